Context: an optimization exercise on an open-source flow, tuned for small area. The choices shown serve that exercise and are no tape-out recipe.
Where RTL was checked, it was by simulation tests only, not by an equivalence proof against the original.
The runs stand in the order in which they began. Some may have run side by side, so a run need not build on the results above it, and the first need not be the original design.
Some runs may be left out. An edit can pass the tests and still lose a function that they never use.
No functional check of the RTL was part of run 1.

$ cat run.sh
#!/bin/bash
# synth_recipe.tcl (not shown) runs the flow's synth.tcl, then flattens the netlist and writes it again
# the make line also repeats each setting of config.mk as NAME=value (left out here)
make -C /OpenROAD-flow-scripts/flow DESIGN_CONFIG=/design/flow/config.mk WORK_HOME=/design/flow/orfs CLKGATE_MAP_FILE= SYNTH_SCRIPT=/design/flow/synth_recipe.tcl finish
$ cat config.mk
export PLATFORM = sky130hd
export DESIGN_NAME = ddr_core
export DESIGN_NICKNAME = ddr_core
export VERILOG_FILES = /design/flow/design.v
export SDC_FILE = /design/flow/constraint.sdc
export NUM_CORES = 4
export LEC_CHECK = 0
export CAP_MARGIN = 20
export CORE_MARGIN = 2
export CORE_UTILIZATION = 45
export PLACE_DENSITY = 0.6
export SLEW_MARGIN = 20
$ cat constraint.sdc
create_clock -name core_clock -period 10.0 [get_ports {clk}]
set_input_delay 2.0000 -clock core_clock [delete_from_list [all_inputs] [get_ports {clk}]]
set_output_delay 2.0000 -clock core_clock [all_outputs]
set_load 0.01 [all_outputs]
$ cat design.v
module dancechoreography(clock,resetn,enablecount);
input clock;
input resetn;
output reg [3:0]enablecount; 
reg [29:0]counterbetweenpulses; 
reg [29:0]upcounter;
reg [1:0]analysetimebetweensteps;
reg [200:0]choreography;
reg [200:0]timing;
reg [20:0]timingcounter;
reg [1:0]analysewhichsteptopress;
reg [1:0]storeChorBits;  
always@(posedge clock)
begin
case(analysetimebetweensteps) 
2'd0:begin
	counterbetweenpulses<=30'd9999;
	end
2'd1:begin
	counterbetweenpulses<=30'd5999;
	end
2'd2:begin
	counterbetweenpulses<=30'd19999;
	end
3'd3:begin
	counterbetweenpulses<=30'd8999;
	end
endcase
end
always@(posedge clock)
begin
	case(analysewhichsteptopress) 
	2'd0:begin
		enablecount<=4'b0001;
	end
	2'd1:begin
		enablecount<=4'b0010;
	end
	2'd2:begin
		enablecount<=4'b0100;
	end
	3'd3:begin
		enablecount<=4'b1000;
	end
	endcase
end
always@(posedge clock)
begin
if(resetn)
	begin
	choreography<= 201'b010101000001011100000011011000000100011001000011000000111001001110010011110011100111110011000101101011101010101101101100001010001101010001001010010100101101000110000010111001111111011001010001010100000;
	timing <= 201'b110011100010011100111100001101001000110011000000010100101100011010101111000001100101110010101100010100000000101100011011110010101001000001110011110101011111100011100101110000010110010000010011011101100; 
	analysewhichsteptopress<=2'b11;
	analysetimebetweensteps<=2'b11;
	storeChorBits<=2'b11;
	upcounter<=0;
	end
else
	begin 
	if(upcounter>=counterbetweenpulses)
		begin
		timing<=timing<<2;
		storeChorBits <= choreography[200:199];
		choreography<=choreography<<2;
		choreography[1:0] <= storeChorBits;
		timing[1:0]<=analysewhichsteptopress;
		analysewhichsteptopress<=choreography[200:199];
		analysetimebetweensteps<=timing[200:199];
		upcounter <= 30'd0;
		end
	else if(upcounter<counterbetweenpulses)
		begin
		upcounter<=upcounter+1;
		end
	end
end
endmodule 
module FSM(clock, resetn,inputs,wir_x,wir_y,colour,plot,enablecount,pressEnable,score);
input clock,resetn;
input [7:0]score;
output plot;
output [3:0]pressEnable;
input [7:0]inputs;
input [3:0]enablecount;
wire [10:0]state;
wire [7:0]x;
wire [7:0]y;
wire [7:0]x1;
wire [7:0]y1;
wire [7:0]x2;
wire [7:0]y2;
wire [7:0]x3;
wire [7:0]y3;
wire [7:0]y4;
wire [7:0]x4;
wire [7:0]y5;
wire [7:0]x5;
assign y4=8'd30;
assign x4=8'd110;
assign y5=8'd30;
assign x5=8'd103;
wire black,moveup,movedown,moveleft,moveright;
wire [5:0]draw;
output [7:0] wir_x;
output [7:0] wir_y;
output [2:0] colour;
reg [7:0]finalx;
reg [7:0]finaly;
wire [7:0]wir_x1;
wire [7:0]wir_x2;
wire [7:0]wir_y1;
wire [7:0]wir_y2;
reg [3:0]inputscore;
control C0(clock,resetn,inputs,state);
datapath D0(clock,resetn,state,x,y,x1,y1,x2,y2,x3,y3,inputs,black,movedown,plot,draw,enablecount,pressEnable);
always@(*)
begin
if(draw==6'b100000)
	inputscore=score[7:4];
else
	inputscore=score[3:0];
end
always@(posedge clock) 
begin
case(draw)
5'b00001:begin
	finalx<=x;
	finaly<=y;
	end	
5'b00010:begin
	finalx<=x1;
	finaly<=y1;
	end	
5'b00100:begin
	finalx<=x2;
	finaly<=y2;
	end	
5'b01000:begin
	finalx<=x3;
	finaly<=y3;
	end
5'b10000: begin
	finalx<=x4;
	finaly<=y4;
	end
6'b100000:begin
	finalx<=x5;
	finaly<=y5;
	end	
endcase
end
square S0(finalx,finaly, clock, wir_x,  wir_y,black,resetn,draw[5:0],plot,colour,inputscore); 
endmodule
module control(clock,resetn,inputs,state);
input clock;
input [7:0]inputs;
input resetn;
output reg [10:0]state;
reg [27:0]counter;
reg [10:0]drawcount;
always@(posedge clock)
	begin
	if(~resetn)
	begin
	state<=0;
	counter<=0;
	drawcount<=0;
	end
	else 
		begin
			case(state)
			25'd0: 
				begin
				if(drawcount<=4)
					drawcount<=drawcount+1;
				else if(drawcount>4)
					begin
					drawcount<=0;
					state<=state+1;
					end
				end
			25'd1:begin 
				if(drawcount<=17)
					drawcount<=drawcount+1;
				else if(drawcount>17)
					begin
					drawcount<=0;
					state<=state+1;
					end
				end
			25'd2: state<=state+1;
			25'd3:
			begin
				if(drawcount<=4)
					drawcount<=drawcount+1;
				else if(drawcount>4)
					begin
					drawcount<=0;
					state<=state+1;
					end
				end
			25'd4: 
				begin
				if(drawcount<=17)
					drawcount<=drawcount+1;
				else if(drawcount>17)
					begin
					drawcount<=0;
					state<=state+1;
					end
				end
			25'd5: state<=state+1;
			25'd6:begin
				if(drawcount<=4)
					drawcount<=drawcount+1;
				else if(drawcount>4)
					begin
					drawcount<=0;
					state<=state+1;
					end
				end
			25'd7:begin 
				if(drawcount<=17)
					drawcount<=drawcount+1;
				else if(drawcount>17)
					begin
					drawcount<=0;
					state<=state+1;
					end
				end
			25'd8: state<=state+1;
			25'd9:begin
				if(drawcount<=4)
					drawcount<=drawcount+1;
				else if(drawcount>4)
					begin
					drawcount<=0;
					state<=state+1;
					end
				end
			25'd10:begin 
				if(drawcount<=17)
					drawcount<=drawcount+1;
				else if(drawcount>17)
					begin
					drawcount<=0;
					state<=state+1;
					end
				end
			25'd11:begin 
					if(counter<=28'd833)
					counter<=counter+1;
					else
						begin
						counter<=0;
						state<=state+1;
						end
					end
			25'd12: state<=state+1;
			25'd13:begin
				if(drawcount<=4)
					drawcount<=drawcount+1;
				else if(drawcount>4)
					begin
					drawcount<=0;
					state<=state+1;
					end
				end	
			25'd14:begin 
					if(drawcount<=17)
					drawcount<=drawcount+1;
				else if(drawcount>17)
						begin
						drawcount<=0;
						state<=state+1;
						end
					end
			25'd15: state<=state+1;
			25'd16:
			begin
				if(drawcount<=4)
					drawcount<=drawcount+1;
				else if(drawcount>4)
					begin
					drawcount<=0;
					state<=state+1;
					end
				end
			25'd17:begin 
				if(drawcount<=17)
					drawcount<=drawcount+1;
				else if(drawcount>17)
					begin
					drawcount<=0;
					state<=state+1;
					end
				end
			25'd18: state<=state+1;
			25'd19:
			begin
				if(drawcount<=4)
					drawcount<=drawcount+1;
				else if(drawcount>4)
					begin
					drawcount<=0;
					state<=state+1;
					end
				end
			25'd20:begin 
					if(drawcount<=17)
					drawcount<=drawcount+1;
				else if(drawcount>17)
						begin
						drawcount<=0;
						state<=state+1;
							end
					end
			25'd21:state<=state+1;
			25'd22:begin
				if(drawcount<=4)
					drawcount<=drawcount+1;
				else if(drawcount>4)
					begin
					drawcount<=0;
					state<=state+1;
					end
				end
			25'd23:begin 
				if(drawcount<=17)
					drawcount<=drawcount+1;
				else if(drawcount>17)
					begin
					drawcount<=0;
					state<=state+1;
					end
				end
			25'd24:state<=state+1;
			25'd25:state<=state+1;
			25'd26:begin
				if(drawcount<=4)
					drawcount<=drawcount+1;
				else if(drawcount>4)
					begin
					drawcount<=0;
					state<=state+1;
					end
				end
			25'd27:begin
				if(drawcount<=100) 
					drawcount<=drawcount+1;
				else if(drawcount>100)
					begin
					drawcount<=0;
					state<=state+1;
					end
				end
			25'd28:state<=state+1;
			25'd29:state<=state+1;
			25'd30:begin
				if(drawcount<=4)
					drawcount<=drawcount+1;
				else if(drawcount>4)
					begin
					drawcount<=0;
					state<=state+1;
					end
				end
			25'd31:begin
				if(drawcount<=100) 
					drawcount<=drawcount+1;
				else if(drawcount>100)
					begin
					drawcount<=0;
					state<=state+1;
					end
				end
			25'd32:state<=state+1;
			25'd33:begin
				if(drawcount<=4)
					drawcount<=drawcount+1;
				else if(drawcount>4)
					begin
					drawcount<=0;
					state<=0;
					end
				end
			default: ;
			endcase
		end
	end
endmodule
module datapath(clock,resetn,state,x,y,x1,y1,x2,y2,x3,y3,inputs,black,movedown,plot,draw,enablecount,pressEnable);
input clock;
input [7:0]inputs;
input resetn;
input [10:0] state;
input [3:0]enablecount;
output reg [3:0]pressEnable;
output reg [7:0]x;
output reg [7:0]y;
output reg [7:0]x1;
output reg [7:0]y1;
output reg [7:0]x2;
output reg [7:0]y2;
output reg [7:0]x3;
output reg [7:0]y3;
output reg plot;
output reg movedown;
output reg black;
output reg [5:0]draw;
reg [3:0]rundown;
always@(posedge clock)
begin
if(~resetn) begin
	plot<=0;
	draw<=0;
	black<=0;
	movedown<=0;
	x<=8'd20;
	y<=8'd20;
	x1<=8'd40;
	y1<=8'd20;
	x2<=8'd60;
	y2<=8'd20;
	x3<=8'd80;
	y3<=8'd20;
	pressEnable<=4'd0;
	rundown<=4'b0;
	end 
	else if(resetn)  begin
	if(enablecount[0]==1&&y==20) 
				begin
					rundown[0]<=1;
					x<= 8'd20;
					y<=8'd20;
				end
				if(enablecount[1]==1&&y1==20)
				begin
					rundown[1]<=1;
					x1<=8'd40;
					y1<=8'd20;
				end
				if(enablecount[2]==1&&y2==20)
				begin
					rundown[2]<=1;
					x2<=8'd60;
						y2<=8'd20;
				end
				if(enablecount[3]==1&&y3==20)
				begin
					rundown[3]<=1;
					x3<=8'd80;
					y3<=8'd20;
				end
		case(state)		
		25'd0:begin
		plot<=0;
		draw<=4'b0001;
		end
		25'd1:begin 
		if(rundown[0])
			begin
			plot<=1;
			draw<=4'b0001;
			end
		end
		25'd2: draw<=0;
		25'd3: begin
		plot<=0;
		draw<=4'b0010;
		end
		25'd4:
		begin
		if(rundown[1]) 
			begin
			plot<=1;
			draw<=4'b0010;
			end
		end
		25'd5: draw<=0;
		25'd6:begin
		plot<=0;
		draw<=4'b0100;
		end
		25'd7:begin
		if(rundown[2]) 
			begin
			plot<=1;
			draw<=4'b0100;
			end
		end
		25'd8: draw<=0;
		25'd9:begin
		plot<=0;
		draw<=4'b1000;
		end
		25'd10:begin 
		if(rundown[3])
			begin
			plot<=1; 
			draw<=4'b1000; 
			end
		end
		25'd11:; 
		25'd12: draw<=0;
		25'd13:begin
		plot<=0;
		draw<=4'b0001;
		end
		25'd14:begin 
		if(rundown[0])
			begin
			plot<=1;
			black<=1;
			draw<=4'b0001;
			end
		end
		25'd15: draw<=0;
		25'd16:begin
		plot<=0;
		draw<=4'b0010;
		end
		25'd17:begin 
		if(rundown[1])
			begin
			plot<=1;
			black<=1;
			draw<=4'b0010;
			end
		end
		25'd18: draw<=0;
		25'd19:begin
		plot<=0;
		draw<=4'b0100;
		end
		25'd20:begin 
		if(rundown[2])
			begin
			plot<=1;
			black<=1;
			draw<=4'b0100;
			end
		end
		25'd21: draw<=0;
		25'd22:begin
		plot<=0;
		draw<=4'b1000;
		end
		25'd23:begin 
		if(rundown[3]) 
		begin
			black<=1;
			draw<=4'b1000;
			plot<=1;
			end
		end
		25'd24:begin  
		black<=0;
		draw<=0;
		plot<=0;
		if(rundown[0])
			begin
			if(y>75)
			pressEnable[0]<=1;
			if(y<90)
			y<=y+1;
				else begin
				y<=20;
				rundown[0]<=0;
				pressEnable[0]<=0;
				end
			end
		if(rundown[1])
			begin
			if(y1>75)
			pressEnable[1]<=1;
			if(y1<90)
			y1<=y1+1;
				else begin
				y1<=20;
				rundown[1]<=0;
				pressEnable[1]<=0;
				end
			end
		if(rundown[2])
			begin
			if(y2>75)
			pressEnable[2]<=1;
			if(y2<90)
			y2<=y2+1;
				else begin
				y2<=20;
				rundown[2]<=0;
				pressEnable[2]<=0;
				end
			end
		if(rundown[3])
			begin
			if(y3>75)
			pressEnable[3]<=1;
			if(y3<90)
			y3<=y3+1;
				else begin
				y3<=20;
				rundown[3]<=0;
				pressEnable[3]<=0;
				end
			end
		end
		25'd25:begin
		draw<=0;
		end
		25'd26:begin
		plot<=0;
		draw<=5'b10000;
		end
		25'd27:plot<=1; 
		25'd28:begin
		draw<=0;
		plot<=0;
		end
		25'd29:begin
		draw<=0;
		end
		25'd30:begin
		plot<=0;
		draw<=6'b100000;
		end
		25'd31:plot<=1; 
		25'd32:begin
		draw<=0;
		plot<=0;
		end
		25'd33:
		begin
		plot<=0;
		draw<=4'b0001;
		end
		default: ; 
		endcase
	end
end
endmodule
	module square (input [7:0]x,input [7:0]y, input clock, output [7:0] wir_x, output [7:0] wir_y,input black,input resetn,input [5:0]draw,input plot,output [2:0]colour,input [3:0]score);
		reg [2:0] countx; 
		reg [2:0] county;  
		reg go;
		reg [24:0]bits;
		reg [2:0] counter;
		reg assignblack;
		reg black2;
		 assign wir_x = x + countx;
		 assign wir_y = y + county;
		 mux2to1 M0(assignblack, colour);
		always@(*)
			begin
			if(draw==5'b1||draw==5'd2||draw==5'd4||draw==5'd8)
			assignblack=black; 
			else
			assignblack=black2; 
			end
		always@ (posedge clock) 
			if(~resetn||draw[5:0]==6'b0)
				begin
				countx<=3'b000;
				county<=3'b000;
				go<=1; 
				counter<=0;
				if(~resetn)
					black2<=1'b0;
				end
			else if(plot)
					begin if(draw[3]==1'b1||draw[2]==1'b1||draw[1]==1'b1||draw[0]==1'b1)
						case(countx)
						3'd0: countx<=countx+1;
						3'd1: countx<=countx+1;
						3'd2:	countx<=countx+1;
						3'd3:	begin
								countx<=3'b0;
								if(county<=2)
									county<=county+1'b1;
								else if(county==3)
									begin
									county<=county;
									countx<=countx;
									end
								end
						endcase
					else if(draw[4]==1'b1||draw[5]==1'b1)
					begin
						case(score)
						4'd0: begin if(go) bits=25'b0111010001100011000101110;go<=0;end
						4'd1: begin if(go) bits=25'b0010000100001000010000100;go<=0;end
						4'd2: begin if(go) bits=25'b1111100001111111000011111;go<=0;end
						4'd3: begin if(go) bits=25'b1111100001111110000111111;go<=0;end
						4'd4: begin if(go) bits=25'b1000110001111110000100001;go<=0;end
						4'd5: begin if(go) bits=25'b1111110000111110000111111;go<=0;end
						4'd6: begin if(go) bits=25'b1111110000111111000111111;go<=0;end
						4'd7: begin if(go) bits=25'b1111100001000010000100001;go<=0;end
						4'd8: begin if(go) bits=25'b1111110001111111000111111;go<=0;end
						4'd9: begin if(go) bits=25'b1111110001111110000100001;go<=0;end
						4'hA: begin if(go) bits=25'b0111010001111111000110001;go<=0;end
						4'hB: begin if(go) bits=25'b1000010000111111000101110;go<=0;end
						4'hC: begin if(go) bits=25'b0111110000100001000001111;go<=0;end
						4'hD: begin if(go) bits=25'b0000100001111111000101110;go<=0;end
						4'hE: begin if(go) bits=25'b1111110000111111000011111;go<=0;end
						4'hF: begin if(go) bits=25'b1111110000111111000010000;go<=0;end
						default: bits=bits;
						endcase
						case(countx) 
						3'd0: begin if(counter<2)
							begin
							counter<=counter+1;
							if(bits[24]==0)
							black2<=1'b1;
							else if (bits[24]==1)
							black2<=1'b0;
							end
						if(counter>=2)
							begin
							counter<=0;
							countx<=countx+1;
							bits<=bits<<1;
							end
						end
						3'd1: begin if(counter<2)
							begin
							counter<=counter+1;
							if(bits[24]==0)
							black2<=1'b1;
							else if (bits[24]==1)
							black2<=1'b0;
							end
						if(counter>=2)
							begin
							counter<=0;
							countx<=countx+1;
							bits<=bits<<1;
							end
						end
						3'd2: begin	if(counter<2)
							begin
							counter<=counter+1;
							if(bits[24]==0)
							black2<=1'b1;
							else if (bits[24]==1)
							black2<=1'b0;
							end
						if(counter>=2)
							begin
							counter<=0;
							countx<=countx+1;
							bits<=bits<<1;
							end
						end
						3'd3: begin if(counter<2)
							begin
							counter<=counter+1;
							if(bits[24]==0)
							black2<=1'b1;
							else if (bits[24]==1)
							black2<=1'b0;
							end
						if(counter>=2)
							begin
							counter<=0;
							countx<=countx+1;
							bits<=bits<<1;
							end
						end
						3'd4:	begin
							if(counter<2)
							begin
							counter<=counter+1;
							if(bits[24]==0)
							black2<=1'b1;
							else if (bits[24]==1)
							black2<=1'b0;
							end
						if(counter>=2)
							begin
							counter<=0;
							bits<=bits<<1;
							countx<=3'b0;
							if(county<=3)
								county<=county+1'b1;
							else if(county==4)
									begin
									county<=county;
									countx<=countx;
									end
							end
						end
						endcase
					end
				end
			endmodule
module mux2to1(input black,  output reg[2:0]color); 
			always@(*)
			begin
			if(black)
				color = 3'b000;
			else
				color = 3'b111;
				end
		endmodule					
module reactiontime(enableCount1, enableCount2, enableCount3, enableCount4, overallScore, press1, press2, press3, press4, clk, reset,HEXCOUNTER1,HEXCOUNTER2,HEXCOUNTER3,HEXCOUNTER4,pad1, pad2, pad3, pad4,resetscore);
	input enableCount1, enableCount2, enableCount3, enableCount4, clk, reset;
	reg startCount1, startCount2, startCount3, startCount4;
	reg enablescore;
	reg [25:0]countbeforeincrement;	
	input press1, press2, press3, press4, pad1, pad2, pad3, pad4;
	input resetscore;
	reg [30:0] count1, count2, count3, count4;
	output reg [7:0]overallScore; 
	output reg [3:0]HEXCOUNTER1;
	output reg [3:0]HEXCOUNTER2;
	output reg [3:0]HEXCOUNTER3;
	output reg [3:0]HEXCOUNTER4;
	always@(posedge clk)
		begin
			if(resetscore)begin
			overallScore<=8'b0;end
			if(reset) begin   
				count1<=31'd50000;
				count2<=31'd50000;
				count3<=31'd50000;
				count4<=31'd50000;
				countbeforeincrement<=0;
				overallScore<=8'b0;
				startCount1<=1'b0;
				startCount2<=1'b0;
				startCount3<=1'b0;
				startCount4<=1'b0;
				enablescore<=1'b0;
				HEXCOUNTER1<=4'd0;
				HEXCOUNTER2<=4'd0;
				HEXCOUNTER3<=4'd0;
				HEXCOUNTER4<=4'd0;
				end
			else begin
			if(enableCount1)
				startCount1<=1'b1;
			if(enableCount2)
				startCount2<=1'b1;
			if(enableCount3)
				startCount3<=1'b1;
			if(enableCount4)
				startCount4<=1'b1;
			if(enablescore==1'b1)
				begin 
					if(countbeforeincrement<26'd5000)
					countbeforeincrement<=countbeforeincrement+1;
					else if(countbeforeincrement>=26'd5000)
						begin
						overallScore<=overallScore+1;
						enablescore<=1'b0;
						countbeforeincrement<=0;
						end
				end
			if(startCount1)begin
				if(count1 > 31'd90000) 
					begin
					HEXCOUNTER1<=4'd3;
					count1<=count1-1;
					end
				else if(count1<=31'd90000 && count1>31'd50001)
					begin
					HEXCOUNTER1 <= 4'd2;
					count1<=count1-1;
					if(press1 || pad1)
						begin
						enablescore<=1'b1;
						startCount1 <= 1'b0;
						count1 <= 31'd0;
						HEXCOUNTER1 <= 3'd0;
						end
					end
				else if(count1<=31'd50001 && count1>31'd5000) 
					begin
					HEXCOUNTER1<=4'd1;
					count1<=count1-1;
					if(press1 || pad1) 
						begin
						enablescore<=1'b1;
						startCount1<=1'b0;
						count1<=31'd0;
						HEXCOUNTER1<=3'd0;
						end
					end
				else if(count1<=31'd5000&&count1>31'd0)
					begin
					HEXCOUNTER1<=4'd0;
					count1<=count1-1;
					if(press1 || pad1)
						begin
						enablescore<=1'b1;
						startCount1<=1'b0;
						count1<=31'd0;
						HEXCOUNTER1<=3'd0;
						end
					end
				else if(count1==31'd0)
					begin
					count1<=31'd50000;
					startCount1<=1'b0;
					end
				end
			if(startCount2)begin
				if(count2>31'd90000)
					begin
					HEXCOUNTER2<=4'd3;
					count2<=count2-1;
					end
				else if(count2<=31'd90000&&count2>31'd50001)
					begin
					HEXCOUNTER2<=4'd2;
					count2<=count2-1;
					if(press2 || pad2)
						begin
						enablescore<=1'b1;
						startCount2<=1'b0;
						count2<=31'd0;
						HEXCOUNTER2<=3'd0;
						end
					end
				else if(count2<=31'd50001&&count2>31'd5000)
					begin
					HEXCOUNTER2<=4'd1;
					count2<=count2-1;
					if(press2 || pad2)
						begin
						enablescore<=1'b1;
						startCount2<=1'b0;
						count2<=31'd0;
						HEXCOUNTER2<=3'd0;
						end
					end
				else if(count2<=31'd5000&&count2>31'd0)
					begin
					HEXCOUNTER2<=4'd0;
					count2<=count2-1;
					if(press2 || pad2)
						begin
						enablescore<=1'b1;
						startCount2<=1'b0;
						count2<=31'd0;
						HEXCOUNTER2<=3'd0;
						end
					end
				else if(count2==31'd0)
					begin
					count2<=31'd50000;
					startCount2 <= 1'b0;
					end
				end
			if(startCount3)begin
				if(count3>31'd90000)
					begin
					HEXCOUNTER3<=4'd3;
					count3<=count3-1;
					end
				else if(count3<=31'd90000&&count3>31'd50001)
					begin
					HEXCOUNTER3<=4'd2;
					count3<=count3-1;
					if(press3 || pad3)
						begin
						enablescore<=1'b1;
						startCount3<=1'b0;
						count3<=31'd0;
						HEXCOUNTER3<=3'd0;
						end
					end
				else if(count3<=31'd50001&&count3>31'd5000)
					begin
					HEXCOUNTER3<=4'd1;
					count3<=count3-1;
					if(press3 || pad3)
						begin
						enablescore<=1'b1;
						startCount3 <= 1'b0;
						count3 <= 31'd0;
						HEXCOUNTER3<=3'd0;
						end
					end
				else if(count3<=31'd5000&&count3>31'd0)
					begin
					HEXCOUNTER3<=4'd0;
					count3<=count3-1;
					if(press3 || pad3)
						begin
						enablescore<=1'b1;
						startCount3<=1'b0;
						count3<=31'd0;
						HEXCOUNTER3<=3'd0;
						end
					end
				else if(count3==31'd0)
					begin
					count3<=31'd50000;
					startCount3<=1'b0;
					end
				end
			if(startCount4)begin
				if(count4>31'd90000)
					begin
					HEXCOUNTER4<=4'd3;
					count4<=count4-1;
					end
				else if(count4<=31'd90000&&count4>31'd50001)
					begin
					HEXCOUNTER4<=4'd2;
					count4<=count4-1;
					if(press4 || pad4)
						begin
						enablescore<=1'b1;
						startCount4<=1'b0;
						count4<=31'd0;
						HEXCOUNTER4<=3'd0;
						end
					end
				else if(count4<=31'd50001&&count4>31'd5000)
					begin
					HEXCOUNTER4<=4'd1;
					count4<=count4-1;
					if(press4 || pad4)
						begin
						enablescore<=1'b1;
						startCount4<=1'b0;
						count4<=31'd0;
						HEXCOUNTER4<=3'd0;
						end
					end
				else if(count4<=31'd5000&&count4>31'd0)
					begin
					HEXCOUNTER4<=4'd0;
					count4<=count4-1;
					if(press4 || pad4)
						begin
						enablescore<=1'b1;
						startCount4<=1'b0;
						count4<=31'd0;
						HEXCOUNTER4<=3'd0;
						end
					end
				else if(count4==31'd0)
					begin
					count4<=31'd50000;
					startCount4<=1'b0;
					end
				end
			end
		end
	endmodule
	module hex_decoder(hex_digit, segments);
    input [3:0] hex_digit;
    output reg [6:0] segments;
    always @(*)
        case (hex_digit)
            4'h0: segments = 7'b100_0000;
            4'h1: segments = 7'b111_1001;
            4'h2: segments = 7'b010_0100;
            4'h3: segments = 7'b011_0000;
            4'h4: segments = 7'b001_1001;
            4'h5: segments = 7'b001_0010;
            4'h6: segments = 7'b000_0010;
            4'h7: segments = 7'b111_1000;
            4'h8: segments = 7'b000_0000;
            4'h9: segments = 7'b001_1000;
            4'hA: segments = 7'b000_1000;
            4'hB: segments = 7'b000_0011;
            4'hC: segments = 7'b100_0110;
            4'hD: segments = 7'b010_0001;
            4'hE: segments = 7'b000_0110;
            4'hF: segments = 7'b000_1110;   
            default: segments = 7'h7f;
        endcase
endmodule
module ddr_core (
	input        clk,
	input        resetn,       
	input        resetscore,   
	input  [3:0] key_n,        
	input  [3:0] pad_n,        
	output [7:0] x,
	output [7:0] y,
	output [2:0] colour,
	output       plot,
	output [6:0] hex0,
	output [6:0] hex1,
	output [6:0] hex2,
	output [6:0] hex3,
	output [6:0] hex4,
	output [6:0] hex5
);
	wire [3:0] HEXCOUNTER1;
	wire [3:0] HEXCOUNTER2;
	wire [3:0] HEXCOUNTER3;
	wire [3:0] HEXCOUNTER4;
	wire [7:0] scoring;
	wire [3:0] enableCount;
	wire [3:0] pressEnable;
	dancechoreography d0(clk, ~resetn, enableCount[3:0]);
	FSM simulatechoreography(clk, resetn, 8'd0, x, y, colour, plot, enableCount[3:0], pressEnable[3:0], scoring[7:0]);
	reactiontime test(pressEnable[0], pressEnable[1], pressEnable[2], pressEnable[3], scoring, ~key_n[0], ~key_n[1], ~key_n[2], ~key_n[3],
		clk, ~resetn, HEXCOUNTER1, HEXCOUNTER2, HEXCOUNTER3, HEXCOUNTER4, ~pad_n[0], ~pad_n[1], ~pad_n[2], ~pad_n[3], resetscore);
	hex_decoder hex0_dec(scoring[3:0], hex0);
	hex_decoder hex1_dec(scoring[7:4], hex1);
	hex_decoder hex3_dec(HEXCOUNTER1, hex2);
	hex_decoder hex4_dec(HEXCOUNTER2, hex3);
	hex_decoder hex5_dec(HEXCOUNTER3, hex4);
	hex_decoder hex6_dec(HEXCOUNTER4, hex5);
endmodule
==> results of run 1 <==
[worst min-delay path by stage]
stage                                       to  slack [ns]
after floorplan                d0.upcounter[0]        0.42
after global placement         d0.upcounter[0]        0.43
after detailed placement         d0.timing[54]        0.44
after CTS                       d0.timing[127]        0.45
after global routing      d0.choreography[149]        0.46
final                           d0.timing[127]        0.45
[flip-flops by register name (all words and copies together), names as in the netlist, 11 cells and up]
| signal | cells |
|---|---|
| test.count3 | 31 |
| test.count1 | 31 |
| simulatechoreography.S0.bits | 25 |
| d0.timing | 201 |
| d0.choreography | 199 |
| test.countbeforeincrement | 26 |
| simulatechoreography.C0.counter | 28 |
| simulatechoreography.C0.state | 11 |
| test.count2 | 31 |
| simulatechoreography.C0.drawcount | 11 |
| test.count4 | 31 |
| d0.upcounter | 30 |
[per-layer routing]
metal  wire [um]  track usage, %  vias up
li1            -               -    14000
met1       34300            24.3    12500
met2       31200            29.0      447
met3        2660            2.83      121
met4        1850            5.56        0
met5           0               0        -
[cells in the mapped netlist (all sizes together), types with 11 or more instances]
cell type / n / area, um2
a211oi: 13 / 103
a21oi: 339 / 1700
a22oi: 15 / 113
a31oi: 27 / 169
and2: 41 / 257
and3: 47 / 294
buf: 22 / 129
clkbuf: 236 / 886
dfxtp: 757 / 15200
edfxtp: 41 / 1230
ha: 75 / 938
inv: 89 / 334
mux2i: 29 / 290
nand2: 1010 / 3790
nand2b: 28 / 175
nand3: 255 / 1280
nand3b: 15 / 113
nand4: 50 / 313
nand4b: 11 / 96.3
nor2: 336 / 1260
nor2b: 26 / 163
nor3: 73 / 377
nor4: 54 / 350
nor4b: 13 / 114
o211ai: 15 / 113
o21ai: 102 / 510
o21bai: 11 / 82.6
o22ai: 14 / 87.6
o311ai: 12 / 105
o31ai: 11 / 82.6
or2: 20 / 125
or3: 27 / 170
or4: 23 / 178
xnor2: 76 / 666
xor2: 74 / 648
[final cells by class]
cell class                      count  area, um2  share of cell area [%]
Clock buffer                      127       2490                    6.53
Sequential cell                   798      16400                    43.0
Tap cell                          969       1210                    3.18
Clock inverter                     31        509                    1.34
Multi-Input combinational cell   3017      16200                    42.6
Timing Repair Buffer               87        886                    2.33
Inverter                           92        353                   0.927
[worst max-delay path, stage by stage, from the launching register on]
cell and delay [ns]:
dfxtp_1 0.56, xnor2_1 0.12, nor2_1 0.09, a211oi_1 0.05, nor4_1 0.54, mux2i_1 0.44
clkdlybuf4s50_1 0.62
[cells by family (layout without fill, tap and decap cells)]
group / after synthesis / count (layout) / synth area share, %
compound gates: 663 / 663 / 11.8
buf+inv: 350 / 337 / 4.01
simple gates: 2068 / 2068 / 27.8
fa+ha+maj: 77 / 77 / 2.89
xor+xnor: 150 / 150 / 3.88
flops: 798 / 798 / 48.3
other cells: 1 / 18 / 0.0111
mux: 41 / 41 / 1.32
[metrics by stage]
step | cell area, um2 | hold WS, ns | cells | util (%) | setup WS [ns]
floorplan | 34000 | 0.418 | 4165 | - | 5.43
global placement | 35000 | 0.427 | 4962 | 47.0 | 5.08
detailed placement | 35000 | 0.444 | 4962 | 47.0 | 5.11
CTS | 38000 | 0.446 | 5120 | 51.0 | 4.90
global route | 38100 | 0.463 | 5121 | 51.0 | 4.74
finish | 38100 | 0.446 | 5121 | 51.0 | 4.95
==> impl_results.md, run 1 <==
* Status: complete, no violations
* TNS Setup at 0 ns
* Reg2reg start: simulatechoreography.D0.draw[1]
* Worst reg2reg path depth at 6
* TritonCTS clock tree: built
* Detail Route Antenna Nets at 0
* FMAX at 198 MHz
* Crit path DAT at 3.05 ns
* Setup crit start kind: flip-flop
* Cells after Synth at 4,148
* MaxCap Viol Count at 0
* Diode count at 0
* TritonRoute pass-1 iters at 5
* Post-synth EDFFs at 41
* Most frequent cells in the layout: nand2_1, dfxtp_1, a21oi_1
* Worst-path fanout max at 12
* Via-per-instance ratio at 5.28
* Min Clock Period, post-route at 5.05 ns
* DIE WIDTH at 278 um
* Post_cts resized at 0
* Final #Nets at 4,170
* Final period utilization at 50.5%
* Post-CTS Setup Repair Bufs at 0
* Avg Inst Size Synth at 8.17 um2
* DP HPWL at 42,400 um
* Ys async rst share at 0%
* Final-report hold violation count at 0
* Avg WL per Cell at 13.7 um
* Crit path to: colour[2]
* CTS Root Cell: clkbuf_16
* Synth cell types at 96
* First-pass GRT wire length at 121,000 um
* Predominant post-synthesis flop cell: dfxtp_1
* Share of layout cells above drive strength 1 at 5.30%
* #FFs+latches synth at 798
* Clk slew on worst S/H paths at 0.06 ns
* Overall routed net length at 70,000 um
* Syn-to-layout area delta at 12.3%
* Reg2reg end: simulatechoreography.S0.bits[20]
* Initial antenna violation count at 0
* TritonCTS Buffers at 86
* Worst Setup SP: simulatechoreography.D0.draw[2]
* Max-slew violations at 0
* Fillers at 7,154
* Yosys warns at 8
* Worst Tran Pin Value at 1.20 ns
* Hold WC Path Type: flip-flop to flip-flop
* CP Class: flip-flop to output port
* Commonest non-fill, non-tap cell in the layout: nand2_1
* Clk sink count at 798
* Rel. slew slack at 20.2%
* CTS Buffer Depth at 3
* RSZ-0062 raised after global routing: false
* Crit end category: output port
* Grt ovf at 0
* Row cnt at 100
* Worst Hold Path Cells at 2
* Vias in the first global route at 25,100
* Core area at 0.0746 mm2
* Die Area at 0.0775 mm2
* Setup Skew at 0.0151 ns
* Seq/Total Area, Yosys at 48.3%
* Port Buf Inserts at 68
* CTS hold repair buffers at 0
* Clk Latency, worst-skew pair at 0.64 ns
* # DRC at 0
* Setup-failing EPs final at 0
* Largest net degree at the start of global routing at 249
* Initial Util at 45.5%
* Detailed Route Iter0 Violations at 1,998
* R2R Setup Slk at 6.32 ns
* H-tree levels at 3
* Via count at 27,000
* Synth Cell Area at 0.0339 mm2
* Number of placed I/O pins at 73
* Die Y at 278 um
* Total GRT Usage at 17.8%
* CP required at 8.00 ns
* Hold path start: d0.timing[125]
* GP Congestion at 0.882
Power of run 1 is not shown: the default activity estimate is doubtful for this run.
==> inputs of run 2 (changes only) <==
==> design.v (replaced) <==
module dancechoreography(
	input            clock,
	input            reset,        
	output     [3:0] enablecount
);
	reg  [7:0]  j;         
	reg         first;     
	reg         stepd;     
	reg  [14:0] upcounter;
	reg  [1:0]  a, bp;
	wire [1:0]  b = first ? bp : a;
	reg  [14:0] interval;
	always @(*) begin
		case (j)
			8'd0: a = 2'd1;
			8'd1: a = 2'd1;
			8'd2: a = 2'd1;
			8'd3: a = 2'd0;
			8'd4: a = 2'd0;
			8'd5: a = 2'd1;
			8'd6: a = 2'd1;
			8'd7: a = 2'd3;
			8'd8: a = 2'd0;
			8'd9: a = 2'd0;
			8'd10: a = 2'd0;
			8'd11: a = 2'd3;
			8'd12: a = 2'd1;
			8'd13: a = 2'd2;
			8'd14: a = 2'd0;
			8'd15: a = 2'd0;
			8'd16: a = 2'd1;
			8'd17: a = 2'd0;
			8'd18: a = 2'd1;
			8'd19: a = 2'd2;
			8'd20: a = 2'd1;
			8'd21: a = 2'd0;
			8'd22: a = 2'd0;
			8'd23: a = 2'd3;
			8'd24: a = 2'd0;
			8'd25: a = 2'd0;
			8'd26: a = 2'd0;
			8'd27: a = 2'd3;
			8'd28: a = 2'd2;
			8'd29: a = 2'd1;
			8'd30: a = 2'd0;
			8'd31: a = 2'd3;
			8'd32: a = 2'd2;
			8'd33: a = 2'd1;
			8'd34: a = 2'd0;
			8'd35: a = 2'd3;
			8'd36: a = 2'd3;
			8'd37: a = 2'd0;
			8'd38: a = 2'd3;
			8'd39: a = 2'd2;
			8'd40: a = 2'd1;
			8'd41: a = 2'd3;
			8'd42: a = 2'd3;
			8'd43: a = 2'd0;
			8'd44: a = 2'd3;
			8'd45: a = 2'd0;
			8'd46: a = 2'd1;
			8'd47: a = 2'd1;
			8'd48: a = 2'd2;
			8'd49: a = 2'd2;
			8'd50: a = 2'd3;
			8'd51: a = 2'd2;
			8'd52: a = 2'd2;
			8'd53: a = 2'd2;
			8'd54: a = 2'd2;
			8'd55: a = 2'd3;
			8'd56: a = 2'd1;
			8'd57: a = 2'd2;
			8'd58: a = 2'd3;
			8'd59: a = 2'd0;
			8'd60: a = 2'd0;
			8'd61: a = 2'd2;
			8'd62: a = 2'd2;
			8'd63: a = 2'd0;
			8'd64: a = 2'd3;
			8'd65: a = 2'd1;
			8'd66: a = 2'd1;
			8'd67: a = 2'd0;
			8'd68: a = 2'd1;
			8'd69: a = 2'd0;
			8'd70: a = 2'd2;
			8'd71: a = 2'd2;
			8'd72: a = 2'd1;
			8'd73: a = 2'd1;
			8'd74: a = 2'd0;
			8'd75: a = 2'd2;
			8'd76: a = 2'd3;
			8'd77: a = 2'd1;
			8'd78: a = 2'd0;
			8'd79: a = 2'd1;
			8'd80: a = 2'd2;
			8'd81: a = 2'd0;
			8'd82: a = 2'd0;
			8'd83: a = 2'd2;
			8'd84: a = 2'd3;
			8'd85: a = 2'd2;
			8'd86: a = 2'd1;
			8'd87: a = 2'd3;
			8'd88: a = 2'd3;
			8'd89: a = 2'd3;
			8'd90: a = 2'd1;
			8'd91: a = 2'd2;
			8'd92: a = 2'd1;
			8'd93: a = 2'd1;
			8'd94: a = 2'd0;
			8'd95: a = 2'd1;
			8'd96: a = 2'd1;
			8'd97: a = 2'd1;
			8'd98: a = 2'd0;
			8'd99: a = 2'd0;
			8'd100: a = 2'd1;
			8'd101: a = 2'd2;
			8'd102: a = 2'd2;
			8'd103: a = 2'd2;
			8'd104: a = 2'd2;
			8'd105: a = 2'd0;
			8'd106: a = 2'd0;
			8'd107: a = 2'd2;
			8'd108: a = 2'd3;
			8'd109: a = 2'd2;
			8'd110: a = 2'd0;
			8'd111: a = 2'd0;
			8'd112: a = 2'd1;
			8'd113: a = 2'd2;
			8'd114: a = 2'd3;
			8'd115: a = 2'd0;
			8'd116: a = 2'd0;
			8'd117: a = 2'd0;
			8'd118: a = 2'd2;
			8'd119: a = 2'd0;
			8'd120: a = 2'd3;
			8'd121: a = 2'd0;
			8'd122: a = 2'd2;
			8'd123: a = 2'd0;
			8'd124: a = 2'd1;
			8'd125: a = 2'd2;
			8'd126: a = 2'd0;
			8'd127: a = 2'd0;
			8'd128: a = 2'd1;
			8'd129: a = 2'd3;
			8'd130: a = 2'd0;
			8'd131: a = 2'd2;
			8'd132: a = 2'd1;
			8'd133: a = 2'd3;
			8'd134: a = 2'd0;
			8'd135: a = 2'd2;
			8'd136: a = 2'd1;
			8'd137: a = 2'd3;
			8'd138: a = 2'd2;
			8'd139: a = 2'd1;
			8'd140: a = 2'd3;
			8'd141: a = 2'd0;
			8'd142: a = 2'd3;
			8'd143: a = 2'd3;
			8'd144: a = 2'd2;
			8'd145: a = 2'd1;
			8'd146: a = 2'd2;
			8'd147: a = 2'd0;
			8'd148: a = 2'd2;
			8'd149: a = 2'd3;
			8'd150: a = 2'd1;
			8'd151: a = 2'd1;
			8'd152: a = 2'd3;
			8'd153: a = 2'd1;
			8'd154: a = 2'd1;
			8'd155: a = 2'd1;
			8'd156: a = 2'd1;
			8'd157: a = 2'd2;
			8'd158: a = 2'd3;
			8'd159: a = 2'd1;
			8'd160: a = 2'd2;
			8'd161: a = 2'd0;
			8'd162: a = 2'd1;
			8'd163: a = 2'd1;
			8'd164: a = 2'd0;
			8'd165: a = 2'd1;
			8'd166: a = 2'd2;
			8'd167: a = 2'd2;
			8'd168: a = 2'd2;
			8'd169: a = 2'd0;
			8'd170: a = 2'd2;
			8'd171: a = 2'd1;
			8'd172: a = 2'd1;
			8'd173: a = 2'd0;
			8'd174: a = 2'd2;
			8'd175: a = 2'd2;
			8'd176: a = 2'd1;
			8'd177: a = 2'd1;
			8'd178: a = 2'd2;
			8'd179: a = 2'd2;
			8'd180: a = 2'd0;
			8'd181: a = 2'd3;
			8'd182: a = 2'd0;
			8'd183: a = 2'd0;
			8'd184: a = 2'd1;
			8'd185: a = 2'd1;
			8'd186: a = 2'd3;
			8'd187: a = 2'd0;
			8'd188: a = 2'd3;
			8'd189: a = 2'd3;
			8'd190: a = 2'd3;
			8'd191: a = 2'd2;
			8'd192: a = 2'd3;
			8'd193: a = 2'd0;
			8'd194: a = 2'd2;
			8'd195: a = 2'd2;
			8'd196: a = 2'd0;
			8'd197: a = 2'd2;
			8'd198: a = 2'd2;
			8'd199: a = 2'd2;
			8'd200: a = 2'd0;
			8'd201: a = 2'd0;
			8'd202: a = 2'd3;
			default: a = 2'd0;
		endcase
	end
	always @(*) begin
		case (j)
			8'd0: bp = 2'd3;
			8'd1: bp = 2'd0;
			8'd2: bp = 2'd3;
			8'd3: bp = 2'd2;
			8'd4: bp = 2'd0;
			8'd5: bp = 2'd2;
			8'd6: bp = 2'd1;
			8'd7: bp = 2'd3;
			8'd8: bp = 2'd0;
			8'd9: bp = 2'd3;
			8'd10: bp = 2'd3;
			8'd11: bp = 2'd0;
			8'd12: bp = 2'd0;
			8'd13: bp = 2'd3;
			8'd14: bp = 2'd1;
			8'd15: bp = 2'd0;
			8'd16: bp = 2'd2;
			8'd17: bp = 2'd0;
			8'd18: bp = 2'd3;
			8'd19: bp = 2'd0;
			8'd20: bp = 2'd3;
			8'd21: bp = 2'd0;
			8'd22: bp = 2'd0;
			8'd23: bp = 2'd0;
			8'd24: bp = 2'd1;
			8'd25: bp = 2'd1;
			8'd26: bp = 2'd0;
			8'd27: bp = 2'd2;
			8'd28: bp = 2'd3;
			8'd29: bp = 2'd0;
			8'd30: bp = 2'd1;
			8'd31: bp = 2'd2;
			8'd32: bp = 2'd2;
			8'd33: bp = 2'd2;
			8'd34: bp = 2'd3;
			8'd35: bp = 2'd3;
			8'd36: bp = 2'd0;
			8'd37: bp = 2'd0;
			8'd38: bp = 2'd1;
			8'd39: bp = 2'd2;
			8'd40: bp = 2'd1;
			8'd41: bp = 2'd1;
			8'd42: bp = 2'd3;
			8'd43: bp = 2'd0;
			8'd44: bp = 2'd2;
			8'd45: bp = 2'd2;
			8'd46: bp = 2'd3;
			8'd47: bp = 2'd0;
			8'd48: bp = 2'd1;
			8'd49: bp = 2'd1;
			8'd50: bp = 2'd0;
			8'd51: bp = 2'd0;
			8'd52: bp = 2'd0;
			8'd53: bp = 2'd0;
			8'd54: bp = 2'd2;
			8'd55: bp = 2'd3;
			8'd56: bp = 2'd0;
			8'd57: bp = 2'd1;
			8'd58: bp = 2'd2;
			8'd59: bp = 2'd3;
			8'd60: bp = 2'd3;
			8'd61: bp = 2'd0;
			8'd62: bp = 2'd2;
			8'd63: bp = 2'd2;
			8'd64: bp = 2'd2;
			8'd65: bp = 2'd1;
			8'd66: bp = 2'd0;
			8'd67: bp = 2'd0;
			8'd68: bp = 2'd1;
			8'd69: bp = 2'd3;
			8'd70: bp = 2'd0;
			8'd71: bp = 2'd3;
			8'd72: bp = 2'd3;
			8'd73: bp = 2'd1;
			8'd74: bp = 2'd1;
			8'd75: bp = 2'd1;
			8'd76: bp = 2'd3;
			8'd77: bp = 2'd3;
			8'd78: bp = 2'd2;
			8'd79: bp = 2'd0;
			8'd80: bp = 2'd3;
			8'd81: bp = 2'd2;
			8'd82: bp = 2'd1;
			8'd83: bp = 2'd1;
			8'd84: bp = 2'd3;
			8'd85: bp = 2'd0;
			8'd86: bp = 2'd0;
			8'd87: bp = 2'd1;
			8'd88: bp = 2'd1;
			8'd89: bp = 2'd2;
			8'd90: bp = 2'd1;
			8'd91: bp = 2'd0;
			8'd92: bp = 2'd0;
			8'd93: bp = 2'd1;
			8'd94: bp = 2'd0;
			8'd95: bp = 2'd3;
			8'd96: bp = 2'd1;
			8'd97: bp = 2'd3;
			8'd98: bp = 2'd1;
			8'd99: bp = 2'd2;
			8'd202: bp = 2'd3;
			default: bp = 2'd0;
		endcase
	end
	always @(*) begin
		case (b)
			2'd0: interval = 15'd9999;
			2'd1: interval = 15'd5999;
			2'd2: interval = 15'd19999;
			default: interval = 15'd8999;
		endcase
	end
	wire pulse = (upcounter == interval);
	assign enablecount = 4'b0001 << a;
	always @(posedge clock) begin
		if (reset) begin
			j <= 8'd202;
			first <= 1'b1;
			stepd <= 1'b0;
			upcounter <= 15'd0;
		end else begin
			stepd <= pulse;
			if (pulse)
				upcounter <= 15'd0;
			else
				upcounter <= upcounter + 15'd1;
			if (stepd) begin
				j <= (j == 8'd202) ? 8'd0 : j + 8'd1;
				if (j == 8'd99)
					first <= 1'b0;
			end
		end
	end
endmodule
module FSM(
	input            clock,
	input            resetn,
	input      [3:0] enablecount,
	input      [7:0] score,
	output     [7:0] wir_x,
	output     [7:0] wir_y,
	output     [2:0] colour,
	output reg       plot,
	output     [3:0] pressEnable
);
	reg [5:0] state;
	reg [9:0] cnt;
	reg [9:0] term;
	always @(*) begin
		case (state)
			6'd0, 6'd3, 6'd6, 6'd9, 6'd13, 6'd16, 6'd19, 6'd22, 6'd26, 6'd30, 6'd33: term = 10'd5;
			6'd1, 6'd4, 6'd7, 6'd10, 6'd14, 6'd17, 6'd20, 6'd23: term = 10'd18;
			6'd27, 6'd31: term = 10'd101;
			6'd11: term = 10'd834;
			default: term = 10'd0;
		endcase
	end
	always @(posedge clock) begin
		if (~resetn) begin
			state <= 6'd0;
			cnt <= 10'd0;
		end else if (cnt == term) begin
			cnt <= 10'd0;
			state <= (state == 6'd33) ? 6'd0 : state + 6'd1;
		end else
			cnt <= cnt + 10'd1;
	end
	reg [2:0] dc;
	reg [6:0] y0, y1, y2, y3;
	reg [3:0] rundown;
	assign pressEnable = {y3 >= 7'd77, y2 >= 7'd77, y1 >= 7'd77, y0 >= 7'd77};
	always @(posedge clock) begin
		if (~resetn) begin
			plot <= 1'b0;
			dc <= 3'd0;
			y0 <= 7'd20; y1 <= 7'd20; y2 <= 7'd20; y3 <= 7'd20;
			rundown <= 4'd0;
		end else begin
			if (enablecount[0] && y0 == 7'd20) rundown[0] <= 1'b1;
			if (enablecount[1] && y1 == 7'd20) rundown[1] <= 1'b1;
			if (enablecount[2] && y2 == 7'd20) rundown[2] <= 1'b1;
			if (enablecount[3] && y3 == 7'd20) rundown[3] <= 1'b1;
			case (state)
				6'd0, 6'd13, 6'd33: begin plot <= 1'b0; dc <= 3'd4; end
				6'd3, 6'd16:        begin plot <= 1'b0; dc <= 3'd5; end
				6'd6, 6'd19:        begin plot <= 1'b0; dc <= 3'd6; end
				6'd9, 6'd22:        begin plot <= 1'b0; dc <= 3'd7; end
				6'd1, 6'd14: if (rundown[0]) plot <= 1'b1;
				6'd4, 6'd17: if (rundown[1]) plot <= 1'b1;
				6'd7, 6'd20: if (rundown[2]) plot <= 1'b1;
				6'd10, 6'd23: if (rundown[3]) plot <= 1'b1;
				6'd2, 6'd5, 6'd8, 6'd12, 6'd15, 6'd18, 6'd21, 6'd25, 6'd29: dc <= 3'd0;
				6'd24: begin
					dc <= 3'd0;
					plot <= 1'b0;
					if (rundown[0]) begin
						if (y0 < 7'd90) y0 <= y0 + 7'd1;
						else begin y0 <= 7'd20; rundown[0] <= 1'b0; end
					end
					if (rundown[1]) begin
						if (y1 < 7'd90) y1 <= y1 + 7'd1;
						else begin y1 <= 7'd20; rundown[1] <= 1'b0; end
					end
					if (rundown[2]) begin
						if (y2 < 7'd90) y2 <= y2 + 7'd1;
						else begin y2 <= 7'd20; rundown[2] <= 1'b0; end
					end
					if (rundown[3]) begin
						if (y3 < 7'd90) y3 <= y3 + 7'd1;
						else begin y3 <= 7'd20; rundown[3] <= 1'b0; end
					end
				end
				6'd26: begin plot <= 1'b0; dc <= 3'd2; end
				6'd30: begin plot <= 1'b0; dc <= 3'd3; end
				6'd27, 6'd31: plot <= 1'b1;
				6'd28, 6'd32: begin plot <= 1'b0; dc <= 3'd0; end
				default: ;
			endcase
		end
	end
	wire colmode = dc[2];
	wire glymode = ~dc[2] & dc[1];
	reg [2:0] countx, county;
	reg [1:0] counter;
	reg       go, done, black2;
	reg [3:0] digit;
	wire [3:0] scoresel = (dc == 3'd3) ? score[7:4] : score[3:0];
	wire [3:0] dsel = go ? scoresel : digit;
	reg [24:0] glyph;
	always @(*) begin
		case (dsel)
			4'd0: glyph = 25'b0111010001100011000101110;
			4'd1: glyph = 25'b0010000100001000010000100;
			4'd2: glyph = 25'b1111100001111111000011111;
			4'd3: glyph = 25'b1111100001111110000111111;
			4'd4: glyph = 25'b1000110001111110000100001;
			4'd5: glyph = 25'b1111110000111110000111111;
			4'd6: glyph = 25'b1111110000111111000111111;
			4'd7: glyph = 25'b1111100001000010000100001;
			4'd8: glyph = 25'b1111110001111111000111111;
			4'd9: glyph = 25'b1111110001111110000100001;
			4'hA: glyph = 25'b0111010001111111000110001;
			4'hB: glyph = 25'b1000010000111111000101110;
			4'hC: glyph = 25'b0111110000100001000001111;
			4'hD: glyph = 25'b0000100001111111000101110;
			4'hE: glyph = 25'b1111110000111111000011111;
			default: glyph = 25'b1111110000111111000010000;
		endcase
	end
	wire [4:0] idx = county * 3'd5 + countx;
	wire pix = ~done & glyph[5'd24 - idx];
	always @(posedge clock) begin
		if (~resetn || dc == 3'd0) begin
			countx <= 3'd0;
			county <= 3'd0;
			go <= 1'b1;
			counter <= 2'd0;
			done <= 1'b0;
			if (~resetn)
				black2 <= 1'b0;
		end else if (plot) begin
			if (colmode) begin
				if (countx == 3'd3) begin
					if (county != 3'd3) begin
						countx <= 3'd0;
						county <= county + 3'd1;
					end
				end else
					countx <= countx + 3'd1;
			end else if (glymode) begin
				go <= 1'b0;
				if (go)
					digit <= scoresel;
				if (counter != 2'd2) begin
					counter <= counter + 2'd1;
					black2 <= ~pix;
				end else begin
					counter <= 2'd0;
					if (countx == 3'd4) begin
						if (county == 3'd4)
							done <= 1'b1;
						else begin
							countx <= 3'd0;
							county <= county + 3'd1;
						end
					end else
						countx <= countx + 3'd1;
				end
			end
		end
	end
	reg [7:0] xb;
	reg [6:0] yb;
	reg       blk;
	always @(*) begin
		xb = 8'd20; yb = y0; blk = 1'b0;
		case (state)
			6'd1, 6'd2, 6'd3:           begin xb = 8'd20; yb = y0; end
			6'd4, 6'd5, 6'd6:           begin xb = 8'd40; yb = y1; end
			6'd7, 6'd8, 6'd9:           begin xb = 8'd60; yb = y2; end
			6'd10, 6'd11, 6'd12, 6'd13: begin xb = 8'd80; yb = y3; end
			6'd14, 6'd15, 6'd16:        begin xb = 8'd20; yb = y0; blk = 1'b1; end
			6'd17, 6'd18, 6'd19:        begin xb = 8'd40; yb = y1; blk = 1'b1; end
			6'd20, 6'd21, 6'd22:        begin xb = 8'd60; yb = y2; blk = 1'b1; end
			6'd23, 6'd24:               begin xb = 8'd80; yb = y3; blk = 1'b1; end
			6'd27, 6'd28:               begin xb = 8'd110; yb = 7'd30; end
			6'd31, 6'd32:               begin xb = 8'd103; yb = 7'd30; end
			default: ;
		endcase
	end
	assign wir_x = xb + {5'd0, countx};
	assign wir_y = {1'b0, yb} + {5'd0, county};
	assign colour = (colmode ? blk : black2) ? 3'b000 : 3'b111;
endmodule
module reactwin(
	input        clk,
	input        reset,
	input        enable,
	input        press,
	output       hit,
	output       digit
);
	reg        s;
	reg [15:0] c;
	assign hit = s & (c != 16'd0) & press;
	assign digit = (c >= 16'd5000) & (c <= 16'd49999);
	always @(posedge clk) begin
		if (reset) begin
			s <= 1'b0;
			c <= 16'd50000;
		end else if (s) begin
			if (c == 16'd0) begin
				c <= 16'd50000;
				s <= 1'b0;
			end else if (press) begin
				c <= 16'd0;
				s <= 1'b0;
			end else
				c <= c - 16'd1;
		end else
			s <= enable;
	end
endmodule
module reactiontime(
	input        clk,
	input        reset,
	input        resetscore,
	input  [3:0] enable,
	input  [3:0] press,
	output [3:0] digit,
	output reg [7:0] overallScore
);
	wire [3:0] hit;
	reactwin w0(clk, reset, enable[0], press[0], hit[0], digit[0]);
	reactwin w1(clk, reset, enable[1], press[1], hit[1], digit[1]);
	reactwin w2(clk, reset, enable[2], press[2], hit[2], digit[2]);
	reactwin w3(clk, reset, enable[3], press[3], hit[3], digit[3]);
	reg        enablescore;
	reg [12:0] cbi;
	wire       inc = enablescore & (cbi == 13'd5000);
	always @(posedge clk) begin
		if (reset) begin
			enablescore <= 1'b0;
			cbi <= 13'd0;
			overallScore <= 8'd0;
		end else begin
			if (enablescore)
				cbi <= inc ? 13'd0 : cbi + 13'd1;
			if (|hit)
				enablescore <= 1'b1;
			else if (inc)
				enablescore <= 1'b0;
			if (inc)
				overallScore <= overallScore + 8'd1;
			else if (resetscore)
				overallScore <= 8'd0;
		end
	end
endmodule
module hex_decoder(hex_digit, segments);
    input [3:0] hex_digit;
    output reg [6:0] segments;
    always @(*)
        case (hex_digit)
            4'h0: segments = 7'b100_0000;
            4'h1: segments = 7'b111_1001;
            4'h2: segments = 7'b010_0100;
            4'h3: segments = 7'b011_0000;
            4'h4: segments = 7'b001_1001;
            4'h5: segments = 7'b001_0010;
            4'h6: segments = 7'b000_0010;
            4'h7: segments = 7'b111_1000;
            4'h8: segments = 7'b000_0000;
            4'h9: segments = 7'b001_1000;
            4'hA: segments = 7'b000_1000;
            4'hB: segments = 7'b000_0011;
            4'hC: segments = 7'b100_0110;
            4'hD: segments = 7'b010_0001;
            4'hE: segments = 7'b000_0110;
            default: segments = 7'b000_1110;
        endcase
endmodule
module ddr_core (
	input        clk,
	input        resetn,       
	input        resetscore,   
	input  [3:0] key_n,        
	input  [3:0] pad_n,        
	output [7:0] x,
	output [7:0] y,
	output [2:0] colour,
	output       plot,
	output [6:0] hex0,
	output [6:0] hex1,
	output [6:0] hex2,
	output [6:0] hex3,
	output [6:0] hex4,
	output [6:0] hex5
);
	wire [3:0] enableCount;
	wire [3:0] pressEnable;
	wire [7:0] scoring;
	wire [3:0] digit;
	dancechoreography d0(clk, ~resetn, enableCount);
	FSM simulatechoreography(clk, resetn, enableCount, scoring, x, y, colour, plot, pressEnable);
	reactiontime test(clk, ~resetn, resetscore, pressEnable, ~key_n | ~pad_n, digit, scoring);
	hex_decoder hex0_dec(scoring[3:0], hex0);
	hex_decoder hex1_dec(scoring[7:4], hex1);
	assign hex2 = {1'b1, {3{digit[0]}}, 2'b00, digit[0]};
	assign hex3 = {1'b1, {3{digit[1]}}, 2'b00, digit[1]};
	assign hex4 = {1'b1, {3{digit[2]}}, 2'b00, digit[2]};
	assign hex5 = {1'b1, {3{digit[3]}}, 2'b00, digit[3]};
endmodule
==> impl_results.md, run 2 <==
* Status: complete, no violations
* TritonCTS clock tree: built
* Overall routed net length at 36,600 um (-48%)
* Grt ovf at 0 (unchanged)
* FMAX at 135 MHz (-32%)
* GP Congestion at 0.913 (+3.5%)
* First-pass GRT wire length at 61,500 um (-49%)
* Total GRT Usage at 21.8% (+4.0 points)
* Die Area at 0.0330 mm2 (-57%)
* Worst Tran Pin Value at 0.972 ns (-0.225 ns)
* TritonRoute pass-1 iters at 7 (+2)
* Largest net degree at the start of global routing at 52 (-79%)
* Ys async rst share at 0% (unchanged)
* Commonest non-fill, non-tap cell in the layout: nor2_1
* Post_cts resized at 0 (unchanged)
* Share of layout cells above drive strength 1 at 4.80% (-0.50 points)
* Clk Latency, worst-skew pair at 0.54 ns (-0.10 ns)
* Setup-failing EPs final at 0 (unchanged)
* Top-area cell type share of the netlist area at 28.3% (-16 points)
* Setup crit start kind: flip-flop
* Seq/Total Area, Yosys at 29.4% (-19 points)
* Post-CTS Setup Repair Bufs at 0 (unchanged)
* Worst-path fanout max at 28 (+16)
* Crit end category: output port
* Crit path DAT at 5.41 ns (+2.36 ns)
* Count leader, synth: nor2_1
* Core area at 0.0313 mm2 (-58%)
* CP Class: flip-flop to output port
* Detailed Route Iter0 Violations at 1,252 (-37%)
* Fillers at 3,017 (-58%)
* Via-per-instance ratio at 5.98 (+13%)
* # DRC at 0 (unchanged)
* Post-synth top cells: nor2_1, dfxtp_1, nand2_1
* Worst Setup SP: simulatechoreography.state[4]
* Clk slew on worst S/H paths at 0.06 ns (about the same)
* Diode count at 0 (unchanged)
* Cells after Synth at 1,852 (-55%)
* Max-slew violations at 0 (unchanged)
* H-tree levels at 1 (-2)
* Placed Area at 0.0148 mm2 (-58%)
* Hold WC Path Type: flip-flop to flip-flop
* R2R Setup Slk at 6.02 ns (-0.30 ns)
* DP HPWL at 26,100 um (-38%)
* Die Y at 182 um (-35%)
* Syn-to-layout area delta at 10.8%
* Vias in the first global route at 12,200 (-51%)
* Row cnt at 65 (-35%)
* Post-route cell area at 0.0158 mm2 (-59%)
* Fin cells at 2,256 (-56%)
* #FFs+latches synth at 206 (-74%)
* DIE WIDTH at 182 um (-35%)
* Avg WL per Cell at 16.2 um (+19%)
* Port Buf Inserts at 60 (-12%)
* Setup Skew at 0.0197 ns (+0.00458 ns)
* Post-synth top area cell: dfxtp_1
* MaxCap Viol Count at 0 (unchanged)
* Reg2reg start: d0.j[3]
* Final period utilization at 74.1% (+24 points)
* Final-report hold violation count at 0 (unchanged)
* Number of placed I/O pins at 73 (unchanged)
* Predominant post-synthesis flop cell: dfxtp_1
* Synth area leaders: dfxtp_1, ha_1, nor2_1
* CTS Root Cell: clkbuf_16
* RSZ-0062 raised after global routing: false
* CTS hold repair buffers at 0 (unchanged)
* Detail Route Antenna Nets at 0 (unchanged)
* Synth Cell Area at 0.0142 mm2 (-58%)
* Avg Inst Size Synth at 7.68 um2 (-6.1%)
* Clk sink count at 206 (-74%)
* Most frequent cells in the layout: nor2_1, dfxtp_1, nand2_1
* Initial Util at 45.4% (-0.061 points)
* CTS Buffer Depth at 3 (unchanged)
* Post-synth EDFFs at 5 (-88%)
* TritonCTS Buffers at 26 (-70%)
* TNS Setup at 0 ns (unchanged)
* Rel. slew slack at 34.4% (+14 points)
* Post-Place Cells at 2,209 (-55%)
* Final #Nets at 1,932 (-54%)
* Min Clock Period, post-route at 7.41 ns (+2.36 ns)
* Initial antenna violation count at 0 (unchanged)
* Via count at 13,500 (-50%)
* Synth cell types at 87 (-9.4%)
* CP required at 8.00 ns (about the same)
* Yosys warns at 5 (-3)
* Hold path start: d0.upcounter[0]
## run 2: logic make-up after synthesis
family / after synthesis / share of synthesized area (%)
AND/OR/NAND/NOR: 710 / 25.0
adder cells (fa/ha/maj): 86 / 7.78
flip-flops: 206 / 29.4
other: 2 / 0.0528
AO/OA/AOI/OAI: 510 / 23.7
buffers and inverters: 232 / 7.05
XOR/XNOR: 73 / 4.50
multiplexers: 33 / 2.55
## run 2: worst max-delay path, cell delays in order, from the launching register on
cell             delay [ns]
dfxtp_1                0.90
mux2_4                 0.37
and3_4                 0.18
or3_1                  0.56
or4_4                  0.68
mux2_2                 0.33
ha_1                   0.28
a21o_1                 0.11
a21oi_1                0.11
or3_1                  0.32
nor3_1                 0.42
clkdlybuf4s50_1        0.63
## run 2: area by class of cell
type | instances | area (um2) | share of cell area (%)
multi-input cells | 1424 | 9080 | 57.6
flip-flops and latches | 206 | 4170 | 26.5
clock buffers | 31 | 699 | 4.44
repair buffers | 72 | 686 | 4.35
well taps | 402 | 503 | 3.19
inverters | 105 | 394 | 2.50
clock inverters | 16 | 219 | 1.39
## run 2: path summary, 6_finish.rpt
kind | endpoint | cells past startpoint
max reg2reg | d0.a[0] | 11
min reg2reg | d0.upcounter[0] | 1
max | y[7] | 11
min | d0.upcounter[0] | 1
## run 2: per-layer routing
layer | GRT usage, % | up-vias | wire, um
met5 | 0 | - | 0
met4 | 6.83 | 0 | 1120
met3 | 2.93 | 89 | 1940
met2 | 34.6 | 425 | 16300
met1 | 30.6 | 6259 | 17300
li1 | - | 6712 | -
## run 2: per-stage QoR
step                      setup WS [ns]  util (%)  hold WS [ns]
final                              2.59      50.3         0.454
after global routing               2.32      50.3         0.500
after CTS                          2.62      50.3         0.454
after detailed placement           3.21      47.4         0.446
after global placement             3.23      47.4         0.429
after floorplan                    4.40         -         0.418
Power of run 2 is not shown: the default activity estimate is doubtful for this run.
==> inputs of run 3 (changes only) <==
==> design.v (replaced) <==
module dancechoreography(
	input        clock,
	input        reset,        
	output [3:0] enablecount
);
	reg  [7:0]  j;         
	reg         first;     
	reg         stepd;     
	reg  [14:0] up;        
	wire [511:0] tab_a = {
		64'b1100000000000000000000000000000000000000000000000000000000000000,
		64'b0000000000000000000000000000000000000000001100001010100010100011,
		64'b1011111100110101000011001010010110100001011000101010010001010010,
		64'b0111100101010111010111100010011011110011011011011000110110001101,
		64'b0000100100100011001000000011100100001011100000101010100100000101,
		64'b0100010110011111110110111000001001000111100001011010000100010111,
		64'b0010100000111001111010101011101001010011001111011011001111000110,
		64'b1100011011000000110000011001000100001001110000001101010000010101};
	wire [255:0] tab_b = {
		64'b0000000000000000000000000000000000000000000000000000000010011101,
		64'b1100010000011001010000110101101100101111010101111100110100000110,
		64'b1010001111100100111000000000010100111010001101011001000011111010,
		64'b1001001110000101000000110011001000011100001111001101100010110011};
	wire [1:0] a = tab_a[{j, 1'b0} +: 2];
	wire [1:0] bp = tab_b[{j[6:0], 1'b0} +: 2];
	wire [1:0] b = first ? bp : a;
	reg [14:0] target;     
	always @(*) begin
		case (b)
			2'd0: target = 15'h0a71;
			2'd1: target = 15'h0650;
			2'd2: target = 15'h4ec9;
			default: target = 15'h4bd8;
		endcase
	end
	wire pulse = (up == target);
	assign enablecount = 4'b0001 << a;
	always @(posedge clock) begin
		up <= (reset | pulse) ? 15'd0 : {up[13:0], ~(up[14] ^ up[12] ^ up[6] ^ up[2])};
		if (reset) begin
			j <= 8'd255;
			first <= 1'b0;
			stepd <= 1'b0;
		end else begin
			stepd <= pulse;
			if (stepd) begin
				j <= (j == 8'd202) ? 8'd0 : j + 8'd1;
				first <= (j == 8'd255) | (first & (j != 8'd99));
			end
		end
	end
endmodule
module FSM(
	input            clock,
	input            resetn,
	input      [3:0] enablecount,
	input      [7:0] score,
	output     [7:0] wir_x,
	output     [7:0] wir_y,
	output     [2:0] colour,
	output reg       plot,
	output     [3:0] pressEnable
);
	reg [5:0] state;
	reg [6:0] cnt;
	wire       colst = ~state[5];
	wire       waitst = state[5] & ~state[4];
	wire       glyst = state[5] & state[4];
	wire [1:0] ss = state[1:0];
	wire       lastwait = waitst & (state[3:0] == 4'd8);
	reg [6:0] term;
	always @(*) begin
		if (colst)
			term = (ss == 2'd0) ? 7'd5 : (ss == 2'd1) ? 7'd18 : 7'd0;
		else if (waitst)
			term = lastwait ? 7'd18 : 7'd101;
		else
			term = (ss == 2'd0 || (state[2] && ss == 2'd3)) ? 7'd5 :
			       (ss == 2'd1) ? 7'd101 : 7'd0;
	end
	reg [5:0] nstate;
	always @(*) begin
		if (colst) begin
			if (state[4:0] == 5'b01101)           
				nstate = 6'b100000;
			else if (state[4:0] == 5'b11111)      
				nstate = 6'b110000;
			else if (ss == 2'd2 && state[4:0] != 5'b11110)
				nstate = {1'b0, state[4:2] + 3'd1, 2'd0};
			else
				nstate = state + 6'd1;
		end else if (waitst)
			nstate = lastwait ? 6'b001110 : state + 6'd1;
		else
			nstate = (state[2] && ss == 2'd3) ? 6'd0 : state + 6'd1;
	end
	always @(posedge clock) begin
		if (~resetn) begin
			state <= 6'd0;
			cnt <= 7'd0;
		end else if (cnt == term) begin
			cnt <= 7'd0;
			state <= nstate;
		end else
			cnt <= cnt + 7'd1;
	end
	reg [2:0] dc;
	reg [6:0] yc [0:3];
	wire [3:0] idle, falling;
	genvar g;
	generate for (g = 0; g < 4; g = g + 1) begin : col
		assign idle[g] = (yc[g] == 7'd19);
		assign falling[g] = ~idle[g];
		assign pressEnable[g] = (yc[g] >= 7'd77);
		always @(posedge clock) begin
			if (~resetn)
				yc[g] <= 7'd19;
			else if (idle[g]) begin
				if (enablecount[g])
					yc[g] <= 7'd20;
			end else if (colst && state[4:0] == 5'b11110)
				yc[g] <= (yc[g] == 7'd90) ? 7'd19 : yc[g] + 7'd1;
		end
	end endgenerate
	wire [1:0] cc = state[3:2];
	always @(posedge clock) begin
		if (~resetn) begin
			plot <= 1'b0;
			dc <= 3'd0;
		end else if (colst) begin
			case (ss)
				2'd0: begin plot <= 1'b0; dc <= {1'b1, cc}; end
				2'd1: if (falling[cc]) plot <= 1'b1;
				default: begin
					dc <= 3'd0;
					if (state[4:0] == 5'b11110) plot <= 1'b0;
				end
			endcase
		end else if (glyst) begin
			case (ss)
				2'd0: begin plot <= 1'b0; dc <= {2'b01, state[2]}; end
				2'd1: plot <= 1'b1;
				2'd2: begin plot <= 1'b0; dc <= 3'd0; end
				default: if (state[2]) begin plot <= 1'b0; dc <= 3'd4; end
			endcase
		end
	end
	wire colmode = dc[2];
	wire glymode = ~dc[2] & dc[1];
	reg [2:0] countx, county;
	reg [1:0] counter;
	reg       go, done, black2;
	reg [3:0] digit;
	wire [3:0] scoresel = dc[0] ? score[7:4] : score[3:0];
	wire [3:0] dsel = go ? scoresel : digit;
	wire [1023:0] font = {
		64'b0000000000000000000000000000000100000001000111110000000100011111,
		64'b0000000000000000000000000001111100000001000111110000000100011111,
		64'b0000000000000000000000000000111000010001000111110001000000010000,
		64'b0000000000000000000000000001111000000001000000010000000100011110,
		64'b0000000000000000000000000000111000010001000111110000000100000001,
		64'b0000000000000000000000000001000100010001000111110001000100001110,
		64'b0000000000000000000000000001000000010000000111110001000100011111,
		64'b0000000000000000000000000001111100010001000111110001000100011111,
		64'b0000000000000000000000000001000000010000000100000001000000011111,
		64'b0000000000000000000000000001111100010001000111110000000100011111,
		64'b0000000000000000000000000001111100010000000111110000000100011111,
		64'b0000000000000000000000000001000000010000000111110001000100010001,
		64'b0000000000000000000000000001111100010000000111110001000000011111,
		64'b0000000000000000000000000001111100000001000111110001000000011111,
		64'b0000000000000000000000000000010000000100000001000000010000000100,
		64'b0000000000000000000000000000111000010001000100010001000100001110};
	wire pix = ~done & font[{dsel, county, countx}];
	always @(posedge clock) begin
		if (~resetn || dc == 3'd0) begin
			countx <= 3'd0;
			county <= 3'd0;
			go <= 1'b1;
			counter <= 2'd0;
			done <= 1'b0;
			if (~resetn)
				black2 <= 1'b0;
		end else if (plot) begin
			if (colmode) begin
				if (countx == 3'd3) begin
					if (county != 3'd3) begin
						countx <= 3'd0;
						county <= county + 3'd1;
					end
				end else
					countx <= countx + 3'd1;
			end else if (glymode) begin
				go <= 1'b0;
				if (go)
					digit <= scoresel;
				if (counter != 2'd2) begin
					counter <= counter + 2'd1;
					black2 <= ~pix;
				end else begin
					counter <= 2'd0;
					if (countx == 3'd4) begin
						if (county == 3'd4)
							done <= 1'b1;
						else begin
							countx <= 3'd0;
							county <= county + 3'd1;
						end
					end else
						countx <= countx + 3'd1;
				end
			end
		end
	end
	wire [1:0] pc = cc - {1'b0, colst && ss == 2'd0};
	wire [1:0] xc = waitst ? 2'd3 : pc;
	reg  [7:0] xb;
	reg  [6:0] yb;
	always @(*) begin
		if (glyst) begin
			xb = state[2] ? 8'd103 : 8'd110;
			yb = 7'd30;
		end else begin
			xb = (xc == 2'd0) ? 8'd20 : (xc == 2'd1) ? 8'd40 : (xc == 2'd2) ? 8'd60 : 8'd80;
			yb = yc[xc];
		end
	end
	wire blk = colst & state[4] & ~(ss == 2'd0 && cc == 2'd0);
	assign wir_x = xb + {5'd0, countx};
	assign wir_y = {1'b0, yb} + {5'd0, county};
	assign colour = (colmode ? blk : black2) ? 3'b000 : 3'b111;
endmodule
module reactwin(
	input        clk,
	input        reset,
	input        enable,
	input        press,
	output       hit,
	output reg   digit
);
	localparam [15:0] C50000 = 16'h813e;
	localparam [15:0] C5000  = 16'h5b4d;
	localparam [15:0] C0     = 16'h813f;
	reg        s;
	reg [15:0] c;
	wire       top = (c[15:1] == C0[15:1]);
	wire       zero = top & c[0];
	wire       full = top & ~c[0];
	wire       load = reset | ~s | zero | press;
	wire       selz = ~reset & (s ^ zero);
	assign hit = s & ~zero & press;
	always @(posedge clk) begin
		c <= load ? {C0[15:1], selz} : {c[14:0], c[15] ^ c[14] ^ c[12] ^ c[3]};
		if (reset) begin
			s <= 1'b0;
			digit <= 1'b0;
		end else if (s) begin
			if (zero | press)
				s <= 1'b0;
			if (~zero) begin
				if (press)
					digit <= 1'b0;
				else if (full)
					digit <= 1'b1;
				else if (c == C5000)
					digit <= 1'b0;
			end
		end else
			s <= enable;
	end
endmodule
module reactiontime(
	input        clk,
	input        reset,
	input        resetscore,
	input  [3:0] enable,
	input  [3:0] press,
	output [3:0] digit,
	output reg [7:0] overallScore
);
	wire [3:0] hit;
	reactwin w0(clk, reset, enable[0], press[0], hit[0], digit[0]);
	reactwin w1(clk, reset, enable[1], press[1], hit[1], digit[1]);
	reactwin w2(clk, reset, enable[2], press[2], hit[2], digit[2]);
	reactwin w3(clk, reset, enable[3], press[3], hit[3], digit[3]);
	reg        enablescore;
	reg [12:0] cbi;
	wire       inc = enablescore & (cbi == 13'h026e);
	always @(posedge clk) begin
		cbi <= (reset | ~enablescore | inc) ? 13'd0 : {cbi[11:0], ~(cbi[12] ^ cbi[0])};
		if (reset) begin
			enablescore <= 1'b0;
			overallScore <= 8'd0;
		end else begin
			if (|hit)
				enablescore <= 1'b1;
			else if (inc)
				enablescore <= 1'b0;
			if (inc)
				overallScore <= overallScore + 8'd1;
			else if (resetscore)
				overallScore <= 8'd0;
		end
	end
endmodule
module hex_decoder(
	input  [3:0] hex_digit,
	output [6:0] segments
);
	wire [15:0] seg6 = 16'b0001000010000011;
	wire [15:0] seg5 = 16'b0010000010001110;
	wire [15:0] seg4 = 16'b0000001010111010;
	wire [15:0] seg3 = 16'b1000011010010010;
	wire [15:0] seg2 = 16'b1101000000000100;
	wire [15:0] seg1 = 16'b1101100001100000;
	wire [15:0] seg0 = 16'b0010100000010010;
	assign segments = {seg6[hex_digit], seg5[hex_digit], seg4[hex_digit], seg3[hex_digit],
	                   seg2[hex_digit], seg1[hex_digit], seg0[hex_digit]};
endmodule
module ddr_core (
	input        clk,
	input        resetn,       
	input        resetscore,   
	input  [3:0] key_n,        
	input  [3:0] pad_n,        
	output [7:0] x,
	output [7:0] y,
	output [2:0] colour,
	output       plot,
	output [6:0] hex0,
	output [6:0] hex1,
	output [6:0] hex2,
	output [6:0] hex3,
	output [6:0] hex4,
	output [6:0] hex5
);
	wire [3:0] enableCount;
	wire [3:0] pressEnable;
	wire [7:0] scoring;
	wire [3:0] digit;
	dancechoreography d0(clk, ~resetn, enableCount);
	FSM simulatechoreography(clk, resetn, enableCount, scoring, x, y, colour, plot, pressEnable);
	reactiontime test(clk, ~resetn, resetscore, pressEnable, ~key_n | ~pad_n, digit, scoring);
	hex_decoder hex0_dec(scoring[3:0], hex0);
	hex_decoder hex1_dec(scoring[7:4], hex1);
	assign hex2 = {1'b1, {3{digit[0]}}, 2'b00, digit[0]};
	assign hex3 = {1'b1, {3{digit[1]}}, 2'b00, digit[1]};
	assign hex4 = {1'b1, {3{digit[2]}}, 2'b00, digit[2]};
	assign hex5 = {1'b1, {3{digit[3]}}, 2'b00, digit[3]};
endmodule
==> impl_results.md, run 3 <==
* Setup Skew at 0.0126 ns (-0.00712 ns)
* CP Class: flip-flop to output port
* Vias in the first global route at 9,095 (-26%)
* Die Y at 162 um (-11%)
* Min Clock Period, post-route at 6.68 ns (-0.729 ns)
* Detailed Route Iter0 Violations at 959 (-23%)
* Top-area cell type share of the netlist area at 31.0% (+2.7 points)
* Port Buf Inserts at 59 (-1.7%)
* Most frequent cells in the layout: dfxtp_1, nor2_1, nand2_1
* RSZ-0062 raised after global routing: false
* Crit path DAT at 4.68 ns (-0.73 ns)
* Synth cell types at 88 (+1.1%)
* Overall routed net length at 27,000 um (-26%)
* Critical path buffers and inverters at 6 (+5)
* Largest stage delay, worst path at 0.55 ns (-0.35 ns)
* Initial antenna violation count at 0 (unchanged)
* Worst Tran Pin Value at 0.920 ns (-0.0513 ns)
* Via count at 9,867 (-27%)
* Grt ovf at 0 (unchanged)
* Final-report hold violation count at 0 (unchanged)
* FMAX at 150 MHz (+11%)
* Avg Inst Size Synth at 8.21 um2 (+6.9%)
* Post-synth EDFFs at 5 (unchanged)
* MaxCap Viol Count at 0 (unchanged)
* Avg WL per Cell at 15.8 um (-3.0%)
* Crit end category: output port
* Via-per-instance ratio at 5.76 (-3.6%)
* Commonest non-fill, non-tap cell in the layout: dfxtp_1
* Post-synth top cells: dfxtp_1, nor2_1, nand2_1
* Status: complete, no violations
* Top Family by Delay on Critical Path: adder cells
* Fillers at 2,383 (-21%)
* GP Congestion at 0.898 (-1.6%)
* H-tree levels at 4 (+3)
* CP required at 8.00 ns (about the same)
* First-pass GRT wire length at 44,800 um (-27%)
* Largest net degree at the start of global routing at 60 (+15%)
* Largest Register: simulatechoreography.yc
* Synth Cell Area at 0.0112 mm2 (-21%)
* Setup crit start kind: flip-flop
* Total GRT Usage at 20.7% (-1.0 points)
* Synth area leaders: dfxtp_1, ha_1, nor2_1
* TritonCTS clock tree: built
* Predominant post-synthesis flop cell: dfxtp_1
* TritonCTS Buffers at 17 (-35%)
* Syn-to-layout area delta at 10.5%
* Yosys warns at 5 (unchanged)
* Share of layout cells above drive strength 1 at 5.69% (+0.89 points)
* TritonRoute pass-1 iters at 5 (-2)
* Ys async rst share at 0% (unchanged)
* Hold WC Path Type: flip-flop to flip-flop
* CTS Buffer Depth at 2 (-1)
* Rel. slew slack at 38.5% (+4.2 points)
* Final period utilization at 66.8% (-7.3 points)
* Row cnt at 57 (-12%)
* Cells after Synth at 1,369 (-26%)
* Clk Latency, worst-skew pair at 0.44 ns (-0.10 ns)
* Worst-path fanout max at 10 (-64%)
* Post-synth top area cell: dfxtp_1
* TNS Setup at 0 ns (unchanged)
* DIE WIDTH at 162 um (-11%)
* Die Area at 0.0262 mm2 (-21%)
* CTS hold repair buffers at 0 (unchanged)
* CTS Root Cell: clkbuf_16
* Clk slew on worst S/H paths at 0.07 ns (about the same)
* Post_cts resized at 0 (unchanged)
* Max-slew violations at 0 (unchanged)
* Worst path slowest cell: clkdlybuf4s50_1
* DP HPWL at 19,000 um (-27%)
* Count leader, synth: dfxtp_1
* Final #Nets at 1,471 (-24%)
* Diode count at 0 (unchanged)
* Critical Path Most Common Cell: inv_1
* CP cell instances: inv_1 > ha_1 > inv_1 > nor2_1 > ha_1 > xnor2_1 > nand2_1 > inv_1 > ha_1 > a222oi_1 > nor2_1 > a21oi_1 > nor2_1 > ha_1 > inv_1 > fa_1 > inv_1 > a21oi_1 > nor4b_1 > xor2_1 > clkdlybuf4s50_1
* #FFs+latches synth at 179 (-13%)
* Seq/Total Area, Yosys at 32.3% (+3.0 points)
* Max reg flops at 28
* Clk sink count at 179 (-13%)
* Setup-failing EPs final at 0 (unchanged)
* Detail Route Antenna Nets at 0 (unchanged)
* # DRC at 0 (unchanged)
* Number of placed I/O pins at 73 (unchanged)
* Initial Util at 46.1% (+0.67 points)
* Post-CTS Setup Repair Bufs at 0 (unchanged)
* Core area at 0.0244 mm2 (-22%)
-- run 3: cell count changes in the layout (fill, tap and decap cells not counted), sizes merged, moves of 30 or more --
cell / previous run / this run
nand3: 77 / 46
and2: 17 / 63
o21ai: 109 / 79
nor4: 40 / 4
nor2: 214 / 119
a21oi: 132 / 62
-- run 3: metal layers --
metal	global-route usage, %	wire length [um]	up-vias
met3	3.09	1440	46
met2	31.8	12000	300
met4	7.72	605	0
li1	-	-	4894
met5	0	0	-
met1	29.5	12900	4627
-- run 3: path summary, 6_finish.rpt --
path,start,end,slack [ns],depth (start not counted)
setup reg to reg,d0.j[1],d0.up[0],4.60,17
setup / recovery,simulatechoreography.state[0],y[6],3.32,21
hold reg to reg,test.w0.c[7],test.w0.c[8],0.44,1
hold / removal,test.w0.c[7],test.w0.c[8],0.44,1
-- run 3: kinds of logic (layout without fill, tap and decap cells) --
logic type	Yosys count	in the layout	share of synthesized area [%]
other	2	13	0.0668
buffers and inverters	172	181	7.13
DFF	179	179	32.3
muxes	28	28	3.12
xor gates and xnor gates	39	39	3.04
adders and majority gates	84	84	9.49
and+or+nand+nor	550	550	25.5
AOI/OAI and AO/OA	315	315	19.3
-- run 3: cell type report --
| type | instances | area (um2) | share of cell area, % |
|---|---|---|---|
| multi-input cells | 1029 | 6840 | 55.1 |
| well taps | 324 | 405 | 3.26 |
| clock buffers | 18 | 429 | 3.46 |
| repair buffers | 67 | 646 | 5.20 |
| clock inverters | 14 | 150 | 1.21 |
| inverters | 82 | 310 | 2.50 |
| flip-flops and latches | 179 | 3630 | 29.3 |
-- run 3: through the flow --
step	setup slack, ns	hold slack, ns	util [%]	cells	instance area, um2
floorplan	4.64	0.406	-	1380	11300
global placement	3.94	0.414	48.5	1681	11800
detailed placement	3.82	0.427	48.5	1681	11800
CTS	3.33	0.435	50.9	1713	12400
global route	2.98	0.458	50.9	1713	12400
finish	3.32	0.437	50.9	1713	12400
Power of run 3 is not shown: the default activity estimate is doubtful for this run.
==> inputs of run 4 (changes only) <==
--- a/config.mk
+++ b/config.mk
@@ -10,2 +10,3 @@
 export CORE_UTILIZATION = 45
+export CTS_BUF_LIST = sky130_fd_sc_hd__clkbuf_8
 export PLACE_DENSITY = 0.6
==> impl_results.md, run 4 <==
* Synth Area in Simple Gates at 25.5% (unchanged)
* Hold path start: test.w0.c[7]
* Crit path depth at 21 (unchanged)
* Largest family of logic cells by synthesized area: simple AND/OR/NAND/NOR gates
* Synth area leaders: dfxtp_1, ha_1, nor2_1
* Worst Hold Path Cells at 1 (unchanged)
* Clk slew on worst S/H paths at 0.10 ns (+0.03 ns)
* Setup-failing EPs final at 0 (unchanged)
* Status: complete, no violations
* CTS hold repair buffers at 0 (unchanged)
* Via count at 9,838 (-0.29%)
* Min Clock Period, post-route at 6.71 ns (+0.0275 ns)
* Count leader, synth: dfxtp_1
* Clk Latency, worst-skew pair at 0.47 ns (+0.03 ns)
* Compound-Gate Fraction of Synth Area at 19.3% (unchanged)
* H-tree levels at 4 (unchanged)
* Final #Nets at 1,471 (unchanged)
* Detail Route Antenna Nets at 0 (unchanged)
* Setup crit start kind: flip-flop
* GP Congestion at 0.898 (unchanged)
* Detailed Route Iter0 Violations at 948 (-1.1%)
* Commonest non-fill, non-tap cell in the layout: dfxtp_1
* Post-CTS Setup Repair Bufs at 0 (unchanged)
* Port Buf Inserts at 59 (unchanged)
* Setup Skew at 0.0209 ns (+0.00834 ns)
* TritonCTS Buffers at 17 (unchanged)
* Clk sink count at 179 (unchanged)
* Post-synth top cells: dfxtp_1, nor2_1, nand2_1
* Critical path buffers and inverters at 6 (unchanged)
* TritonRoute pass-1 iters at 6 (+1)
* Register area at 0.00363 mm2 (unchanged)
* DP HPWL at 19,000 um (unchanged)
* Predominant post-synthesis flop cell: dfxtp_1
* Yosys warns at 5 (unchanged)
* Post_cts resized at 0 (unchanged)
* Largest stage delay, worst path at 0.55 ns (about the same)
* M1 GR Usage at 29.4% (-0.064 points)
* Synth Cell Area at 0.0112 mm2 (unchanged)
* Overall routed net length at 27,000 um (about the same)
* Worst-path fanout max at 10 (unchanged)
* Final period utilization at 67.1% (+0.27 points)
* Avg Inst Size Synth at 8.21 um2 (unchanged)
* Synth cell types at 88 (unchanged)
* Initial Util at 46.1% (unchanged)
* Die Area at 0.0262 mm2 (unchanged)
* Ys async rst share at 0% (unchanged)
* First-pass GRT wire length at 44,700 um (-0.22%)
* Die Y at 162 um (unchanged)
* Core area at 0.0244 mm2 (unchanged)
* Syn-to-layout area delta at 8.82%
* Grt ovf at 0 (unchanged)
* Max reg flops at 28 (unchanged)
* Post-synthesis xor/xnor area fraction at 3.04% (unchanged)
* Max-slew violations at 0 (unchanged)
* Cells after Synth at 1,369 (unchanged)
* RSZ-0062 raised after global routing: false
* Final-report hold violation count at 0 (unchanged)
* Post-synth top area cell: dfxtp_1
* Top Family by Delay on Critical Path: adder cells
* Area of the multi-input gates at 0.00684 mm2 (unchanged)
* Avg WL per Cell at 15.8 um (about the same)
* GRT busiest layer: met2
* FMAX at 149 MHz (-0.41%)
* Row cnt at 57 (unchanged)
* CTS Root Cell: clkbuf_8
* Top-area cell type share of the netlist area at 31.0% (unchanged)
* M3 GR Usage at 3.27% (+0.18 points)
* Reg2reg end: d0.up[0]
* Total GRT Usage at 20.7% (-0.076 points)
* Critical Path Most Common Cell: inv_1
* CP required at 8.00 ns (about the same)
* # DRC at 0 (unchanged)
* Min-Delay Endpoint: test.w0.c[8]
* Diode count at 0 (unchanged)
* Number of placed I/O pins at 73 (unchanged)
* Worst path slowest cell: clkdlybuf4s50_1
* Vias in the first global route at 9,074 (-0.23%)
* Initial antenna violation count at 0 (unchanged)
* MaxCap Viol Count at 0 (unchanged)
* Share of layout cells above drive strength 1 at 5.69% (unchanged)
* Largest net degree at the start of global routing at 60 (unchanged)
* TritonCTS clock tree: built
* DIE WIDTH at 162 um (unchanged)
* Post-Synth Adder-Cell Area at 9.49% (unchanged)
* Post-synth EDFFs at 5 (unchanged)
* TNS Setup at 0 ns (unchanged)
* Most frequent cells in the layout: dfxtp_1, nor2_1, nand2_1
* CP cell instances: inv_1 > ha_1 > inv_1 > nor2_1 > ha_1 > xnor2_1 > nand2_1 > inv_1 > ha_1 > a222oi_1 > nor2_1 > a21oi_1 > nor2_1 > ha_1 > inv_1 > fa_1 > inv_1 > a21oi_1 > nor4b_1 > xor2_1 > clkdlybuf4s50_1
* Largest Register: simulatechoreography.yc
* Crit path DAT at 4.71 ns (+0.03 ns)
* Worst reg2reg path depth at 17 (unchanged)
* Multiplexer share of the synthesized area at 3.12% (unchanged)
* R2R Setup Slk at 4.57 ns (-0.03 ns)
* Rel. slew slack at 37.7% (-0.88 points)
* CP Class: flip-flop to output port
* Hold WC Path Type: flip-flop to flip-flop
* Reg2reg start: d0.j[1]
* Via-per-instance ratio at 5.74 (-0.29%)
* CTS Buffer Depth at 2 (unchanged)
* GR Util met2 at 31.8% (unchanged)
* Seq/Total Area, Yosys at 32.3% (unchanged)
* Worst Tran Pin Value at 0.934 ns (+0.0132 ns)
* Crit end category: output port
* Fillers at 2,402 (+0.80%)
* #FFs+latches synth at 179 (unchanged)
==> run 4: cell counts after synthesis <==
No cell type changed its count.
==> run 4: worst register-to-register path, delay by kind of cell (launching register included) <==
kind	cells	cell delay (ns)
AO/OA/AOI/OAI	4	1.21
XOR/XNOR	1	0.16
AND/OR/NAND/NOR	8	2.00
flip-flops	1	0.78
adder cells (fa/ha/maj)	2	0.74
buffers and inverters	2	0.41
==> run 4: kinds of logic after synthesis <==
| group | count (synthesis) |
|---|---|
| buffers and inverters | 172 |
| XOR/XNOR | 39 |
| AND/OR/NAND/NOR | 550 |
| flip-flops | 179 |
| AO/OA/AOI/OAI | 315 |
| adder cells (fa/ha/maj) | 84 |
| other | 2 |
| multiplexers | 28 |
==> run 4: layout make-up <==
| type | instances | share of cell area, % |
|---|---|---|
| clock buffer | 17 | 1.91 |
| clock inverter | 15 | 1.26 |
| inverter | 82 | 2.54 |
| multi-input combinational | 1029 | 56.0 |
| sequential | 179 | 29.7 |
| tap | 324 | 3.32 |
| timing repair buffer | 67 | 5.28 |
==> run 4: routing by layer <==
metal	part of all wire (%)	up-vias
met5	0	-
met4	2.2	0
met3	4.6	46
met2	44	303
met1	49	4597
li1	-	4892
==> run 4: worst max-delay path by stage <==
| stage | end | from | slack, ns |
|---|---|---|---|
| CTS | y[6] | simulatechoreography.state[0] | 3.28 |
| global route | y[6] | simulatechoreography.state[0] | 2.92 |
| detailed placement | y[6] | simulatechoreography.state[0] | 3.82 |
| finish | y[6] | simulatechoreography.state[0] | 3.29 |
| global placement | y[6] | simulatechoreography.state[0] | 3.94 |
| floorplan | y[6] | simulatechoreography.state[0] | 4.64 |
==> run 4: through the flow <==
step                area (um2)  hold slack [ns]  worst slack, ns  utilization, %  cells
finish                   12200            0.443             3.29            50.1   1713
global route             12200            0.466             2.92            50.1   1713
CTS                      12200            0.443             3.28            50.1   1713
detailed placement       11800            0.427             3.82            48.5   1681
global placement         11800            0.414             3.94            48.5   1681
floorplan                11300            0.406             4.64               -   1380
Power of run 4 is not shown: the default activity estimate is doubtful for this run.
## Run 5: large edit since run 4, in outline
design.v: 349 -> 8888 lines; modules unchanged: 0
  ddr_core: edited, 31 -> 8888 lines, shown in part
  removed: dancechoreography, FSM, reactwin, reactiontime, hex_decoder
==> module ddr_core, changes in run 5, first 65 of 8919 lines <==
@@ -1,31 +1,8888 @@
-module ddr_core (
-	input        clk,
-	input        resetn,       
-	input        resetscore,   
-	input  [3:0] key_n,        
-	input  [3:0] pad_n,        
-	output [7:0] x,
-	output [7:0] y,
-	output [2:0] colour,
-	output       plot,
-	output [6:0] hex0,
-	output [6:0] hex1,
-	output [6:0] hex2,
-	output [6:0] hex3,
-	output [6:0] hex4,
-	output [6:0] hex5
-);
-	wire [3:0] enableCount;
-	wire [3:0] pressEnable;
-	wire [7:0] scoring;
-	wire [3:0] digit;
-	dancechoreography d0(clk, ~resetn, enableCount);
-	FSM simulatechoreography(clk, resetn, enableCount, scoring, x, y, colour, plot, pressEnable);
-	reactiontime test(clk, ~resetn, resetscore, pressEnable, ~key_n | ~pad_n, digit, scoring);
-	hex_decoder hex0_dec(scoring[3:0], hex0);
-	hex_decoder hex1_dec(scoring[7:4], hex1);
-	assign hex2 = {1'b1, {3{digit[0]}}, 2'b00, digit[0]};
-	assign hex3 = {1'b1, {3{digit[1]}}, 2'b00, digit[1]};
-	assign hex4 = {1'b1, {3{digit[2]}}, 2'b00, digit[2]};
-	assign hex5 = {1'b1, {3{digit[3]}}, 2'b00, digit[3]};
+module ddr_core(clk, resetn, resetscore, key_n, pad_n, x, y, colour, plot, hex0, hex1, hex2, hex3, hex4, hex5);
+  input clk;
+  wire clk;
+  input resetn;
+  wire resetn;
+  input resetscore;
+  wire resetscore;
+  input [3:0] key_n;
+  wire [3:0] key_n;
+  input [3:0] pad_n;
+  wire [3:0] pad_n;
+  output [7:0] x;
+  wire [7:0] x;
+  output [7:0] y;
+  wire [7:0] y;
+  output [2:0] colour;
+  wire [2:0] colour;
+  output plot;
+  reg plot;
+  output [6:0] hex0;
+  wire [6:0] hex0;
+  output [6:0] hex1;
+  wire [6:0] hex1;
+  output [6:0] hex2;
+  wire [6:0] hex2;
+  output [6:0] hex3;
+  wire [6:0] hex3;
+  output [6:0] hex4;
+  wire [6:0] hex4;
+  output [6:0] hex5;
+  wire [6:0] hex5;
+  reg \d0.first ;
+  reg [7:0] \d0.j ;
+  reg \d0.stepd ;
removed: run.sh
==> flow/run.sh (new file) <==
#!/bin/bash
# The standard layout (standard.sh: ORFS synthesis through finish),
# with the port buffers that global placement inserts made of the smallest
# buffer cell instead of the default choice. All tool output goes to
# standard.log here (and ORFS's own per-step logs under orfs/logs/).
set -euo pipefail
export BUFFER_PORTS_ARGS="-buffer_cell sky130_fd_sc_hd__buf_1"
bash standard.sh > standard.log 2>&1
==> standard.sh (new file) <==
#!/bin/bash
# synth_recipe.tcl (not shown) runs the flow's synth.tcl, then flattens the netlist and writes it again
# the make line also repeats each setting of config.mk as NAME=value (left out here)
make -C /OpenROAD-flow-scripts/flow DESIGN_CONFIG=/design/flow/config.mk WORK_HOME=/design/flow/orfs CLKGATE_MAP_FILE= SYNTH_SCRIPT=/design/flow/synth_recipe.tcl "${@:-finish}"
--- a/config.mk
+++ b/config.mk
@@ -7,2 +7,3 @@
 export LEC_CHECK = 0
+export ABC_AREA = 1
 export CAP_MARGIN = 20
==> impl_results.md, run 5 <==
* Status: complete, no violations
* Max reg flops at 28 (unchanged)
* Post_cts resized at 0 (unchanged)
* Cells after Synth at 1,326 (-3.1%)
* #FFs+latches synth at 178 (-0.56%)
* DP HPWL at 17,000 um (-10%)
* Top-area cell type share of the netlist area at 37.5% (+6.5 points)
* Worst path slowest cell: dfxtp_1
* Yosys warns at 1 (-4)
* Synth Cell Area at 0.00941 mm2 (-16%)
* Post-synth top area cell: dfxtp_1
* Max-slew violations at 0 (unchanged)
* Placed Area at 0.00964 mm2 (-19%)
* Row cnt at 52 (-8.8%)
* Detailed Route Iter0 Violations at 613 (-35%)
* Count leader, synth: nand2_1
* Final #Nets at 1,414 (-3.9%)
* TritonRoute pass-1 iters at 7 (+1)
* Clk Latency, worst-skew pair at 0.46 ns (about the same)
* Avg WL per Cell at 13.8 um (-13%)
* Grt ovf at 0 (unchanged)
* RSZ-0062 raised after global routing: false
* Post-CTS Setup Repair Bufs at 0 (unchanged)
* Core area at 0.0204 mm2 (-17%)
* Largest stage delay, worst path at 0.51 ns (-0.04 ns)
* Register area at 0.00358 mm2 (-1.4%)
* Port Buf Inserts at 59 (unchanged)
* Rel. slew slack at 44.9% (+7.3 points)
* Post-route cell area at 0.0100 mm2 (-18%)
* CP required at 8.00 ns (about the same)
* Vias in the first global route at 7,677 (-15%)
* Post-synth EDFFs at 2 (-3)
* Clk sink count at 178 (-0.56%)
* Synth cell types at 51 (-42%)
* Clk slew on worst S/H paths at 0.10 ns (about the same)
* Min Clock Period, post-route at 5.87 ns (-0.838 ns)
* First-pass GRT wire length at 37,100 um (-17%)
* Share of layout cells above drive strength 1 at 6.85% (+1.2 points)
* Seq/Total Area, Yosys at 38.1% (+5.8 points)
* GP Congestion at 0.959 (+6.7%)
* TNS Setup at 0 ns (unchanged)
* Via-per-instance ratio at 5.13 (-11%)
* Fillers at 2,067 (-14%)
* Detail Route Antenna Nets at 0 (unchanged)
* DIE WIDTH at 149 um (-8.3%)
* Diode count at 0 (unchanged)
* Largest Register: simulatechoreography.yc
* Final-report hold violation count at 0 (unchanged)
* Critical Path Most Common Cell: ha_1
* Initial Util at 46.2% (+0.13 points)
* Worst-path fanout max at 8 (-2)
* Largest net degree at the start of global routing at 36 (-40%)
* Syn-to-layout area delta at 6.56%
* Commonest non-fill, non-tap cell in the layout: nand2_1
* Number of placed I/O pins at 73 (unchanged)
* Avg Inst Size Synth at 7.09 um2 (-14%)
* Setup-failing EPs final at 0 (unchanged)
* FMAX at 170 MHz (+14%)
* TritonCTS clock tree: built
* CTS hold repair buffers at 0 (unchanged)
* H-tree levels at 4 (unchanged)
* Crit path DAT at 3.87 ns (-0.84 ns)
* MaxCap Viol Count at 0 (unchanged)
* Predominant post-synthesis flop cell: dfxtp_1
* CTS Root Cell: clkbuf_8
* Setup crit start kind: flip-flop
* Setup Skew at 0.0177 ns (-0.00323 ns)
* Worst Tran Pin Value at 0.816 ns (-0.118 ns)
* Final period utilization at 58.7% (-8.4 points)
* CP Class: flip-flop to output port
* Hold WC Path Type: flip-flop to flip-flop
* # DRC at 0 (unchanged)
* TritonCTS Buffers at 17 (unchanged)
* CP cell instances: inv_2 > ha_1 > nand2_1 > nor2_1 > inv_1 > o22ai_1 > nor3_1 > ha_1 > inv_1 > fa_1 > o21bai_1 > ha_1 > ha_1 > ha_1 > inv_1 > nor2_1 > a21oi_1 > buf_1
* Area of the multi-input gates at 0.00467 mm2 (-32%)
* Ys async rst share at 0% (unchanged)
* Post-synth top cells: nand2_1, inv_1, dfxtp_1
* Die Y at 149 um (-8.3%)
* Overall routed net length at 22,700 um (-16%)
* Die Area at 0.0221 mm2 (-16%)
* Synth area leaders: dfxtp_1, nand2_1, inv_1
* Fin util at 49.2% (-0.91 points)
* CTS Buffer Depth at 2 (unchanged)
* Initial antenna violation count at 0 (unchanged)
* Most frequent cells in the layout: nand2_1, inv_1, dfxtp_1
* Via count at 8,423 (-14%)
* Crit end category: output port
* Total GRT Usage at 20.8% (+0.12 points)
==> run 5: cell types whose count changed in the layout (fill, tap and decap cells not counted), moves of 39 or more <==
| cell | change |
|---|---|
| and2_1 | -62 |
| buf_1 | +58 |
| inv_1 | +132 |
| ha_1 | -40 |
| nand3_1 | +39 |
| nand2_1 | +113 |
| nor2_1 | +55 |
| clkdlybuf4s50_1 | -58 |
==> run 5: final cells by class <==
cell class | instances | area share (%)
clock buffer | 19 | 2.61
clock inverter | 13 | 1.20
inverter | 216 | 8.09
multi-input combinational | 886 | 46.6
sequential | 178 | 35.8
tap | 270 | 3.37
timing repair buffer | 61 | 2.37
==> run 5: per-layer routing <==
metal	up-vias	track usage (%)	wire, um
li1	4305	-	-
met1	3809	29.3	10900
met2	285	32.5	9950
met3	24	4.66	1520
met4	0	4.76	253
met5	-	0	0
==> run 5: worst max-delay path: cells and delay by family (launching register included) <==
family / cells / cell delay, ns
AOI/OAI and AO/OA: 3 / 0.39
adders and majority gates: 6 / 1.25
buffers and inverters: 5 / 0.66
DFF: 1 / 0.51
and+or+nand+nor: 4 / 0.59
==> run 5: kinds of logic after synthesis <==
group	synth area share, %
compound gates	13.0
xor+xnor	2.79
fa+ha+maj	5.80
buf+inv	12.7
flops	38.1
other cells	0.0798
simple gates	27.5
==> run 5: through the flow <==
step	hold slack, ns	instances	setup slack (ns)
detailed placement	0.412	1611	4.71
CTS	0.432	1643	4.17
global route	0.450	1643	3.85
floorplan	0.399	1337	5.07
finish	0.432	1643	4.13
global placement	0.409	1611	4.78
==> run 5: worst paths after layout <==
check / cells after the start / slack (ns) / endpoint / from
hold / removal: 2 / 0.43 / test.w1.c[14] / test.w1.c[13]
setup / recovery: 18 / 4.13 / y[6] / simulatechoreography.cc[0]
setup reg to reg: 20 / 5.88 / simulatechoreography.yc[0][4] / d0.j[3]
hold reg to reg: 2 / 0.43 / test.w1.c[14] / test.w1.c[13]
Power of run 5 is not shown: the default activity estimate is doubtful for this run.
==> inputs of run 6 (changes only) <==
==> design.v (replaced) <==
module dancechoreography(
	input        clock,
	input        reset,        
	output [3:0] enablecount
);
	reg  [7:0]  j;         
	reg         first;     
	reg         stepd;     
	reg  [14:0] up;        
	wire [511:0] tab_a = {
		64'b1100000000000000000000000000000000000000000000000000000000000000,
		64'b0000000000000000000000000000000000000000001100001010100010100011,
		64'b1011111100110101000011001010010110100001011000101010010001010010,
		64'b0111100101010111010111100010011011110011011011011000110110001101,
		64'b0000100100100011001000000011100100001011100000101010100100000101,
		64'b0100010110011111110110111000001001000111100001011010000100010111,
		64'b0010100000111001111010101011101001010011001111011011001111000110,
		64'b1100011011000000110000011001000100001001110000001101010000010101};
	wire [255:0] tab_b = {
		64'b0000000000000000000000000000000000000000000000000000000010011101,
		64'b1100010000011001010000110101101100101111010101111100110100000110,
		64'b1010001111100100111000000000010100111010001101011001000011111010,
		64'b1001001110000101000000110011001000011100001111001101100010110011};
	wire [1:0] a = tab_a[{j, 1'b0} +: 2];
	wire [1:0] bp = tab_b[{j[6:0], 1'b0} +: 2];
	wire [1:0] b = first ? bp : a;
	reg [14:0] target;     
	always @(*) begin
		case (b)
			2'd0: target = 15'h0a71;
			2'd1: target = 15'h0650;
			2'd2: target = 15'h4ec9;
			default: target = 15'h4bd8;
		endcase
	end
	wire pulse = (up == target);
	assign enablecount = 4'b0001 << a;
	always @(posedge clock) begin
		up <= (reset | pulse) ? 15'd0 : {up[13:0], ~(up[14] ^ up[12] ^ up[6] ^ up[2])};
		if (reset) begin
			j <= 8'd255;
			first <= 1'b0;
			stepd <= 1'b0;
		end else begin
			stepd <= pulse;
			if (stepd) begin
				j <= (j == 8'd202) ? 8'd0 : j + 8'd1;
				first <= (j == 8'd255) | (first & (j != 8'd99));
			end
		end
	end
endmodule
module FSM(
	input            clock,
	input            resetn,
	input      [3:0] enablecount,
	input      [7:0] score,
	output     [7:0] wir_x,
	output     [7:0] wir_y,
	output     [2:0] colour,
	output reg       plot,
	output     [3:0] pressEnable
);
	reg [5:0] state;
	reg [6:0] cnt;         
	wire       colst = ~state[5];
	wire       waitst = state[5] & ~state[4];
	wire       glyst = state[5] & state[4];
	wire [1:0] ss = state[1:0];
	wire       lastwait = waitst & (state[3:0] == 4'd8);
	localparam [6:0] T6 = 7'h1f, T19 = 7'h4f, T102 = 7'h2d;
	reg [6:0] term;
	always @(*) begin
		if (colst)
			term = (ss == 2'd0) ? T6 : (ss == 2'd1) ? T19 : 7'd0;
		else if (waitst)
			term = lastwait ? T19 : T102;
		else
			term = (ss == 2'd0 || (state[2] && ss == 2'd3)) ? T6 :
			       (ss == 2'd1) ? T102 : 7'd0;
	end
	reg [5:0] nstate;
	always @(*) begin
		if (colst) begin
			if (state[4:0] == 5'b01101)           
				nstate = 6'b100000;
			else if (state[4:0] == 5'b11111)      
				nstate = 6'b110000;
			else if (ss == 2'd2 && state[4:0] != 5'b11110)
				nstate = {1'b0, state[4:2] + 3'd1, 2'd0};
			else
				nstate = state + 6'd1;
		end else if (waitst)
			nstate = lastwait ? 6'b001110 : state + 6'd1;
		else
			nstate = (state[2] && ss == 2'd3) ? 6'd0 : state + 6'd1;
	end
	always @(posedge clock) begin
		if (~resetn) begin
			state <= 6'd0;
			cnt <= 7'd0;
		end else if (cnt == term) begin
			cnt <= 7'd0;
			state <= nstate;
		end else
			cnt <= {cnt[5:0], ~(cnt[6] ^ cnt[5])};
	end
	reg [2:0] dc;
	reg [27:0] ycs;        
	wire [6:0] yc [0:3];
	wire [3:0] idle, falling;
	genvar g;
	generate for (g = 0; g < 4; g = g + 1) begin : col
		assign yc[g] = ycs[7*g +: 7];
		assign idle[g] = (yc[g] == 7'd19);
		assign falling[g] = ~idle[g];
		assign pressEnable[g] = (yc[g] >= 7'd77);
		always @(posedge clock) begin
			if (~resetn)
				ycs[7*g +: 7] <= 7'd19;
			else if (idle[g] ? enablecount[g] : (colst && state[4:0] == 5'b11110))
				ycs[7*g +: 7] <= (yc[g] == 7'd90) ? 7'd19 : yc[g] + 7'd1;
		end
	end endgenerate
	wire [1:0] cc = state[3:2];
	always @(posedge clock) begin
		if (~resetn) begin
			plot <= 1'b0;
			dc <= 3'd0;
		end else if (colst) begin
			case (ss)
				2'd0: begin plot <= 1'b0; dc <= {1'b1, cc}; end
				2'd1: if (falling[cc]) plot <= 1'b1;
				default: begin
					dc <= 3'd0;
					if (state[4:0] == 5'b11110) plot <= 1'b0;
				end
			endcase
		end else if (glyst) begin
			case (ss)
				2'd0: begin plot <= 1'b0; dc <= {2'b01, state[2]}; end
				2'd1: plot <= 1'b1;
				2'd2: begin plot <= 1'b0; dc <= 3'd0; end
				default: if (state[2]) begin plot <= 1'b0; dc <= 3'd4; end
			endcase
		end
	end
	wire colmode = dc[2];
	wire glymode = ~dc[2] & dc[1];
	reg [2:0] countx, county;
	reg [1:0] counter;
	reg       done, black2;
	wire      go = (counter == 2'd0) & (countx == 3'd0) & (county == 3'd0);
	reg [3:0] digit;
	wire [3:0] scoresel = dc[0] ? score[7:4] : score[3:0];
	wire [3:0] dsel = go ? scoresel : digit;
	wire [383:0] rowcode = {
		64'b1001001001001001101001101101101101101001101001100100100100101011,
		64'b1000000001101101101110010010001101001001001010111010010010110110,
		64'b1101101110101010000000000000000110101110110110110110101110101110,
		64'b0000000000000000000001101101101101101011101001101101101101100001,
		64'b1010011000000000000000011010110111011011011000011000011011011011,
		64'b0110100110000110001001001001001001001001010010010010101101101010};
	wire [2:0]  prow = rowcode[{dsel, county}*3 +: 3];
	wire [63:0] pattern = 64'b1111000011111111111100010000000111111110000011100000010011110000;
	wire pix = ~done & pattern[{prow, countx}];
	always @(posedge clock) begin
		if (~resetn || dc == 3'd0) begin
			countx <= 3'd0;
			county <= 3'd0;
			counter <= 2'd0;
			done <= 1'b0;
			if (~resetn)
				black2 <= 1'b0;
		end else if (plot) begin
			if (colmode) begin
				if (countx == 3'd3) begin
					if (county != 3'd3) begin
						countx <= 3'd0;
						county <= county + 3'd1;
					end
				end else
					countx <= countx + 3'd1;
			end else if (glymode) begin
				if (go)
					digit <= scoresel;
				if (counter != 2'd2) begin
					counter <= counter + 2'd1;
					black2 <= ~pix;
				end else begin
					counter <= 2'd0;
					if (countx == 3'd4) begin
						if (county == 3'd4)
							done <= 1'b1;
						else begin
							countx <= 3'd0;
							county <= county + 3'd1;
						end
					end else
						countx <= countx + 3'd1;
				end
			end
		end
	end
	wire [1:0] pc = cc - {1'b0, colst && ss == 2'd0};
	wire [1:0] xc = waitst ? 2'd3 : pc;
	reg  [7:0] xb;
	reg  [6:0] yb;
	always @(*) begin
		if (glyst) begin
			xb = state[2] ? 8'd103 : 8'd110;
			yb = 7'd30;
		end else begin
			xb = (xc == 2'd0) ? 8'd20 : (xc == 2'd1) ? 8'd40 : (xc == 2'd2) ? 8'd60 : 8'd80;
			yb = yc[xc];
		end
	end
	wire blk = colst & state[4] & ~(ss == 2'd0 && cc == 2'd0);
	assign wir_x = xb + {5'd0, countx};
	assign wir_y = {1'b0, yb} + {5'd0, county};
	assign colour = (colmode ? blk : black2) ? 3'b000 : 3'b111;
endmodule
module reactwin(
	input        clk,
	input        reset,
	input        enable,
	input        press,
	output       hit,
	output reg   digit
);
	localparam [15:0] C50000 = 16'h1cbd;
	localparam [15:0] C5000  = 16'hd4bd;
	localparam [15:0] C0     = 16'h1c9d;
	reg        s;
	reg [15:0] c;
	wire       zero = (c == C0);
	wire       full = (c == C50000);
	wire       load = reset | ~s | zero | press;
	wire       selz = ~reset & (s ^ zero);
	assign hit = s & ~zero & press;
	always @(posedge clk) begin
		c <= load ? {C0[15:6], ~selz, C0[4:0]} : {c[14:0], c[15] ^ c[10] ^ c[8] ^ c[6]};
		if (reset) begin
			s <= 1'b0;
			digit <= 1'b0;
		end else if (s) begin
			if (zero | press)
				s <= 1'b0;
			if (~zero) begin
				if (press)
					digit <= 1'b0;
				else if (full)
					digit <= 1'b1;
				else if (c == C5000)
					digit <= 1'b0;
			end
		end else
			s <= enable;
	end
endmodule
module reactiontime(
	input        clk,
	input        reset,
	input        resetscore,
	input  [3:0] enable,
	input  [3:0] press,
	output [3:0] digit,
	output reg [7:0] overallScore
);
	wire [3:0] hit;
	reactwin w0(clk, reset, enable[0], press[0], hit[0], digit[0]);
	reactwin w1(clk, reset, enable[1], press[1], hit[1], digit[1]);
	reactwin w2(clk, reset, enable[2], press[2], hit[2], digit[2]);
	reactwin w3(clk, reset, enable[3], press[3], hit[3], digit[3]);
	reg        enablescore;
	reg [12:0] cbi;
	wire       inc = enablescore & (cbi == 13'h026e);
	always @(posedge clk) begin
		cbi <= (reset | ~enablescore | inc) ? 13'd0 : {cbi[11:0], ~(cbi[12] ^ cbi[0])};
		if (reset) begin
			enablescore <= 1'b0;
			overallScore <= 8'd0;
		end else begin
			if (|hit)
				enablescore <= 1'b1;
			else if (inc)
				enablescore <= 1'b0;
			if (inc)
				overallScore <= overallScore + 8'd1;
			else if (resetscore)
				overallScore <= 8'd0;
		end
	end
endmodule
module hex_decoder(
	input  [3:0] hex_digit,
	output [6:0] segments
);
	wire [15:0] seg6 = 16'b0001000010000011;
	wire [15:0] seg5 = 16'b0010000010001110;
	wire [15:0] seg4 = 16'b0000001010111010;
	wire [15:0] seg3 = 16'b1000011010010010;
	wire [15:0] seg2 = 16'b1101000000000100;
	wire [15:0] seg1 = 16'b1101100001100000;
	wire [15:0] seg0 = 16'b0010100000010010;
	assign segments = {seg6[hex_digit], seg5[hex_digit], seg4[hex_digit], seg3[hex_digit],
	                   seg2[hex_digit], seg1[hex_digit], seg0[hex_digit]};
endmodule
module ddr_core (
	input        clk,
	input        resetn,       
	input        resetscore,   
	input  [3:0] key_n,        
	input  [3:0] pad_n,        
	output [7:0] x,
	output [7:0] y,
	output [2:0] colour,
	output       plot,
	output [6:0] hex0,
	output [6:0] hex1,
	output [6:0] hex2,
	output [6:0] hex3,
	output [6:0] hex4,
	output [6:0] hex5
);
	wire [3:0] enableCount;
	wire [3:0] pressEnable;
	wire [7:0] scoring;
	wire [3:0] digit;
	dancechoreography d0(clk, ~resetn, enableCount);
	FSM simulatechoreography(clk, resetn, enableCount, scoring, x, y, colour, plot, pressEnable);
	reactiontime test(clk, ~resetn, resetscore, pressEnable, ~key_n | ~pad_n, digit, scoring);
	hex_decoder hex0_dec(scoring[3:0], hex0);
	hex_decoder hex1_dec(scoring[7:4], hex1);
	assign hex2 = {1'b1, {3{digit[0]}}, 2'b00, digit[0]};
	assign hex3 = {1'b1, {3{digit[1]}}, 2'b00, digit[1]};
	assign hex4 = {1'b1, {3{digit[2]}}, 2'b00, digit[2]};
	assign hex5 = {1'b1, {3{digit[3]}}, 2'b00, digit[3]};
endmodule
==> flow/run.sh (replaced) <==
#!/bin/bash
# Own layout flow: the standard flow (standard.sh) with two changes.
#  1. After the standard synthesis, the combinational logic of its netlist is
#     optimised again (flow/reopt.sh: ABC &deepsyn, then area mapping to the
#     sky130hd cells). The flip-flops, their cell types and names are kept.
#  2. The port buffers that global placement inserts use the smallest buffer
#     cell.
# Each tool's output goes to its own log in this folder (ORFS's per-step logs
# are under orfs/logs/).
set -euo pipefail
R=orfs/results/${FLOW_PLATFORM:-sky130hd}/ddr_core/base
export BUFFER_PORTS_ARGS="-buffer_cell sky130_fd_sc_hd__buf_1"
bash standard.sh synth > synth.log 2>&1
cp $R/1_2_yosys.v 1_2_yosys.standard.v
bash flow/reopt.sh 1_2_yosys.standard.v $R/1_2_yosys.v reopt.log reopt_tmp
rm -f $R/1_synth.odb $R/1_synth.sdc
bash standard.sh > standard.log 2>&1
==> flow/cellmodels.py (new file) <==
#!/usr/bin/env python3
"""cellmodels.py LIB NETLIST > models.v
Writes a Verilog model (assign from the Liberty function) for every
combinational sky130 cell type used in NETLIST, under the cell's own name.
Sequential cells (those with an ff/latch group) get no model."""
import re, sys
lib = open(sys.argv[1]).read()
net = open(sys.argv[2]).read()
used = sorted(set(re.findall(r'^\s*(sky130_fd_sc_hd__\w+)\s', net, re.M)))
def block(text, start):
    j = text.index('{', start); depth = 0; k = j
    while True:
        if text[k] == '{': depth += 1
        elif text[k] == '}':
            depth -= 1
            if depth == 0: return text[j:k]
        k += 1
def conv(f):
    f = f.strip().replace('!', '~').replace('+', '|').replace('*', '&')
    f = re.sub(r'(\w|\))\s+(?=[\w~(])', r'\1 & ', f)
    return f if f not in ('0', '1') else "1'b" + f
out = []
for c in used:
    body = block(lib, lib.index('cell ("%s")' % c))
    if re.search(r'\b(ff|latch|statetable)\s*\(', body):
        continue
    ins, outs = [], []
    for m in re.finditer(r'\bpin\s*\(\s*"?(\w+)"?\s*\)\s*\{', body):
        blk = block(body, m.end() - 1)
        d = re.search(r'direction\s*:\s*"?(\w+)"?', blk).group(1)
        f = re.search(r'\bfunction\s*:\s*"([^"]*)"', blk)
        (ins if d == 'input' else outs).append((m.group(1), f.group(1) if f else None))
    ports = ', '.join(['input ' + p for p, _ in ins] + ['output ' + p for p, _ in outs])
    out.append('module %s(%s);' % (c, ports))
    for p, f in outs:
        out.append('\tassign %s = %s;' % (p, conv(f)))
    out.append('endmodule')
print('\n'.join(out))
==> flow/reopt.abc (new file) <==
strash
&get -n
&deepsyn -T 60
&put
dch -f
amap
topo
==> flow/reopt.sh (new file) <==
#!/bin/bash
# reopt.sh IN.v OUT.v LOG TMPDIR : re-optimises the combinational logic of the
# standard synthesis netlist IN.v (flip-flops and their names untouched) and
# maps it again to the sky130hd cells, avoiding the platform's don't-use cells.
set -euo pipefail
IN=$1; OUT=$2; LOG=$3; TMP=$4
HERE=$(dirname "$(readlink -f "$0")")
PLAT=${FLOW_HOME:-/OpenROAD-flow-scripts/flow}/platforms/sky130hd
LIB=$PLAT/lib/sky130_fd_sc_hd__tt_025C_1v80.lib
YOSYS=$(command -v yosys || echo ${FLOW_HOME:-/OpenROAD-flow-scripts/flow}/../tools/install/yosys/bin/yosys)
mkdir -p "$TMP"
python3 "$HERE/cellmodels.py" "$LIB" "$IN" > "$TMP/models.v"
DONT=$(sed -n '/^export DONT_USE_CELLS/,/^$/p' "$PLAT/config.mk" | grep -oE 'sky130_fd_sc_hd__\w+' | sed 's/^/-dont_use /' | tr '\n' ' ')
cp "$HERE/reopt.abc" "$TMP/reopt.abc"
cat > "$TMP/reopt.ys" <<EOY
read_liberty -lib $LIB
read_verilog -overwrite $TMP/models.v
read_verilog $IN
hierarchy -top ddr_core
flatten
techmap
opt -fast -purge
opt_clean -purge
abc -script $TMP/reopt.abc -liberty $LIB $DONT
opt_clean -purge
hilomap -singleton -hicell sky130_fd_sc_hd__conb_1 HI -locell sky130_fd_sc_hd__conb_1 LO
insbuf -buf sky130_fd_sc_hd__buf_4 A X
splitnets
opt_clean -purge
rename -enumerate -pattern rn%
tee -o $TMP/stat.txt stat -liberty $LIB
write_verilog -noattr -nohex -nodec $OUT
EOY
"$YOSYS" -s "$TMP/reopt.ys" > "$LOG" 2>&1
==> impl_results.md, run 6 <==
* Status: complete, no violations
* Setup-failing EPs final at 0 (unchanged)
* Placed Area at 0.00895 mm2 (-7.1%)
* Most frequent cells in the layout: nor2_1, dfxtp_1, clkinv_1
* Share of layout cells above drive strength 1 at 2.90% (-3.9 points)
* Initial Util at 46.1% (-0.12 points)
* Final #Nets at 1,240 (-12%)
* First-pass GRT wire length at 35,400 um (-4.7%)
* Worst Tran Pin Value at 1.14 ns (+0.322 ns)
* Via-per-instance ratio at 5.48 (+7.0%)
* Via count at 8,094 (-3.9%)
* TritonRoute pass-1 iters at 5 (-2)
* DIE WIDTH at 143 um (-4.0%)
* Avg WL per Cell at 14.4 um (+4.3%)
* Synth Cell Area at 0.00865 mm2 (-8.1%)
* Initial antenna violation count at 0 (unchanged)
* Diode count at 0 (unchanged)
* Yosys warns at 4 (+3)
* Clk slew on worst S/H paths at 0.10 ns (about the same)
* TritonCTS Buffers at 17 (unchanged)
* Post-route cell area at 0.00937 mm2 (-6.6%)
* CTS Root Cell: clkbuf_8
* # DRC at 0 (unchanged)
* Core area at 0.0188 mm2 (-7.8%)
* Detailed Route Iter0 Violations at 536 (-13%)
* TNS Setup at 0 ns (unchanged)
* Die Y at 143 um (-4.0%)
* Syn-to-layout area delta at 8.34%
* Largest Register: simulatechoreography.ycs
* CP required at 8.00 ns (about the same)
* Clk sink count at 178 (unchanged)
* Setup crit start kind: flip-flop
* Final-report hold violation count at 0 (unchanged)
* Overall routed net length at 21,200 um (-6.3%)
* Detail Route Antenna Nets at 0 (unchanged)
* DP HPWL at 16,100 um (-5.5%)
* H-tree levels at 4 (unchanged)
* Cells after Synth at 1,173 (-12%)
* Worst-path fanout max at 6 (-2)
* Worst path slowest cell: a2111oi_0
* Port Buf Inserts at 59 (unchanged)
* Critical Path Most Common Cell: nor2_1
* Fin cells at 1,476 (-10%)
* Final period utilization at 63.6% (+5.0 points)
* Total GRT Usage at 21.5% (+0.73 points)
* Largest net degree at the start of global routing at 48 (+33%)
* CTS Buffer Depth at 2 (unchanged)
* Pre-CTS WS at 4.16 ns (-0.553 ns)
* Avg Inst Size Synth at 7.37 um2 (+3.9%)
* Grt ovf at 0 (unchanged)
* Clk Latency, worst-skew pair at 0.45 ns (about the same)
* Row cnt at 50 (-3.8%)
* Setup Skew at 0.0149 ns (-0.00272 ns)
* Commonest non-fill, non-tap cell in the layout: nor2_1
* Rel. slew slack at 22.2% (-23 points)
* Hold WC Path Type: flip-flop to flip-flop
* TritonCTS clock tree: built
* CTS hold repair buffers at 0 (unchanged)
* Post_cts resized at 0 (unchanged)
* Crit path DAT at 4.36 ns (+0.49 ns)
* FMAX at 157 MHz (-7.8%)
* CP Class: flip-flop to output port
* Max-slew violations at 0 (unchanged)
* Post-Place Cells at 1,444 (-10%)
* Number of placed I/O pins at 73 (unchanged)
* Largest stage delay, worst path at 0.67 ns (+0.16 ns)
* Worst Slack Setup Final at 3.64 ns (-0.496 ns)
* Die Area at 0.0203 mm2 (-7.9%)
* Fillers at 1,852 (-10%)
* Min Clock Period, post-route at 6.36 ns (+0.496 ns)
* RSZ-0062 raised after global routing: false
* Crit end category: output port
* MaxCap Viol Count at 0 (unchanged)
* Vias in the first global route at 7,313 (-4.7%)
* Post-CTS Setup Repair Bufs at 0 (unchanged)
* CP cell instances: nor2_1 > clkinv_1 > o22ai_1 > or2_0 > nor2_1 > clkinv_1 > o22ai_1 > a2111oi_0 > nor2_1 > a21oi_1 > nand2_1 > o21ai_0 > nand2_1 > o21ai_0 > nand2_1 > nor2_1 > and2_0 > nor2_1 > nor2_1 > buf_1
* GP Congestion at 0.929 (-3.1%)
* Max reg flops at 28 (unchanged)
## run 6: area by class of cell
type                    count  area, um2  area share [%]
multi-input cells         811       4200            44.9
clock inverters            14        164            1.75
flip-flops and latches    178       3610            38.6
well taps                 234        293            3.13
repair buffers             63        253            2.70
inverters                 158        593            6.33
clock buffers              18        248            2.64
## run 6: per-stage QoR
step	util, %	hold WS (ns)
4_1_cts	49.9	0.417
2_1_floorplan	-	0.398
3_3_place_gp	47.7	0.410
3_5_place_dp	47.7	0.412
5_1_grt	49.9	0.422
6_report	49.9	0.422
## run 6: worst paths after layout
kind | startpoint | to | slack, ns | depth (start not counted)
min | test.w1.c[12] | test.w1.c[13] | 0.42 | 2
max reg2reg | d0.j[0] | d0.up[6] | 4.84 | 14
max | simulatechoreography.state[1] | y[6] | 3.64 | 20
min reg2reg | test.w1.c[12] | test.w1.c[13] | 0.42 | 2
## run 6: metal layers
metal | GRT usage, % | vias up | share of wire, % | routed length, um
met2 | 33.1 | 270 | 44 | 9430
met3 | 4.43 | 41 | 5.0 | 1060
met1 | 29.7 | 3608 | 48 | 10200
met5 | 0 | - | 0 | 0
met4 | 8.34 | 0 | 2.4 | 517
li1 | - | 4175 | - | -
## run 6: critical path: cells and delay by family (launching register included)
kind	cells	cell delay, ns
compound gates	6	1.48
simple gates	11	1.65
buf+inv	3	0.43
flops	1	0.36
Power of run 6 is not shown: the default activity estimate is doubtful for this run.
==> inputs of run 7 (changes only) <==
==> flow/reopt.abc (replaced) <==
strash
&get -n
&deepsyn -T 60 -S @SEED@
&put
dch -f
amap
topo
strash
dch -f
amap
topo
--- a/flow/reopt.sh
+++ b/flow/reopt.sh
@@ -2,4 +2,6 @@
 # reopt.sh IN.v OUT.v LOG TMPDIR : re-optimises the combinational logic of the
-# standard synthesis netlist IN.v (flip-flops and their names untouched) and
-# maps it again to the sky130hd cells, avoiding the platform's don't-use cells.
+# standard synthesis netlist IN.v (flip-flops, their cell types and names
+# untouched) and maps it again to the sky130hd cells, avoiding the platform's
+# don't-use cells. Four ABC runs with different &deepsyn seeds go in parallel;
+# the netlist with the smallest cell area is kept.
 set -euo pipefail
@@ -13,4 +15,5 @@
 DONT=$(sed -n '/^export DONT_USE_CELLS/,/^$/p' "$PLAT/config.mk" | grep -oE 'sky130_fd_sc_hd__\w+' | sed 's/^/-dont_use /' | tr '\n' ' ')
-cp "$HERE/reopt.abc" "$TMP/reopt.abc"
-cat > "$TMP/reopt.ys" <<EOY
+for S in 1 2 3 4; do
+  sed "s/@SEED@/$S/" "$HERE/reopt.abc" > "$TMP/reopt$S.abc"
+  cat > "$TMP/reopt$S.ys" <<EOY
 read_liberty -lib $LIB
@@ -22,4 +25,3 @@
 opt -fast -purge
-opt_clean -purge
-abc -script $TMP/reopt.abc -liberty $LIB $DONT
+abc -script $TMP/reopt$S.abc -liberty $LIB $DONT
 opt_clean -purge
@@ -30,5 +32,10 @@
 rename -enumerate -pattern rn%
-tee -o $TMP/stat.txt stat -liberty $LIB
-write_verilog -noattr -nohex -nodec $OUT
+tee -o $TMP/stat$S.txt stat -liberty $LIB
+write_verilog -noattr -nohex -nodec $TMP/out$S.v
 EOY
-"$YOSYS" -s "$TMP/reopt.ys" > "$LOG" 2>&1
+  "$YOSYS" -s "$TMP/reopt$S.ys" > "$TMP/reopt$S.log" 2>&1 &
+done
+wait
+best=$(for S in 1 2 3 4; do echo "$(grep 'Chip area' "$TMP/stat$S.txt" | awk '{print $NF}') $S"; done | sort -g | head -1 | awk '{print $2}')
+{ for S in 1 2 3 4; do echo "seed $S: $(grep 'Chip area' "$TMP/stat$S.txt")"; done; echo "kept seed $best"; cat "$TMP/reopt$best.log"; } > "$LOG"
+cp "$TMP/out$best.v" "$OUT"
==> impl_results.md, run 7 <==
* GP Congestion at 0.983 (+5.8%)
* Final-report hold violation count at 0 (unchanged)
* TNS Setup at 0 ns (unchanged)
* Max reg flops at 28 (unchanged)
* Largest net degree at the start of global routing at 41 (-15%)
* CP Class: flip-flop to output port
* Clk Latency, worst-skew pair at 0.46 ns (about the same)
* Hold path start: test.w0.c[12]
* DIE WIDTH at 142 um (-0.31%)
* Max-slew violations at 0 (unchanged)
* TritonCTS clock tree: built
* RSZ-0062 raised after global routing: false
* CTS Root Cell: clkbuf_8
* Largest Register: simulatechoreography.ycs
* Overall routed net length at 21,500 um (+1.4%)
* First-pass GRT wire length at 36,200 um (+2.5%)
* Worst path slowest cell: dfxtp_1
* Synth Cell Area at 0.00859 mm2 (-0.64%)
* Clk slew on worst S/H paths at 0.10 ns (about the same)
* # DRC at 0 (unchanged)
* Die Area at 0.0202 mm2 (-0.62%)
* Worst Setup SP: simulatechoreography.state[1]
* Setup crit start kind: flip-flop
* Fillers at 1,884 (+1.7%)
* Clk sink count at 178 (unchanged)
* Vias in the first global route at 7,435 (+1.7%)
* Min Clock Period, post-route at 5.94 ns (-0.425 ns)
* Commonest non-fill, non-tap cell in the layout: nor2_1
* Worst-path fanout max at 7 (+1)
* Die Y at 142 um (-0.31%)
* Post_cts resized at 0 (unchanged)
* FMAX at 168 MHz (+7.2%)
* Hold WC Path Type: flip-flop to flip-flop
* Worst Tran Pin Value at 1.14 ns (+0.00309 ns)
* Area of the multi-input gates at 0.00413 mm2 (-1.8%)
* Syn-to-layout area delta at 8.45%
* Post-Place Cells at 1,450 (+0.42%)
* TritonRoute pass-1 iters at 8 (+3)
* Grt ovf at 0 (unchanged)
* Port Buf Inserts at 59 (unchanged)
* Register area at 0.00361 mm2 (unchanged)
* Final #Nets at 1,247 (+0.56%)
* TritonCTS Buffers at 17 (unchanged)
* Row cnt at 50 (unchanged)
* Setup Skew at 0.0113 ns (-0.00361 ns)
* Core area at 0.0187 mm2 (-0.33%)
* DP HPWL at 15,900 um (-1.1%)
* Most frequent cells in the layout: nor2_1, dfxtp_1, clkinv_1
* CP required at 8.00 ns (about the same)
* Share of layout cells above drive strength 1 at 2.80% (-0.096 points)
* Cells after Synth at 1,179 (+0.51%)
* H-tree levels at 4 (unchanged)
* Avg Inst Size Synth at 7.29 um2 (-1.1%)
* Via-per-instance ratio at 5.50 (+0.24%)
* Critical Path Most Common Cell: nand2_1
* Yosys warns at 4 (unchanged)
* Reg2reg start: simulatechoreography.county[2]
* Diode count at 0 (unchanged)
* Avg WL per Cell at 14.5 um (+0.90%)
* CP cell instances: clkinv_1 > nand3_1 > nor2_1 > o21ai_0 > clkinv_1 > a221oi_1 > o221ai_1 > nand2_1 > o21ai_0 > o21ai_0 > nand2_1 > nand2_1 > nand2_1 > nor2_1 > nand2_1 > o21a_1 > nor2_1 > buf_1
* Largest stage delay, worst path at 0.44 ns (-0.23 ns)
* Initial Util at 45.9% (-0.14 points)
* CTS Buffer Depth at 2 (unchanged)
* Via count at 8,152 (+0.72%)
* Rel. slew slack at 23.3% (+1.1 points)
* Setup-failing EPs final at 0 (unchanged)
* Post-CTS Setup Repair Bufs at 0 (unchanged)
* Total GRT Usage at 22.3% (+0.74 points)
* Status: complete, no violations
* Detailed Route Iter0 Violations at 735 (+37%)
* Crit end category: output port
* Crit path DAT at 3.94 ns (-0.42 ns)
* Final period utilization at 59.4% (-4.2 points)
* Number of placed I/O pins at 73 (unchanged)
* Fin cells at 1,483 (+0.47%)
* MaxCap Viol Count at 0 (unchanged)
* Initial antenna violation count at 0 (unchanged)
* CTS hold repair buffers at 0 (unchanged)
* Detail Route Antenna Nets at 0 (unchanged)
## run 7: per-stage QoR
step	setup WS (ns)	util, %	cell area (um2)	hold WS [ns]
finish	4.06	49.8	9320	0.416
global route	3.34	49.8	9320	0.433
CTS	4.04	49.7	9300	0.417
detailed placement	4.58	47.6	8900	0.412
global placement	4.73	47.6	8900	0.408
floorplan	5.05	-	8630	0.398
## run 7: worst paths after layout
check                                      to  slack, ns  cells after the start
setup / recovery                         y[6]       4.06                     18
hold / removal                  test.w0.c[13]       0.42                      2
setup reg to reg  simulatechoreography.black2       5.01                     22
hold reg to reg                 test.w0.c[13]       0.42                      2
## run 7: routing by layer
layer	vias up	global-route usage [%]	routed length, um
li1	4186	-	-
met5	-	0	0
met4	0	6.79	474
met2	266	35.7	9740
met3	42	4.88	1220
met1	3658	30.1	10100
## run 7: layout make-up
type | count | share of cell area (%)
clock buffer | 17 | 2.51
clock inverter | 15 | 1.83
inverter | 165 | 6.65
multi-input combinational | 811 | 44.3
sequential | 178 | 38.8
tap | 234 | 3.14
timing repair buffer | 63 | 2.77
## run 7: worst max-delay path: cells and delay by family, from the launching register on
family	cells	cell delay [ns]
AOI/OAI and AO/OA	6	1.44
and+or+nand+nor	9	0.99
buffers and inverters	3	0.62
DFF	1	0.44
Power of run 7 is not shown: the default activity estimate is doubtful for this run.
==> inputs of run 8 (changes only) <==
--- a/flow/run.sh
+++ b/flow/run.sh
@@ -7,2 +7,4 @@
 #     cell.
+#  3. Clock tree synthesis (same options as the standard flow with the
+#     CTS_BUF_LIST of config.mk) inserts no dummy loads to balance the tree.
 # Each tool's output goes to its own log in this folder (ORFS's per-step logs
@@ -12,2 +14,3 @@
 export BUFFER_PORTS_ARGS="-buffer_cell sky130_fd_sc_hd__buf_1"
+export CTS_ARGS="-sink_clustering_enable -repair_clock_nets -buf_list sky130_fd_sc_hd__clkbuf_8 -dont_use_dummy_load"
 bash standard.sh synth > synth.log 2>&1
==> impl_results.md, run 8 <==
* Status: complete, no violations
* Post_cts resized at 0 (unchanged)
* Crit path DAT at 4.55 ns (+0.61 ns)
* FMAX at 153 MHz (-9.4%)
* Post-route cell area at 0.00919 mm2 (-1.4%)
* Final-report hold violation count at 0 (unchanged)
* Initial Util at 45.9% (about the same)
* Commonest non-fill, non-tap cell in the layout: nor2_1
* Hold WC Path Type: flip-flop to flip-flop
* Most frequent cells in the layout: nor2_1, dfxtp_1, clkinv_1
* Worst-path fanout max at 13 (+6)
* Largest Register: simulatechoreography.ycs
* Worst Tran Pin Value at 1.01 ns (-0.131 ns)
* CTS Buffer Depth at 2 (unchanged)
* CTS hold repair buffers at 0 (unchanged)
* TNS Setup at 0 ns (unchanged)
* Final period utilization at 65.5% (+6.2 points)
* Die Y at 142 um (+0.18%)
* CP Class: flip-flop to output port
* Min Clock Period, post-route at 6.55 ns (+0.617 ns)
* Row cnt at 50 (unchanged)
* TritonRoute pass-1 iters at 5 (-3)
* Die Area at 0.0203 mm2 (+0.35%)
* Rel. slew slack at 32.5% (+9.2 points)
* RSZ-0062 raised after global routing: false
* Core area at 0.0188 mm2 (+0.33%)
* Vias in the first global route at 7,123 (-4.2%)
* DP HPWL at 16,000 um (+0.32%)
* Setup crit start kind: flip-flop
* Max-slew violations at 0 (unchanged)
* Diode count at 0 (unchanged)
* Post-CTS Setup Repair Bufs at 0 (unchanged)
* Largest stage delay, worst path at 0.76 ns (+0.32 ns)
* Clk Latency, worst-skew pair at 0.47 ns (about the same)
* CP cell instances: nand2_1 > o21ai_0 > nor2_1 > clkinv_1 > o22ai_1 > a2111oi_0 > nor2_1 > a21oi_1 > nand2_1 > o21ai_0 > nand2_1 > nand2_1 > nand2_1 > nor2_1 > nand2_1 > o21a_1 > nor2_1 > buf_1
* Crit end category: output port
* Max reg flops at 28 (unchanged)
* # DRC at 0 (unchanged)
* Worst path slowest cell: o21ai_0
* TritonCTS clock tree: built
* Setup-failing EPs final at 0 (unchanged)
* Number of placed I/O pins at 73 (unchanged)
* Detailed Route Iter0 Violations at 692 (-5.9%)
* MaxCap Viol Count at 0 (unchanged)
* Grt ovf at 0 (unchanged)
* Yosys warns at 4 (unchanged)
* Total GRT Usage at 21.5% (-0.80 points)
* Largest net degree at the start of global routing at 45 (+9.8%)
* CP required at 8.00 ns (about the same)
* Clk slew on worst S/H paths at 0.09 ns (about the same)
* R2R Setup Slk at 5.27 ns (+0.26 ns)
* TritonCTS Buffers at 17 (unchanged)
* Cells after Synth at 1,169 (-0.85%)
* Share of layout cells above drive strength 1 at 1.80% (-1.0 points)
* Critical Path Most Common Cell: nand2_1
* Avg Inst Size Synth at 7.38 um2 (+1.2%)
* Detail Route Antenna Nets at 0 (unchanged)
* Placed Area at 0.00895 mm2 (+0.59%)
* GP Congestion at 0.991 (+0.82%)
* H-tree levels at 4 (unchanged)
* First-pass GRT wire length at 34,900 um (-3.6%)
* Synth Cell Area at 0.00862 mm2 (+0.36%)
* DIE WIDTH at 142 um (+0.18%)
* Port Buf Inserts at 59 (unchanged)
* Final #Nets at 1,238 (-0.72%)
* Overall routed net length at 21,400 um (-0.55%)
* Setup Skew at 0.0461 ns (+0.0347 ns)
* Via count at 8,176 (+0.29%)
* Critical path buffers and inverters at 2 (-1)
* CTS Root Cell: clkbuf_8
* Syn-to-layout area delta at 6.54%
* Clk sink count at 178 (unchanged)
* Via-per-instance ratio at 5.60 (+1.9%)
* Top Family by Delay on Critical Path: compound AO/OA/AOI/OAI gates
* Avg WL per Cell at 14.7 um (+1.1%)
* Initial antenna violation count at 0 (unchanged)
## run 8: area by class of cell
| cell class | instances | area [um2] |
|---|---|---|
| Clock buffer | 17 | 234 |
| Fill cell | 1886 | 9580 |
| Inverter | 171 | 642 |
| Multi-Input combinational cell | 797 | 4160 |
| Sequential cell | 178 | 3610 |
| Tap cell | 234 | 293 |
| Timing Repair Buffer | 62 | 245 |
## run 8: routing by layer
layer  GRT usage, %  wire (um)
met1           31.9      10800
met2           30.5       8710
met3           4.91       1500
met4           7.14        420
met5              0          0
## run 8: worst register-to-register path: stages (launching register included)
cell      delay, ns
dfxtp_1        0.57
clkinv_1       0.49
nand2_1        0.28
nor2_1         0.09
or4_1          0.54
o41ai_1        0.59
o21ai_0        0.38
o32ai_1        0.47
nand2_1        0.13
nor2_1         0.21
clkinv_1       0.12
nor3_1         0.19
nand2_1        0.13
nor2_1         0.14
o21ai_0        0.11
a211oi_1       0.23
## run 8: through the flow
stage / hold slack [ns] / worst slack (ns) / util, % / std cells
final: 0.390 / 3.45 / 48.9 / 1459
after global routing: 0.407 / 2.83 / 48.9 / 1459
after CTS: 0.402 / 3.43 / 48.9 / 1459
after detailed placement: 0.406 / 3.93 / 47.7 / 1442
after global placement: 0.407 / 4.12 / 47.7 / 1442
after floorplan: 0.398 / 4.79 / - / 1180
## run 8: worst paths after layout
path,endpoint,startpoint,cells past startpoint
worst min-delay path,test.cbi[8],test.cbi[7],2
worst min register to register,test.cbi[8],test.cbi[7],2
worst max register to register,simulatechoreography.ycs[6],d0.j[0],15
worst max-delay path,y[6],simulatechoreography.state[3],18
Power of run 8 is not shown: the default activity estimate is doubtful for this run.
==> inputs of run 9 (changes only) <==
--- a/design.v
+++ b/design.v
@@ -107,3 +107,2 @@
 	end
-	reg [2:0] dc;
 	reg [27:0] ycs;        
@@ -126,13 +125,9 @@
 	always @(posedge clock) begin
-		if (~resetn) begin
+		if (~resetn)
 			plot <= 1'b0;
-			dc <= 3'd0;
-		end else if (colst) begin
+		else if (colst) begin
 			case (ss)
-				2'd0: begin plot <= 1'b0; dc <= {1'b1, cc}; end
+				2'd0: plot <= 1'b0;
 				2'd1: if (falling[cc]) plot <= 1'b1;
-				default: begin
-					dc <= 3'd0;
-					if (state[4:0] == 5'b11110) plot <= 1'b0;
-				end
+				default: if (state[4:0] == 5'b11110) plot <= 1'b0;
 			endcase
@@ -140,6 +135,6 @@
 			case (ss)
-				2'd0: begin plot <= 1'b0; dc <= {2'b01, state[2]}; end
+				2'd0: plot <= 1'b0;
 				2'd1: plot <= 1'b1;
-				2'd2: begin plot <= 1'b0; dc <= 3'd0; end
-				default: if (state[2]) begin plot <= 1'b0; dc <= 3'd4; end
+				2'd2: plot <= 1'b0;
+				default: if (state[2]) plot <= 1'b0;
 			endcase
@@ -147,2 +142,20 @@
 	end
+	wire       first = (cnt == 7'd0);
+	reg  [2:0] dc;
+	always @(*) begin
+		if (colst)
+			case (ss)
+				2'd0: dc = ~first ? {1'b1, cc} : (state[4:0] == 5'd0) ? 3'd4 : 3'd0;
+				2'd3: dc = 3'd0;
+				default: dc = {1'b1, cc};
+			endcase
+		else if (waitst)
+			dc = 3'd7;
+		else
+			case (ss)
+				2'd0: dc = first ? 3'd0 : {2'b01, state[2]};
+				2'd3: dc = (state[2] & ~first) ? 3'd4 : 3'd0;
+				default: dc = {2'b01, state[2]};
+			endcase
+	end
 	wire colmode = dc[2];
@@ -151,3 +164,4 @@
 	reg [1:0] counter;
-	reg       done, black2;
+	reg       black2;
+	wire      done = (counter == 2'd3);    
 	wire      go = (counter == 2'd0) & (countx == 3'd0) & (county == 3'd0);
@@ -171,3 +185,2 @@
 			counter <= 2'd0;
-			done <= 1'b0;
 			if (~resetn)
@@ -186,3 +199,5 @@
 					digit <= scoresel;
-				if (counter != 2'd2) begin
+				if (done)
+					black2 <= 1'b1;
+				else if (counter != 2'd2) begin
 					counter <= counter + 2'd1;
@@ -193,3 +208,3 @@
 						if (county == 3'd4)
-							done <= 1'b1;
+							counter <= 2'd3;
 						else begin
@@ -233,27 +248,33 @@
 	localparam [15:0] C0     = 16'h1c9d;
-	reg        s;
-	reg [15:0] c;
-	wire       zero = (c == C0);
-	wire       full = (c == C50000);
-	wire       load = reset | ~s | zero | press;
-	wire       selz = ~reset & (s ^ zero);
-	assign hit = s & ~zero & press;
+	localparam [15:0] IDLE   = 16'h9cbd;
+	localparam [15:0] IDLEZ  = 16'h9c9d;
+	reg  [15:0] c;
+	wire        idle  = (c == IDLE);
+	wire        idlez = (c == IDLEZ);
+	wire        zero  = (c == C0);
+	wire        open_ = ~(idle | idlez | zero);    
+	assign hit = open_ & press;
 	always @(posedge clk) begin
-		c <= load ? {C0[15:6], ~selz, C0[4:0]} : {c[14:0], c[15] ^ c[10] ^ c[8] ^ c[6]};
-		if (reset) begin
-			s <= 1'b0;
+		if (reset)
+			c <= IDLE;
+		else if (idle)
+			c <= enable ? C50000 : IDLE;
+		else if (idlez)
+			c <= enable ? C0 : IDLEZ;
+		else if (zero)
+			c <= IDLE;
+		else if (press)
+			c <= IDLEZ;
+		else
+			c <= {c[14:0], c[15] ^ c[10] ^ c[8] ^ c[6]};
+		if (reset)
 			digit <= 1'b0;
-		end else if (s) begin
-			if (zero | press)
-				s <= 1'b0;
-			if (~zero) begin
-				if (press)
-					digit <= 1'b0;
-				else if (full)
-					digit <= 1'b1;
-				else if (c == C5000)
-					digit <= 1'b0;
-			end
-		end else
-			s <= enable;
+		else if (open_) begin
+			if (press)
+				digit <= 1'b0;
+			else if (c == C50000)
+				digit <= 1'b1;
+			else if (c == C5000)
+				digit <= 1'b0;
+		end
 	end
@@ -274,20 +295,19 @@
 	reactwin w3(clk, reset, enable[3], press[3], hit[3], digit[3]);
-	reg        enablescore;
-	reg [12:0] cbi;
-	wire       inc = enablescore & (cbi == 13'h026e);
+	localparam [12:0] SEND = 13'h026e, REST = 13'h1000;
+	reg  [12:0] cbi;
+	wire        rest = (cbi == REST);
+	wire        inc = (cbi == SEND);
 	always @(posedge clk) begin
-		cbi <= (reset | ~enablescore | inc) ? 13'd0 : {cbi[11:0], ~(cbi[12] ^ cbi[0])};
-		if (reset) begin
-			enablescore <= 1'b0;
+		if (reset)
+			cbi <= REST;
+		else if (rest | inc)
+			cbi <= (|hit) ? 13'd0 : REST;
+		else
+			cbi <= {cbi[11:0], ~(cbi[12] ^ cbi[0])};
+		if (reset)
+			overallScore <= 8'd0;
+		else if (inc)
+			overallScore <= overallScore + 8'd1;
+		else if (resetscore)
 			overallScore <= 8'd0;
-		end else begin
-			if (|hit)
-				enablescore <= 1'b1;
-			else if (inc)
-				enablescore <= 1'b0;
-			if (inc)
-				overallScore <= overallScore + 8'd1;
-			else if (resetscore)
-				overallScore <= 8'd0;
-		end
 	end
--- a/flow/run.sh
+++ b/flow/run.sh
@@ -1,3 +1,3 @@
 #!/bin/bash
-# Own layout flow: the standard flow (standard.sh) with two changes.
+# Own layout flow: the standard flow (standard.sh) with three changes.
 #  1. After the standard synthesis, the combinational logic of its netlist is
==> impl_results.md, run 9 <==
* GP Congestion at 0.943 (-4.9%)
* Initial antenna violation count at 0 (unchanged)
* Worst reg2reg path depth at 20 (+5)
* Port Buf Inserts at 59 (unchanged)
* TritonRoute pass-1 iters at 5 (unchanged)
* Grt ovf at 0 (unchanged)
* Overall routed net length at 20,800 um (-2.8%)
* TritonCTS Buffers at 17 (unchanged)
* Avg WL per Cell at 14.5 um (-1.1%)
* Synth Cell Area at 0.00838 mm2 (-2.8%)
* Initial Util at 46.3% (+0.39 points)
* Most frequent cells in the layout: nor2_1, dfxtp_1, clkinv_1
* Diode count at 0 (unchanged)
* RSZ-0062 raised after global routing: false
* R2R Setup Slk at 5.18 ns (-0.09 ns)
* Clk sink count at 169 (-5.1%)
* DP HPWL at 15,700 um (-1.8%)
* Core area at 0.0181 mm2 (-3.6%)
* Setup Skew at 0.0425 ns (-0.00353 ns)
* Crit path DAT at 4.93 ns (+0.38 ns)
* Share of layout cells above drive strength 1 at 1.66% (-0.14 points)
* H-tree levels at 4 (unchanged)
* Largest Register: simulatechoreography.ycs
* Hold WC Path Type: flip-flop to flip-flop
* Commonest non-fill, non-tap cell in the layout: nor2_1
* Total GRT Usage at 21.3% (-0.17 points)
* Avg Inst Size Synth at 7.28 um2 (-1.3%)
* Final period utilization at 69.3% (+3.7 points)
* Status: complete, no violations
* First-pass GRT wire length at 34,700 um (-0.85%)
* Reg2reg end: simulatechoreography.ycs[27]
* TritonCTS clock tree: built
* Die Y at 140 um (-1.4%)
* Via-per-instance ratio at 5.55 (-0.97%)
* Max-slew violations at 0 (unchanged)
* CTS Root Cell: clkbuf_8
* Clk slew on worst S/H paths at 0.09 ns (about the same)
* Row cnt at 49 (-2.0%)
* Hold path start: test.w2.c[7]
* Max reg flops at 28 (unchanged)
* Setup crit start kind: flip-flop
* Worst-path fanout max at 6 (-7)
* MaxCap Viol Count at 0 (unchanged)
* CTS Buffer Depth at 2 (unchanged)
* Post-CTS Setup Repair Bufs at 0 (unchanged)
* Worst Tran Pin Value at 0.923 ns (-0.0866 ns)
* Detailed Route Iter0 Violations at 496 (-28%)
* # DRC at 0 (unchanged)
* Yosys warns at 4 (unchanged)
* Die Area at 0.0197 mm2 (-2.7%)
* CP required at 8.00 ns (about the same)
* CTS hold repair buffers at 0 (unchanged)
* FMAX at 144 MHz (-5.4%)
* Setup-failing EPs final at 0 (unchanged)
* Vias in the first global route at 7,178 (+0.77%)
* Rel. slew slack at 36.9% (+4.4 points)
* Crit end category: output port
* Worst Hold Path Cells at 2 (unchanged)
* Largest net degree at the start of global routing at 41 (-8.9%)
* Min-Delay Endpoint: test.w2.c[8]
* Clk Latency, worst-skew pair at 0.45 ns (-0.02 ns)
* Syn-to-layout area delta at 6.41%
* DIE WIDTH at 140 um (-1.4%)
* Final-report hold violation count at 0 (unchanged)
* Final #Nets at 1,218 (-1.6%)
* Via count at 7,958 (-2.7%)
* Detail Route Antenna Nets at 0 (unchanged)
* CP Class: flip-flop to output port
* Cells after Synth at 1,151 (-1.5%)
* Number of placed I/O pins at 73 (unchanged)
* Fin util at 49.3% (+0.35 points)
* Post_cts resized at 0 (unchanged)
* TNS Setup at 0 ns (unchanged)
* Reg2reg start: d0.j[5]
* Min Clock Period, post-route at 6.93 ns (+0.375 ns)
[run 9: worst max-delay path by stage]
stage	startpoint	to	depth (start not counted)
after detailed placement	simulatechoreography.state[1]	y[6]	23
after CTS	simulatechoreography.state[1]	y[6]	23
after global placement	simulatechoreography.state[1]	y[6]	23
final	simulatechoreography.state[1]	y[6]	23
after floorplan	simulatechoreography.state[1]	y[6]	22
after global routing	simulatechoreography.state[1]	y[6]	23
[run 9: final cells by class]
cell class                      instances  area (um2)
Sequential cell                       169        3430
Tap cell                              229         287
Fill cell                            1840        9170
Timing Repair Buffer                   61         238
Inverter                              161         604
Multi-Input combinational cell        797        4120
Clock buffer                           17         234
[run 9: per-layer routing]
| layer | global-route usage [%] | up-vias | share of wire, % |
|---|---|---|---|
| met2 | 31.6 | 299 | 42 |
| met3 | 5.20 | 30 | 7.0 |
| li1 | - | 4064 | - |
| met4 | 5.63 | 0 | 1.5 |
| met1 | 30.9 | 3565 | 50 |
| met5 | 0 | - | 0 |
[run 9: worst max-delay path: stages (launching register included)]
cell and delay (ns):
dfxtp_1 0.32, nor2_1 0.29, clkinv_1 0.21, nor2_1 0.22
clkinv_1 0.11, o21ai_0 0.30, a21oi_1 0.19, clkinv_1 0.14
nor2_1 0.09, clkinv_1 0.12, nor2_1 0.05, a2111oi_0 0.73
nor2_1 0.08, a21oi_1 0.18, nand2_1 0.09, o21ai_0 0.10
and2_0 0.18, nor2_1 0.06, nor2_1 0.17, and2_0 0.24
and2_0 0.18, nor2_1 0.06, nor2_1 0.22, buf_1 0.19
[run 9: per-stage QoR]
stage	hold WS, ns	setup slack, ns	cell area, um2	cells
floorplan	0.403	4.53	8420	1162
global placement	0.419	3.88	8680	1417
detailed placement	0.417	3.59	8680	1417
CTS	0.423	3.09	8920	1434
global route	0.443	2.56	8920	1434
finish	0.431	3.07	8920	1434
Power of run 9 is not shown: the default activity estimate is doubtful for this run.
==> inputs of run 10 (changes only) <==
--- a/flow/run.sh
+++ b/flow/run.sh
@@ -14,3 +14,3 @@
 export BUFFER_PORTS_ARGS="-buffer_cell sky130_fd_sc_hd__buf_1"
-export CTS_ARGS="-sink_clustering_enable -repair_clock_nets -buf_list sky130_fd_sc_hd__clkbuf_8 -dont_use_dummy_load"
+export CTS_ARGS="-sink_clustering_enable -repair_clock_nets -buf_list sky130_fd_sc_hd__clkbuf_8 -dont_use_dummy_load -sink_clustering_size 20 -sink_clustering_max_diameter 100"
 bash standard.sh synth > synth.log 2>&1
==> impl_results.md, run 10 <==
* Status: complete, no violations
* CP required at 8.00 ns (about the same)
* Worst path slowest cell: a2111oi_0
* Vias in the first global route at 7,178 (unchanged)
* Max Used Layer: met4
* TritonCTS Buffers at 17 (unchanged)
* Hold path start: test.w2.c[7]
* Clk Latency, worst-skew pair at 0.45 ns (about the same)
* Post_cts resized at 0 (unchanged)
* Port Buf Inserts at 59 (unchanged)
* Detailed Route Iter0 Violations at 496 (unchanged)
* Largest Register: simulatechoreography.ycs
* Diode count at 0 (unchanged)
* Worst reg2reg path depth at 20 (unchanged)
* Post-route cell area at 0.00892 mm2 (unchanged)
* CTS Buffer Depth at 2 (unchanged)
* CP cell instances: nor2_1 > clkinv_1 > nor2_1 > clkinv_1 > o21ai_0 > a21oi_1 > clkinv_1 > nor2_1 > clkinv_1 > nor2_1 > a2111oi_0 > nor2_1 > a21oi_1 > nand2_1 > o21ai_0 > and2_0 > nor2_1 > nor2_1 > and2_0 > and2_0 > nor2_1 > nor2_1 > buf_1
* Min Clock Period, post-route at 6.93 ns (unchanged)
* Max reg flops at 28 (unchanged)
* TritonCTS clock tree: built
* Clk slew on worst S/H paths at 0.09 ns (about the same)
* Reg2reg start: d0.j[5]
* TritonRoute pass-1 iters at 5 (unchanged)
* Setup crit start kind: flip-flop
* Overall routed net length at 20,800 um (unchanged)
* Row cnt at 49 (unchanged)
* Rel. slew slack at 36.9% (unchanged)
* Wire length on met3 at 1450 um (unchanged)
* Worst-path fanout max at 6 (unchanged)
* Met1 Wirelength at 10,300 um (unchanged)
* Yosys warns at 4 (unchanged)
* Initial antenna violation count at 0 (unchanged)
* DIE WIDTH at 140 um (unchanged)
* Worst Tran Pin Value at 0.923 ns (unchanged)
* TNS Setup at 0 ns (unchanged)
* Detail Route Antenna Nets at 0 (unchanged)
* Number of placed I/O pins at 73 (unchanged)
* Crit end category: output port
* GP Congestion at 0.943 (unchanged)
* R2R Setup Slk at 5.18 ns (about the same)
* First-pass GRT wire length at 34,700 um (unchanged)
* Initial Util at 46.3% (unchanged)
* Via-per-instance ratio at 5.55 (unchanged)
* Final-report hold violation count at 0 (unchanged)
* CP Class: flip-flop to output port
* Avg Inst Size Synth at 7.28 um2 (unchanged)
* # DRC at 0 (unchanged)
* Grt ovf at 0 (unchanged)
* Largest net degree at the start of global routing at 41 (unchanged)
* MaxCap Viol Count at 0 (unchanged)
* Setup Skew at 0.0425 ns (unchanged)
* Final #Nets at 1,218 (unchanged)
* Crit path DAT at 4.93 ns (about the same)
* Max-slew violations at 0 (unchanged)
* Placed Area at 0.00868 mm2 (unchanged)
* Core area at 0.0181 mm2 (unchanged)
* CTS hold repair buffers at 0 (unchanged)
* Commonest non-fill, non-tap cell in the layout: nor2_1
* Clk sink count at 169 (unchanged)
* Die Y at 140 um (unchanged)
* Setup-failing EPs final at 0 (unchanged)
* Cells after Synth at 1,151 (unchanged)
* Avg WL per Cell at 14.5 um (unchanged)
* Total GRT Usage at 21.3% (unchanged)
* Worst Setup SP: simulatechoreography.state[1]
* Reg2reg end: simulatechoreography.ycs[27]
* Hold WC Path Type: flip-flop to flip-flop
* Most frequent cells in the layout: nor2_1, dfxtp_1, clkinv_1
* Register area at 0.00343 mm2 (unchanged)
* Largest stage delay, worst path at 0.73 ns (about the same)
* Worst Hold Path Cells at 2 (unchanged)
* Die Area at 0.0197 mm2 (unchanged)
* Critical Path Most Common Cell: nor2_1
* Via count at 7,958 (unchanged)
* CTS Root Cell: clkbuf_8
* Post-CTS Setup Repair Bufs at 0 (unchanged)
* FMAX at 144 MHz (unchanged)
* RSZ-0062 raised after global routing: false
* Share of layout cells above drive strength 1 at 1.66% (unchanged)
* H-tree levels at 4 (unchanged)
* Fillers at 1,840 (unchanged)
* Final period utilization at 69.3% (unchanged)
* Syn-to-layout area delta at 6.41% (unchanged)
* DP HPWL at 15,700 um (unchanged)
* Min-Delay Endpoint: test.w2.c[8]
* Area of the multi-input gates at 0.00412 mm2 (unchanged)
* WL met2 at 8750 um (unchanged)
* Synth Cell Area at 0.00838 mm2 (unchanged)
-- run 10: critical path, delay by kind of cell (launching register included) --
| kind | cells | cell delay, ns |
|---|---|---|
| AOI/OAI and AO/OA | 5 | 1.50 |
| buffers and inverters | 5 | 0.77 |
| and+or+nand+nor | 13 | 1.93 |
| DFF | 1 | 0.32 |
-- run 10: through the flow --
stage	worst slack [ns]	std cells	hold WS [ns]	utilization [%]
after global routing	2.56	1434	0.443	49.3
after CTS	3.09	1434	0.423	49.3
after global placement	3.88	1417	0.419	48.0
after detailed placement	3.59	1417	0.417	48.0
final	3.07	1434	0.431	49.3
after floorplan	4.53	1162	0.403	-
-- run 10: area by class of cell --
class | count | area share (%)
clock buffer | 17 | 2.62
tap | 229 | 3.21
sequential | 169 | 38.5
multi-input combinational | 797 | 46.2
inverter | 161 | 6.78
timing repair buffer | 61 | 2.67
-- run 10: how the worst max path moves through the flow --
| stage | to | slack, ns |
|---|---|---|
| 2_1_floorplan | y[6] | 4.53 |
| 3_3_place_gp | y[6] | 3.88 |
| 3_5_place_dp | y[6] | 3.59 |
| 4_1_cts | y[6] | 3.09 |
| 5_1_grt | y[6] | 2.56 |
| 6_report | y[6] | 3.07 |
-- run 10: layer usage --
| layer | GRT usage [%] | vias up |
|---|---|---|
| met5 | 0 | - |
| met4 | 5.63 | 0 |
| met3 | 5.20 | 30 |
| met2 | 31.6 | 299 |
| met1 | 30.9 | 3565 |
| li1 | - | 4064 |
Power of run 10 is not shown: the default activity estimate is doubtful for this run.
==> inputs of run 11 (changes only) <==
--- a/flow/run.sh
+++ b/flow/run.sh
@@ -14,3 +14,3 @@
 export BUFFER_PORTS_ARGS="-buffer_cell sky130_fd_sc_hd__buf_1"
-export CTS_ARGS="-sink_clustering_enable -repair_clock_nets -buf_list sky130_fd_sc_hd__clkbuf_8 -dont_use_dummy_load -sink_clustering_size 20 -sink_clustering_max_diameter 100"
+export CTS_ARGS="-sink_clustering_enable -repair_clock_nets -buf_list sky130_fd_sc_hd__clkbuf_16 -dont_use_dummy_load -sink_clustering_size 30 -sink_clustering_max_diameter 200"
 bash standard.sh synth > synth.log 2>&1
==> impl_results.md, run 11 <==
* Grt ovf at 0 (unchanged)
* CP cell instances: clkinv_1 > a31oi_1 > clkinv_1 > o21ai_0 > clkinv_1 > a2111oi_0 > nand2_1 > o21a_1 > nand2_1 > and3_1 > or2_0 > and3_1 > nand2_1 > nor2_1 > a21oi_1 > buf_1
* First-pass GRT wire length at 35,600 um (+2.7%)
* Synth Cell Area at 0.00838 mm2 (about the same)
* Die Y at 140 um (about the same)
* Port Buf Inserts at 59 (unchanged)
* Core area at 0.0181 mm2 (unchanged)
* TritonCTS Buffers at 17 (unchanged)
* Rel. slew slack at 38.0% (+1.1 points)
* CTS hold repair buffers at 0 (unchanged)
* MaxCap Viol Count at 0 (unchanged)
* Cells after Synth at 1,154 (+0.26%)
* # DRC at 0 (unchanged)
* Avg Inst Size Synth at 7.26 um2 (-0.29%)
* Max-slew violations at 0 (unchanged)
* Hold WC Path Type: flip-flop to flip-flop
* Setup Skew at 0.0266 ns (-0.0159 ns)
* H-tree levels at 4 (unchanged)
* Via-per-instance ratio at 5.62 (+1.3%)
* Row cnt at 49 (unchanged)
* Crit path DAT at 4.18 ns (-0.75 ns)
* Worst path slowest cell: o21ai_0
* Worst Tran Pin Value at 0.917 ns (-0.00517 ns)
* Commonest non-fill, non-tap cell in the layout: nor2_1
* CTS Root Cell: clkbuf_16
* Post_cts resized at 0 (unchanged)
* Largest net degree at the start of global routing at 40 (-2.4%)
* Clk slew on worst S/H paths at 0.07 ns (-0.02 ns)
* Final #Nets at 1,223 (+0.41%)
* CTS Buffer Depth at 2 (unchanged)
* Most frequent cells in the layout: nor2_1, clkinv_1, dfxtp_1
* Status: complete, no violations
* CP Class: flip-flop to output port
* Via count at 8,088 (+1.6%)
* Detail Route Antenna Nets at 0 (unchanged)
* Yosys warns at 4 (unchanged)
* Setup-failing EPs final at 0 (unchanged)
* DIE WIDTH at 140 um (about the same)
* RSZ-0062 raised after global routing: false
* TritonRoute pass-1 iters at 5 (unchanged)
* GP Congestion at 0.968 (+2.7%)
* Total GRT Usage at 22.2% (+0.88 points)
* TNS Setup at 0 ns (unchanged)
* Max reg flops at 28 (unchanged)
* Fin cells at 1,439 (+0.35%)
* Overall routed net length at 21,400 um (+2.7%)
* Diode count at 0 (unchanged)
* Clk sink count at 169 (unchanged)
* Worst Hold Path Cells at 2 (unchanged)
* Avg WL per Cell at 14.9 um (+2.4%)
* Final-report hold violation count at 0 (unchanged)
* Number of placed I/O pins at 73 (unchanged)
* Worst-path fanout max at 8 (+2)
* Post-CTS Setup Repair Bufs at 0 (unchanged)
* Setup crit start kind: flip-flop
* Syn-to-layout area delta at 8.95%
* Min Clock Period, post-route at 6.18 ns (-0.747 ns)
* Initial antenna violation count at 0 (unchanged)
* Crit end category: output port
* Share of layout cells above drive strength 1 at 1.90% (+0.24 points)
* Largest stage delay, worst path at 0.59 ns (-0.14 ns)
* Worst reg2reg path depth at 19 (-5.0%)
* CP required at 8.00 ns (about the same)
* Final period utilization at 61.8% (-7.5 points)
* FMAX at 162 MHz (+12%)
* Initial Util at 46.3% (about the same)
* DP HPWL at 16,000 um (+2.1%)
* Clk Latency, worst-skew pair at 0.43 ns (-0.02 ns)
* TritonCTS clock tree: built
* Detailed Route Iter0 Violations at 648 (+31%)
* Vias in the first global route at 7,281 (+1.4%)
* Post-Place Cells at 1,422 (+0.35%)
* Largest Register: simulatechoreography.ycs
* Hold Worst Slack at 0.405 ns (-0.0256 ns)
* Die Area at 0.0197 mm2 (about the same)
[run 11: through the flow]
step | setup WS (ns) | utilization (%) | area, um2
after floorplan | 4.76 | - | 8420
after global placement | 4.37 | 48.1 | 8690
after detailed placement | 4.32 | 48.1 | 8690
after CTS | 3.84 | 50.4 | 9120
after global routing | 3.33 | 50.5 | 9130
final | 3.82 | 50.5 | 9130
[run 11: worst max-delay path, delay by kind of cell (launching register included)]
kind                   cells  cell delay [ns]
DFF                        1             0.41
AOI/OAI and AO/OA          5             1.62
and+or+nand+nor            7             1.08
buffers and inverters      4             0.66
[run 11: cell type report]
| class | count | area (um2) |
|---|---|---|
| Timing Repair Buffer | 63 | 253 |
| Sequential cell | 169 | 3430 |
| Fill cell | 1780 | 8960 |
| Inverter | 166 | 623 |
| Multi-Input combinational cell | 795 | 4110 |
| Clock buffer | 17 | 425 |
| Tap cell | 229 | 287 |
[run 11: final timing paths]
check | end | slack, ns | from
setup / recovery | y[6] | 3.82 | simulatechoreography.state[2]
hold / removal | test.w2.c[8] | 0.41 | test.w2.c[7]
setup reg to reg | d0.up[0] | 4.97 | d0.j[0]
hold reg to reg | test.w2.c[8] | 0.41 | test.w2.c[7]
[run 11: layer usage]
layer / global-route usage (%) / wire [um] / vias up / share of wire (%)
met5: 0 / 0 / - / 0
met3: 4.24 / 1510 / 57 / 7.1
met2: 32.8 / 8900 / 307 / 42
met4: 9.46 / 693 / 0 / 3.2
li1: - / - / 4119 / -
met1: 31.6 / 10300 / 3605 / 48
Power of run 11 is not shown: the default activity estimate is doubtful for this run.
==> inputs of run 12 (changes only) <==
--- a/flow/run.sh
+++ b/flow/run.sh
@@ -3,4 +3,4 @@
 #  1. After the standard synthesis, the combinational logic of its netlist is
-#     optimised again (flow/reopt.sh: ABC &deepsyn, then area mapping to the
-#     sky130hd cells). The flip-flops, their cell types and names are kept.
+#     optimised again (flow/reopt.sh: ABC &deepsyn with eight seeds, then area
+#     mapping to the sky130hd cells; the smallest result is kept). The flip-flops, their cell types and names are kept.
 #  2. The port buffers that global placement inserts use the smallest buffer
@@ -14,3 +14,3 @@
 export BUFFER_PORTS_ARGS="-buffer_cell sky130_fd_sc_hd__buf_1"
-export CTS_ARGS="-sink_clustering_enable -repair_clock_nets -buf_list sky130_fd_sc_hd__clkbuf_16 -dont_use_dummy_load -sink_clustering_size 30 -sink_clustering_max_diameter 200"
+export CTS_ARGS="-sink_clustering_enable -repair_clock_nets -buf_list sky130_fd_sc_hd__clkbuf_8 -dont_use_dummy_load"
 bash standard.sh synth > synth.log 2>&1
==> flow/reopt.abc (replaced) <==
strash
&get -n
&deepsyn -T 120 -S @SEED@
&put
dch -f
amap
topo
strash
dch -f
amap
topo
--- a/flow/reopt.sh
+++ b/flow/reopt.sh
@@ -4,4 +4,4 @@
 # untouched) and maps it again to the sky130hd cells, avoiding the platform's
-# don't-use cells. Four ABC runs with different &deepsyn seeds go in parallel;
-# the netlist with the smallest cell area is kept.
+# don't-use cells. Eight ABC runs with different &deepsyn seeds (four at a
+# time) are made; the netlist with the smallest cell area is kept.
 set -euo pipefail
@@ -15,3 +15,3 @@
 DONT=$(sed -n '/^export DONT_USE_CELLS/,/^$/p' "$PLAT/config.mk" | grep -oE 'sky130_fd_sc_hd__\w+' | sed 's/^/-dont_use /' | tr '\n' ' ')
-for S in 1 2 3 4; do
+for S in 1 2 3 4 5 6 7 8; do
   sed "s/@SEED@/$S/" "$HERE/reopt.abc" > "$TMP/reopt$S.abc"
@@ -35,7 +35,12 @@
 EOY
-  "$YOSYS" -s "$TMP/reopt$S.ys" > "$TMP/reopt$S.log" 2>&1 &
+  ( "$YOSYS" -s "$TMP/reopt$S.ys" > "$TMP/reopt$S.log" 2>&1 || true ) &
+  if [ $S -eq 4 ]; then wait; fi
 done
 wait
-best=$(for S in 1 2 3 4; do echo "$(grep 'Chip area' "$TMP/stat$S.txt" | awk '{print $NF}') $S"; done | sort -g | head -1 | awk '{print $2}')
-{ for S in 1 2 3 4; do echo "seed $S: $(grep 'Chip area' "$TMP/stat$S.txt")"; done; echo "kept seed $best"; cat "$TMP/reopt$best.log"; } > "$LOG"
+best=$(for S in 1 2 3 4 5 6 7 8; do
+  if [ -s "$TMP/out$S.v" ] && [ -s "$TMP/stat$S.txt" ]; then
+    echo "$(grep 'Chip area' "$TMP/stat$S.txt" | awk '{print $NF}') $S"
+  fi
+done | sort -g | head -1 | awk '{print $2}')
+{ for S in 1 2 3 4 5 6 7 8; do echo "seed $S: $(grep -s 'Chip area' "$TMP/stat$S.txt" || echo failed)"; done; echo "kept seed $best"; cat "$TMP/reopt$best.log"; } > "$LOG"
 cp "$TMP/out$best.v" "$OUT"
==> impl_results.md, run 12 <==
* Die Area at 0.0197 mm2 (about the same)
* Vias in the first global route at 7,008 (-3.7%)
* Cells after Synth at 1,142 (-1.0%)
* TNS Setup at 0 ns (unchanged)
* Register area at 0.00343 mm2 (unchanged)
* CTS Buffer Depth at 2 (unchanged)
* Worst Tran Pin Value at 0.941 ns (+0.0238 ns)
* Clk Latency, worst-skew pair at 0.45 ns (+0.02 ns)
* Via count at 7,961 (-1.6%)
* Setup crit start kind: flip-flop
* H-tree levels at 4 (unchanged)
* MaxCap Viol Count at 0 (unchanged)
* CP Class: flip-flop to output port
* Most frequent cells in the layout: nor2_1, dfxtp_1, clkinv_1
* TritonCTS clock tree: built
* Setup Skew at 0.0360 ns (+0.00939 ns)
* Detail Route Antenna Nets at 0 (unchanged)
* Die Y at 141 um (about the same)
* Number of placed I/O pins at 73 (unchanged)
* Area of the multi-input gates at 0.00418 mm2 (+1.8%)
* Final period utilization at 62.0% (+0.18 points)
* Diode count at 0 (unchanged)
* Share of layout cells above drive strength 1 at 1.92% (+0.022 points)
* Commonest non-fill, non-tap cell in the layout: nor2_1
* Avg WL per Cell at 14.7 um (-1.2%)
* Crit path DAT at 4.20 ns (+0.02 ns)
* Fillers at 1,866 (+4.8%)
* TritonRoute pass-1 iters at 7 (+2)
* RSZ-0062 raised after global routing: false
* Clk slew on worst S/H paths at 0.10 ns (+0.03 ns)
* Status: complete, no violations
* Synth Cell Area at 0.00838 mm2 (about the same)
* Post_cts resized at 0 (unchanged)
* Final-report hold violation count at 0 (unchanged)
* Initial Util at 46.2% (-0.12 points)
* FMAX at 161 MHz (-0.29%)
* DIE WIDTH at 141 um (about the same)
* Via-per-instance ratio at 5.59 (-0.60%)
* Largest net degree at the start of global routing at 43 (+7.5%)
* Avg Inst Size Synth at 7.34 um2 (+1.1%)
* Hold WC Path Type: flip-flop to flip-flop
* Setup-failing EPs final at 0 (unchanged)
* Worst-path fanout max at 8 (unchanged)
* Initial antenna violation count at 0 (unchanged)
* Final #Nets at 1,209 (-1.1%)
* GP Congestion at 0.974 (+0.64%)
* Total GRT Usage at 21.2% (-0.93 points)
* Largest Register: simulatechoreography.ycs
* DP HPWL at 15,700 um (-2.1%)
* CTS hold repair buffers at 0 (unchanged)
* Overall routed net length at 20,900 um (-2.2%)
* Yosys warns at 4 (unchanged)
* Grt ovf at 0 (unchanged)
* Detailed Route Iter0 Violations at 811 (+25%)
* Core area at 0.0181 mm2 (+0.34%)
* First-pass GRT wire length at 34,200 um (-3.9%)
* Crit end category: output port
* TritonCTS Buffers at 17 (unchanged)
* Min Clock Period, post-route at 6.20 ns (+0.0183 ns)
* CTS Root Cell: clkbuf_8
* Max-slew violations at 0 (unchanged)
* # DRC at 0 (unchanged)
* Row cnt at 49 (unchanged)
* Rel. slew slack at 36.6% (-1.4 points)
* CP required at 8.00 ns (about the same)
* Port Buf Inserts at 59 (unchanged)
* Syn-to-layout area delta at 6.40%
* Clk sink count at 169 (unchanged)
* Max reg flops at 28 (unchanged)
* Post-CTS Setup Repair Bufs at 0 (unchanged)
run 12: path summary, 6_finish.rpt:
check / from / to / slack (ns) / depth (start not counted)
setup reg to reg: d0.j[1] / simulatechoreography.ycs[20] / 4.19 / 20
hold reg to reg: test.w1.c[12] / test.w1.c[13] / 0.42 / 2
hold / removal: test.w1.c[12] / test.w1.c[13] / 0.42 / 2
setup / recovery: simulatechoreography.state[2] / y[6] / 3.80 / 17
run 12: per-stage QoR:
| step | util [%] | instance area, um2 | std cells | setup slack (ns) | hold slack [ns] |
|---|---|---|---|---|---|
| final | 49.2 | 8920 | 1425 | 3.80 | 0.422 |
| after global routing | 49.2 | 8920 | 1425 | 3.19 | 0.446 |
| after detailed placement | 47.9 | 8690 | 1408 | 4.27 | 0.414 |
| after CTS | 49.2 | 8920 | 1425 | 3.77 | 0.428 |
| after global placement | 47.9 | 8690 | 1408 | 4.36 | 0.413 |
| after floorplan | - | 8430 | 1153 | 5.14 | 0.398 |
run 12: layout make-up:
| cell class | count | share of cell area (%) |
|---|---|---|
| repair buffers | 64 | 2.92 |
| well taps | 229 | 3.21 |
| clock buffers | 17 | 2.62 |
| inverters | 141 | 5.93 |
| flip-flops and latches | 169 | 38.5 |
| multi-input cells | 805 | 46.8 |
run 12: routing by layer:
metal / vias up / GRT usage [%] / part of all wire (%)
met3: 47 / 4.51 / 6.1
li1: 4054 / - / -
met5: - / 0 / 0
met2: 261 / 32.7 / 43
met4: 0 / 7.37 / 2.3
met1: 3599 / 29.6 / 48
run 12: worst max-delay path: stages, from the launching register on:
cell	delay, ns
dfxtp_1	0.49
nand2_1	0.16
o21ai_0	0.51
clkinv_1	0.28
nand2_1	0.16
clkinv_1	0.20
a211oi_1	0.44
nand2_1	0.12
o21a_1	0.13
nand2_1	0.07
nand2_1	0.08
o22ai_1	0.22
nand2_1	0.14
nor2_1	0.27
nand2_1	0.14
o21a_1	0.13
nor2_1	0.07
buf_1	0.15
Power of run 12 is not shown: the default activity estimate is doubtful for this run.
==> inputs of run 13 (changes only) <==
--- a/design.v
+++ b/design.v
@@ -5,22 +5,25 @@
 );
-	reg  [7:0]  j;         
+	reg  [7:0]  m;         
+	reg         p;         
+	reg  [1:0]  a;         
 	reg         first;     
 	reg         stepd;     
+	reg         stepdd;    
 	reg  [14:0] up;        
-	wire [511:0] tab_a = {
-		64'b1100000000000000000000000000000000000000000000000000000000000000,
-		64'b0000000000000000000000000000000000000000001100001010100010100011,
-		64'b1011111100110101000011001010010110100001011000101010010001010010,
-		64'b0111100101010111010111100010011011110011011011011000110110001101,
-		64'b0000100100100011001000000011100100001011100000101010100100000101,
-		64'b0100010110011111110110111000001001000111100001011010000100010111,
-		64'b0010100000111001111010101011101001010011001111011011001111000110,
-		64'b1100011011000000110000011001000100001001110000001101010000010101};
-	wire [255:0] tab_b = {
-		64'b0000000000000000000000000000000000000000000000000000000010011101,
-		64'b1100010000011001010000110101101100101111010101111100110100000110,
-		64'b1010001111100100111000000000010100111010001101011001000011111010,
-		64'b1001001110000101000000110011001000011100001111001101100010110011};
-	wire [1:0] a = tab_a[{j, 1'b0} +: 2];
-	wire [1:0] bp = tab_b[{j[6:0], 1'b0} +: 2];
+	wire [255:0] tab_c = {
+		64'b0000000000000000000000000000000000000000000000000000011000001010,
+		64'b1000101001101111111001110100000110001011010010100101001000101011,
+		64'b0001010000110110110101010111010110100011001111100111001111001001,
+		64'b1100100111000000110000100110001000000110110000001110100000101010};
+	wire [511:0] tab_b = {
+		64'b0000000000000000000000000000000000000000000000000000000000000000,
+		64'b0000000000000000000000000000000000000000000010100101111101011111,
+		64'b0000010100000000010110100101010100000000111101010101101011110000,
+		64'b1010111111110101010101011111111100001111010100000000010110101010,
+		64'b1010000011111111101001010000111110100000000000000000010101010000,
+		64'b1111101010100000111101010101101001010000000011111111101010101010,
+		64'b0101000011111010000001010101000000000000111100001111000010100000,
+		64'b0101111100000000111111110000111101011010000010101111000011111111};
+	wire       bit_ = tab_c[m];
+	wire [1:0] bp = tab_b[{m, 1'b0} +: 2];
 	wire [1:0] b = first ? bp : a;
@@ -40,11 +43,20 @@
 		if (reset) begin
-			j <= 8'd255;
-			first <= 1'b0;
+			m <= 8'd1;
+			p <= 1'b0;
+			a <= 2'd3;
+			first <= 1'b1;
 			stepd <= 1'b0;
+			stepdd <= 1'b0;
 		end else begin
 			stepd <= pulse;
+			stepdd <= stepd;
+			if (stepd | stepdd)
+				m <= (m == 8'd202) ? 8'd0 : m + 8'd1;
 			if (stepd) begin
-				j <= (j == 8'd202) ? 8'd0 : j + 8'd1;
-				first <= (j == 8'd255) | (first & (j != 8'd99));
+				a <= {p, bit_};
+				if (m == 8'd201)
+					first <= 1'b0;
 			end
+			if (stepdd)
+				p <= bit_;
 		end
@@ -107,3 +119,3 @@
 	end
-	reg [27:0] ycs;        
+	reg [27:0] ycsn;       
 	wire [6:0] yc [0:3];
@@ -112,3 +124,3 @@
 	generate for (g = 0; g < 4; g = g + 1) begin : col
-		assign yc[g] = ycs[7*g +: 7];
+		assign yc[g] = ~ycsn[7*g +: 7];
 		assign idle[g] = (yc[g] == 7'd19);
@@ -118,5 +130,5 @@
 			if (~resetn)
-				ycs[7*g +: 7] <= 7'd19;
+				ycsn[7*g +: 7] <= ~7'd19;
 			else if (idle[g] ? enablecount[g] : (colst && state[4:0] == 5'b11110))
-				ycs[7*g +: 7] <= (yc[g] == 7'd90) ? 7'd19 : yc[g] + 7'd1;
+				ycsn[7*g +: 7] <= ~((yc[g] == 7'd90) ? 7'd19 : yc[g] + 7'd1);
 		end
@@ -133,10 +145,4 @@
 			endcase
-		end else if (glyst) begin
-			case (ss)
-				2'd0: plot <= 1'b0;
-				2'd1: plot <= 1'b1;
-				2'd2: plot <= 1'b0;
-				default: if (state[2]) plot <= 1'b0;
-			endcase
-		end
+		end else if (glyst)
+			plot <= (ss == 2'd1);    
 	end
--- a/flow/run.sh
+++ b/flow/run.sh
@@ -3,4 +3,5 @@
 #  1. After the standard synthesis, the combinational logic of its netlist is
-#     optimised again (flow/reopt.sh: ABC &deepsyn with eight seeds, then area
-#     mapping to the sky130hd cells; the smallest result is kept). The flip-flops, their cell types and names are kept.
+#     optimised again (flow/reopt.sh: ABC &deepsyn with eight seeds, then
+#     area mapping to the sky130hd cells; the smallest result is kept). The
+#     flip-flops, their cell types and names are kept.
 #  2. The port buffers that global placement inserts use the smallest buffer
==> impl_results.md, run 13 <==
* Reg2reg end: simulatechoreography.black2
* Hold path start: test.w0.c[12]
* Die Y at 138 um (-1.4%)
* Worst reg2reg path depth at 18 (-10%)
* Final period utilization at 57.6% (-4.4 points)
* Die Area at 0.0192 mm2 (-2.9%)
* Post-CTS Setup Repair Bufs at 0 (unchanged)
* Vias in the first global route at 6,802 (-2.9%)
* Min Clock Period, post-route at 5.76 ns (-0.437 ns)
* RSZ-0062 raised after global routing: false
* DP HPWL at 14,200 um (-9.6%)
* Port Buf Inserts at 59 (unchanged)
* Worst-path fanout max at 8 (unchanged)
* Diode count at 0 (unchanged)
* Setup-failing EPs final at 0 (unchanged)
* # DRC at 0 (unchanged)
* Detailed Route Iter0 Violations at 528 (-35%)
* Max-slew violations at 0 (unchanged)
* Commonest non-fill, non-tap cell in the layout: nor2_1
* Clk sink count at 173 (+2.4%)
* Worst Tran Pin Value at 1.04 ns (+0.0990 ns)
* Min-Delay Endpoint: test.w0.c[13]
* H-tree levels at 4 (unchanged)
* First-pass GRT wire length at 32,300 um (-5.4%)
* Share of layout cells above drive strength 1 at 1.77% (-0.15 points)
* Max reg flops at 28 (unchanged)
* CTS Buffer Depth at 2 (unchanged)
* Fin util at 48.6% (-0.58 points)
* FMAX at 173 MHz (+7.6%)
* Setup crit start kind: flip-flop
* Via count at 7,447 (-6.5%)
* Syn-to-layout area delta at 6.50% (about the same)
* Largest Register: simulatechoreography.ycsn
* Crit end category: output port
* CP required at 8.00 ns (about the same)
* TritonRoute pass-1 iters at 6 (-1)
* DIE WIDTH at 138 um (-1.4%)
* Most frequent cells in the layout: nor2_1, dfxtp_1, clkinv_1
* Overall routed net length at 18,900 um (-9.5%)
* Crit path DAT at 3.76 ns (-0.44 ns)
* Number of placed I/O pins at 73 (unchanged)
* CTS Root Cell: clkbuf_8
* TritonCTS clock tree: built
* Hold WC Path Type: flip-flop to flip-flop
* Fillers at 1,843 (-1.2%)
* CP cell instances: clkinv_1 > nand2_1 > o21ai_0 > nor2_1 > nand2_1 > o22ai_1 > a21oi_1 > o21ai_0 > nand2_1 > o21a_1 > nand2_1 > nand2_1 > nand2_1 > nand2_1 > nor2_1 > clkinv_1 > nor2_1 > and2_0 > nor2_1 > nor2_1 > buf_1
* Critical Path Most Common Cell: nand2_1
* MaxCap Viol Count at 0 (unchanged)
* GP Congestion at 0.907 (-6.9%)
* Total GRT Usage at 20.1% (-1.1 points)
* Core area at 0.0178 mm2 (-1.7%)
* Max Used Layer: met4
* Final-report hold violation count at 0 (unchanged)
* Worst path slowest cell: dfxtp_1
* Post_cts resized at 0 (unchanged)
* Initial antenna violation count at 0 (unchanged)
* Rel. slew slack at 29.7% (-6.8 points)
* Grt ovf at 0 (unchanged)
* R2R Setup Slk at 5.65 ns (+1.46 ns)
* Yosys warns at 4 (unchanged)
* Worst Hold Path Cells at 2 (unchanged)
* TritonCTS Buffers at 17 (unchanged)
* Via-per-instance ratio at 5.49 (-1.8%)
* Pre-CTS WS at 4.69 ns (+0.413 ns)
* Wire length on met3 at 874 um (-31%)
* CTS hold repair buffers at 0 (unchanged)
* TNS Setup at 0 ns (unchanged)
* Largest net degree at the start of global routing at 36 (-16%)
* Setup Skew at 0.0363 ns (+0.000332 ns)
* Synth Cell Area at 0.00814 mm2 (-2.9%)
* CP Class: flip-flop to output port
* Avg Inst Size Synth at 7.57 um2 (+3.1%)
* Final #Nets at 1,141 (-5.6%)
* Largest stage delay, worst path at 0.46 ns (-0.05 ns)
* Avg WL per Cell at 13.9 um (-5.0%)
* Cells after Synth at 1,075 (-5.9%)
* Worst Slack Setup Final at 4.24 ns (+0.437 ns)
* Clk slew on worst S/H paths at 0.07 ns (-0.03 ns)
* Reg2reg start: simulatechoreography.cnt[1]
* Placed Area at 0.00843 mm2 (-2.9%)
* Met1 Wirelength at 9140 um (-9.3%)
* Detail Route Antenna Nets at 0 (unchanged)
* Status: complete, no violations
* Clk Latency, worst-skew pair at 0.47 ns (+0.02 ns)
* Initial Util at 45.6% (-0.59 points)
* Post-route cell area at 0.00867 mm2 (-2.8%)
* WL met2 at 8610 um (-5.2%)
* Row cnt at 49 (unchanged)
[run 13: cell count changes in the layout (fill, tap and decap cells not counted), sizes merged, moves of 4 or more]
cell	delta
a211oi	-10
a21oi	+38
and3	+8
nand2	+6
o32a	-4
nor2	-52
nor3	-16
a221oi	-4
dfxtp	+4
o22ai	+6
nor2b	-16
o21ai	-31
a211o	+4
o221ai	+6
[run 13: cell type report]
class,instances,area (um2),share of cell area (%)
flip-flops and latches,173,3510,40.5
clock buffers,17,234,2.70
multi-input cells,735,3860,44.6
repair buffers,61,238,2.74
well taps,229,287,3.31
inverters,142,533,6.15
[run 13: worst max-delay path: cells and delay by family, from the launching register on]
family,cells,cell delay [ns]
DFF,1,0.46
and+or+nand+nor,13,1.78
buffers and inverters,3,0.50
AOI/OAI and AO/OA,5,0.60
[run 13: how the worst max path moves through the flow]
| stage | from | endpoint | slack [ns] | depth (start not counted) |
|---|---|---|---|---|
| final | simulatechoreography.state[2] | y[6] | 4.24 | 21 |
| after global routing | simulatechoreography.state[2] | y[6] | 3.67 | 21 |
| after CTS | simulatechoreography.state[2] | y[6] | 4.20 | 21 |
| after detailed placement | simulatechoreography.state[2] | y[6] | 4.69 | 21 |
| after global placement | simulatechoreography.state[2] | y[6] | 4.85 | 21 |
| after floorplan | simulatechoreography.state[2] | y[6] | 5.27 | 20 |
[run 13: stage by stage]
stage                     hold slack [ns]  cells
final                               0.417   1357
after global routing                0.445   1357
after CTS                           0.418   1357
after detailed placement            0.409   1340
after global placement              0.408   1340
after floorplan                     0.397   1086
[run 13: layer usage]
metal	global-route usage, %	vias up
met5	0	-
met4	5.37	0
met3	4.47	30
met2	32.9	198
met1	27.1	3364
li1	-	3855
Power of run 13 is not shown: the default activity estimate is doubtful for this run.
==> inputs of run 14 (changes only) <==
--- a/design.v
+++ b/design.v
@@ -251,7 +251,7 @@
 );
-	localparam [15:0] C50000 = 16'h1cbd;
-	localparam [15:0] C5000  = 16'hd4bd;
-	localparam [15:0] C0     = 16'h1c9d;
-	localparam [15:0] IDLE   = 16'h9cbd;
-	localparam [15:0] IDLEZ  = 16'h9c9d;
+	localparam [15:0] C50000 = 16'hde90;
+	localparam [15:0] C5000  = 16'h9585;
+	localparam [15:0] C0     = 16'hde98;
+	localparam [15:0] IDLE   = 16'hdf90;
+	localparam [15:0] IDLEZ  = 16'hdf98;
 	reg  [15:0] c;
@@ -274,3 +274,3 @@
 		else
-			c <= {c[14:0], c[15] ^ c[10] ^ c[8] ^ c[6]};
+			c <= {c[14:0], c[15] ^ c[2]};
 		if (reset)
==> impl_results.md, run 14 <==
* Status: complete, no violations
* Post_cts resized at 0 (unchanged)
* Detail Route Antenna Nets at 0 (unchanged)
* Clk Latency, worst-skew pair at 0.46 ns (about the same)
* Min Clock Period, post-route at 5.91 ns (+0.143 ns)
* Final period utilization at 59.1% (+1.4 points)
* Grt ovf at 0 (unchanged)
* FMAX at 169 MHz (-2.4%)
* Core area at 0.0179 mm2 (+0.34%)
* CTS hold repair buffers at 0 (unchanged)
* Share of layout cells above drive strength 1 at 1.79% (+0.014 points)
* # DRC at 0 (unchanged)
* Largest stage delay, worst path at 0.47 ns (about the same)
* Worst reg2reg path depth at 16 (-2)
* Rel. slew slack at 46.2% (+16 points)
* CTS Buffer Depth at 2 (unchanged)
* Area of the multi-input gates at 0.00389 mm2 (+0.68%)
* Detailed Route Iter0 Violations at 585 (+11%)
* Yosys warns at 4 (unchanged)
* Total GRT Usage at 19.9% (-0.18 points)
* WL met2 at 8560 um (-0.51%)
* Overall routed net length at 19,100 um (+0.78%)
* Final-report hold violation count at 0 (unchanged)
* TritonRoute pass-1 iters at 5 (-1)
* Wire length on met3 at 915 um (+4.7%)
* Synth Cell Area at 0.00816 mm2 (+0.23%)
* Setup-failing EPs final at 0 (unchanged)
* Fillers at 1,775 (-3.7%)
* Critical path buffers and inverters at 1 (-2)
* Crit path DAT at 3.91 ns (+0.15 ns)
* DIE WIDTH at 139 um (+0.11%)
* Via-per-instance ratio at 5.56 (+1.2%)
* First-pass GRT wire length at 32,000 um (-1.2%)
* Avg Inst Size Synth at 7.66 um2 (+1.2%)
* GP Congestion at 0.928 (+2.3%)
* TritonCTS clock tree: built
* Via count at 7,490 (+0.58%)
* Worst path slowest cell: dfxtp_1
* Hold WC Path Type: flip-flop to flip-flop
* Clk sink count at 173 (unchanged)
* Met1 Wirelength at 9240 um (+1.1%)
* Cells after Synth at 1,065 (-0.93%)
* Hold path start: test.w1.c[1]
* CP cell instances: nand2_1 > o21ai_0 > or2_0 > nor2_1 > a311oi_1 > nor2_1 > nand2_1 > o21ai_0 > o21ai_0 > nand2_1 > nand2_1 > and3_1 > nand2_1 > nor2_1 > a21oi_1 > buf_1
* CTS Root Cell: clkbuf_8
* Number of placed I/O pins at 73 (unchanged)
* Die Y at 139 um (+0.11%)
* Worst Hold Path Cells at 2 (unchanged)
* Register area at 0.00351 mm2 (unchanged)
* Reg2reg end: simulatechoreography.black2
* Top Family by Delay on Critical Path: simple AND/OR/NAND/NOR gates
* Port Buf Inserts at 59 (unchanged)
* Setup crit start kind: flip-flop
* Initial antenna violation count at 1 (+1)
* Post-CTS Setup Repair Bufs at 0 (unchanged)
* CP required at 8.00 ns (about the same)
* Syn-to-layout area delta at 6.58% (about the same)
* Reg2reg start: simulatechoreography.cnt[1]
* CP Class: flip-flop to output port
* Crit end category: output port
* Critical Path Most Common Cell: nand2_1
* Worst Tran Pin Value at 0.801 ns (-0.240 ns)
* Most frequent cells in the layout: nor2_1, dfxtp_1, clkinv_1
* Clk slew on worst S/H paths at 0.09 ns (+0.02 ns)
* Largest Register: simulatechoreography.ycsn
* Setup Skew at 0.0330 ns (-0.00336 ns)
* Commonest non-fill, non-tap cell in the layout: nor2_1
* TritonCTS Buffers at 17 (unchanged)
* Diode count at 0 (unchanged)
* RSZ-0062 raised after global routing: false
* Max-slew violations at 0 (unchanged)
* Final #Nets at 1,132 (-0.79%)
* DP HPWL at 14,200 um (about the same)
* Die Area at 0.0192 mm2 (+0.22%)
* Avg WL per Cell at 14.1 um (+1.5%)
* Max Used Layer: met4
* TNS Setup at 0 ns (unchanged)
* Row cnt at 49 (unchanged)
* MaxCap Viol Count at 0 (unchanged)
* Min-Delay Endpoint: test.w1.c[2]
* H-tree levels at 4 (unchanged)
* Initial Util at 45.6% (-0.051 points)
* Worst-path fanout max at 9 (+1)
* R2R Setup Slk at 6.01 ns (+0.36 ns)
* Largest net degree at the start of global routing at 37 (+2.8%)
* Vias in the first global route at 6,651 (-2.2%)
* Fin util at 48.6% (about the same)
* Max reg flops at 28 (unchanged)
-- run 14: cell types whose count changed in the layout (fill, tap and decap cells not counted), sizes merged, moves of 4 or more --
cell and change:
nor2 +5, nor2b -4, a21oi -30, a211oi +8, or2 +5, nor4 -5, a211o -7, o21a +6
o21ai -15, a2111oi +4
-- run 14: per-stage QoR --
stage / setup slack, ns / area (um2) / hold WS [ns] / instances
2_1_floorplan: 5.13 / 8200 / 0.400 / 1076
3_3_place_gp: 4.65 / 8460 / 0.412 / 1331
3_5_place_dp: 4.55 / 8460 / 0.410 / 1331
4_1_cts: 4.05 / 8690 / 0.417 / 1348
5_1_grt: 3.49 / 8690 / 0.440 / 1348
6_report: 4.09 / 8690 / 0.417 / 1348
-- run 14: how the worst max path moves through the flow --
stage,start,endpoint,slack [ns],depth (start not counted)
6_report,simulatechoreography.state[2],y[6],4.09,16
5_1_grt,simulatechoreography.state[2],y[6],3.49,16
4_1_cts,simulatechoreography.state[2],y[6],4.05,16
3_5_place_dp,simulatechoreography.state[2],y[6],4.55,16
3_3_place_gp,simulatechoreography.state[2],y[6],4.65,16
2_1_floorplan,simulatechoreography.state[2],y[6],5.13,15
-- run 14: metal layers --
metal  vias to the layer above  GRT usage, %
met3                        31          3.42
met2                       231          31.7
met1                      3389          27.8
li1                       3839             -
met5                         -             0
met4                         0          6.59
-- run 14: layout make-up --
cell class	instances	share of cell area (%)
inverters	142	6.13
clock buffers	17	2.69
well taps	229	3.30
flip-flops and latches	173	40.4
multi-input cells	726	44.7
repair buffers	61	2.73
-- run 14: worst reg2reg max path, delay by kind of cell, from the launching register on --
family	cells	cell delay, ns
AO/OA/AOI/OAI	9	2.05
buffers and inverters	2	0.28
flip-flops	1	0.36
AND/OR/NAND/NOR	5	1.03
Power of run 14 is not shown: the default activity estimate is doubtful for this run.

-- afterwards: timing with drivers on the ports --
No port has a modelled driver above. Below, the same layouts with a new extraction and two added sets of constraints.
Step 1: set_driving_cell puts a clkbuf_16 on clk and a buf_2 on each other input, an assumption about the parent block.
Step 2 times the ports against the registers' clock, not the clock port: input delays grow and output delays shrink by t, the midpoint of the rising clock arrivals with the driver on.
Slacks: ideal / step 1 / step 2; pairs: ideal / step 1.
run	shift t [ns]	slack for setup (ns)	worst setup path at the end	slew at the worst register clock pin (ns)	worst slew at a driven data input, ns
run 1	0.688	4.950 / 4.890 / 5.071	input to register	0.06 / 0.06	0.05
run 2	0.582	2.594 / 2.541 / 3.123	register to output	0.06 / 0.06	0.04
run 3	0.481	3.322 / 3.275 / 3.756	register to output	0.08 / 0.08	0.04
run 4	0.506	3.295 / 3.253 / 3.759	register to output	0.12 / 0.12	0.04
run 5	0.494	4.133 / 4.093 / 4.587	register to output	0.11 / 0.11	0.03
run 6	0.485	3.637 / 3.597 / 4.082	register to output	0.10 / 0.10	0.03
run 7	0.496	4.062 / 4.019 / 4.516	register to output	0.11 / 0.11	0.03
run 8	0.485	3.445 / 3.404 / 3.888	register to output	0.11 / 0.11	0.03
run 9	0.465	3.070 / 3.032 / 3.497	register to output	0.10 / 0.10	0.04
run 10	0.465	3.070 / 3.032 / 3.497	register to output	0.10 / 0.10	0.04
run 11	0.460	3.817 / 3.771 / 4.231	register to output	0.07 / 0.07	0.03
run 12	0.480	3.798 / 3.756 / 4.187	register to register	0.10 / 0.10	0.04
run 13	0.486	4.235 / 4.196 / 4.682	register to output	0.10 / 0.10	0.05
run 14	0.480	4.093 / 4.054 / 4.534	register to output	0.09 / 0.09	0.03
After both steps setup and hold are still met in every run listed.
